Context: an optimization exercise on an open-source flow, tuned for small area, a short achievable clock period and few clock cycles. The choices shown serve that exercise and are no tape-out recipe. Where RTL was checked, it was by simulation tests only, not by an equivalence proof against the original. The runs stand in the order in which they began. Some may have run side by side, so a run need not build on the results above it, and the first need not be the original design. The series may have gaps, and a smaller design here may also do less where the tests do not look. No functional check of the RTL was part of runs 3 to 5. Power is estimated from default activity; no workload was simulated.

[run.sh]
#!/bin/bash
# synth_recipe.tcl (not shown) runs the flow's synth.tcl, then flattens the netlist and writes it again
# the make line also repeats each setting of config.mk as NAME=value (left out here)
make -C /OpenROAD-flow-scripts/flow DESIGN_CONFIG=/design/flow/config.mk WORK_HOME=/design/flow/orfs CLKGATE_MAP_FILE= SYNTH_SCRIPT=/design/flow/synth_recipe.tcl finish
[config.mk]
export PLATFORM = sky130hd
export DESIGN_NAME = Pipelined_CPU
export DESIGN_NICKNAME = Pipelined_CPU
export VERILOG_FILES = /design/flow/design.v
export SDC_FILE = /design/flow/constraint.sdc
export NUM_CORES = 8
export LEC_CHECK = 0
export CAP_MARGIN = 20
export CORE_MARGIN = 2
export CORE_UTILIZATION = 40
export SETUP_SLACK_MARGIN = 1.0
export SLEW_MARGIN = 20
[constraint.sdc]
create_clock -name core_clock -period 22.0 [get_ports {clk}]
set_input_delay 4.4000 -clock core_clock [delete_from_list [all_inputs] [get_ports {clk}]]
set_output_delay 4.4000 -clock core_clock [all_outputs]
set_load 0.01 [all_outputs]
[design.v]
`timescale 1ns / 1ps
module PC_Reg(
   input clk,
	input rst_n,
	input [6:0]PCin,
	input StallF,
	output reg [6:0]PCF
    );
always@(posedge clk or negedge rst_n)
begin
  if(~rst_n)
    PCF <= 7'd0;
  else
  begin
    if(~StallF)  PCF <= PCin;
  end
end
endmodule
`timescale 1ns / 1ps
module PC_Plus_Module(
   input signed [6:0]PC_Plus1D,
	input signed [6:0]ins_extend,
	output [6:0]PCBranchD
    );
 assign PCBranchD = PC_Plus1D + ins_extend;
endmodule
`timescale 1ns / 1ps
module PCSrcD_Mulselect(
   input [1:0]PCSrcD,
   input [6:0]PC_plus1F,
	input [6:0]PC_BranchD,
	input [6:0]ins_extend,
	input [6:0]JR,
	output [6:0]PC
    );
assign PC = (PCSrcD==2'd0)?PC_plus1F:(PCSrcD==2'd1)?PC_BranchD:(PCSrcD==2'd2)?JR:ins_extend;
endmodule
`timescale 1ns / 1ps
module D_RegFile(
  input clk,
  input rst_n,
  input [31:0]ins,
  input StallD,
  input [6:0]PC_plus1F,
  input [1:0]PCSrcD,
  output reg [31:0]insD,
  output reg [6:0]PC_plus1D
    );
always@(posedge clk or negedge rst_n)
begin
  if(~rst_n)
     begin
     insD <= 32'd0;
     PC_plus1D <= 7'd0;
     end
  else if(~StallD)
     begin
	  if(PCSrcD!=2'd0)
		  begin
        insD <= 32'd0;
		  PC_plus1D <= 7'd0;
		  end
     else
        begin
	     insD <= ins;
	     PC_plus1D <= PC_plus1F;
		  end
	  end
end
endmodule
`timescale 1ns / 1ps
module CU(
   input [5:0]Op,
	input [5:0]Funct,
	input rst_n,
	output reg RegWriteD,
	output reg MemtoRegD,
	output reg MemWriteD,
	output reg [3:0]ALUControlD,
	output reg ALUSrcD,
	output reg RegDstD
    );
always@(*)
begin
   if(~rst_n)
	  begin
	    RegWriteD = 0;
	    MemtoRegD = 0;
	    MemWriteD = 0;
		 ALUControlD = 4'd0;
		 ALUSrcD = 0;
		 RegDstD = 0;
	  end
	else
	  begin
	    case(Op)
	    6'h00:   
		    begin
			   case(Funct)
				  6'h20:  
				    begin
					   RegWriteD = 1;
	               MemtoRegD = 0;
	               MemWriteD = 0;
		            ALUControlD = 4'd1;
		            ALUSrcD = 0;
		            RegDstD = 1;
		    		 end
				  6'h21:  
				    begin
					   RegWriteD = 1;
	               MemtoRegD = 0;
	               MemWriteD = 0;
		            ALUControlD = 4'h7;
		            ALUSrcD = 0;
		            RegDstD = 1;
					 end
				  6'h22: 
				    begin
					   RegWriteD = 1;
	               MemtoRegD = 0;
	               MemWriteD = 0;
		            ALUControlD = 4'h2;
		            ALUSrcD = 0;
		            RegDstD = 1;
					 end
				  6'h23:  
				    begin
					   RegWriteD = 1;
	               MemtoRegD = 0;
	               MemWriteD = 0;
		            ALUControlD = 4'h8;
		            ALUSrcD = 0;
		            RegDstD = 1;
					 end
				  6'h24:  
				    begin
					   RegWriteD = 1;
	               MemtoRegD = 0;
	               MemWriteD = 0;
		            ALUControlD = 4'h3;
		            ALUSrcD = 0;
		            RegDstD = 1;
					 end
				  6'h25:  
				    begin
					   RegWriteD = 1;
	               MemtoRegD = 0;
	               MemWriteD = 0;
		            ALUControlD = 4'h4;
		            ALUSrcD = 0;
		            RegDstD = 1;
					 end
				  6'h27:  
				    begin
					   RegWriteD = 1;
	               MemtoRegD = 0;
	               MemWriteD = 0;
		            ALUControlD = 4'h6;
		            ALUSrcD = 0;
		            RegDstD = 1;
					 end
				  6'h26:  
				    begin
					   RegWriteD = 1;
	               MemtoRegD = 0;
	               MemWriteD = 0;
		            ALUControlD = 4'h5;
		            ALUSrcD = 0;
		            RegDstD = 1;
					 end
				  6'h04:  
				    begin
					   RegWriteD = 1;
	               MemtoRegD = 0;
	               MemWriteD = 0;
		            ALUControlD = 4'h9;
		            ALUSrcD = 0;
		            RegDstD = 1;
					 end
				  6'h07:  
				    begin
					   RegWriteD = 1;
	               MemtoRegD = 0;
	               MemWriteD = 0;
		            ALUControlD = 4'hA;
		            ALUSrcD = 0;
		            RegDstD = 1;
					 end
				  6'h06:  
				    begin
					   RegWriteD = 1;
	               MemtoRegD = 0;
	               MemWriteD = 0;
		            ALUControlD = 4'hB;
		            ALUSrcD = 0;
		            RegDstD = 1;
					 end
				  6'h2A:   
				    begin
					   RegWriteD = 1;
	               MemtoRegD = 0;
	               MemWriteD = 0;
		            ALUControlD = 4'hC;
		            ALUSrcD = 0;
		            RegDstD = 1;
					 end
				  6'h2B:   
				    begin
					   RegWriteD = 1;
	               MemtoRegD = 0;
	               MemWriteD = 0;
		            ALUControlD = 4'hD;
		            ALUSrcD = 0;
		            RegDstD = 1;
					 end
				  6'h08:  
				    begin
					   RegWriteD = 0;
	               MemtoRegD = 0;
	               MemWriteD = 0;
		            ALUControlD = 4'h0;
		            ALUSrcD = 0;
		            RegDstD = 0;
					 end
				  default:
				    begin
					   RegWriteD = 0;
	               MemtoRegD = 0;
	               MemWriteD = 0;
		            ALUControlD = 4'h0;
		            ALUSrcD = 0;
		            RegDstD = 0;
					 end
			   endcase
			 end
	    6'h08:   
		    begin
			   RegWriteD = 1;
	         MemtoRegD = 0;
	         MemWriteD = 0;
		      ALUControlD = 4'd1;
		      ALUSrcD = 1;
		      RegDstD = 0;
			 end
		 6'h0D:   
		    begin
			   RegWriteD = 1;
	         MemtoRegD = 0;
	         MemWriteD = 0;
		      ALUControlD = 4'd4;
		      ALUSrcD = 1;
		      RegDstD = 0;
			 end
		 6'h0E:   
		     begin
			   RegWriteD = 1;
	         MemtoRegD = 0;
	         MemWriteD = 0;
		      ALUControlD = 4'd5;
		      ALUSrcD = 1;
		      RegDstD = 0;
			 end
		 6'h0F:   
		     begin
			   RegWriteD = 1;
	         MemtoRegD = 0;
	         MemWriteD = 0;
		      ALUControlD = 4'hE;
		      ALUSrcD = 1;
		      RegDstD = 0;
			 end
		 6'h09:   
		     begin
			   RegWriteD = 1;
	         MemtoRegD = 0;
	         MemWriteD = 0;
		      ALUControlD = 4'd7;
		      ALUSrcD = 1;
		      RegDstD = 0;
			  end
	    6'h0C:  
		    begin
			   RegWriteD = 1;
	         MemtoRegD = 0;
	         MemWriteD = 0;
		      ALUControlD = 4'd3;
		      ALUSrcD = 1;
		      RegDstD = 0;
			 end
		 6'h04:  
		    begin
			   RegWriteD = 0;
	         MemtoRegD = 0;
	         MemWriteD = 0;
		      ALUControlD = 4'd0;
		      ALUSrcD = 0;
		      RegDstD = 0;
			 end
		 6'h01:  
		    begin
			   RegWriteD = 0;
	         MemtoRegD = 0;
	         MemWriteD = 0;
		      ALUControlD = 4'd0;
		      ALUSrcD = 0;
		      RegDstD = 0;
			 end
		 6'h06:  
		    begin
			   RegWriteD = 0;
	         MemtoRegD = 0;
	         MemWriteD = 0;
		      ALUControlD = 4'd0;
		      ALUSrcD = 0;
		      RegDstD = 0;
			 end
		 6'h07:  
		    begin
			   RegWriteD = 0;
	         MemtoRegD = 0;
	         MemWriteD = 0;
		      ALUControlD = 4'd0;
		      ALUSrcD = 0;
		      RegDstD = 0;
			 end
		 6'h05:  
		    begin
			   RegWriteD = 0;
	         MemtoRegD = 0;
	         MemWriteD = 0;
		      ALUControlD = 4'd0;
		      ALUSrcD = 0;
		      RegDstD = 0;
			 end
		 6'h02:   
		    begin
			   RegWriteD = 0;
	         MemtoRegD = 0;
	         MemWriteD = 0;
		      ALUControlD = 4'd0;
		      ALUSrcD = 0;
		      RegDstD = 0;
			 end
		 6'h0A:  
		    begin
			   RegWriteD = 1;
	         MemtoRegD = 0;
	         MemWriteD = 0;
		      ALUControlD = 4'hC;
		      ALUSrcD = 1;
		      RegDstD = 0;
			 end
		 6'h0B:  
		    begin
			   RegWriteD = 1;
	         MemtoRegD = 0;
	         MemWriteD = 0;
		      ALUControlD = 4'hD;
		      ALUSrcD = 1;
		      RegDstD = 0;
			 end
		 6'h23:  
		    begin
			   RegWriteD = 1;
	         MemtoRegD = 1;
	         MemWriteD = 0;
		      ALUControlD = 4'd1;
		      ALUSrcD = 1;
		      RegDstD = 0;
			 end
		 6'h2B:  
		    begin
			   RegWriteD = 0;
	         MemtoRegD = 0;
	         MemWriteD = 1;
		      ALUControlD = 4'd1;
		      ALUSrcD = 1;
		      RegDstD = 0;
			 end
	    default:
		    begin
			   RegWriteD = 0;
	         MemtoRegD = 0;
	         MemWriteD = 0;
		      ALUControlD = 4'd0;
		      ALUSrcD = 0;
		      RegDstD = 0;
			 end
		endcase
	  end
end
endmodule
`timescale 1ns / 1ps
module REG(
    input clk,
    input rst_n,
    input [4:0]   r1_addr,
    input [4:0]	r2_addr,
    input [4:0]	r3_addr,
    input [31:0]  r3_din,
    input r3_wr,
    output  [31:0]	r1_dout,	
    output  [31:0]	r2_dout
    );
  reg [31:0] mem [31:0];
  integer i;
  always @(negedge clk or negedge rst_n)
  begin 
    if(~rst_n)
	 begin
		for(i=0; i<=31;i=i+1)
		  mem[i]<=0;
	 end
	else
	   begin
		if(r3_wr)
	    mem[r3_addr]<= r3_din;
	   else
	    mem[r3_addr]<= mem[r3_addr];
		end
  end
	assign r1_dout = mem[r1_addr];
	assign r2_dout = mem[r2_addr];
endmodule
`timescale 1ns / 1ps
module ForwardAD_Mulselect(
    input [1:0]ForwardAD,
	 input [31:0]ALUOutM,
	 input [31:0]RD1,
	 input [31:0]ResultW,
	 output [31:0]r1_out
    );
 assign r1_out = (ForwardAD==2'd0)?RD1:(ForwardAD==2'd1)?ALUOutM:ResultW;
endmodule
`timescale 1ns / 1ps
module ForwardBD_Mulselect(
    input [1:0]ForwardBD,
	 input [31:0]ALUOutM,
	 input [31:0]RD2,
	 input [31:0]ResultW,
	 output [31:0]r2_out
    );
 assign r2_out = (ForwardBD==2'd0)?RD2:(ForwardBD==2'd1)?ALUOutM:ResultW;
endmodule
`timescale 1ns / 1ps
module PCSrc_Branch(
   input rst_n,
   input signed [31:0]r1_dout,
	input signed [31:0]r2_dout,
	input [5:0]ins,
	input [5:0]Funct,
	input [4:0]bgez,
	input StallF,
	output reg [1:0]PCSrc,
	output reg [1:0]BranchD
    );
 wire EqualD;
 assign EqualD = (r1_dout==r2_dout)?1:0;
 always@(*)
 begin
    if(~rst_n)  PCSrc = 2'd0;
	 else
	   begin
	    case(ins)
		 6'h01: begin if(StallF) PCSrc = 2'd0; else if((bgez==5'd1&&r1_dout>=32'sd0)||(bgez==5'd0&&r1_dout<32'sd0)) PCSrc = 2'd1; else PCSrc = 2'd0; end
		 6'h00: begin if(StallF) PCSrc = 2'd0; else if(Funct==6'h08)  PCSrc = 2'd2; else PCSrc = 2'd0; end
		 6'h04: begin if(StallF) PCSrc = 2'd0; else if(EqualD) PCSrc = 2'd1; else PCSrc = 2'd0; end
		 6'h05: begin if(StallF) PCSrc = 2'd0; else if(EqualD) PCSrc = 2'd0; else PCSrc = 2'd1; end
		 6'h06: begin if(StallF) PCSrc = 2'd0; else if(r1_dout<=32'sd0) PCSrc = 2'd1; else PCSrc = 2'd0; end
	    6'h07: begin if(StallF) PCSrc = 2'd0; else if(r1_dout>32'sd0) PCSrc = 2'd1; else PCSrc = 2'd0; end
		 6'h02: PCSrc = 2'd3;
		 default: PCSrc = 2'd0;
		 endcase
		end
 end
 always@(*)
 begin
   if(~rst_n)  BranchD = 2'd0;
	else
	 begin
    case(ins)
	 6'h01:  BranchD = 2'd1;
	 6'h04:  BranchD = 2'd1;
	 6'h05:  BranchD = 2'd1;
	 6'h06:  BranchD = 2'd1;
    6'h07:  BranchD = 2'd1;
	 6'h00: begin if(Funct==6'h08) BranchD = 2'd2; else BranchD = 2'd0; end
	 6'h02: BranchD = 2'd3;
    default: BranchD = 2'd0;
	 endcase
	 end
 end
endmodule
`timescale 1ns / 1ps
module E_RegFile(
   input clk,
	input FlushE,
	input RegWriteD,
	input MemtoRegD,
	input MemWriteD,
	input [3:0]ALUControlD,
	input ALUSrcD,
	input RegDstD,
	input [31:0]RD1,
	input [31:0]RD2,
	input [4:0]RsD,
	input [4:0]RtD,
	input [4:0]RdD,
	input [15:0]extend,
	output reg RegWriteE,
	output reg MemtoRegE,
	output reg MemWriteE,
	output reg [3:0]ALUControlE,
	output reg ALUSrcE,
	output reg RegDstE,
	output reg [31:0]RD1_out,
	output reg [31:0]RD2_out,
	output reg [4:0]RsE,
	output reg [4:0]RtE,
	output reg [4:0]RdE,
	output reg [15:0]extend_out
    );
	always@(posedge clk)
	begin
	   if(FlushE)
		  begin 
		    RegWriteE <= 0;
			 MemtoRegE <= 0;
		    MemWriteE <= 0;
			 ALUControlE <= 4'd0;
			 ALUSrcE   <= 0;
			 RegDstE   <= 0;
			 RD1_out   <= 32'd0;
			 RD2_out   <= 32'd0;
			 RsE       <= 5'd0;
			 RtE       <= 5'd0;
			 RdE       <= 5'd0;
			 extend_out<= 16'h0;
		  end
	  else
	     begin
		    RegWriteE <= RegWriteD;
			 MemtoRegE <= MemtoRegD;
		    MemWriteE <= MemWriteD;
			 ALUControlE <= ALUControlD;
			 ALUSrcE   <= ALUSrcD;
			 RegDstE   <= RegDstD;
			 RD1_out   <= RD1;
			 RD2_out   <= RD2;
			 RsE       <= RsD;
			 RtE       <= RtD;
			 RdE       <= RdD;
			 extend_out<= extend;
		  end
	end
endmodule
`timescale 1ns / 1ps
module RegDstE_Mulselect(
    input [4:0]RtE,
	 input [4:0]RdE,
	 input RegDstE,
	 output [4:0]WriteRegE
    );
  assign WriteRegE = (~RegDstE)?RtE:RdE;
endmodule
`timescale 1ns / 1ps
module ForwardAE_Mulselect(
   input [31:0]RD1_out,
	input [31:0]ALUOutM,
	input [31:0]ResultW,
   input [1:0]ForwardAE,
	output [31:0]SrcAE
);
  assign SrcAE = (ForwardAE==2'd0)?RD1_out:(ForwardAE==2'd1)?ResultW:ALUOutM;
endmodule
`timescale 1ns / 1ps
module ForwardBE_Mulselect(
   input [31:0]RD2_out,
	input [31:0]ALUOutM,
	input [31:0]ResultW,
   input [1:0]ForwardBE,
	output [31:0]RD2_outE
);
  assign RD2_outE = (ForwardBE==2'd0)?RD2_out:(ForwardBE==2'd1)?ResultW:ALUOutM;
endmodule
module ALUSrcE_Mulselect(
   input [31:0]RD2_outE,
	input [15:0]extend_out,
	input ALUSrcE,
	output [31:0]SrcBE
    );
assign SrcBE[15:0] = (~ALUSrcE)?RD2_outE[15:0]:extend_out;
assign SrcBE[31:16]= (~ALUSrcE)?RD2_outE[31:16]:(extend_out[15:15]==0)?16'h0000:16'hFFFF;
endmodule
`timescale 1ns / 1ps
module ALU(
  input  [31:0]alu_a,
  input  [31:0]alu_b,
  input        [4:0]alu_op,
  output   reg [31:0]alu_out
    );
 parameter A_NOP=5'h00;
 parameter A_ADD=5'h01;
 parameter A_SUB=5'h02;
 parameter A_AND=5'h03;
 parameter A_OR =5'h04;
 parameter A_XOR=5'h05;
 parameter A_NOR=5'h06;
 parameter A_ADDU=5'h07;
 parameter A_SUBU=5'h08;
 parameter A_LL  =5'h09;
 parameter A_RR  =5'h0A;
 parameter A_RRU =5'h0B;
 parameter A_SMALL=5'h0C;
 parameter A_SMALLU=5'h0D;
 parameter A_LUI  =5'h0E;
 wire signed [31:0]alu_A_signed;
 wire signed [31:0]alu_B_signed;
 assign alu_A_signed = alu_a;
 assign alu_B_signed = alu_b;
 always @(*)
 begin
 case(alu_op)
	A_ADD:  alu_out=alu_A_signed+alu_B_signed;
	A_SUB:  alu_out=alu_A_signed-alu_B_signed;
	A_AND:  alu_out=alu_a&alu_b;
	A_OR:   alu_out=alu_a|alu_b;
	A_XOR:  alu_out=alu_a^alu_b;
	A_NOR:  alu_out=~(alu_a|alu_b);
	A_ADDU: alu_out=alu_a+alu_b;
	A_SUBU: alu_out=alu_a-alu_b;
	A_LL:   alu_out=alu_b<<alu_a;
	A_RR:   alu_out=alu_B_signed>>>alu_a;
	A_RRU:  alu_out=alu_b>>alu_a;
	A_SMALL:alu_out=(alu_A_signed<alu_B_signed)?32'd1:32'd0;
	A_SMALLU:  alu_out=(alu_a<alu_b)?32'd1:32'd0;
	A_LUI:  alu_out=alu_b<<16;
	default: alu_out=32'b0;
 endcase
 end
endmodule
`timescale 1ns / 1ps
module M_RegFile(
   input clk,
	input RegWriteE,
	input MemtoRegE,
   input MemWriteE,
   input [31:0]alu_out,
   input [31:0]WriteDataE,
   input [4:0]WriteRegE,
   output reg RegWriteM,
	output reg MemtoRegM,
   output reg MemWriteM,
   output reg [31:0]ALUOutM,
   output reg [31:0]WriteDataM,
   output reg [4:0]WriteRegM
    );
always@(posedge clk)
begin
          RegWriteM <= RegWriteE;
			 MemtoRegM <= MemtoRegE;
		    MemWriteM <= MemWriteE;
			 ALUOutM   <= alu_out;
			 WriteDataM<= WriteDataE;
			 WriteRegM <= WriteRegE;
end
endmodule
`timescale 1ns / 1ps
module W_RegFile(
   input clk,
	input RegWriteM,
	input MemtoRegM,
	input [31:0]ALUOutM,
	input [4:0]WriteRegM,
	output reg RegWriteW,
	output reg MemtoRegW,
	output reg [31:0]ALUOutW,
	output reg [4:0]WriteRegW
    );
always@(posedge clk)
begin
   RegWriteW <= RegWriteM;
	MemtoRegW <= MemtoRegM;
	ALUOutW   <= ALUOutM;
	WriteRegW <= WriteRegM;
end
endmodule
`timescale 1ns / 1ps
module MemtoRegW_Mulselect(
   input MemtoRegW,
	input [31:0]ReadDataW,
	input [31:0]ALUOutW,
	output [31:0]ResultW
    );
 assign ResultW = (~MemtoRegW)?ALUOutW:ReadDataW;
endmodule
module HU(
   input rst_n,
   input [1:0]BranchD,
	input [4:0]RsD,
	input [4:0]RtD,
	input [4:0]RtE,
	input [4:0]RsE,
	input [4:0]WriteRegE,
	input MemtoRegE,
	input RegWriteE,
	input MemtoRegM,
	input RegWriteM,
	input RegWriteW,
	input [4:0]WriteRegM,
	input [4:0]WriteRegW,
	input [1:0]PCSrcD,
	output StallF,
	output StallD,
	output [1:0]ForwardAD,
	output [1:0]ForwardBD,
	output FlushE,
	output [1:0]ForwardAE,
	output [1:0]ForwardBE
    );
 assign ForwardAE = (RegWriteM&&WriteRegM==RsE)?2'b10:(RegWriteW&&WriteRegW==RsE)?2'b01:2'b00;
 assign ForwardBE = (RegWriteM&&WriteRegM==RtE)?2'b10:(RegWriteW&&WriteRegW==RtE)?2'b01:2'b00;
 assign StallF    = ((MemtoRegE&&(RtE==RsD||RtE==RtD))||((BranchD==2'd1||BranchD==2'd2)&&((RegWriteE&&(WriteRegE==RsD||WriteRegE==RtD))||(MemtoRegM&&RegWriteM&&(WriteRegM==RsD||WriteRegM==RtD)))))?1:0;
 assign StallD    =  (~rst_n||StallF)?1:0;
 assign FlushE    =  (PCSrcD==2'd0&&~StallF)?0:1;
 assign ForwardAD = ((BranchD==2'd1||BranchD==2'd2)&&RegWriteM&&WriteRegM==RsD)?2'd1:((BranchD==2'd1||BranchD==2'd2)&&RegWriteW&&WriteRegW==RsD)?2'd2:2'd0;
 assign ForwardBD = ((BranchD==2'd1||BranchD==2'd2)&&RegWriteM&&WriteRegM==RtD)?2'd1:((BranchD==2'd1||BranchD==2'd2)&&RegWriteW&&WriteRegW==RtD)?2'd2:2'd0;
endmodule
`timescale 1ns / 1ps
module Pipelined_CPU(
   input clk,
	input rst_n,
	output [6:0]imem_addr,
	input [31:0]imem_data,
	output [6:0]dmem_addr,
	output [31:0]dmem_wdata,
	output dmem_we,
	input [31:0]dmem_rdata
    );
  wire [1:0]PCSrcD;
  wire [6:0]PCF;
  wire [1:0]BranchD;
  wire [6:0]PCBranchD;
  wire [6:0]PCin;
  wire StallF;
  wire StallD;
  wire [31:0]ins;
  wire [31:0]insD;
  wire  [6:0]PC_plus1D;
  wire RegWriteD;
  wire MemtoRegD;
  wire MemWriteD;
  wire [3:0]ALUControlD;
  wire ALUSrcD;
  wire RegDstD;
  wire [4:0]WriteRegW;
  wire [31:0]ResultW;
  wire [31:0]RD1;
  wire [31:0]RD2;
  wire [31:0]r1_out;
  wire [31:0]r2_out;
  wire [1:0]ForwardAD;
  wire [1:0]ForwardBD;
  wire [1:0]ForwardAE;
  wire [1:0]ForwardBE;
  wire [31:0]ALUOutM;
  wire FlushE;
  wire RegWriteE;
  wire MemtoRegE;
  wire MemWriteE;
  wire [3:0]ALUControlE;
  wire ALUSrcE;
  wire RegDstE;
  wire [31:0]RD1_out;
  wire [31:0]RD2_out;
  wire [4:0]RsE;
  wire [4:0]RtE;
  wire [4:0]RdE;
  wire [15:0]extend_out;
  wire [4:0]WriteRegE;
  wire [31:0]SrcAE;
  wire [31:0]SrcBE;
  wire [31:0]RD2_outE;
  wire [31:0]alu_out;
  wire RegWriteM;
  wire MemtoRegM;
  wire MemWriteM;
  wire [31:0]WriteDataM;
  wire [4:0]WriteRegM;
  wire RegWriteW;
  wire [31:0]ReadDataW;
  wire [31:0]ALUOutW;
  wire MemtoRegW;
  wire [4:0]ALUControlE_modify;
  assign ALUControlE_modify[4:4] = 0;
  assign ALUControlE_modify[3:0] = ALUControlE;
  PCSrcD_Mulselect PCSrcD_Mulselect(.PCSrcD(PCSrcD),.PC_plus1F(PCF+7'b0000001),.PC_BranchD(PCBranchD),.ins_extend(insD[6:0]),.JR(r1_out[6:0]),.PC(PCin));
  PC_Reg PC_Reg(.clk(clk),.rst_n(rst_n),.PCin(PCin),.StallF(StallF),.PCF(PCF));
  assign imem_addr = (~rst_n) ? 7'd0 : (StallF ? PCF : PCin);
  assign ins = imem_data;
  D_RegFile D_RegFile(.clk(clk),.rst_n(rst_n),.ins(ins),.StallD(StallD),.PC_plus1F(PCF+7'd1),.PCSrcD(PCSrcD),.insD(insD),.PC_plus1D(PC_plus1D));
  CU CU(.Op(insD[31:26]),.rst_n(rst_n),.Funct(insD[5:0]),.RegWriteD(RegWriteD),.MemtoRegD(MemtoRegD),.MemWriteD(MemWriteD),.ALUControlD(ALUControlD),.ALUSrcD(ALUSrcD),.RegDstD(RegDstD));
  REG Reg(.clk(clk),.rst_n(rst_n),.r1_addr(insD[25:21]),.r2_addr(insD[20:16]),.r3_addr(WriteRegW),.r3_din(ResultW),.r3_wr(RegWriteW),.r1_dout(RD1),.r2_dout(RD2));
  ForwardAD_Mulselect ForwardAD_Mulselect(.ForwardAD(ForwardAD),.ALUOutM(ALUOutM),.RD1(RD1),.ResultW(ResultW),.r1_out(r1_out));
  ForwardBD_Mulselect ForwardBD_Mulselect(.ForwardBD(ForwardBD),.ALUOutM(ALUOutM),.RD2(RD2),.ResultW(ResultW),.r2_out(r2_out));
  PCSrc_Branch PCSrc_Branch(.rst_n(rst_n),.r1_dout(r1_out),.r2_dout(r2_out),.Funct(insD[5:0]),.bgez(insD[20:16]),.StallF(StallF),.ins(insD[31:26]),.PCSrc(PCSrcD),.BranchD(BranchD));
  PC_Plus_Module PC_Plus_Module(.PC_Plus1D(PC_plus1D),.ins_extend(insD[6:0]),.PCBranchD(PCBranchD));
  E_RegFile E_RegFile(.clk(clk),.FlushE(FlushE),.RegWriteD(RegWriteD),.MemtoRegD(MemtoRegD),.MemWriteD(MemWriteD),.ALUControlD(ALUControlD),.ALUSrcD(ALUSrcD),.RegDstD(RegDstD),.RD1(RD1),.RD2(RD2),.RsD(insD[25:21]),.RtD(insD[20:16]),.RdD(insD[15:11]),.extend(insD[15:0]),.RegWriteE(RegWriteE),.MemtoRegE(MemtoRegE),.MemWriteE(MemWriteE),.ALUControlE(ALUControlE),.ALUSrcE(ALUSrcE),.RegDstE(RegDstE),.RD1_out(RD1_out),.RD2_out(RD2_out),.RsE(RsE),.RtE(RtE),.RdE(RdE),.extend_out(extend_out));
  RegDstE_Mulselect RegDstE_Mulselect(.RtE(RtE),.RdE(RdE),.RegDstE(RegDstE),.WriteRegE(WriteRegE));
  ForwardAE_Mulselect ForwardAE_Mulselect(.RD1_out(RD1_out),.ALUOutM(ALUOutM),.ResultW(ResultW),.ForwardAE(ForwardAE),.SrcAE(SrcAE));
  ForwardBE_Mulselect ForwardBE_Mulselect(.RD2_out(RD2_out),.ALUOutM(ALUOutM),.ResultW(ResultW),.ForwardBE(ForwardBE),.RD2_outE(RD2_outE));
  ALUSrcE_Mulselect ALUSrcE_Mulselect(.RD2_outE(RD2_outE),.extend_out(extend_out),.ALUSrcE(ALUSrcE),.SrcBE(SrcBE));
  ALU ALU(.alu_a(SrcAE),.alu_b(SrcBE),.alu_op(ALUControlE_modify),.alu_out(alu_out));
  M_RegFile M_RegFile(.clk(clk),.RegWriteE(RegWriteE),.MemtoRegE(MemtoRegE),.MemWriteE(MemWriteE),.alu_out(alu_out),.WriteDataE(RD2_outE),.WriteRegE(WriteRegE),.RegWriteM(RegWriteM),.MemtoRegM(MemtoRegM),.MemWriteM(MemWriteM),.ALUOutM(ALUOutM),.WriteDataM(WriteDataM),.WriteRegM(WriteRegM));
  assign dmem_addr = ALUOutM[8:2];
  assign dmem_wdata = WriteDataM;
  assign dmem_we = MemWriteM;
  assign ReadDataW = dmem_rdata;
  W_RegFile W_RegFile(.clk(clk),.RegWriteM(RegWriteM),.MemtoRegM(MemtoRegM),.ALUOutM(ALUOutM),.WriteRegM(WriteRegM),.RegWriteW(RegWriteW),.MemtoRegW(MemtoRegW),.ALUOutW(ALUOutW),.WriteRegW(WriteRegW));
  MemtoRegW_Mulselect MemtoRegW_Mulselect(.MemtoRegW(MemtoRegW),.ReadDataW(ReadDataW),.ALUOutW(ALUOutW),.ResultW(ResultW));
  HU HU(.rst_n(rst_n),.BranchD(BranchD),.RsD(insD[25:21]),.RtD(insD[20:16]),.RtE(RtE),.RsE(RsE),.PCSrcD(PCSrcD),.WriteRegE(WriteRegE),.MemtoRegE(MemtoRegE),.RegWriteE(RegWriteE),.MemtoRegM(MemtoRegM),.RegWriteM(RegWriteM),.RegWriteW(RegWriteW),.WriteRegM(WriteRegM),.WriteRegW(WriteRegW),.StallF(StallF),.StallD(StallD),.ForwardAD(ForwardAD),.ForwardBD(ForwardBD),.FlushE(FlushE),.ForwardAE(ForwardAE),.ForwardBE(ForwardBE));
endmodule
==> results of run 1 <==
worst max-delay path, delay by kind of cell (launching register included):
family,cells,cell delay [ns]
and+or+nand+nor,8,1.72
AOI/OAI and AO/OA,4,1.27
buffers and inverters,4,0.96
DFF,1,0.40
muxes,2,0.48
xor gates and xnor gates,1,0.16
cell type report:
cell class	count	share of cell area
Clock inverter	61	0.00887
Antenna cell	71	0.00194
Timing Repair Buffer	521	0.0498
Multi-Input combinational cell	7749	0.511
Tap cell	2672	0.0365
Sequential cell	1280	0.338
Clock buffer	213	0.0486
Inverter	135	0.00553
power groups by stage:
stage | Combinational, W | Clock (W) | Sequential [W]
2_1_floorplan | 0.00375 | 0 | 0.00416
3_3_place_gp | 0.00594 | 0 | 0.00465
3_5_place_dp | 0.00597 | 0 | 0.00467
4_1_cts | 0.00602 | 0.00273 | 0.00465
5_1_grt | 0.00665 | 0.00283 | 0.00481
6_report | 0.00633 | 0.00274 | 0.00474
per-stage QoR:
| step | util | hold WS, ns | worst slack, ns | power (W) |
|---|---|---|---|---|
| after CTS | 0.452 | 0.346 | 0.971 | 0.0134 |
| final | 0.454 | 0.343 | 0.812 | 0.0138 |
| after global routing | 0.453 | 0.352 | 0.810 | 0.0143 |
| after global placement | 0.425 | 0.319 | 0.560 | 0.0106 |
| after floorplan | - | 0.310 | 3.02 | 0.00791 |
| after detailed placement | 0.425 | 0.331 | 0.855 | 0.0106 |
registers in the layout (all words and copies together) (netlist names), 7 cells and up:
register	flops
D_RegFile.insD	32
E_RegFile.extend_out	15
D_RegFile.PC_plus1D	7
M_RegFile.ALUOutM	32
E_RegFile.RD1_out	32
E_RegFile.RD2_out	32
M_RegFile.WriteDataM	32
W_RegFile.ALUOutW	32
PC_Reg.PCF	7
Reg.mem	1024
metal layers:
layer / vias to the layer above / wire length (um)
li1: 37216 / -
met1: 45151 / 176000
met2: 9374 / 199000
met3: 3138 / 77500
met4: 32 / 54000
met5: - / 582
synthesized netlist by cell type, drive strengths merged (51+ instances only):
cell | number | area share
nor2 | 1263 | 0.059
a21oi | 1107 | 0.068
dfrtn | 1024 | 0.32
nand3 | 951 | 0.059
clkbuf | 832 | 0.038
nand2 | 625 | 0.029
o21ai | 567 | 0.035
a22oi | 483 | 0.045
and3 | 398 | 0.031
nand4 | 371 | 0.029
a221oi | 226 | 0.024
a22o | 215 | 0.023
dfxtp | 210 | 0.052
buf | 199 | 0.011
ha | 137 | 0.021
inv | 133 | 0.0062
mux2i | 121 | 0.015
xnor2 | 115 | 0.013
nor4 | 107 | 0.0086
nor3 | 98 | 0.0060
a2111oi | 88 | 0.0095
xor2 | 55 | 0.0059
mux2 | 51 | 0.0071
worst max-delay path by stage:
stage	from	to	slack (ns)	cells after the start
after global placement	Reg.mem[4][1]	imem_addr[6]	0.56	18
after CTS	Reg.mem[2][29]	imem_addr[2]	0.97	20
final	Reg.mem[8][19]	imem_addr[2]	0.81	19
after global routing	Reg.mem[7][10]	imem_addr[2]	0.81	18
after detailed placement	Reg.mem[14][25]	imem_addr[6]	0.85	17
after floorplan	Reg.mem[14][25]	imem_addr[5]	3.02	15
cells by family (layout without fill, tap and decap cells):
group	Yosys count	after routing	synth area share
muxes	173	173	0.0227
and+or+nand+nor	4088	4089	0.244
xor gates and xnor gates	170	170	0.0184
buffers and inverters	1166	930	0.0561
AOI/OAI and AO/OA	3176	3176	0.254
other	0	71	0
DFF	1280	1280	0.382
adders and majority gates	141	141	0.0221
timing repair:
| action | in CTS | in global routing |
|---|---|---|
| gates cloned | 1 | 0 |
| resized for setup | 47 | 36 |
| hold endpoints to repair | 0 | 0 |
| pin swaps | 8 | 6 |
| endpoints found under the setup margin | 7 | 7 |
| setup buffers | 8 | 2 |
==> impl_table.tex, run 1 <==
\begin{tabular}{lr}
\hline
Metric & Value \\
\hline
\multicolumn{2}{l}{\textbf{Outcome}} \\
\quad Status & timing/DRC/antenna clean \\
\multicolumn{2}{l}{\textbf{Route}} \\
\quad Wire length reported by the detailed router & 507,000 um \\
\quad Iteration-0 DRC count of the detailed router & 18,598 \\
\quad DR DRC count & 0 \\
\quad Post-route antenna net violation count & 0 \\
\quad Total via count in the routed design & 94,911 \\
\quad Vias/cell & 7.47 \\
\quad Wirelength per Cell & 39.9 um \\
\quad First-pass DRT Iterations & 12 \\
\multicolumn{2}{l}{\textbf{Global route}} \\
\quad Met2 global-route usage & 0.651 \\
\quad Number of antenna violations at the first check in global routing & 66 \\
\quad Global Route met1 Usage & 0.565 \\
\quad Met3 layer usage reported by global route & 0.207 \\
\quad First-pass GRT wire length & 695,000 um \\
\quad Global-route total usage across every layer & 0.474 \\
\quad GR Overflow Total & 0 \\
\quad Gr busiest metal & met2 \\
\quad Largest net degree at the start of global routing & 151 \\
\quad Via count of the first global-routing pass & 87,050 \\
\multicolumn{2}{l}{\textbf{Power}} \\
\quad Worst VDD drop & 0.0937 mV \\
\quad Comb pwr share & 0.458 \\
\quad PwrDens & 151 nW/um2 \\
\quad Switching part of the total & 0.492 \\
\quad Relative contribution of sequential cells to total power & 0.343 \\
\quad Switching power total & 0.00680 W \\
\quad Clock power frac & 0.198 \\
\quad Leakage & 36.3 nW \\
\quad Internal power consumption & 0.00702 W \\
\multicolumn{2}{l}{\textbf{Yosys}} \\
\quad Synth Flop Type & dfrtn\_1 \\
\quad Yosys warnings & 10 \\
\quad Gate count of the mapped netlist & 10,194 \\
\quad Synth async-reset ratio & 0.836 \\
\quad Yosys reg bits & 1,280 \\
\quad Number of enable-type register cells in the synthesized netlist & 0 \\
\quad Net Count, Synth & 10,401 \\
\quad Netlist area before placement & 81,100 um2 \\
\quad Share of the yosys chip area belonging to registers & 0.382 \\
\quad Yosys cell types & 98 \\
\quad Synthesized area divided by synthesized cell count & 7.96 um2 \\
\multicolumn{2}{l}{\textbf{Layout}} \\
\quad FF/Latch Area & 31,000 um2 \\
\quad Final instance count without filler cells & 12,702 \\
\quad Filler cell count & 19,990 \\
\quad Share of final-layout standard cells stronger than drive strength 1 & 0.101 \\
\quad Net total in the final layout & 10,047 \\
\quad Most common cell after layout, fill and taps aside & nor2\_1 \\
\quad Area Overhead vs Synth & 13.0\% \\
\quad Combined area of the multi-input logic cells & 46,800 um2 \\
\quad Most frequent cells in the layout & nor2\_1 (1,177), a21oi\_1 (1,067), dfrtn\_1 (1,024) \\
\quad Final Instance Area & 91,700 um2 \\
\multicolumn{2}{l}{\textbf{CTS}} \\
\quad Number of clock buffers inserted by TritonCTS & 153 \\
\quad TritonCTS clock tree & yes \\
\quad Clock input transition at the sequential cells of the worst setup and hold paths & 0.06 ns \\
\quad Largest buffer count on any clock path & 3 \\
\quad CTS H-tree lvls & 4 \\
\quad Insertion delay of the later-clocked pin in the worst-skew pair & 0.87 ns \\
\quad Root Driver & clkbuf\_16 \\
\quad Number of hold buffers added after CTS & 0 \\
\quad Clock sink count & 1,280 \\
\multicolumn{2}{l}{\textbf{Placed design}} \\
\quad Buffers on Ports & 112 \\
\quad Cell count after placement & 12,345 \\
\quad Global placement routability congestion & 1.08 \\
\quad Placed cell area & 85,800 um2 \\
\quad Hpwl dp & 330,000 um \\
\multicolumn{2}{l}{\textbf{Min path}} \\
\quad End point of the most critical hold path & M\_RegFile.MemWriteM \\
\quad Worst hold path startpoint & E\_RegFile.MemWriteE \\
\quad Hold path depth & 0 \\
\quad Type of the worst min-delay path & register to register \\
\multicolumn{2}{l}{\textbf{Die}} \\
\quad Floorplan die height & 454 um \\
\quad Overall die width & 454 um \\
\quad Core Box Area & 202,000 um2 \\
\quad Die Area & 206,000 um2 \\
\quad Number of standard-cell rows in the floorplan & 165 \\
\quad Effective utilization at floorplan & 0.402 \\
\quad I/O pin count & 113 \\
\multicolumn{2}{l}{\textbf{Worst setup path}} \\
\quad Standard cell with the maximum stage delay on the critical path & nor4\_1 \\
\quad R2R setup slack & 5.41 ns \\
\quad Reg-to-Reg End & E\_RegFile.RD2\_out[5] \\
\quad Worst-case reg-to-reg path depth & 19 \\
\quad Critical-path cell list & nand2b\_1 > nand3\_1 > nand4\_1 > nor4\_1 > a21oi\_1 > a22oi\_1 > xnor2\_1 > nand4\_1 > nor4\_4 > a31oi\_4 > buf\_4 > mux2i\_1 > buf\_6 > buf\_12 > nor2\_4 > mux2\_2 > a22oi\_1 > nor2\_1 > clkdlybuf4s50\_1 \\
\quad Arrival time of data at the critical path endpoint & 16.79 ns \\
\quad Crit end category & output pin \\
\quad CP max stage delay & 0.69 ns \\
\quad Kind of start point of the critical path & register \\
\quad Max Fanout on Critical Path & 8 \\
\quad Startpoint-to-endpoint class of the critical path & register to output pin \\
\quad Worst R2R Start & Reg.mem[8][19] \\
\quad CP required & 17.60 ns \\
\multicolumn{2}{l}{\textbf{Flow run}} \\
\quad Max Cap Viol & 0 \\
\multicolumn{2}{l}{\textbf{STA}} \\
\quad Number of hold violations in the final report & 0 \\
\quad Max\_slew headroom & 0.0795 \\
\quad Slew at the pin closest to its max-slew limit & 1.38 ns \\
\quad Setup repair after global routing missed its margin & true \\
\quad Count of pins over their slew limit & 0 \\
\quad Final setup violation count & 0 \\
\quad Setup tns final & 0 ns \\
\quad Worst setup skew after layout & 0.113 ns \\
\hline
\end{tabular}
Testbench counts, summed over its fixed seeds: cycles 49,596.
==> run 2, diff against run 1 <==
==> design.v (replaced) <==
`timescale 1ns / 1ps
module Pipelined_CPU(
  input         clk,
  input         rst_n,
  output [6:0]  imem_addr,
  input  [31:0] imem_data,
  output [6:0]  dmem_addr,
  output [31:0] dmem_wdata,
  output        dmem_we,
  input  [31:0] dmem_rdata
);
  reg  [6:0]  FA;           
  reg  [6:0]  IA;           
  reg         AV;           
  reg  [31:0] IR;           
  reg  [6:0]  XPC;          
  reg         XV;           
  reg  [6:0]  EPC;          
  reg  [31:0] M_res;        
  reg  [31:0] M_wd;         
  reg  [4:0]  M_dst;
  reg         M_wr, M_ld, M_st;
  reg  [31:0] W_res;
  reg  [4:0]  W_dst;
  reg         W_wr, W_ld;
  reg  [31:0] rf [0:31];
  reg  [31:0] rv;           
  assign imem_addr  = FA;
  assign dmem_addr  = M_res[8:2];
  assign dmem_wdata = M_wd;
  assign dmem_we    = M_st;
  wire [5:0] op = IR[31:26];
  wire [4:0] rs = IR[25:21];
  wire [4:0] rt = IR[20:16];
  wire [4:0] rd = IR[15:11];
  wire [5:0] fn = IR[5:0];
  wire [31:0] imm = {{16{IR[15]}}, IR[15:0]};
  wire rtype  = (op == 6'h00);
  wire f_add  = rtype & (fn[5:1] == 5'b10000);
  wire f_sub  = rtype & (fn[5:1] == 5'b10001);
  wire f_and  = rtype & (fn == 6'h24);
  wire f_or   = rtype & (fn == 6'h25);
  wire f_xor  = rtype & (fn == 6'h26);
  wire f_nor  = rtype & (fn == 6'h27);
  wire f_sll  = rtype & (fn == 6'h04);
  wire f_srl  = rtype & (fn == 6'h06);
  wire f_sra  = rtype & (fn == 6'h07);
  wire f_slt  = rtype & (fn == 6'h2A);
  wire f_sltu = rtype & (fn == 6'h2B);
  wire is_jr  = rtype & (fn == 6'h08);
  wire r_alu  = f_add | f_sub | f_and | f_or | f_xor | f_nor | f_sll | f_srl | f_sra | f_slt | f_sltu;
  wire i_add  = (op[5:1] == 5'b00100);
  wire i_slt  = (op == 6'h0A);
  wire i_sltu = (op == 6'h0B);
  wire i_and  = (op == 6'h0C);
  wire i_or   = (op == 6'h0D);
  wire i_xor  = (op == 6'h0E);
  wire i_lui  = (op == 6'h0F);
  wire is_lw  = (op == 6'h23);
  wire is_sw  = (op == 6'h2B);
  wire i_alu  = i_add | i_slt | i_sltu | i_and | i_or | i_xor;
  wire is_beq  = (op == 6'h04);
  wire is_bne  = (op == 6'h05);
  wire is_blez = (op == 6'h06);
  wire is_bgtz = (op == 6'h07);
  wire is_bltz = (op == 6'h01) & (rt == 5'd0);
  wire is_bgez = (op == 6'h01) & (rt == 5'd1);
  wire is_j    = (op == 6'h02);
  wire useA = r_alu | is_jr | i_alu | is_lw | is_sw | is_beq | is_bne | is_blez | is_bgtz | is_bltz | is_bgez;
  wire useB = r_alu | is_sw | is_beq | is_bne;
  wire wreg = r_alu | i_alu | i_lui | is_lw;
  wire [4:0] dst = rtype ? rd : rt;
  wire mA = M_wr & (M_dst == rs);
  wire mB = M_wr & (M_dst == rt);
  wire wA = W_wr & (W_dst == rs);
  wire wB = W_wr & (W_dst == rt);
  wire stall = XV & ((useA & (mA ? M_ld : (wA & W_ld))) |
                     (useB & (mB ? M_ld : (wB & W_ld))));
  wire xexec = XV & ~stall;
  wire [31:0] rfA = rv[rs] ? rf[rs] : 32'd0;
  wire [31:0] rfB = rv[rt] ? rf[rt] : 32'd0;
  wire [31:0] opA = mA ? M_res : (wA ? W_res : rfA);
  wire [31:0] opB = mB ? M_res : (wB ? W_res : rfB);
  wire        use_imm = ~rtype;
  wire [31:0] srcB = use_imm ? imm : opB;
  wire        sub  = f_sub | f_slt | f_sltu | i_slt | i_sltu;
  wire [32:0] sum  = {1'b0, opA} + {1'b0, srcB ^ {32{sub}}} + {32'd0, sub};
  wire        lt_s = (opA[31] ^ srcB[31]) ? opA[31] : sum[31];
  wire        lt_u = ~sum[32];
  function [31:0] rev32(input [31:0] x);
    integer k;
    begin
      for (k = 0; k < 32; k = k + 1) rev32[k] = x[31 - k];
    end
  endfunction
  wire [31:0] sh_in  = f_sll ? rev32(opB) : opB;
  wire        fill   = f_sra & opB[31];
  wire        sh_big = |opA[31:5];
  wire [63:0] sh_ext = {{32{fill}}, sh_in} >> opA[4:0];
  wire [31:0] sh_r   = sh_big ? {32{fill}} : sh_ext[31:0];
  wire [31:0] sh_out = f_sll ? rev32(sh_r) : sh_r;
  reg [31:0] alu;
  always @(*) begin
    if (f_and | i_and)        alu = opA & srcB;
    else if (f_or | i_or)     alu = opA | srcB;
    else if (f_xor | i_xor)   alu = opA ^ srcB;
    else if (f_nor)           alu = ~(opA | srcB);
    else if (f_slt | i_slt)   alu = {31'd0, lt_s};
    else if (f_sltu | i_sltu) alu = {31'd0, lt_u};
    else if (f_sll | f_srl | f_sra) alu = sh_out;
    else if (i_lui)           alu = {IR[15:0], 16'd0};
    else                      alu = sum[31:0];
  end
  wire eq   = (opA == opB);
  wire zer  = (opA == 32'd0);
  wire neg  = opA[31];
  wire taken = (is_beq & eq) | (is_bne & ~eq) | (is_blez & (neg | zer)) |
               (is_bgtz & ~(neg | zer)) | (is_bltz & neg) | (is_bgez & ~neg);
  wire [6:0] pc1  = XPC + 7'd1;
  wire [6:0] btgt = pc1 + IR[6:0];
  wire [6:0] xnext = is_jr ? opA[6:0] : is_j ? IR[6:0] : taken ? btgt : pc1;
  wire [6:0] expc   = XV ? (stall ? pc1 : xnext) : EPC;
  wire       accept = AV & ~stall & (IA == expc);
  wire [5:0] iop = imem_data[31:26];
  wire       ibr = (iop == 6'h04) | (iop == 6'h05) | (iop == 6'h06) | (iop == 6'h07) |
                   ((iop == 6'h01) & (imem_data[20:17] == 4'd0));
  wire       ij  = (iop == 6'h02);
  wire       ipt = ij | (ibr & imem_data[6]);
  wire [6:0] itgt = ij ? imem_data[6:0] : (IA + 7'd1 + imem_data[6:0]);
  wire [6:0] fa_next = accept ? (ipt ? itgt : FA + 7'd1)
                              : ((FA == expc) ? FA + 7'd1 : expc);
  always @(posedge clk or negedge rst_n) begin
    if (!rst_n) begin
      FA  <= 7'd0;
      AV  <= 1'b0;
      XV  <= 1'b0;
      EPC <= 7'd0;
      M_wr <= 1'b0;
      M_st <= 1'b0;
      W_wr <= 1'b0;
    end else begin
      FA  <= fa_next;
      AV  <= 1'b1;
      if (!stall) XV <= accept;
      if (xexec) EPC <= xnext;
      M_wr <= xexec & wreg;
      M_st <= xexec & is_sw;
      W_wr <= M_wr;
    end
  end
  always @(posedge clk) begin
    IA <= FA;
    if (!stall) begin
      IR  <= imem_data;
      XPC <= IA;
    end
    M_res <= alu;
    M_wd  <= opB;
    M_dst <= dst;
    M_ld  <= is_lw;
    W_res <= M_res;
    W_dst <= M_dst;
    W_ld  <= M_ld;
  end
  wire [31:0] wdata = W_ld ? dmem_rdata : W_res;
  always @(posedge clk) begin
    if (W_wr) rf[W_dst] <= wdata;
  end
  always @(posedge clk or negedge rst_n) begin
    if (!rst_n) rv <= 32'd0;
    else if (W_wr) rv[W_dst] <= 1'b1;
  end
endmodule
==> run 2 against run 1 <==
  * Still clean on timing, DRC and antenna
  * Sequential cell count fell by 41
  * Utilization barely moved
  * Critical path depth fell by 1
  * Die area fell by 19%
  * Non-clock buffer count decreased by 274
  * Critical endpoint is now FA[1]
  * Highest routed layer unchanged
==> impl_table.tex, run 2 <==
\begin{tabular}{lr}
\hline
Metric & Value \\
\hline
\multicolumn{2}{l}{\textbf{Flow run}} \\
\quad Max Cap Viol & 0 \\
\multicolumn{2}{l}{\textbf{Placed design}} \\
\quad Hpwl dp & 161,000 um \\
\quad Cell count after placement & 6,907 \\
\quad Global placement routability congestion & 1.03 \\
\quad Buffers on Ports & 112 \\
\quad Worst setup timing slack at the placement stage & 13.04 ns \\
\multicolumn{2}{l}{\textbf{Power}} \\
\quad Clock power frac & 0.380 \\
\quad Switching power total & 0.00175 W \\
\quad Relative contribution of sequential cells to total power & 0.459 \\
\quad Switching part of the total & 0.284 \\
\quad Internal power consumption & 0.00441 W \\
\quad PwrDens & 83.2 nW/um2 \\
\quad Worst VDD drop & 0.0732 mV \\
\quad Leakage & 26.2 nW \\
\quad Comb pwr share & 0.161 \\
\multicolumn{2}{l}{\textbf{CTS}} \\
\quad Clock input transition at the sequential cells of the worst setup and hold paths & 0.06 ns \\
\quad Number of buffers added for setup after CTS & 0 \\
\quad Number of clock buffers inserted by TritonCTS & 139 \\
\quad Largest buffer count on any clock path & 3 \\
\quad Root Driver & clkbuf\_16 \\
\quad Clock sink count & 1,239 \\
\quad Insertion delay of the later-clocked pin in the worst-skew pair & 0.80 ns \\
\quad Number of hold buffers added after CTS & 0 \\
\quad Resized Gates After CTS & 0 \\
\quad TritonCTS clock tree & yes \\
\quad CTS H-tree lvls & 4 \\
\multicolumn{2}{l}{\textbf{Worst setup path}} \\
\quad Kind of start point of the critical path & register \\
\quad Crit end category & register \\
\quad Arrival time of data at the critical path endpoint & 9.71 ns \\
\quad Startpoint-to-endpoint class of the critical path & register to register \\
\quad CP required & 22.65 ns \\
\quad Max Fanout on Critical Path & 116 \\
\multicolumn{2}{l}{\textbf{Die}} \\
\quad Floorplan die height & 409 um \\
\quad Number of standard-cell rows in the floorplan & 148 \\
\quad Core Box Area & 163,000 um2 \\
\quad I/O pin count & 113 \\
\quad Overall die width & 409 um \\
\quad Die Area & 167,000 um2 \\
\quad Effective utilization at floorplan & 0.403 \\
\multicolumn{2}{l}{\textbf{Global route}} \\
\quad Largest net degree at the start of global routing & 117 \\
\quad Number of antenna violations at the first check in global routing & 11 \\
\quad Global-route total usage across every layer & 0.299 \\
\quad Via count of the first global-routing pass & 46,890 \\
\quad First-pass GRT wire length & 357,000 um \\
\quad GR Overflow Total & 0 \\
\multicolumn{2}{l}{\textbf{STA}} \\
\quad Setup tns final & 0 ns \\
\quad Max\_slew headroom & 0.223 \\
\quad Period utilization & 0.412 \\
\quad Period minus WS final & 9.06 ns \\
\quad Count of pins over their slew limit & 0 \\
\quad Minimum setup slack in the final design & 12.94 ns \\
\quad Maximum achievable frequency & 0.110 GHz \\
\quad Final setup violation count & 0 \\
\quad Slew at the pin closest to its max-slew limit & 1.17 ns \\
\quad Setup repair after global routing missed its margin & false \\
\quad Worst setup skew after layout & 0.0530 ns \\
\quad Number of hold violations in the final report & 0 \\
\multicolumn{2}{l}{\textbf{Route}} \\
\quad Wirelength per Cell & 35.7 um \\
\quad Total via count in the routed design & 48,440 \\
\quad Vias/cell & 6.77 \\
\quad Post-route antenna net violation count & 0 \\
\quad DR DRC count & 0 \\
\quad Iteration-0 DRC count of the detailed router & 7,672 \\
\quad First-pass DRT Iterations & 8 \\
\quad Wire length reported by the detailed router & 256,000 um \\
\multicolumn{2}{l}{\textbf{Yosys}} \\
\quad Yosys top cell area share & 0.486 \\
\quad Number of enable-type register cells in the synthesized netlist & 1,063 \\
\quad Yosys warnings & 1 \\
\quad Post-synth top area cell & edfxtp\_1 \\
\quad Commonest cells in the synthesized netlist & edfxtp\_1 (1,063), mux2i\_1 (436), mux4\_2 (365) \\
\quad Synthesized area divided by synthesized cell count & 13.5 um2 \\
\quad Synth Flop Type & edfxtp\_1 \\
\quad Gate count of the mapped netlist & 4,848 \\
\quad Yosys reg bits & 1,239 \\
\quad Leading cell type by number of instances after synthesis & edfxtp\_1 \\
\quad Yosys cell types & 92 \\
\quad Synth async-reset ratio & 0.0412 \\
\quad Net Count, Synth & 5,030 \\
\quad Share of the yosys chip area belonging to registers & 0.544 \\
\quad Netlist area before placement & 65,600 um2 \\
\quad Cell types with the largest area share after synthesis & edfxtp\_1 (49\%), mux4\_2 (13\%), mux2i\_1 (6.6\%), dfxtp\_1 (3.8\%), a22oi\_1 (3.1\%) \\
\multicolumn{2}{l}{\textbf{Layout}} \\
\quad Share of final-layout standard cells stronger than drive strength 1 & 0.177 \\
\quad Filler cell count & 14,329 \\
\quad Combined area of the multi-input logic cells & 28,400 um2 \\
\quad Area Overhead vs Synth & 12.7\% \\
\quad Register bank with the most flops & rf \\
\quad Final instance count without filler cells & 7,160 \\
\quad Most frequent cells in the layout & edfxtp\_1 (1,063), mux2i\_1 (436), mux4\_2 (365) \\
\quad FF/Latch Area & 35,700 um2 \\
\quad Number of flip-flops under the largest register name & 1,024 \\
\quad Net total in the final layout & 5,055 \\
\quad Most common cell after layout, fill and taps aside & edfxtp\_1 \\
\multicolumn{2}{l}{\textbf{Outcome}} \\
\quad Status & timing/DRC/antenna clean \\
\multicolumn{2}{l}{\textbf{Min path}} \\
\quad Type of the worst min-delay path & register to register \\
\hline
\end{tabular}
run 2: changes by cell type after synthesis, moves of 209 or more:
cell | previous run | this run
a22oi_1 | 483 | 274
nand4_1 | 371 | 51
and3_1 | 398 | 49
mux2i_1 | 116 | 436
o21ai_0 | 549 | 173
nand3_1 | 951 | 210
edfxtp_1 | 0 | 1063
mux4_2 | 1 | 365
nand2_1 | 624 | 237
clkbuf_1 | 832 | 222
nor2_1 | 1260 | 209
a21oi_1 | 1107 | 150
dfrtn_1 | 1024 | 0
run 2: kinds of logic (layout without fill, tap and decap cells):
family | Yosys count | count (layout) | share of synthesized area
adder cells (fa/ha/maj) | 116 | 116 | 0.0225
multiplexers | 866 | 866 | 0.203
other | 1 | 2 | 0.0000571
XOR/XNOR | 112 | 112 | 0.0149
flip-flops | 1239 | 1239 | 0.544
AO/OA/AOI/OAI | 1086 | 1086 | 0.115
buffers and inverters | 474 | 610 | 0.0297
AND/OR/NAND/NOR | 954 | 954 | 0.0707
run 2: per-stage QoR:
step / power [W] / cell area [um2] / util / hold WS, ns
finish: 0.00616 / 74000 / 0.454 / 0.364
global route: 0.00633 / 74000 / 0.454 / 0.374
CTS: 0.00615 / 74000 / 0.454 / 0.359
detailed placement: 0.00384 / 69500 / 0.427 / 0.362
global placement: 0.00383 / 69400 / 0.427 / 0.359
floorplan: 0.00344 / 65600 / - / 0.344
run 2: final cells by class:
type,instances,share of cell area
Timing Repair Buffer,247,0.0293
Antenna cell,1,0.0000338
Clock inverter,76,0.00981
Multi-Input combinational cell,3135,0.384
Sequential cell,1239,0.483
Tap cell,2175,0.0368
Clock buffer,176,0.0510
Inverter,111,0.00563
run 2: power by group through the flow:
stage | Combinational (W) | Sequential, W | Clock, W
detailed placement | 0.000966 | 0.00287 | 0
global route | 0.00105 | 0.00283 | 0.00244
CTS | 0.000969 | 0.00282 | 0.00236
floorplan | 0.000649 | 0.00279 | 0
global placement | 0.000963 | 0.00287 | 0
finish | 0.000992 | 0.00283 | 0.00234
run 2: final timing paths:
check	from	to	slack, ns	depth (start not counted)
max in group asynchronous	rst_n	rv[26]	17.72	2
max reg2reg	register	FA[1]	12.94	18
min	M_res[31]	W_res[31]	0.36	0
min in group asynchronous	rst_n	EPC[2]	3.73	2
min reg2reg	M_res[31]	W_res[31]	0.36	0
max	register	FA[1]	12.94	18
run 2: per-layer routing:
layer / share of wire / global-route usage
met2: 0.44 / 0.449
met1: 0.37 / 0.390
met3: 0.13 / 0.0909
met5: 0.00028 / 0
met4: 0.060 / 0.153
run 2: worst max-delay path, cell delays in order (launching register included):
cell	delay, ns
dfxtp_4	0.80
buf_12	0.52
buf_4	0.93
mux4_2	0.43
a22oi_1	0.41
nand4_1	0.61
a222oi_1	0.81
nand3_1	0.15
a211oi_1	0.27
nand4_1	0.20
nor4_4	0.67
mux2i_1	0.66
o21ai_0	0.31
a2111oi_0	0.43
nand4bb_1	0.21
a41oi_1	0.11
a2111o_1	0.52
a2111oi_0	0.50
a211oi_2	0.09
Testbench counts for the RTL of run 2, summed over its fixed seeds: cycles 48,083.
==> run 3, diff against run 2 <==
--- a/design.v
+++ b/design.v
@@ -16,6 +16,8 @@
   reg  [6:0]  XPC;          
   reg         XV;           
   reg  [6:0]  EPC;          
+  reg  [31:0] SA, SB;       
+  reg  [6:0]  DA;           
   reg  [31:0] M_res;        
   reg  [31:0] M_wd;         
   reg  [4:0]  M_dst;
@@ -26,7 +28,7 @@
   reg  [31:0] rf [0:31];
   reg  [31:0] rv;           
   assign imem_addr  = FA;
-  assign dmem_addr  = M_res[8:2];
+  assign dmem_addr  = DA;
   assign dmem_wdata = M_wd;
   assign dmem_we    = M_st;
   wire [5:0] op = IR[31:26];
@@ -77,10 +79,26 @@
   wire stall = XV & ((useA & (mA ? M_ld : (wA & W_ld))) |
                      (useB & (mB ? M_ld : (wB & W_ld))));
   wire xexec = XV & ~stall;
-  wire [31:0] rfA = rv[rs] ? rf[rs] : 32'd0;
-  wire [31:0] rfB = rv[rt] ? rf[rt] : 32'd0;
-  wire [31:0] opA = mA ? M_res : (wA ? W_res : rfA);
-  wire [31:0] opB = mB ? M_res : (wB ? W_res : rfB);
+  reg  [31:0] rfA, rfB;
+  integer k;
+  always @(*) begin
+    rfA = 32'd0;
+    rfB = 32'd0;
+    for (k = 0; k < 32; k = k + 1) begin
+      rfA = rfA | ({32{SA[k]}} & rf[k]);
+      rfB = rfB | ({32{SB[k]}} & rf[k]);
+    end
+  end
+  wire rvA = |(SA & rv);
+  wire rvB = |(SB & rv);
+  wire sMA = mA;
+  wire sWA = ~mA & wA;
+  wire sRA = ~mA & ~wA & rvA;
+  wire sMB = mB;
+  wire sWB = ~mB & wB;
+  wire sRB = ~mB & ~wB & rvB;
+  wire [31:0] opA = ({32{sMA}} & M_res) | ({32{sWA}} & W_res) | ({32{sRA}} & rfA);
+  wire [31:0] opB = ({32{sMB}} & M_res) | ({32{sWB}} & W_res) | ({32{sRB}} & rfB);
   wire        use_imm = ~rtype;
   wire [31:0] srcB = use_imm ? imm : opB;
   wire        sub  = f_sub | f_slt | f_sltu | i_slt | i_sltu;
@@ -127,8 +145,28 @@
   wire       ij  = (iop == 6'h02);
   wire       ipt = ij | (ibr & imem_data[6]);
   wire [6:0] itgt = ij ? imem_data[6:0] : (IA + 7'd1 + imem_data[6:0]);
-  wire [6:0] fa_next = accept ? (ipt ? itgt : FA + 7'd1)
-                              : ((FA == expc) ? FA + 7'd1 : expc);
+  localparam NB = 2;
+  localparam NBB = (NB > 1) ? $clog2(NB) : 1;
+  reg  [6:0] bt_tag [0:NB-1];
+  reg  [6:0] bt_tgt [0:NB-1];
+  reg  [NB-1:0] bt_v;
+  wire [NBB-1:0] fidx = (NB > 1) ? FA[NBB-1:0] : 0;
+  wire [NBB-1:0] xidx = (NB > 1) ? XPC[NBB-1:0] : 0;
+  wire       bhit  = bt_v[fidx] & (bt_tag[fidx] == FA);
+  wire [6:0] bpred = bhit ? bt_tgt[fidx] : FA + 7'd1;
+  wire       xtk   = xexec & (is_jr | is_j | taken);
+  wire [6:0] fa_next = accept ? ((ipt & (FA != itgt)) ? itgt : bpred)
+                              : ((FA == expc) ? bpred : expc);
+  always @(posedge clk or negedge rst_n) begin
+    if (!rst_n) bt_v <= 0;
+    else if (xtk) bt_v[xidx] <= 1'b1;
+  end
+  always @(posedge clk) begin
+    if (xtk) begin
+      bt_tag[xidx] <= XPC;
+      bt_tgt[xidx] <= xnext;
+    end
+  end
   always @(posedge clk or negedge rst_n) begin
     if (!rst_n) begin
       FA  <= 7'd0;
@@ -153,7 +191,10 @@
     if (!stall) begin
       IR  <= imem_data;
       XPC <= IA;
-    end
+      SA  <= 32'd1 << imem_data[25:21];
+      SB  <= 32'd1 << imem_data[20:16];
+    end
+    if (xexec & (is_lw | is_sw)) DA <= sum[8:2];
     M_res <= alu;
     M_wd  <= opB;
     M_dst <= dst;
==> run 3 against run 2 <==
  * Final cell count up 3.3%
  * Maximum frequency up 4.1%
  * First-iteration DRC count up 76%
  * Combinational power down 24%
  * Synthesized cell count up 4.5%
  * Largest cell class unchanged
  * Largest power group unchanged
  * Highest routed layer unchanged
==> impl_table.tex, run 3 <==
\begin{tabular}{lr}
\hline
Metric & Value \\
\hline
\multicolumn{2}{l}{\textbf{Outcome}} \\
\quad Status & timing/DRC/antenna clean \\
\multicolumn{2}{l}{\textbf{Power}} \\
\quad Post-route total power & 0.00613 W \\
\quad Clock power frac & 0.400 \\
\quad Relative contribution of sequential cells to total power & 0.477 \\
\quad PwrDens & 85.0 nW/um2 \\
\quad Leakage & 24.3 nW \\
\quad Comb pwr share & 0.123 \\
\quad Worst VDD drop & 0.0751 mV \\
\quad Internal power consumption & 0.00445 W \\
\quad Switching power total & 0.00168 W \\
\quad Switching part of the total & 0.274 \\
\multicolumn{2}{l}{\textbf{Yosys}} \\
\quad Synthesized area divided by synthesized cell count & 12.4 um2 \\
\quad Commonest cells in the synthesized netlist & edfxtp\_1 (1,162), a22oi\_1 (1,073), clkbuf\_1 (296) \\
\quad Cell types with the largest area share after synthesis & edfxtp\_1 (56\%), a22oi\_1 (13\%), dfxtp\_1 (3.7\%), nand4\_1 (2.9\%), mux2i\_1 (2.2\%) \\
\quad Net Count, Synth & 5,207 \\
\quad Yosys warnings & 1 \\
\quad Area fraction in and, or, nand and nor cells after synthesis & 0.0967 \\
\quad Gate count of the mapped netlist & 5,065 \\
\quad Post-synth top area cell & edfxtp\_1 \\
\quad Yosys top cell area share & 0.556 \\
\quad Yosys reg bits & 1,330 \\
\quad Parity-gate share of the synthesized area counting xor and xnor cells & 0.0223 \\
\quad Area fraction in compound gates after synthesis & 0.193 \\
\quad Leading cell type by number of instances after synthesis & edfxtp\_1 \\
\quad Netlist area before placement & 62,800 um2 \\
\quad Share of the yosys chip area belonging to registers & 0.614 \\
\quad Yosys cell types & 90 \\
\quad Synth Flop Type & edfxtp\_1 \\
\quad Multiplexer fraction of the synthesized cell area & 0.0291 \\
\quad Post-Synth Adder-Cell Area & 0.0169 \\
\quad Number of enable-type register cells in the synthesized netlist & 1,162 \\
\quad Synth async-reset ratio & 0.0398 \\
\quad Largest family of logic cells by synthesized area & compound AO/OA/AOI/OAI gates \\
\multicolumn{2}{l}{\textbf{Die}} \\
\quad Number of standard-cell rows in the floorplan & 145 \\
\quad Core Box Area & 156,000 um2 \\
\quad Overall die width & 400 um \\
\quad Effective utilization at floorplan & 0.402 \\
\quad Die Area & 160,000 um2 \\
\quad Floorplan die height & 400 um \\
\quad I/O pin count & 113 \\
\multicolumn{2}{l}{\textbf{Worst setup path}} \\
\quad Crit end category & register \\
\quad CP required & 22.73 ns \\
\quad Max Fanout on Critical Path & 22 \\
\quad Largest delay contributor family on the critical path & compound AO/OA/AOI/OAI gates \\
\quad Kind of start point of the critical path & register \\
\quad Standard cell with the maximum stage delay on the critical path & nor4\_1 \\
\quad R2R setup slack & 13.30 ns \\
\quad CP max stage delay & 0.91 ns \\
\quad Arrival time of data at the critical path endpoint & 9.43 ns \\
\quad Critical Path Most Common Cell & o21ai\_0 \\
\quad Startpoint-to-endpoint class of the critical path & register to register \\
\quad Critical path buffer and inverter count & 2 \\
\multicolumn{2}{l}{\textbf{Layout}} \\
\quad Area Overhead vs Synth & 15.0\% \\
\quad Share of final-layout standard cells stronger than drive strength 1 & 0.113 \\
\quad Most frequent cells in the layout & edfxtp\_1 (1,162), a22oi\_1 (1,073), nand4\_1 (291) \\
\quad Number of flip-flops under the largest register name & 1,024 \\
\quad Register bank with the most flops & rf \\
\quad Net total in the final layout & 5,346 \\
\quad Most common cell after layout, fill and taps aside & edfxtp\_1 \\
\quad Final cell utilization of the core & 0.463 \\
\multicolumn{2}{l}{\textbf{CTS}} \\
\quad Clock input transition at the sequential cells of the worst setup and hold paths & 0.06 ns \\
\quad Largest buffer count on any clock path & 3 \\
\quad Resized Gates After CTS & 0 \\
\quad Root Driver & clkbuf\_16 \\
\quad TritonCTS clock tree & yes \\
\quad Number of buffers added for setup after CTS & 0 \\
\quad Number of hold buffers added after CTS & 0 \\
\quad Insertion delay of the later-clocked pin in the worst-skew pair & 0.84 ns \\
\quad CTS H-tree lvls & 4 \\
\quad Clock sink count & 1,330 \\
\quad Number of clock buffers inserted by TritonCTS & 143 \\
\multicolumn{2}{l}{\textbf{Route}} \\
\quad Iteration-0 DRC count of the detailed router & 13,520 \\
\quad Post-route antenna net violation count & 0 \\
\quad DR DRC count & 0 \\
\quad Total via count in the routed design & 55,366 \\
\quad First-pass DRT Iterations & 14 \\
\quad Wirelength per Cell & 41.6 um \\
\quad Vias/cell & 7.49 \\
\quad Wire length reported by the detailed router & 308,000 um \\
\multicolumn{2}{l}{\textbf{STA}} \\
\quad Number of hold violations in the final report & 0 \\
\quad Final hold slack & 0.376 ns \\
\quad Worst setup skew after layout & 0.0654 ns \\
\quad Minimum setup slack in the final design & 13.30 ns \\
\quad Count of pins over their slew limit & 0 \\
\quad Period utilization & 0.396 \\
\quad Maximum achievable frequency & 0.115 GHz \\
\quad Setup tns final & 0 ns \\
\quad Final setup violation count & 0 \\
\quad Setup repair after global routing missed its margin & false \\
\quad Slew at the pin closest to its max-slew limit & 1.38 ns \\
\quad Max\_slew headroom & 0.0757 \\
\quad Period minus WS final & 8.70 ns \\
\multicolumn{2}{l}{\textbf{Min path}} \\
\quad Type of the worst min-delay path & register to register \\
\multicolumn{2}{l}{\textbf{Global route}} \\
\quad Global-route total usage across every layer & 0.374 \\
\quad First-pass GRT wire length & 414,000 um \\
\quad GR Overflow Total & 0 \\
\quad Via count of the first global-routing pass & 51,311 \\
\quad Largest net degree at the start of global routing & 86 \\
\quad Number of antenna violations at the first check in global routing & 18 \\
\multicolumn{2}{l}{\textbf{Placed design}} \\
\quad Worst setup timing slack at the placement stage & 13.78 ns \\
\quad Global placement routability congestion & 1.03 \\
\quad Buffers on Ports & 112 \\
\quad Hpwl dp & 178,000 um \\
\multicolumn{2}{l}{\textbf{Flow run}} \\
\quad Max Cap Viol & 0 \\
\hline
\end{tabular}
run 3: layout make-up:
| class | instances | area, um2 |
|---|---|---|
| timing repair buffer | 340 | 2830 |
| inverter | 120 | 450 |
| multi-input combinational | 3269 | 23000 |
| antenna | 18 | 45.0 |
| clock buffer | 182 | 3810 |
| tap | 2058 | 2570 |
| clock inverter | 77 | 922 |
| sequential | 1330 | 38500 |
| fill | 13887 | 83800 |
run 3: stage by stage:
stage / instances / area, um2
after detailed placement: 7117 / 67400
after global routing: 7376 / 72200
after global placement: 7115 / 67300
after CTS: 7376 / 72100
after floorplan: 5065 / 62800
final: 7394 / 72200
run 3: path summary, 6_finish.rpt:
kind / startpoint / cells past startpoint / endpoint
worst max-delay path: SB[16] / 28 / M_res[22]
worst min-delay path: M_res[4] / 0 / W_res[4]
worst max register to register: SB[16] / 28 / M_res[22]
worst min register to register: M_res[4] / 0 / W_res[4]
max in group asynchronous: rst_n / 2 / rv[3]
min in group asynchronous: rst_n / 2 / FA[0]
run 3: cell families (layout without fill, tap and decap cells):
| family | after synthesis | in the layout |
|---|---|---|
| AOI/OAI and AO/OA | 1676 | 1676 |
| and+or+nand+nor | 1170 | 1170 |
| adders and majority gates | 85 | 85 |
| DFF | 1330 | 1330 |
| buffers and inverters | 466 | 719 |
| muxes | 177 | 177 |
| xor gates and xnor gates | 160 | 160 |
| other | 1 | 19 |
run 3: per-layer routing:
metal | vias up | part of all wire | wire (um) | track usage
li1 | 20812 | - | - | -
met2 | 6226 | 0.41 | 125000 | 0.534
met5 | - | 0.00088 | 270 | 0.0103
met4 | 18 | 0.093 | 28700 | 0.258
met3 | 1846 | 0.17 | 52500 | 0.176
met1 | 26464 | 0.33 | 101000 | 0.443
run 3: worst reg2reg max path: cells and delay by family, from the launching register on:
kind	cells	cell delay [ns]
compound gates	15	3.50
simple gates	7	1.86
flops	1	0.90
mux	2	0.81
buf+inv	2	0.81
xor+xnor	1	0.43
fa+ha+maj	1	0.33
run 3: power groups by stage:
stage          Clock [W]  Combinational [W]  Sequential (W)
2_1_floorplan          0           0.000439         0.00293
3_3_place_gp           0           0.000708         0.00297
3_5_place_dp           0           0.000711         0.00298
4_1_cts          0.00245           0.000714         0.00292
5_1_grt          0.00255           0.000788         0.00293
6_report         0.00245           0.000755         0.00293
==> run 4, diff against run 3 <==
==> design.v (replaced) <==
`timescale 1ns / 1ps
module Pipelined_CPU(
  input         clk,
  input         rst_n,
  output [6:0]  imem_addr,
  input  [31:0] imem_data,
  output [6:0]  dmem_addr,
  output [31:0] dmem_wdata,
  output        dmem_we,
  input  [31:0] dmem_rdata
);
  reg  [6:0]  FA;           
  reg  [6:0]  IA;           
  reg  [6:0]  IA1;          
  reg         AV;           
  reg  [31:0] IR;           
  reg  [6:0]  XPC;          
  reg         XV;           
  reg  [6:0]  EPC;          
  reg  [31:0] SA, SB;       
  reg  [6:0]  DA;           
  reg  [31:0] M_res;        
  reg  [31:0] M_wd;         
  reg  [4:0]  M_dst;
  reg         M_wr, M_ld, M_st;
  reg  [31:0] W_res;
  reg  [4:0]  W_dst;
  reg         W_wr, W_ld;
  reg  [31:0] rf [0:31];
  reg  [31:0] rv;           
  assign imem_addr  = FA;
  assign dmem_addr  = DA;
  assign dmem_wdata = M_wd;
  assign dmem_we    = M_st;
  localparam C_SUB = 0, C_RT = 1, C_AND = 2, C_OR = 3, C_XOR = 4, C_NOR = 5,
             C_SLT = 6, C_STU = 7, C_SH = 8, C_LUI = 9, C_SUM = 10, C_SLL = 11,
             C_SRA = 12, C_UA = 13, C_UB = 14, NCTL = 15;
  function [NCTL-1:0] decode(input [31:0] w);
    reg [5:0] o, f;
    reg rt0, fadd, fsub, fand, f_or, fxor, fnor, fsll, fsrl, fsra, fslt, fstu, fjr, ralu;
    reg iadd, islt, istu, iand, i_or, ixor, ilui, ilw, isw, ialu, ibr2, ibr1;
    begin
      o = w[31:26];
      f = w[5:0];
      rt0  = (o == 6'h00);
      fadd = rt0 & (f[5:1] == 5'b10000);
      fsub = rt0 & (f[5:1] == 5'b10001);
      fand = rt0 & (f == 6'h24);
      f_or = rt0 & (f == 6'h25);
      fxor = rt0 & (f == 6'h26);
      fnor = rt0 & (f == 6'h27);
      fsll = rt0 & (f == 6'h04);
      fsrl = rt0 & (f == 6'h06);
      fsra = rt0 & (f == 6'h07);
      fslt = rt0 & (f == 6'h2A);
      fstu = rt0 & (f == 6'h2B);
      fjr  = rt0 & (f == 6'h08);
      ralu = fadd | fsub | fand | f_or | fxor | fnor | fsll | fsrl | fsra | fslt | fstu;
      iadd = (o[5:1] == 5'b00100);
      islt = (o == 6'h0A);
      istu = (o == 6'h0B);
      iand = (o == 6'h0C);
      i_or = (o == 6'h0D);
      ixor = (o == 6'h0E);
      ilui = (o == 6'h0F);
      ilw  = (o == 6'h23);
      isw  = (o == 6'h2B);
      ialu = iadd | islt | istu | iand | i_or | ixor;
      ibr2 = (o == 6'h04) | (o == 6'h05);
      ibr1 = (o == 6'h06) | (o == 6'h07) | ((o == 6'h01) & (w[20:17] == 4'd0));
      decode[C_SUB] = fsub | fslt | fstu | islt | istu;
      decode[C_RT]  = rt0;
      decode[C_AND] = fand | iand;
      decode[C_OR]  = f_or | i_or;
      decode[C_XOR] = fxor | ixor;
      decode[C_NOR] = fnor;
      decode[C_SLT] = fslt | islt;
      decode[C_STU] = fstu | istu;
      decode[C_SH]  = fsll | fsrl | fsra;
      decode[C_LUI] = ilui;
      decode[C_SUM] = ~(fand | iand | f_or | i_or | fxor | ixor | fnor | fslt | islt |
                        fstu | istu | fsll | fsrl | fsra | ilui);
      decode[C_SLL] = fsll;
      decode[C_SRA] = fsra;
      decode[C_UA]  = ralu | fjr | ialu | ilw | isw | ibr2 | ibr1;
      decode[C_UB]  = ralu | isw | ibr2;
    end
  endfunction
  reg [NCTL-1:0] CTL;
  wire [5:0] op = IR[31:26];
  wire [4:0] rs = IR[25:21];
  wire [4:0] rt = IR[20:16];
  wire [4:0] rd = IR[15:11];
  wire [5:0] fn = IR[5:0];
  wire [31:0] imm = {{16{IR[15]}}, IR[15:0]};
  wire rtype   = CTL[C_RT];
  wire is_jr   = (op == 6'h00) & (fn == 6'h08);
  wire r_alu   = (op == 6'h00) & ((fn[5:3] == 3'b100) | (fn[5:1] == 5'b10101) |
                                  (fn == 6'h04) | (fn == 6'h06) | (fn == 6'h07));
  wire i_alu   = (op[5:3] == 3'b001) & (op != 6'h0F);
  wire i_lui   = CTL[C_LUI];
  wire is_lw   = (op == 6'h23);
  wire is_sw   = (op == 6'h2B);
  wire is_beq  = (op == 6'h04);
  wire is_bne  = (op == 6'h05);
  wire is_blez = (op == 6'h06);
  wire is_bgtz = (op == 6'h07);
  wire is_bltz = (op == 6'h01) & (rt == 5'd0);
  wire is_bgez = (op == 6'h01) & (rt == 5'd1);
  wire is_j    = (op == 6'h02);
  wire useA = CTL[C_UA];
  wire useB = CTL[C_UB];
  wire wreg = r_alu | i_alu | i_lui | is_lw;
  wire [4:0] dst = rtype ? rd : rt;
  wire mA = M_wr & (M_dst == rs);
  wire mB = M_wr & (M_dst == rt);
  wire wA = W_wr & (W_dst == rs);
  wire wB = W_wr & (W_dst == rt);
  wire stall = XV & ((useA & (mA ? M_ld : (wA & W_ld))) |
                     (useB & (mB ? M_ld : (wB & W_ld))));
  wire xexec = XV & ~stall;
  reg  [31:0] rfA, rfB;
  integer k;
  always @(*) begin
    rfA = 32'd0;
    rfB = 32'd0;
    for (k = 0; k < 32; k = k + 1) begin
      rfA = rfA | ({32{SA[k]}} & rf[k]);
      rfB = rfB | ({32{SB[k]}} & rf[k]);
    end
  end
  wire rvA = |(SA & rv);
  wire rvB = |(SB & rv);
  wire sMA = mA;
  wire sWA = ~mA & wA;
  wire sRA = ~mA & ~wA & rvA;
  wire sMB = mB;
  wire sWB = ~mB & wB;
  wire sRB = ~mB & ~wB & rvB;
  wire [31:0] opA = ({32{sMA}} & M_res) | ({32{sWA}} & W_res) | ({32{sRA}} & rfA);
  wire [31:0] opB = ({32{sMB}} & M_res) | ({32{sWB}} & W_res) | ({32{sRB}} & rfB);
  wire        use_imm = ~rtype;
  wire [31:0] srcB = ({32{sMB & rtype}} & M_res) | ({32{sWB & rtype}} & W_res) |
                     ({32{sRB & rtype}} & rfB) | ({32{use_imm}} & imm);
  wire        sub = CTL[C_SUB];
  wire [31:0] bx  = srcB ^ {32{sub}};
  function [31:0] carries(input [31:0] g, input [31:0] p, input cin);
    reg [31:0] G, P, Gn, Pn;
    integer l, i, j;
    begin
      G = g;
      P = p;
      G[0] = g[0] | (p[0] & cin);
      for (l = 0; l < 5; l = l + 1) begin
        Gn = G;
        Pn = P;
        for (i = 0; i < 32; i = i + 1) begin
          if ((i >> l) & 1) begin
            j = ((i >> (l + 1)) << (l + 1)) + (1 << l) - 1;
            Gn[i] = G[i] | (P[i] & G[j]);
            Pn[i] = P[i] & P[j];
          end
        end
        G = Gn;
        P = Pn;
      end
      carries = G;
    end
  endfunction
  wire [31:0] pg = opA & bx;
  wire [31:0] pp = opA ^ bx;
  wire [31:0] cy = carries(pg, pp, sub);
  wire [31:0] sum  = pp ^ {cy[30:0], sub};
  wire        lt_s = (opA[31] ^ srcB[31]) ? opA[31] : sum[31];
  wire        lt_u = ~cy[31];
  function [31:0] rev32(input [31:0] x);
    integer k;
    begin
      for (k = 0; k < 32; k = k + 1) rev32[k] = x[31 - k];
    end
  endfunction
  wire        f_sll  = CTL[C_SLL];
  wire [31:0] sh_in  = f_sll ? rev32(opB) : opB;
  wire        fill   = CTL[C_SRA] & opB[31];
  wire        sh_big = |opA[31:5];
  wire [63:0] sh_ext = {{32{fill}}, sh_in} >> opA[4:0];
  wire [31:0] sh_r   = sh_big ? {32{fill}} : sh_ext[31:0];
  wire [31:0] sh_out = f_sll ? rev32(sh_r) : sh_r;
  wire r_and = CTL[C_AND];
  wire r_or  = CTL[C_OR];
  wire r_xor = CTL[C_XOR];
  wire f_nor = CTL[C_NOR];
  wire r_slt = CTL[C_SLT];
  wire r_stu = CTL[C_STU];
  wire r_sh  = CTL[C_SH];
  wire r_sum = CTL[C_SUM];
  wire [31:0] alu = ({32{r_and}} & pg) | ({32{r_or}} & (pg | pp)) | ({32{r_xor}} & pp) |
                    ({32{f_nor}} & ~(pg | pp)) | ({32{r_sh}} & sh_out) |
                    ({32{i_lui}} & {IR[15:0], 16'd0}) | ({32{r_sum}} & sum) |
                    {31'd0, (r_slt & lt_s) | (r_stu & lt_u)};
  wire eq   = (opA == opB);
  wire zer  = (opA == 32'd0);
  wire neg  = opA[31];
  wire taken = (is_beq & eq) | (is_bne & ~eq) | (is_blez & (neg | zer)) |
               (is_bgtz & ~(neg | zer)) | (is_bltz & neg) | (is_bgez & ~neg);
  wire [6:0] pc1  = XPC + 7'd1;
  wire [6:0] btgt = pc1 + IR[6:0];
  wire [6:0] xnext = is_jr ? opA[6:0] : is_j ? IR[6:0] : taken ? btgt : pc1;
  wire s_epc = ~XV;
  wire s_jr  = XV & ~stall & is_jr;
  wire s_j   = XV & ~stall & is_j;
  wire s_bt  = XV & ~stall & ~is_jr & ~is_j & taken;
  wire s_pc1 = XV & ~(s_jr | s_j | s_bt);
  wire [6:0] expc = ({7{s_epc}} & EPC) | ({7{s_jr}} & opA[6:0]) | ({7{s_j}} & IR[6:0]) |
                    ({7{s_bt}} & btgt) | ({7{s_pc1}} & pc1);
  wire ia_hit = (s_epc & (IA == EPC)) | (s_jr & (IA == opA[6:0])) | (s_j & (IA == IR[6:0])) |
                (s_bt & (IA == btgt)) | (s_pc1 & (IA == pc1));
  wire fa_hit = (s_epc & (FA == EPC)) | (s_jr & (FA == opA[6:0])) | (s_j & (FA == IR[6:0])) |
                (s_bt & (FA == btgt)) | (s_pc1 & (FA == pc1));
  wire accept = AV & ~stall & ia_hit;
  wire [5:0] iop = imem_data[31:26];
  wire       ibr = (iop == 6'h04) | (iop == 6'h05) | (iop == 6'h06) | (iop == 6'h07) |
                   ((iop == 6'h01) & (imem_data[20:17] == 4'd0));
  wire       ij  = (iop == 6'h02);
  wire       ipt = ij | (ibr & imem_data[6]);
  wire [6:0] itgt = ij ? imem_data[6:0] : (IA1 + imem_data[6:0]);
  localparam NB = 2;
  localparam NBB = (NB > 1) ? $clog2(NB) : 1;
  reg  [6:0] bt_tag [0:NB-1];
  reg  [6:0] bt_tgt [0:NB-1];
  reg  [NB-1:0] bt_v;
  wire [NBB-1:0] fidx = (NB > 1) ? FA[NBB-1:0] : 0;
  wire [NBB-1:0] xidx = (NB > 1) ? XPC[NBB-1:0] : 0;
  wire       bhit  = bt_v[fidx] & (bt_tag[fidx] == FA);
  wire [6:0] bpred = bhit ? bt_tgt[fidx] : FA + 7'd1;
  wire       xtk   = xexec & (is_jr | is_j | taken);
  wire [6:0] fdist   = FA - IA1;
  wire       fa_same = ij ? (imem_data[6:0] == FA) : (imem_data[6:0] == fdist);
  wire       redir   = ipt & ~fa_same;
  wire [6:0] fa_next = accept ? (redir ? itgt : bpred) : (fa_hit ? bpred : expc);
  always @(posedge clk or negedge rst_n) begin
    if (!rst_n) bt_v <= 0;
    else if (xtk) bt_v[xidx] <= 1'b1;
  end
  always @(posedge clk) begin
    if (xtk) begin
      bt_tag[xidx] <= XPC;
      bt_tgt[xidx] <= xnext;
    end
  end
  always @(posedge clk or negedge rst_n) begin
    if (!rst_n) begin
      FA  <= 7'd0;
      AV  <= 1'b0;
      XV  <= 1'b0;
      EPC <= 7'd0;
      M_wr <= 1'b0;
      M_st <= 1'b0;
      W_wr <= 1'b0;
    end else begin
      FA  <= fa_next;
      AV  <= 1'b1;
      if (!stall) XV <= accept;
      if (xexec) EPC <= xnext;
      M_wr <= xexec & wreg;
      M_st <= xexec & is_sw;
      W_wr <= M_wr;
    end
  end
  always @(posedge clk) begin
    IA  <= FA;
    IA1 <= FA + 7'd1;
    IR  <= ir_n;
    CTL <= decode(ir_n);
    SA  <= 32'd1 << ir_n[25:21];
    SB  <= 32'd1 << ir_n[20:16];
    if (!stall) XPC <= IA;
    if (xexec & (is_lw | is_sw)) DA <= sum[8:2];
    M_res <= alu;
    M_wd  <= opB;
    M_dst <= dst;
    M_ld  <= is_lw;
    W_res <= M_res;
    W_dst <= M_dst;
    W_ld  <= M_ld;
  end
  wire [31:0] ir_n = stall ? IR : imem_data;
  wire [31:0] wdata = W_ld ? dmem_rdata : W_res;
  always @(posedge clk) begin
    if (W_wr) rf[W_dst] <= wdata;
  end
  always @(posedge clk or negedge rst_n) begin
    if (!rst_n) rv <= 32'd0;
    else if (W_wr) rv[W_dst] <= 1'b1;
  end
endmodule
==> run 4 against run 3 <==
  * Still clean
  * Critical path depth decreased by 2
  * Maximum frequency up 4.7%
  * Worst setup slack improved by 0.39 ns
  * Largest power group unchanged
  * First-iteration DRC count decreased by 2.2%
  * Clock power hardly changed
==> impl_table.tex, run 4 <==
\begin{tabular}{lr}
\hline
Metric & Value \\
\hline
\multicolumn{2}{l}{\textbf{Yosys}} \\
\quad Net Count, Synth & 5,060 \\
\quad Gate count of the mapped netlist & 4,914 \\
\quad Commonest cells in the synthesized netlist & edfxtp\_1 (1,076), a22oi\_1 (930), nor2\_1 (263) \\
\quad Synthesized area divided by synthesized cell count & 12.7 um2 \\
\quad Yosys top cell area share & 0.518 \\
\quad Synth async-reset ratio & 0.0392 \\
\quad Yosys cell types & 90 \\
\quad Number of enable-type register cells in the synthesized netlist & 1,076 \\
\quad Share of the yosys chip area belonging to registers & 0.610 \\
\quad Leading cell type by number of instances after synthesis & edfxtp\_1 \\
\quad Yosys reg bits & 1,352 \\
\quad Synth Flop Type & edfxtp\_1 \\
\quad Cell types with the largest area share after synthesis & edfxtp\_1 (52\%), a22oi\_1 (11\%), dfxtp\_1 (7.2\%), nand4\_1 (2.2\%), xnor2\_1 (2.2\%) \\
\quad Netlist area before placement & 62,400 um2 \\
\quad Yosys warnings & 1 \\
\quad Post-synth top area cell & edfxtp\_1 \\
\multicolumn{2}{l}{\textbf{STA}} \\
\quad Maximum achievable frequency & 0.120 GHz \\
\quad Setup tns final & 0 ns \\
\quad Setup repair after global routing missed its margin & false \\
\quad Max\_slew headroom & 0.105 \\
\quad Count of pins over their slew limit & 0 \\
\quad Final setup violation count & 0 \\
\quad Worst setup skew after layout & 0.0324 ns \\
\quad Period minus WS final & 8.31 ns \\
\quad Slew at the pin closest to its max-slew limit & 1.33 ns \\
\quad Number of hold violations in the final report & 0 \\
\quad Period utilization & 0.378 \\
\multicolumn{2}{l}{\textbf{Worst setup path}} \\
\quad Startpoint-to-endpoint class of the critical path & register to register \\
\quad Max Fanout on Critical Path & 28 \\
\quad Kind of start point of the critical path & register \\
\quad Crit end category & register \\
\quad Arrival time of data at the critical path endpoint & 9.01 ns \\
\quad R2R setup slack & 13.69 ns \\
\quad Worst R2R Start & SB[8] \\
\quad CP required & 22.70 ns \\
\quad Worst-case reg-to-reg path depth & 26 \\
\quad Reg-to-Reg End & M\_res[31] \\
\multicolumn{2}{l}{\textbf{CTS}} \\
\quad Resized Gates After CTS & 0 \\
\quad Number of buffers added for setup after CTS & 0 \\
\quad Largest buffer count on any clock path & 3 \\
\quad Number of clock buffers inserted by TritonCTS & 142 \\
\quad Clock input transition at the sequential cells of the worst setup and hold paths & 0.06 ns \\
\quad Clock sink count & 1,352 \\
\quad Root Driver & clkbuf\_16 \\
\quad Insertion delay of the later-clocked pin in the worst-skew pair & 0.81 ns \\
\quad CTS H-tree lvls & 4 \\
\quad Number of hold buffers added after CTS & 0 \\
\quad TritonCTS clock tree & yes \\
\multicolumn{2}{l}{\textbf{Global route}} \\
\quad Number of antenna violations at the first check in global routing & 20 \\
\quad First-pass GRT wire length & 413,000 um \\
\quad Global-route total usage across every layer & 0.376 \\
\quad Largest net degree at the start of global routing & 54 \\
\quad Via count of the first global-routing pass & 50,255 \\
\quad GR Overflow Total & 0 \\
\multicolumn{2}{l}{\textbf{Placed design}} \\
\quad Hpwl dp & 180,000 um \\
\quad Global placement routability congestion & 1.01 \\
\quad Placed cell area & 66,900 um2 \\
\quad Buffers on Ports & 112 \\
\multicolumn{2}{l}{\textbf{Flow run}} \\
\quad Max Cap Viol & 0 \\
\multicolumn{2}{l}{\textbf{Die}} \\
\quad Core Box Area & 155,000 um2 \\
\quad Effective utilization at floorplan & 0.404 \\
\quad Overall die width & 399 um \\
\quad I/O pin count & 113 \\
\quad Die Area & 159,000 um2 \\
\quad Number of standard-cell rows in the floorplan & 144 \\
\quad Floorplan die height & 399 um \\
\multicolumn{2}{l}{\textbf{Layout}} \\
\quad Final Instance Area & 71,600 um2 \\
\quad Number of flip-flops under the largest register name & 1,024 \\
\quad Share of final-layout standard cells stronger than drive strength 1 & 0.127 \\
\quad Area Overhead vs Synth & 14.8\% \\
\quad Register bank with the most flops & rf \\
\quad Most common cell after layout, fill and taps aside & edfxtp\_1 \\
\quad Net total in the final layout & 5,194 \\
\quad Filler cell count & 13,637 \\
\quad Most frequent cells in the layout & edfxtp\_1 (1,076), a22oi\_1 (930), nor2\_1 (231) \\
\multicolumn{2}{l}{\textbf{Power}} \\
\quad Internal power consumption & 0.00459 W \\
\quad Relative contribution of sequential cells to total power & 0.467 \\
\quad Comb pwr share & 0.152 \\
\quad Leakage & 24.4 nW \\
\quad Worst VDD drop & 0.0912 mV \\
\quad Switching part of the total & 0.284 \\
\quad Clock power frac & 0.382 \\
\quad PwrDens & 89.5 nW/um2 \\
\quad Switching power total & 0.00182 W \\
\multicolumn{2}{l}{\textbf{Route}} \\
\quad First-pass DRT Iterations & 12 \\
\quad Vias/cell & 7.52 \\
\quad Wirelength per Cell & 42.8 um \\
\quad Wire length reported by the detailed router & 309,000 um \\
\quad Iteration-0 DRC count of the detailed router & 13,217 \\
\quad Post-route antenna net violation count & 0 \\
\quad Total via count in the routed design & 54,200 \\
\quad DR DRC count & 0 \\
\multicolumn{2}{l}{\textbf{Min path}} \\
\quad Worst hold path startpoint & M\_res[1] \\
\quad End point of the most critical hold path & W\_res[1] \\
\quad Type of the worst min-delay path & register to register \\
\quad Hold path depth & 0 \\
\multicolumn{2}{l}{\textbf{Outcome}} \\
\quad Status & timing/DRC/antenna clean \\
\hline
\end{tabular}
-- run 4: changes by cell type after synthesis, sizes merged, moves of 36 or more --
cell	delta
buf	+44
a221oi	+71
o21ai	-64
a22o	+61
dfxtp	+108
edfxtp	-86
nand3	+52
clkbuf	-52
nand4	-75
a22oi	-143
a222oi	+39
nand2	-94
a21oi	-36
-- run 4: kinds of logic after synthesis --
family	synth area share
simple gates	0.0813
flops	0.610
other cells	0.0000601
buf+inv	0.0310
compound gates	0.189
fa+ha+maj	0.0169
mux	0.0404
xor+xnor	0.0309
-- run 4: final cells by class --
class / instances / area [um2] / area share
Tap cell: 2044 / 2560 / 0.0357
Sequential cell: 1352 / 38200 / 0.533
Timing Repair Buffer: 328 / 2830 / 0.0394
Inverter: 154 / 578 / 0.00807
Multi-Input combinational cell: 3070 / 22900 / 0.319
Antenna cell: 10 / 25.0 / 0.000349
Clock buffer: 174 / 3820 / 0.0533
Clock inverter: 78 / 790 / 0.0110
-- run 4: power by group through the flow --
stage | combinational [W] | sequential [W] | clock [W]
floorplan | 0.000637 | 0.00296 | 0
global placement | 0.000916 | 0.00304 | 0
detailed placement | 0.000920 | 0.00304 | 0
CTS | 0.000925 | 0.00299 | 0.00244
global route | 0.00102 | 0.00300 | 0.00253
finish | 0.000972 | 0.00299 | 0.00245
-- run 4: worst max-delay path by stage --
stage	from	to	slack (ns)
finish	SB[8]	M_res[31]	13.69
global route	SB[8]	M_res[31]	13.31
CTS	SB[8]	M_res[31]	14.05
detailed placement	imem_data[30]	FA[5]	13.78
global placement	imem_data[30]	FA[5]	13.69
floorplan	imem_data[30]	FA[0]	15.25
-- run 4: critical path, cell delays in order (launching register included) --
cell and delay (ns):
dfxtp_2 0.54, buf_4 0.44, a22oi_1 0.28, nand4_1 0.16
nor4_1 0.68, buf_4 0.28, nor3_2 0.04, buf_4 0.26
a222oi_1 0.99, nor2_1 0.07, a21oi_1 0.19, xnor2_1 0.11
ha_1 0.34, nor2b_1 0.13, o21ai_0 0.25, a21boi_0 0.26
o211a_1 0.29, o21ai_0 0.27, a21oi_1 0.14, o31ai_1 0.37
o2111ai_1 0.24, a31oi_1 0.49, o31a_1 0.25, o21ai_1 0.19
a211oi_1 0.40, mux2_2 0.38, o21ai_1 0.10
-- run 4: routing by layer --
| metal | vias up | global-route usage | wire length [um] |
|---|---|---|---|
| met5 | - | 0.00847 | 297 |
| met4 | 29 | 0.236 | 25800 |
| met3 | 1721 | 0.185 | 54800 |
| met2 | 5967 | 0.523 | 123000 |
| met1 | 26268 | 0.463 | 105000 |
| li1 | 20215 | - | - |
-- run 4: stage by stage --
stage          hold WS, ns  utilization  total power [W]  std cells  setup WS (ns)
2_1_floorplan        0.349            -          0.00359       4914          15.25
3_3_place_gp         0.358        0.432          0.00396       6942          13.69
3_5_place_dp         0.354        0.433          0.00396       6947          13.78
4_1_cts              0.376        0.463          0.00635       7199          14.05
5_1_grt              0.389        0.463          0.00655       7200          13.31
6_report             0.382        0.463          0.00641       7210          13.69
==> run 5, diff against run 4 <==
--- a/design.v
+++ b/design.v
@@ -19,6 +19,7 @@
   reg  [6:0]  EPC;          
   reg  [31:0] SA, SB;       
   reg  [6:0]  DA;           
+  reg  [6:0]  FAO;          
   reg  [31:0] M_res;        
   reg  [31:0] M_wd;         
   reg  [4:0]  M_dst;
@@ -28,7 +29,7 @@
   reg         W_wr, W_ld;
   reg  [31:0] rf [0:31];
   reg  [31:0] rv;           
-  assign imem_addr  = FA;
+  assign imem_addr  = FAO;
   assign dmem_addr  = DA;
   assign dmem_wdata = M_wd;
   assign dmem_we    = M_st;
@@ -255,7 +256,6 @@
       XV  <= 1'b0;
       EPC <= 7'd0;
       M_wr <= 1'b0;
-      M_st <= 1'b0;
       W_wr <= 1'b0;
     end else begin
       FA  <= fa_next;
@@ -263,7 +263,6 @@
       if (!stall) XV <= accept;
       if (xexec) EPC <= xnext;
       M_wr <= xexec & wreg;
-      M_st <= xexec & is_sw;
       W_wr <= M_wr;
     end
   end
@@ -275,7 +274,9 @@
     SA  <= 32'd1 << ir_n[25:21];
     SB  <= 32'd1 << ir_n[20:16];
     if (!stall) XPC <= IA;
-    if (xexec & (is_lw | is_sw)) DA <= sum[8:2];
+    DA  <= sum[8:2];
+    FAO  <= rst_n ? fa_next : 7'd0;
+    M_st <= rst_n & xexec & is_sw;
     M_res <= alu;
     M_wd  <= opB;
     M_dst <= dst;
==> flow/run.sh (new file) <==
#!/bin/bash
# Layout flow for this design: the standard ORFS flow (standard.sh, with
# the standard synthesis and the design's constraint.sdc unchanged), with
#  - the setup repair steps (floorplan, CTS, global route) asked for a larger
#    setup margin, so that they size and buffer the logic for speed instead of
#    stopping as soon as the 22 ns constraint is met;
#  - a plain buf_4 as the port buffer on every input and output;
#  - larger clock-tree sink clusters (fewer clock buffers).
# Each tool's full output is in orfs/logs/...; the make output is in flow.log.
set -euo pipefail
bash standard.sh \
  SETUP_SLACK_MARGIN=16.3 \
  "BUFFER_PORTS_ARGS=-buffer_cell sky130_fd_sc_hd__buf_4" \
  CTS_CLUSTER_SIZE=24 \
  CTS_CLUSTER_DIAMETER=150 \
  finish > flow.log 2>&1
==> standard.sh (new file) <==
#!/bin/bash
# synth_recipe.tcl (not shown) runs the flow's synth.tcl, then flattens the netlist and writes it again
# the make line also repeats each setting of config.mk as NAME=value (left out here)
make -C /OpenROAD-flow-scripts/flow DESIGN_CONFIG=/design/flow/config.mk WORK_HOME=/design/flow/orfs CLKGATE_MAP_FILE= SYNTH_SCRIPT=/design/flow/synth_recipe.tcl "${@:-finish}"
removed: run.sh
==> run 5 against run 4 <==
  * Still clean on timing, DRC and antenna
  * Final cell count grew 1.2%
  * Non-clock buffer count grew 246
  * Utilization grew 0.95 points
  * Power shrank 15%
  * Worst setup slack gained 2.4 ns
  * Global-route usage grew 1.2 points
  * Critical path depth shrank 4
==> impl_table.tex, run 5 <==
\begin{tabular}{lr}
\hline
Metric & Value \\
\hline
\multicolumn{2}{l}{\textbf{Worst setup path}} \\
\quad Reg-to-Reg End & M\_res[30] \\
\quad Crit end category & register \\
\quad Startpoint-to-endpoint class of the critical path & register to register \\
\quad R2R setup slack & 16.07 ns \\
\quad Max Fanout on Critical Path & 21 \\
\quad Largest delay contributor family on the critical path & compound AO/OA/AOI/OAI gates \\
\quad CP required & 22.65 ns \\
\quad Arrival time of data at the critical path endpoint & 6.58 ns \\
\quad Critical Path Most Common Cell & o21ai\_2 \\
\quad Standard cell with the maximum stage delay on the critical path & or4\_1 \\
\quad Critical-path cell list & buf\_6 > a22oi\_1 > nand4\_1 > or4\_1 > a222oi\_1 > bufbuf\_16 > fa\_2 > nor2b\_2 > o21ai\_2 > a21boi\_2 > o21ai\_2 > a211oi\_2 > o211ai\_1 > o311a\_1 > nand4b\_1 > a221o\_1 > a21o\_1 > a31oi\_4 > o31ai\_4 > a311oi\_2 > a21oi\_1 > a211o\_1 \\
\quad Worst R2R Start & SA[18] \\
\quad Kind of start point of the critical path & register \\
\quad CP max stage delay & 0.60 ns \\
\quad Critical path buffer and inverter count & 2 \\
\quad Worst-case reg-to-reg path depth & 22 \\
\multicolumn{2}{l}{\textbf{STA}} \\
\quad Worst setup skew after layout & 0.0498 ns \\
\quad Max\_slew headroom & 0.195 \\
\quad Minimum setup slack in the final design & 16.07 ns \\
\quad Period utilization & 0.270 \\
\quad Setup tns final & 0 ns \\
\quad Slew at the pin closest to its max-slew limit & 1.19 ns \\
\quad Final setup violation count & 0 \\
\quad Count of pins over their slew limit & 0 \\
\quad Number of hold violations in the final report & 0 \\
\quad Period minus WS final & 5.93 ns \\
\quad Maximum achievable frequency & 0.169 GHz \\
\quad Setup repair after global routing missed its margin & true \\
\multicolumn{2}{l}{\textbf{Layout}} \\
\quad Most frequent cells in the layout & edfxtp\_1 (1,069), a22oi\_1 (983), buf\_4 (430) \\
\quad Number of flip-flops under the largest register name & 1,024 \\
\quad Register bank with the most flops & rf \\
\quad Area Overhead vs Synth & 17.1\% \\
\quad Share of final-layout standard cells stronger than drive strength 1 & 0.200 \\
\quad Net total in the final layout & 5,356 \\
\quad Most common cell after layout, fill and taps aside & edfxtp\_1 \\
\multicolumn{2}{l}{\textbf{Placed design}} \\
\quad Worst setup timing slack at the placement stage & 14.03 ns \\
\quad Global placement routability congestion & 1.02 \\
\quad Hpwl dp & 189,000 um \\
\quad Buffers on Ports & 112 \\
\multicolumn{2}{l}{\textbf{Yosys}} \\
\quad Net Count, Synth & 5,050 \\
\quad Yosys reg bits & 1,359 \\
\quad Commonest cells in the synthesized netlist & edfxtp\_1 (1,069), a22oi\_1 (1,008), nand4\_1 (255) \\
\quad Synth Flop Type & edfxtp\_1 \\
\quad Netlist area before placement & 62,400 um2 \\
\quad Yosys cell types & 85 \\
\quad Synth async-reset ratio & 0.0383 \\
\quad Synthesized area divided by synthesized cell count & 12.7 um2 \\
\quad Post-synth top area cell & edfxtp\_1 \\
\quad Leading cell type by number of instances after synthesis & edfxtp\_1 \\
\quad Yosys top cell area share & 0.515 \\
\quad Cell types with the largest area share after synthesis & edfxtp\_1 (51\%), a22oi\_1 (12\%), dfxtp\_1 (7.6\%), mux2i\_1 (2.8\%), nand4\_1 (2.6\%) \\
\quad Share of the yosys chip area belonging to registers & 0.612 \\
\quad Gate count of the mapped netlist & 4,904 \\
\quad Yosys warnings & 1 \\
\quad Number of enable-type register cells in the synthesized netlist & 1,069 \\
\multicolumn{2}{l}{\textbf{CTS}} \\
\quad Number of clock buffers inserted by TritonCTS & 67 \\
\quad Root Driver & clkbuf\_16 \\
\quad TritonCTS clock tree & yes \\
\quad Largest buffer count on any clock path & 3 \\
\quad Number of hold buffers added after CTS & 0 \\
\quad Insertion delay of the later-clocked pin in the worst-skew pair & 0.77 ns \\
\quad CTS H-tree lvls & 3 \\
\quad Clock input transition at the sequential cells of the worst setup and hold paths & 0.11 ns \\
\quad Clock sink count & 1,359 \\
\multicolumn{2}{l}{\textbf{Route}} \\
\quad Post-route antenna net violation count & 0 \\
\quad DR DRC count & 0 \\
\quad Wire length reported by the detailed router & 322,000 um \\
\quad First-pass DRT Iterations & 15 \\
\quad Total via count in the routed design & 54,788 \\
\quad Vias/cell & 7.51 \\
\quad Wirelength per Cell & 44.2 um \\
\quad Iteration-0 DRC count of the detailed router & 12,992 \\
\multicolumn{2}{l}{\textbf{Power}} \\
\quad Worst VDD drop & 0.0615 mV \\
\quad Switching part of the total & 0.294 \\
\quad Leakage & 25.0 nW \\
\quad Relative contribution of sequential cells to total power & 0.547 \\
\quad Switching power total & 0.00160 W \\
\quad Internal power consumption & 0.00385 W \\
\quad PwrDens & 74.7 nW/um2 \\
\quad Clock power frac & 0.268 \\
\quad Comb pwr share & 0.186 \\
\multicolumn{2}{l}{\textbf{Global route}} \\
\quad Via count of the first global-routing pass & 50,428 \\
\quad Largest net degree at the start of global routing & 62 \\
\quad Global-route total usage across every layer & 0.388 \\
\quad Number of antenna violations at the first check in global routing & 18 \\
\quad First-pass GRT wire length & 424,000 um \\
\quad GR Overflow Total & 0 \\
\multicolumn{2}{l}{\textbf{Min path}} \\
\quad End point of the most critical hold path & W\_res[19] \\
\quad Worst hold path startpoint & M\_res[19] \\
\quad Hold path depth & 0 \\
\quad Type of the worst min-delay path & register to register \\
\multicolumn{2}{l}{\textbf{Die}} \\
\quad Overall die width & 399 um \\
\quad Number of standard-cell rows in the floorplan & 144 \\
\quad Floorplan die height & 399 um \\
\quad I/O pin count & 113 \\
\quad Core Box Area & 154,000 um2 \\
\quad Effective utilization at floorplan & 0.404 \\
\quad Die Area & 159,000 um2 \\
\multicolumn{2}{l}{\textbf{Outcome}} \\
\quad Status & timing/DRC/antenna clean \\
\multicolumn{2}{l}{\textbf{Flow run}} \\
\quad Max Cap Viol & 0 \\
\hline
\end{tabular}
## run 5: area by class of cell
type	instances	area [um2]
Inverter	147	564
Clock buffer	94	1820
Multi-Input combinational cell	3061	23700
Clock inverter	7	101
Fill cell	13537	81400
Sequential cell	1359	38300
Antenna cell	9	22.5
Timing Repair Buffer	574	5860
Tap cell	2044	2560
## run 5: stage by stage
stage               cells  total power (W)  utilization  hold WS [ns]  instance area [um2]
floorplan            4904          0.00357            -         0.345                62500
global placement     6931          0.00392        0.431         0.363                66600
detailed placement   6938          0.00393        0.432         0.366                66700
CTS                  7180          0.00536        0.460         0.385                71000
global route         7286          0.00558        0.473         0.405                73000
finish               7295          0.00546        0.473         0.391                73000
## run 5: kinds of logic (layout without fill, tap and decap cells)
logic type | count (synthesis) | after routing | synth area share
flip-flops | 1359 | 1359 | 0.612
multiplexers | 244 | 244 | 0.0427
other | 1 | 10 | 0.0000601
XOR/XNOR | 220 | 220 | 0.0309
AND/OR/NAND/NOR | 977 | 979 | 0.0834
AO/OA/AOI/OAI | 1537 | 1537 | 0.184
adder cells (fa/ha/maj) | 80 | 80 | 0.0168
buffers and inverters | 486 | 822 | 0.0302
## run 5: worst max path at each step
| stage | to | startpoint | cells past startpoint | slack [ns] |
|---|---|---|---|---|
| after floorplan | FAO[1] | imem_data[31] | 11 | 15.61 |
| after global placement | M_res[30] | SA[28] | 24 | 14.07 |
| after detailed placement | M_res[30] | SA[28] | 24 | 14.03 |
| after CTS | FAO[3] | imem_data[30] | 12 | 16.14 |
| after global routing | M_res[30] | SB[20] | 27 | 15.97 |
| final | M_res[30] | SA[18] | 22 | 16.07 |
## run 5: metal layers
metal / up-vias / GRT usage / part of all wire / wire length (um)
li1: 20406 / - / - / -
met1: 26417 / 0.463 / 0.33 / 108000
met2: 6007 / 0.544 / 0.40 / 128000
met3: 1940 / 0.190 / 0.17 / 55100
met4: 18 / 0.272 / 0.097 / 31400
met5: - / 0.00272 / 0.00048 / 156
## run 5: power groups by stage
| stage | registers [W] | logic (W) | clock network (W) |
|---|---|---|---|
| 2_1_floorplan | 0.00297 | 0.000600 | 0 |
| 3_3_place_gp | 0.00304 | 0.000878 | 0 |
| 3_5_place_dp | 0.00304 | 0.000886 | 0 |
| 4_1_cts | 0.00298 | 0.000930 | 0.00145 |
| 5_1_grt | 0.00299 | 0.00106 | 0.00153 |
| 6_report | 0.00298 | 0.00101 | 0.00146 |
## run 5: timing repair
item	4_1_cts	5_1_grt
setup buffers	134	95
pin swaps	52	88
resized for setup	258	212
gates cloned	7	11
setup endpoints to repair	101	73
==> run 6, diff against run 5 <==
--- a/design.v
+++ b/design.v
@@ -12,6 +12,7 @@
   reg  [6:0]  FA;           
   reg  [6:0]  IA;           
   reg  [6:0]  IA1;          
+  reg         BH;           
   reg         AV;           
   reg  [31:0] IR;           
   reg  [6:0]  XPC;          
@@ -145,32 +146,15 @@
                      ({32{sRB & rtype}} & rfB) | ({32{use_imm}} & imm);
   wire        sub = CTL[C_SUB];
   wire [31:0] bx  = srcB ^ {32{sub}};
-  function [31:0] carries(input [31:0] g, input [31:0] p, input cin);
-    reg [31:0] G, P, Gn, Pn;
-    integer l, i, j;
-    begin
-      G = g;
-      P = p;
-      G[0] = g[0] | (p[0] & cin);
-      for (l = 0; l < 5; l = l + 1) begin
-        Gn = G;
-        Pn = P;
-        for (i = 0; i < 32; i = i + 1) begin
-          if ((i >> l) & 1) begin
-            j = ((i >> (l + 1)) << (l + 1)) + (1 << l) - 1;
-            Gn[i] = G[i] | (P[i] & G[j]);
-            Pn[i] = P[i] & P[j];
-          end
-        end
-        G = Gn;
-        P = Pn;
-      end
-      carries = G;
-    end
-  endfunction
   wire [31:0] pg = opA & bx;
   wire [31:0] pp = opA ^ bx;
-  wire [31:0] cy = carries(pg, pp, sub);
+  wire [31:0] g0 = {pg[31:1], pg[0] | (pp[0] & sub)};
+  wire [31:0] g1, g2, g3, g4, cy, p1, p2, p3, p4, p5;
+  pfx_level #(0) pl0 (.g(g0), .p(pp), .go(g1), .po(p1));
+  pfx_level #(1) pl1 (.g(g1), .p(p1), .go(g2), .po(p2));
+  pfx_level #(2) pl2 (.g(g2), .p(p2), .go(g3), .po(p3));
+  pfx_level #(3) pl3 (.g(g3), .p(p3), .go(g4), .po(p4));
+  pfx_level #(4) pl4 (.g(g4), .p(p4), .go(cy), .po(p5));
   wire [31:0] sum  = pp ^ {cy[30:0], sub};
   wire        lt_s = (opA[31] ^ srcB[31]) ? opA[31] : sum[31];
   wire        lt_u = ~cy[31];
@@ -225,20 +209,17 @@
   wire       ij  = (iop == 6'h02);
   wire       ipt = ij | (ibr & imem_data[6]);
   wire [6:0] itgt = ij ? imem_data[6:0] : (IA1 + imem_data[6:0]);
-  localparam NB = 2;
-  localparam NBB = (NB > 1) ? $clog2(NB) : 1;
-  reg  [6:0] bt_tag [0:NB-1];
-  reg  [6:0] bt_tgt [0:NB-1];
-  reg  [NB-1:0] bt_v;
-  wire [NBB-1:0] fidx = (NB > 1) ? FA[NBB-1:0] : 0;
-  wire [NBB-1:0] xidx = (NB > 1) ? XPC[NBB-1:0] : 0;
+  reg  [6:0] bt_tag [0:1];
+  reg  [6:0] bt_tgt [0:1];
+  reg  [1:0] bt_v;
+  wire       fidx = FA[0];
+  wire       xidx = XPC[0];
   wire       bhit  = bt_v[fidx] & (bt_tag[fidx] == FA);
   wire [6:0] bpred = bhit ? bt_tgt[fidx] : FA + 7'd1;
   wire       xtk   = xexec & (is_jr | is_j | taken);
-  wire [6:0] fdist   = FA - IA1;
-  wire       fa_same = ij ? (imem_data[6:0] == FA) : (imem_data[6:0] == fdist);
-  wire       redir   = ipt & ~fa_same;
+  wire       redir   = ipt & ~BH;
   wire [6:0] fa_next = accept ? (redir ? itgt : bpred) : (fa_hit ? bpred : expc);
+  wire       bh_next = bhit & (accept ? ~redir : fa_hit);
   always @(posedge clk or negedge rst_n) begin
     if (!rst_n) bt_v <= 0;
     else if (xtk) bt_v[xidx] <= 1'b1;
@@ -252,6 +233,7 @@
   always @(posedge clk or negedge rst_n) begin
     if (!rst_n) begin
       FA  <= 7'd0;
+      BH  <= 1'b0;
       AV  <= 1'b0;
       XV  <= 1'b0;
       EPC <= 7'd0;
@@ -259,6 +241,7 @@
       W_wr <= 1'b0;
     end else begin
       FA  <= fa_next;
+      BH  <= bh_next;
       AV  <= 1'b1;
       if (!stall) XV <= accept;
       if (xexec) EPC <= xnext;
@@ -295,3 +278,23 @@
     else if (W_wr) rv[W_dst] <= 1'b1;
   end
 endmodule
+module pfx_level #(parameter L = 0) (
+  input  [31:0] g,
+  input  [31:0] p,
+  output [31:0] go,
+  output [31:0] po
+);
+  genvar i;
+  generate
+    for (i = 0; i < 32; i = i + 1) begin : b
+      if (((i >> L) & 1) == 1) begin : c
+        localparam integer J = ((i >> (L + 1)) << (L + 1)) + (1 << L) - 1;
+        assign go[i] = g[i] | (p[i] & g[J]);
+        assign po[i] = p[i] & p[J];
+      end else begin : n
+        assign go[i] = g[i];
+        assign po[i] = p[i];
+      end
+    end
+  endgenerate
+endmodule
==> flow/run.sh (replaced) <==
#!/bin/bash
# Layout flow for this design: the standard ORFS flow (standard.sh, with
# the standard synthesis and the design's constraint.sdc unchanged), with
#  - the setup repair steps (floorplan, CTS, global route) asked for a larger
#    setup margin, so that they size and buffer the logic for speed instead of
#    stopping as soon as the 22 ns constraint is met;
set -euo pipefail
bash standard.sh \
  SETUP_SLACK_MARGIN=16.8 \
  "BUFFER_PORTS_ARGS=-buffer_cell sky130_fd_sc_hd__buf_4" \
  finish > flow.log 2>&1
--- a/config.mk
+++ b/config.mk
@@ -8,5 +8,8 @@
 export CAP_MARGIN = 20
 export CORE_MARGIN = 2
 export CORE_UTILIZATION = 40
+export CTS_CLUSTER_DIAMETER = 120
+export CTS_CLUSTER_SIZE = 20
 export SETUP_SLACK_MARGIN = 1.0
 export SLEW_MARGIN = 20
+export SYNTH_HIERARCHICAL = 1
==> run 6 against run 5 <==
  * Register-to-register slack improved by 0.44 ns
  * Power increased by 1.6%
  * Clock skew increased by 0.015 ns
  * Count of clock-buffer cells in the layout increased by 26
  * Sequential power about the same
  * Combinational power decreased by 7%
  * Critical endpoint is now imem_addr[3]
  * Largest cell class unchanged
  * Highest routed layer unchanged
==> impl_table.tex, run 6 <==
\begin{tabular}{lr}
\hline
Metric & Value \\
\hline
\multicolumn{2}{l}{\textbf{Layout}} \\
\quad Filler cell count & 14,289 \\
\quad Register bank with the most flops & rf \\
\quad Final Instance Area & 74,300 um2 \\
\quad Number of flip-flops under the largest register name & 1,024 \\
\quad Most frequent cells in the layout & edfxtp\_1 (1,069), a22oi\_1 (905), buf\_4 (380) \\
\quad Net total in the final layout & 5,449 \\
\quad FF/Latch Area & 38,400 um2 \\
\quad Combined area of the multi-input logic cells & 24,800 um2 \\
\quad Area Overhead vs Synth & 15.1\% \\
\quad Most common cell after layout, fill and taps aside & edfxtp\_1 \\
\quad Share of final-layout standard cells stronger than drive strength 1 & 0.205 \\
\multicolumn{2}{l}{\textbf{CTS}} \\
\quad Clock input transition at the sequential cells of the worst setup and hold paths & 0.09 ns \\
\quad TritonCTS clock tree & yes \\
\quad Number of clock buffers inserted by TritonCTS & 79 \\
\quad Largest buffer count on any clock path & 3 \\
\quad Root Driver & clkbuf\_16 \\
\quad Number of hold buffers added after CTS & 0 \\
\quad Insertion delay of the later-clocked pin in the worst-skew pair & 0.77 ns \\
\quad Clock sink count & 1,360 \\
\quad CTS H-tree lvls & 3 \\
\multicolumn{2}{l}{\textbf{Global route}} \\
\quad Number of antenna violations at the first check in global routing & 8 \\
\quad First-pass GRT wire length & 431,000 um \\
\quad Via count of the first global-routing pass & 51,292 \\
\quad Largest net degree at the start of global routing & 63 \\
\quad GR Overflow Total & 0 \\
\quad Global-route total usage across every layer & 0.380 \\
\multicolumn{2}{l}{\textbf{Worst setup path}} \\
\quad Kind of start point of the critical path & register \\
\quad CP required & 17.60 ns \\
\quad Largest delay contributor family on the critical path & flip-flops \\
\quad Standard cell with the maximum stage delay on the critical path & dfxtp\_4 \\
\quad Startpoint-to-endpoint class of the critical path & register to output pin \\
\quad CP startpoint & FAO[3] \\
\quad Critical path buffer and inverter count & 1 \\
\quad Max Fanout on Critical Path & 1 \\
\quad Crit end category & output pin \\
\quad Worst-case reg-to-reg path depth & 14 \\
\quad Worst setup path endpoint & imem\_addr[3] \\
\quad Critical-path cell list & buf\_6 \\
\quad Worst R2R Start & SA[18] \\
\quad Critical path depth & 1 \\
\quad R2R setup slack & 16.51 ns \\
\quad CP max stage delay & 0.38 ns \\
\quad Arrival time of data at the critical path endpoint & 1.23 ns \\
\quad Reg-to-Reg End & FAO[2] \\
\multicolumn{2}{l}{\textbf{STA}} \\
\quad Setup repair after global routing missed its margin & true \\
\quad Max\_slew headroom & 0.178 \\
\quad Final setup violation count & 0 \\
\quad Setup tns final & 0 ns \\
\quad Period utilization & 0.256 \\
\quad Count of pins over their slew limit & 0 \\
\quad Maximum achievable frequency & 0.178 GHz \\
\quad Period minus WS final & 5.63 ns \\
\quad Worst setup skew after layout & 0.0644 ns \\
\quad Slew at the pin closest to its max-slew limit & 1.23 ns \\
\quad Number of hold violations in the final report & 0 \\
\multicolumn{2}{l}{\textbf{Placed design}} \\
\quad Global placement routability congestion & 1.04 \\
\quad Placed cell area & 67,400 um2 \\
\quad Hpwl dp & 188,000 um \\
\quad Buffers on Ports & 112 \\
\multicolumn{2}{l}{\textbf{Route}} \\
\quad Post-route antenna net violation count & 0 \\
\quad Iteration-0 DRC count of the detailed router & 13,613 \\
\quad DR DRC count & 0 \\
\quad Wire length reported by the detailed router & 328,000 um \\
\quad Total via count in the routed design & 56,281 \\
\quad Wirelength per Cell & 43.7 um \\
\quad Vias/cell & 7.49 \\
\quad First-pass DRT Iterations & 16 \\
\multicolumn{2}{l}{\textbf{Yosys}} \\
\quad Yosys warnings & 7 \\
\quad Synthesized area divided by synthesized cell count & 12.5 um2 \\
\quad Netlist area before placement & 64,600 um2 \\
\quad Gate count of the mapped netlist & 5,160 \\
\quad Net Count, Synth & 5,310 \\
\multicolumn{2}{l}{\textbf{Die}} \\
\quad Die Area & 165,000 um2 \\
\quad Overall die width & 406 um \\
\quad Effective utilization at floorplan & 0.403 \\
\quad Number of standard-cell rows in the floorplan & 147 \\
\quad Core Box Area & 160,000 um2 \\
\quad I/O pin count & 113 \\
\quad Floorplan die height & 406 um \\
\multicolumn{2}{l}{\textbf{Min path}} \\
\quad Type of the worst min-delay path & register to register \\
\multicolumn{2}{l}{\textbf{Power}} \\
\quad Worst VDD drop & 0.0626 mV \\
\quad Leakage & 26.8 nW \\
\quad PwrDens & 74.6 nW/um2 \\
\multicolumn{2}{l}{\textbf{Flow run}} \\
\quad Max Cap Viol & 0 \\
\multicolumn{2}{l}{\textbf{Outcome}} \\
\quad Status & timing/DRC/antenna clean \\
\hline
\end{tabular}
run 6: worst min path at each step:
stage	from	to	slack, ns	cells past startpoint
finish	M_res[3]	W_res[3]	0.37	0
global route	M_res[3]	W_res[3]	0.39	0
CTS	M_res[3]	W_res[3]	0.37	0
detailed placement	M_res[3]	W_res[3]	0.36	0
global placement	M_res[3]	W_res[3]	0.35	0
floorplan	M_res[11]	W_res[11]	0.34	0
run 6: cell type report:
cell class,instances,share of cell area
Sequential cell,1360,0.517
Multi-Input combinational cell,3161,0.333
Timing Repair Buffer,544,0.0738
Tap cell,2160,0.0364
Clock buffer,120,0.0292
Inverter,152,0.00791
Clock inverter,9,0.00229
Antenna cell,7,0.000236
Timing Repair inverter,1,0.0000673
run 6: per-stage QoR:
stage	hold WS [ns]	utilization	power [W]	worst slack, ns	instances
final	0.372	0.464	0.00554	16.37	7514
after global routing	0.386	0.463	0.00566	16.31	7509
after CTS	0.373	0.450	0.00544	16.31	7374
after detailed placement	0.362	0.421	0.00384	15.32	7120
after global placement	0.352	0.420	0.00384	14.31	7117
after floorplan	0.336	-	0.00351	15.92	5160
run 6: report_power, final:
part / switching, W / internal, W
clock: 0.000905 / 0.000706
sequential: 0.000124 / 0.00287
combinational: 0.000590 / 0.000347
total: 0.00162 / 0.00392
run 6: repair_timing:
action                                  in CTS  in global routing
gates cloned                                10                 11
resized for setup                          354                170
pin swaps                                   59                105
endpoints found under the setup margin     152                150
buffers inserted                           115                121
run 6: layer usage:
metal | GRT usage | routed length, um | vias up
li1 | - | - | 20751
met1 | 0.450 | 106000 | 27218
met2 | 0.548 | 132000 | 6330
met3 | 0.180 | 56900 | 1962
met4 | 0.250 | 32300 | 20
met5 | 0.00565 | 407 | -
Testbench counts for the RTL of run 6, summed over its fixed seeds: cycles 45,979.
==> run 7, diff against run 6 <==
==> run.sh (new file) <==
#!/bin/bash
# synth_recipe.tcl (not shown) runs the flow's synth.tcl, then flattens the netlist and writes it again
# the make line also repeats each setting of config.mk as NAME=value (left out here)
make -C /OpenROAD-flow-scripts/flow DESIGN_CONFIG=/design/flow/config.mk WORK_HOME=/design/flow/orfs CLKGATE_MAP_FILE= SYNTH_SCRIPT=/design/flow/synth_recipe.tcl finish
--- a/config.mk
+++ b/config.mk
@@ -12,4 +12,3 @@
 export CTS_CLUSTER_SIZE = 20
 export SETUP_SLACK_MARGIN = 1.0
 export SLEW_MARGIN = 20
-export SYNTH_HIERARCHICAL = 1
removed: flow/run.sh
removed: standard.sh
==> run 7 against run 6 <==
  * Die area fell by 3.6%
  * Worst setup slack lost 2.0 ns
  * Final cell count is 6.9% lower
  * Routed wire length is 7.8% lower
  * Non-clock buffer count down 252
  * Global-route usage shrank 1.0 points
  * Utilization decreased by 1.8 points
  * Largest cell class unchanged
==> impl_table.tex, run 7 <==
\begin{tabular}{lr}
\hline
Metric & Value \\
\hline
\multicolumn{2}{l}{\textbf{Placed design}} \\
\quad Cell count after placement & 6,866 \\
\quad Global placement routability congestion & 1.04 \\
\quad Placed cell area & 66,400 um2 \\
\quad Hpwl dp & 177,000 um \\
\quad Buffers on Ports & 112 \\
\multicolumn{2}{l}{\textbf{Layout}} \\
\quad Most frequent cells in the layout & edfxtp\_1 (1,069), a22oi\_1 (978), nand4\_1 (246) \\
\quad Filler cell count & 14,018 \\
\quad Most common cell after layout, fill and taps aside & edfxtp\_1 \\
\quad Number of flip-flops under the largest register name & 1,024 \\
\quad Share of final-layout standard cells stronger than drive strength 1 & 0.108 \\
\quad Net total in the final layout & 5,042 \\
\quad Final instance count without filler cells & 6,997 \\
\quad Area Overhead vs Synth & 10.4\% \\
\quad Final Instance Area & 68,700 um2 \\
\quad Register bank with the most flops & rf \\
\multicolumn{2}{l}{\textbf{CTS}} \\
\quad TritonCTS clock tree & yes \\
\quad Root Driver & clkbuf\_16 \\
\quad Insertion delay of the later-clocked pin in the worst-skew pair & 0.76 ns \\
\quad Clock input transition at the sequential cells of the worst setup and hold paths & 0.10 ns \\
\quad Resized Gates After CTS & 0 \\
\quad Number of hold buffers added after CTS & 0 \\
\quad Number of clock buffers inserted by TritonCTS & 78 \\
\quad Largest buffer count on any clock path & 3 \\
\quad Clock sink count & 1,360 \\
\quad Number of buffers added for setup after CTS & 0 \\
\quad CTS H-tree lvls & 3 \\
\multicolumn{2}{l}{\textbf{Die}} \\
\quad Core Box Area & 154,000 um2 \\
\quad Die Area & 159,000 um2 \\
\quad I/O pin count & 113 \\
\quad Effective utilization at floorplan & 0.403 \\
\quad Number of standard-cell rows in the floorplan & 144 \\
\quad Overall die width & 398 um \\
\quad Floorplan die height & 398 um \\
\multicolumn{2}{l}{\textbf{STA}} \\
\quad Worst setup skew after layout & 0.0603 ns \\
\quad Count of pins over their slew limit & 0 \\
\quad Maximum achievable frequency & 0.132 GHz \\
\quad Period utilization & 0.346 \\
\quad Slew at the pin closest to its max-slew limit & 1.31 ns \\
\quad Period minus WS final & 7.60 ns \\
\quad Final setup violation count & 0 \\
\quad Setup tns final & 0 ns \\
\quad Max\_slew headroom & 0.122 \\
\quad Number of hold violations in the final report & 0 \\
\quad Setup repair after global routing missed its margin & false \\
\multicolumn{2}{l}{\textbf{Power}} \\
\quad Leakage & 22.7 nW \\
\quad Worst VDD drop & 0.0736 mV \\
\quad PwrDens & 79.9 nW/um2 \\
\multicolumn{2}{l}{\textbf{Outcome}} \\
\quad Status & timing/DRC/antenna clean \\
\multicolumn{2}{l}{\textbf{Global route}} \\
\quad Global-route total usage across every layer & 0.370 \\
\quad First-pass GRT wire length & 406,000 um \\
\quad Via count of the first global-routing pass & 49,073 \\
\quad GR Overflow Total & 0 \\
\quad Largest net degree at the start of global routing & 82 \\
\quad Number of antenna violations at the first check in global routing & 18 \\
\multicolumn{2}{l}{\textbf{Worst setup path}} \\
\quad Standard cell with the maximum stage delay on the critical path & a222oi\_1 \\
\quad Arrival time of data at the critical path endpoint & 8.22 ns \\
\quad Crit end category & register \\
\quad Critical Path Most Common Cell & a21oi\_1 \\
\quad CP required & 22.62 ns \\
\quad CP max stage delay & 0.96 ns \\
\quad Kind of start point of the critical path & register \\
\quad Max Fanout on Critical Path & 26 \\
\quad Startpoint-to-endpoint class of the critical path & register to register \\
\multicolumn{2}{l}{\textbf{Yosys}} \\
\quad Yosys top cell area share & 0.516 \\
\quad Parity-gate share of the synthesized area counting xor and xnor cells & 0.0284 \\
\quad Post-synth top area cell & edfxtp\_1 \\
\quad Gate count of the mapped netlist & 4,873 \\
\quad Area fraction in and, or, nand and nor cells after synthesis & 0.0844 \\
\quad Yosys reg bits & 1,360 \\
\quad Synth async-reset ratio & 0.0390 \\
\quad Yosys cell types & 97 \\
\quad Largest family of logic cells by synthesized area & compound AO/OA/AOI/OAI gates \\
\quad Number of enable-type register cells in the synthesized netlist & 1,069 \\
\quad Synth Flop Type & edfxtp\_1 \\
\quad Netlist area before placement & 62,200 um2 \\
\quad Commonest cells in the synthesized netlist & edfxtp\_1 (1,069), a22oi\_1 (978), clkbuf\_1 (263) \\
\quad Net Count, Synth & 5,012 \\
\quad Multiplexer fraction of the synthesized cell area & 0.0407 \\
\quad Area fraction in compound gates after synthesis & 0.187 \\
\quad Post-Synth Adder-Cell Area & 0.0153 \\
\quad Cell types with the largest area share after synthesis & edfxtp\_1 (52\%), a22oi\_1 (12\%), dfxtp\_1 (7.7\%), nand4\_1 (2.5\%), mux2i\_1 (2.3\%) \\
\quad Synthesized area divided by synthesized cell count & 12.8 um2 \\
\quad Leading cell type by number of instances after synthesis & edfxtp\_1 \\
\quad Yosys warnings & 1 \\
\quad Share of the yosys chip area belonging to registers & 0.614 \\
\multicolumn{2}{l}{\textbf{Min path}} \\
\quad Type of the worst min-delay path & register to register \\
\multicolumn{2}{l}{\textbf{Route}} \\
\quad Wire length reported by the detailed router & 303,000 um \\
\quad DR DRC count & 0 \\
\quad Wire length on met3 & 53,700 um \\
\quad Vias/cell & 7.56 \\
\quad Post-route antenna net violation count & 0 \\
\quad Met1 routed wirelength after detailed routing & 103,000 um \\
\quad First-pass DRT Iterations & 13 \\
\quad Total via count in the routed design & 52,929 \\
\quad Wirelength per Cell & 43.2 um \\
\quad Iteration-0 DRC count of the detailed router & 13,635 \\
\quad Top metal layer carrying routed signals & met5 \\
\quad WL met2 & 120,000 um \\
\multicolumn{2}{l}{\textbf{Flow run}} \\
\quad Max Cap Viol & 0 \\
\hline
\end{tabular}
-- run 7: through the flow --
stage	util	hold slack, ns	total power, W	setup slack [ns]
global route	0.445	0.382	0.00562	13.87
floorplan	-	0.342	0.00356	15.72
global placement	0.430	0.366	0.00392	14.88
finish	0.446	0.383	0.00549	14.40
CTS	0.445	0.378	0.00544	14.64
detailed placement	0.430	0.363	0.00393	14.68
-- run 7: layout make-up --
cell class	instances	area, um2	area share
clock inverters	10	164	0.00239
flip-flops and latches	1360	38300	0.557
well taps	2044	2560	0.0372
diodes	11	27.5	0.000401
multi-input cells	3023	22600	0.329
repair buffers	292	2460	0.0359
clock buffers	109	2090	0.0304
inverters	148	556	0.00808
-- run 7: critical path: cells and delay by family, from the launching register on --
kind / cells / cell delay, ns
DFF: 1 / 0.61
buffers and inverters: 1 / 0.26
adders and majority gates: 1 / 0.27
AOI/OAI and AO/OA: 14 / 4.20
and+or+nand+nor: 7 / 1.77
xor gates and xnor gates: 2 / 0.35
-- run 7: routing by layer --
layer  global-route usage  up-vias
li1                     -    19744
met1                0.454    25484
met2                0.517     5901
met3                0.186     1784
met4                0.222       16
met5                    0        -
-- run 7: cell families after synthesis --
family,count (synthesis)
other,1
DFF,1360
adders and majority gates,73
and+or+nand+nor,979
AOI/OAI and AO/OA,1546
muxes,222
buffers and inverters,490
xor gates and xnor gates,202
-- run 7: path summary, 6_finish.rpt --
path	startpoint	endpoint	slack, ns	cells past startpoint
hold / removal	M_res[1]	W_res[1]	0.38	0
min in group asynchronous	rst_n	FA[4]	3.85	2
setup / recovery	W_dst[2]	M_res[0]	14.40	25
hold reg to reg	M_res[1]	W_res[1]	0.38	0
max in group asynchronous	rst_n	rv[3]	17.59	2
setup reg to reg	W_dst[2]	M_res[0]	14.40	25
-- run 7: report_power, final --
part | internal, W | total (W) | switching, W
sequential | 0.00289 | 0.00304 | 0.000142
combinational | 0.000314 | 0.000885 | 0.000571
clock | 0.000675 | 0.00157 | 0.000894
==> run 8, diff against run 7 <==
--- a/design.v
+++ b/design.v
@@ -15,7 +15,7 @@
   reg         BH;           
   reg         AV;           
   reg  [31:0] IR;           
-  reg  [6:0]  XPC;          
+  reg  [6:0]  XP1;          
   reg         XV;           
   reg  [6:0]  EPC;          
   reg  [31:0] SA, SB;       
@@ -188,7 +188,7 @@
   wire neg  = opA[31];
   wire taken = (is_beq & eq) | (is_bne & ~eq) | (is_blez & (neg | zer)) |
                (is_bgtz & ~(neg | zer)) | (is_bltz & neg) | (is_bgez & ~neg);
-  wire [6:0] pc1  = XPC + 7'd1;
+  wire [6:0] pc1  = XP1;
   wire [6:0] btgt = pc1 + IR[6:0];
   wire [6:0] xnext = is_jr ? opA[6:0] : is_j ? IR[6:0] : taken ? btgt : pc1;
   wire s_epc = ~XV;
@@ -212,10 +212,11 @@
   reg  [6:0] bt_tag [0:1];
   reg  [6:0] bt_tgt [0:1];
   reg  [1:0] bt_v;
-  wire       fidx = FA[0];
-  wire       xidx = XPC[0];
-  wire       bhit  = bt_v[fidx] & (bt_tag[fidx] == FA);
-  wire [6:0] bpred = bhit ? bt_tgt[fidx] : FA + 7'd1;
+  wire [6:0] FA1  = FA + 7'd1;
+  wire       fidx = FA1[0];
+  wire       xidx = XP1[0];
+  wire       bhit  = bt_v[fidx] & (bt_tag[fidx] == FA1);
+  wire [6:0] bpred = bhit ? bt_tgt[fidx] : FA1;
   wire       xtk   = xexec & (is_jr | is_j | taken);
   wire       redir   = ipt & ~BH;
   wire [6:0] fa_next = accept ? (redir ? itgt : bpred) : (fa_hit ? bpred : expc);
@@ -226,7 +227,7 @@
   end
   always @(posedge clk) begin
     if (xtk) begin
-      bt_tag[xidx] <= XPC;
+      bt_tag[xidx] <= XP1;
       bt_tgt[xidx] <= xnext;
     end
   end
@@ -256,7 +257,7 @@
     CTL <= decode(ir_n);
     SA  <= 32'd1 << ir_n[25:21];
     SB  <= 32'd1 << ir_n[20:16];
-    if (!stall) XPC <= IA;
+    if (!stall) XP1 <= IA1;
     DA  <= sum[8:2];
     FAO  <= rst_n ? fa_next : 7'd0;
     M_st <= rst_n & xexec & is_sw;
==> flow/run.sh (new file) <==
#!/bin/bash
# Layout flow for this design: the standard ORFS flow (standard.sh, with
# the standard synthesis and the design's constraint.sdc unchanged), with
#  - the setup repair steps (floorplan, CTS, global route) asked for a larger
#    setup margin, so that they size and buffer the logic for speed instead of
#    stopping as soon as the 22 ns constraint is met;
set -euo pipefail
bash standard.sh \
  SETUP_SLACK_MARGIN=16.4 \
  "BUFFER_PORTS_ARGS=-buffer_cell sky130_fd_sc_hd__buf_4" \
  finish > flow.log 2>&1
==> standard.sh (new file) <==
#!/bin/bash
# synth_recipe.tcl (not shown) runs the flow's synth.tcl, then flattens the netlist and writes it again
# the make line also repeats each setting of config.mk as NAME=value (left out here)
make -C /OpenROAD-flow-scripts/flow DESIGN_CONFIG=/design/flow/config.mk WORK_HOME=/design/flow/orfs CLKGATE_MAP_FILE= SYNTH_SCRIPT=/design/flow/synth_recipe.tcl "${@:-finish}"
--- a/config.mk
+++ b/config.mk
@@ -7,8 +7,9 @@
 export LEC_CHECK = 0
 export CAP_MARGIN = 20
 export CORE_MARGIN = 2
-export CORE_UTILIZATION = 40
+export CORE_UTILIZATION = 55
 export CTS_CLUSTER_DIAMETER = 120
 export CTS_CLUSTER_SIZE = 20
 export SETUP_SLACK_MARGIN = 1.0
 export SLEW_MARGIN = 20
+export SYNTH_HIERARCHICAL = 1
removed: run.sh
==> run 8 against run 7 <==
  * Global-route usage up 12 points
  * Hold slack worse by 0.0029 ns
  * Combinational power down 12%
  * Sequential share of layout area down 1.1 points
  * Power down 2.9%
  * Synthesized cell count up 4.5%
  * Routed wire length up 0.54%
  * Critical path type unchanged
  * Largest cell class unchanged
  * Largest power group unchanged
==> impl_table.tex, run 8 <==
\begin{tabular}{lr}
\hline
Metric & Value \\
\hline
\multicolumn{2}{l}{\textbf{CTS}} \\
\quad Insertion delay of the later-clocked pin in the worst-skew pair & 0.75 ns \\
\quad Number of hold buffers added after CTS & 0 \\
\quad Root Driver & clkbuf\_16 \\
\quad Number of clock buffers inserted by TritonCTS & 78 \\
\quad Clock input transition at the sequential cells of the worst setup and hold paths & 0.10 ns \\
\quad CTS H-tree lvls & 3 \\
\quad Clock sink count & 1,360 \\
\quad Largest buffer count on any clock path & 3 \\
\quad TritonCTS clock tree & yes \\
\multicolumn{2}{l}{\textbf{STA}} \\
\quad Final hold slack & 0.380 ns \\
\quad Setup repair after global routing missed its margin & true \\
\quad Max\_slew headroom & 0.216 \\
\quad Slew at the pin closest to its max-slew limit & 1.17 ns \\
\quad Final setup violation count & 0 \\
\quad Period minus WS final & 5.76 ns \\
\quad Setup tns final & 0 ns \\
\quad Maximum achievable frequency & 0.174 GHz \\
\quad Worst setup skew after layout & 0.0467 ns \\
\quad Period utilization & 0.262 \\
\quad Number of hold violations in the final report & 0 \\
\quad Minimum setup slack in the final design & 16.24 ns \\
\quad Count of pins over their slew limit & 0 \\
\multicolumn{2}{l}{\textbf{Die}} \\
\quad Floorplan die height & 347 um \\
\quad I/O pin count & 113 \\
\quad Effective utilization at floorplan & 0.555 \\
\quad Overall die width & 347 um \\
\quad Core Box Area & 116,000 um2 \\
\quad Die Area & 120,000 um2 \\
\quad Number of standard-cell rows in the floorplan & 125 \\
\multicolumn{2}{l}{\textbf{Power}} \\
\quad Worst VDD drop & 0.0759 mV \\
\quad Clock power frac & 0.293 \\
\quad Comb pwr share & 0.145 \\
\quad Leakage & 24.5 nW \\
\quad Relative contribution of sequential cells to total power & 0.561 \\
\quad Internal power consumption & 0.00382 W \\
\quad PwrDens & 75.9 nW/um2 \\
\quad Switching part of the total & 0.283 \\
\quad Switching power total & 0.00151 W \\
\multicolumn{2}{l}{\textbf{Route}} \\
\quad Iteration-0 DRC count of the detailed router & 13,429 \\
\quad Post-route antenna net violation count & 0 \\
\quad Wirelength per Cell & 46.0 um \\
\quad Total via count in the routed design & 54,014 \\
\quad First-pass DRT Iterations & 11 \\
\quad Wire length reported by the detailed router & 304,000 um \\
\quad DR DRC count & 0 \\
\quad Vias/cell & 8.16 \\
\multicolumn{2}{l}{\textbf{Global route}} \\
\quad Largest net degree at the start of global routing & 53 \\
\quad Via count of the first global-routing pass & 50,360 \\
\quad Number of antenna violations at the first check in global routing & 14 \\
\quad GR Overflow Total & 0 \\
\quad First-pass GRT wire length & 410,000 um \\
\quad Global-route total usage across every layer & 0.494 \\
\multicolumn{2}{l}{\textbf{Layout}} \\
\quad Most common cell after layout, fill and taps aside & edfxtp\_1 \\
\quad Final cell utilization of the core & 0.604 \\
\quad Share of final-layout standard cells stronger than drive strength 1 & 0.153 \\
\quad Register bank with the most flops & rf \\
\quad Most frequent cells in the layout & edfxtp\_1 (1,069), a22oi\_1 (1,036), nand4\_1 (289) \\
\quad Number of flip-flops under the largest register name & 1,024 \\
\quad Net total in the final layout & 5,194 \\
\quad Area Overhead vs Synth & 8.85\% \\
\quad Final instance count without filler cells & 6,619 \\
\multicolumn{2}{l}{\textbf{Placed design}} \\
\quad Hpwl dp & 177,000 um \\
\quad Buffers on Ports & 112 \\
\quad Global placement routability congestion & 1.00 \\
\quad Worst setup timing slack at the placement stage & 14.82 ns \\
\quad Cell count after placement & 6,452 \\
\multicolumn{2}{l}{\textbf{Worst setup path}} \\
\quad Arrival time of data at the critical path endpoint & 6.34 ns \\
\quad CP required & 22.58 ns \\
\quad Kind of start point of the critical path & register \\
\quad Startpoint-to-endpoint class of the critical path & register to register \\
\quad Max Fanout on Critical Path & 19 \\
\quad Crit end category & register \\
\multicolumn{2}{l}{\textbf{Yosys}} \\
\quad Netlist area before placement & 64,500 um2 \\
\quad Net Count, Synth & 5,242 \\
\quad Synthesized area divided by synthesized cell count & 12.7 um2 \\
\quad Gate count of the mapped netlist & 5,092 \\
\quad Yosys warnings & 7 \\
\multicolumn{2}{l}{\textbf{Outcome}} \\
\quad Status & timing/DRC/antenna clean \\
\multicolumn{2}{l}{\textbf{Min path}} \\
\quad Type of the worst min-delay path & register to register \\
\multicolumn{2}{l}{\textbf{Flow run}} \\
\quad Max Cap Viol & 0 \\
\hline
\end{tabular}
==> run 8: power groups by stage <==
stage	Combinational (W)	Clock, W	Sequential (W)
2_1_floorplan	0.000484	0	0.00297
3_3_place_gp	0.000704	0	0.00305
3_5_place_dp	0.000706	0	0.00305
4_1_cts	0.000721	0.00156	0.00299
5_1_grt	0.000803	0.00165	0.00300
6_report	0.000775	0.00156	0.00299
==> run 8: routing by layer <==
metal / vias up / GRT usage / wire, um
met1: 26061 / 0.612 / 100000
met4: 16 / 0.332 / 28600
met2: 5921 / 0.698 / 123000
met5: - / 0 / 122
met3: 1820 / 0.214 / 52500
li1: 20196 / - / -
==> run 8: critical path: stages, from the launching register on <==
cell and delay, ns:
dfxtp_2 0.57, buf_4 0.44, a22oi_1 0.27, nand4_1 0.16
or4_1 0.63, a222oi_1 0.35, buf_4 0.30, nand2_1 0.08
o21ai_0 0.12, xnor2_1 0.15, ha_1 0.39, and2_1 0.18
and2_1 0.15, a21o_4 0.25, a21o_4 0.31, a21o_2 0.27
xor2_1 0.14, maj3_1 0.36, a221oi_1 0.30, o21ai_0 0.14
==> run 8: final timing paths <==
kind / cells after the start / endpoint / slack, ns / start
max: 19 / M_res[0] / 16.24 / SB[12]
min reg2reg: 0 / W_res[25] / 0.38 / M_res[25]
min in group asynchronous: 1 / AV / 3.56 / rst_n
max reg2reg: 19 / M_res[0] / 16.24 / SB[12]
min: 0 / W_res[25] / 0.38 / M_res[25]
max in group asynchronous: 2 / rv[27] / 17.56 / rst_n
==> run 8: what timing repair did <==
action / CTS / global route
pin swaps: 12 / 26
gates cloned: 1 / 0
setup buffers: 11 / 24
endpoints found under the setup margin: 107 / 96
resized for setup: 116 / 106
endpoints found under the hold margin: 0 / 0
==> run 8: layout make-up <==
class	instances	area, um2
Antenna cell	4	10.0
Clock buffer	118	2100
Clock inverter	9	171
Fill cell	9259	46100
Inverter	155	593
Multi-Input combinational cell	3094	24000
Sequential cell	1360	38300
Tap cell	1524	1910
Timing Repair Buffer	355	3100
==> run 8: metrics by stage <==
step,area [um2],power (W)
floorplan,64600,0.00345
global route,70200,0.00545
detailed placement,66800,0.00375
global placement,66800,0.00375
CTS,69600,0.00527
finish,70300,0.00533
Testbench counts for the RTL of run 8, summed over its fixed seeds: cycles 45,979.
==> run 9, diff against run 8 <==
--- a/design.v
+++ b/design.v
@@ -19,6 +19,7 @@
   reg         XV;           
   reg  [6:0]  EPC;          
   reg  [31:0] SA, SB;       
+  reg         BMA, BWA, LDA, BMB, BWB, LDB;
   reg  [6:0]  DA;           
   reg  [6:0]  FAO;          
   reg  [31:0] M_res;        
@@ -114,12 +115,7 @@
   wire useB = CTL[C_UB];
   wire wreg = r_alu | i_alu | i_lui | is_lw;
   wire [4:0] dst = rtype ? rd : rt;
-  wire mA = M_wr & (M_dst == rs);
-  wire mB = M_wr & (M_dst == rt);
-  wire wA = W_wr & (W_dst == rs);
-  wire wB = W_wr & (W_dst == rt);
-  wire stall = XV & ((useA & (mA ? M_ld : (wA & W_ld))) |
-                     (useB & (mB ? M_ld : (wB & W_ld))));
+  wire stall = XV & ((useA & LDA) | (useB & LDB));
   wire xexec = XV & ~stall;
   reg  [31:0] rfA, rfB;
   integer k;
@@ -131,19 +127,11 @@
       rfB = rfB | ({32{SB[k]}} & rf[k]);
     end
   end
-  wire rvA = |(SA & rv);
-  wire rvB = |(SB & rv);
-  wire sMA = mA;
-  wire sWA = ~mA & wA;
-  wire sRA = ~mA & ~wA & rvA;
-  wire sMB = mB;
-  wire sWB = ~mB & wB;
-  wire sRB = ~mB & ~wB & rvB;
-  wire [31:0] opA = ({32{sMA}} & M_res) | ({32{sWA}} & W_res) | ({32{sRA}} & rfA);
-  wire [31:0] opB = ({32{sMB}} & M_res) | ({32{sWB}} & W_res) | ({32{sRB}} & rfB);
+  wire [31:0] opA = ({32{BMA}} & M_res) | ({32{BWA}} & W_res) | rfA;
+  wire [31:0] opB = ({32{BMB}} & M_res) | ({32{BWB}} & W_res) | rfB;
   wire        use_imm = ~rtype;
-  wire [31:0] srcB = ({32{sMB & rtype}} & M_res) | ({32{sWB & rtype}} & W_res) |
-                     ({32{sRB & rtype}} & rfB) | ({32{use_imm}} & imm);
+  wire [31:0] srcB = ({32{BMB & rtype}} & M_res) | ({32{BWB & rtype}} & W_res) |
+                     ({32{rtype}} & rfB) | ({32{use_imm}} & imm);
   wire        sub = CTL[C_SUB];
   wire [31:0] bx  = srcB ^ {32{sub}};
   wire [31:0] pg = opA & bx;
@@ -208,14 +196,16 @@
                    ((iop == 6'h01) & (imem_data[20:17] == 4'd0));
   wire       ij  = (iop == 6'h02);
   wire       ipt = ij | (ibr & imem_data[6]);
-  wire [6:0] itgt = ij ? imem_data[6:0] : (IA1 + imem_data[6:0]);
-  reg  [6:0] bt_tag [0:1];
+  wire [6:0] isum;
+  add7 tadd (.a(IA1), .b(imem_data[6:0]), .s(isum));
+  wire [6:0] itgt = ij ? imem_data[6:0] : isum;
+  reg  [6:1] bt_tag [0:1];
   reg  [6:0] bt_tgt [0:1];
   reg  [1:0] bt_v;
   wire [6:0] FA1  = FA + 7'd1;
   wire       fidx = FA1[0];
   wire       xidx = XP1[0];
-  wire       bhit  = bt_v[fidx] & (bt_tag[fidx] == FA1);
+  wire       bhit  = bt_v[fidx] & (bt_tag[fidx] == FA1[6:1]);
   wire [6:0] bpred = bhit ? bt_tgt[fidx] : FA1;
   wire       xtk   = xexec & (is_jr | is_j | taken);
   wire       redir   = ipt & ~BH;
@@ -227,7 +217,7 @@
   end
   always @(posedge clk) begin
     if (xtk) begin
-      bt_tag[xidx] <= XP1;
+      bt_tag[xidx] <= XP1[6:1];
       bt_tgt[xidx] <= xnext;
     end
   end
@@ -252,11 +242,17 @@
   end
   always @(posedge clk) begin
     IA  <= FA;
-    IA1 <= FA + 7'd1;
+    IA1 <= FA1;
     IR  <= ir_n;
     CTL <= decode(ir_n);
-    SA  <= 32'd1 << ir_n[25:21];
-    SB  <= 32'd1 << ir_n[20:16];
+    SA  <= (32'd1 << nrs) & rv_n & {32{~(n_ma | n_wa)}};
+    SB  <= (32'd1 << nrt) & rv_n & {32{~(n_mb | n_wb)}};
+    BMA <= n_ma & ~is_lw;
+    BWA <= ~n_ma & n_wa & ~M_ld;
+    LDA <= n_ma ? is_lw : (n_wa & M_ld);
+    BMB <= n_mb & ~is_lw;
+    BWB <= ~n_mb & n_wb & ~M_ld;
+    LDB <= n_mb ? is_lw : (n_wb & M_ld);
     if (!stall) XP1 <= IA1;
     DA  <= sum[8:2];
     FAO  <= rst_n ? fa_next : 7'd0;
@@ -270,13 +266,21 @@
     W_ld  <= M_ld;
   end
   wire [31:0] ir_n = stall ? IR : imem_data;
+  wire [31:0] rv_n = rv | ({32{W_wr}} & (32'd1 << W_dst));
+  wire [4:0] nrs  = ir_n[25:21];
+  wire [4:0] nrt  = ir_n[20:16];
+  wire       n_wx = xexec & wreg;
+  wire       n_ma = n_wx & (dst == nrs);
+  wire       n_mb = n_wx & (dst == nrt);
+  wire       n_wa = M_wr & (M_dst == nrs);
+  wire       n_wb = M_wr & (M_dst == nrt);
   wire [31:0] wdata = W_ld ? dmem_rdata : W_res;
   always @(posedge clk) begin
     if (W_wr) rf[W_dst] <= wdata;
   end
   always @(posedge clk or negedge rst_n) begin
     if (!rst_n) rv <= 32'd0;
-    else if (W_wr) rv[W_dst] <= 1'b1;
+    else rv <= rv_n;
   end
 endmodule
 module pfx_level #(parameter L = 0) (
@@ -291,6 +295,39 @@
       if (((i >> L) & 1) == 1) begin : c
         localparam integer J = ((i >> (L + 1)) << (L + 1)) + (1 << L) - 1;
         assign go[i] = g[i] | (p[i] & g[J]);
+        assign po[i] = p[i] & p[J];
+      end else begin : n
+        assign go[i] = g[i];
+        assign po[i] = p[i];
+      end
+    end
+  endgenerate
+endmodule
+module add7 (
+  input  [6:0] a,
+  input  [6:0] b,
+  output [6:0] s
+);
+  wire [6:0] g0 = a & b;
+  wire [6:0] p0 = a ^ b;
+  wire [6:0] g1, p1, g2, p2, g3;
+  pfx_level7 #(0) l0 (.g(g0), .p(p0), .go(g1), .po(p1));
+  pfx_level7 #(1) l1 (.g(g1), .p(p1), .go(g2), .po(p2));
+  pfx_level7 #(2) l2 (.g(g2), .p(p2), .go(g3), .po());
+  assign s = p0 ^ {g3[5:0], 1'b0};
+endmodule
+module pfx_level7 #(parameter L = 0) (
+  input  [6:0] g,
+  input  [6:0] p,
+  output [6:0] go,
+  output [6:0] po
+);
+  genvar i;
+  generate
+    for (i = 0; i < 7; i = i + 1) begin : b
+      if (((i >> L) & 1) == 1) begin : c
+        localparam integer J = ((i >> (L + 1)) << (L + 1)) + (1 << L) - 1;
+        assign go[i] = g[i] | (p[i] & g[J]);
         assign po[i] = p[i] & p[J];
       end else begin : n
         assign go[i] = g[i];
--- a/flow/run.sh
+++ b/flow/run.sh
@@ -6,6 +6,6 @@
 #    stopping as soon as the 22 ns constraint is met;
 set -euo pipefail
 bash standard.sh \
-  SETUP_SLACK_MARGIN=16.4 \
+  SETUP_SLACK_MARGIN=16.6 \
   "BUFFER_PORTS_ARGS=-buffer_cell sky130_fd_sc_hd__buf_4" \
   finish > flow.log 2>&1
==> run 9 against run 8 <==
  * Still clean
  * Routed wire length grew 0.22%
  * Die area shrank 1.3%
  * Via count is 1.4% lower
  * Hold slack better by 0.050 ns
  * Final cell count decreased by 1.7%
  * Critical path type unchanged
==> impl_table.tex, run 9 <==
\begin{tabular}{lr}
\hline
Metric & Value \\
\hline
\multicolumn{2}{l}{\textbf{STA}} \\
\quad Period minus WS final & 5.74 ns \\
\quad Period utilization & 0.261 \\
\quad Slew at the pin closest to its max-slew limit & 1.27 ns \\
\quad Maximum achievable frequency & 0.174 GHz \\
\quad Setup repair after global routing missed its margin & true \\
\quad Final setup violation count & 0 \\
\quad Minimum setup slack in the final design & 16.26 ns \\
\quad Count of pins over their slew limit & 0 \\
\quad Setup tns final & 0 ns \\
\quad Worst setup skew after layout & 0.0516 ns \\
\quad Max\_slew headroom & 0.154 \\
\quad Number of hold violations in the final report & 0 \\
\multicolumn{2}{l}{\textbf{Global route}} \\
\quad First-pass GRT wire length & 405,000 um \\
\quad Number of antenna violations at the first check in global routing & 21 \\
\quad GR Overflow Total & 0 \\
\quad Largest net degree at the start of global routing & 60 \\
\quad Global-route total usage across every layer & 0.504 \\
\quad Via count of the first global-routing pass & 48,666 \\
\multicolumn{2}{l}{\textbf{Min path}} \\
\quad Worst hold path startpoint & M\_dst[1] \\
\quad Type of the worst min-delay path & register to register \\
\multicolumn{2}{l}{\textbf{Route}} \\
\quad Total via count in the routed design & 53,254 \\
\quad First-pass DRT Iterations & 11 \\
\quad Wire length reported by the detailed router & 305,000 um \\
\quad Post-route antenna net violation count & 0 \\
\quad Wirelength per Cell & 46.9 um \\
\quad DR DRC count & 0 \\
\quad Iteration-0 DRC count of the detailed router & 12,974 \\
\quad Vias/cell & 8.19 \\
\multicolumn{2}{l}{\textbf{Yosys}} \\
\quad Gate count of the mapped netlist & 4,986 \\
\quad Net Count, Synth & 5,131 \\
\quad Netlist area before placement & 63,700 um2 \\
\quad Synthesized area divided by synthesized cell count & 12.8 um2 \\
\quad Yosys warnings & 7 \\
\multicolumn{2}{l}{\textbf{CTS}} \\
\quad Number of hold buffers added after CTS & 0 \\
\quad TritonCTS clock tree & yes \\
\quad Root Driver & clkbuf\_16 \\
\quad CTS H-tree lvls & 3 \\
\quad Clock input transition at the sequential cells of the worst setup and hold paths & 0.10 ns \\
\quad Insertion delay of the later-clocked pin in the worst-skew pair & 0.73 ns \\
\quad Clock sink count & 1,364 \\
\quad Number of clock buffers inserted by TritonCTS & 79 \\
\quad Largest buffer count on any clock path & 3 \\
\multicolumn{2}{l}{\textbf{Placed design}} \\
\quad Worst setup timing slack at the placement stage & 15.68 ns \\
\quad Buffers on Ports & 112 \\
\quad Global placement routability congestion & 0.996 \\
\quad Hpwl dp & 176,000 um \\
\multicolumn{2}{l}{\textbf{Layout}} \\
\quad Number of flip-flops under the largest register name & 1,024 \\
\quad Area Overhead vs Synth & 8.02\% \\
\quad Most frequent cells in the layout & edfxtp\_1 (1,067), a22oi\_1 (1,045), buf\_4 (249) \\
\quad Share of final-layout standard cells stronger than drive strength 1 & 0.160 \\
\quad Filler cell count & 9,039 \\
\quad Final cell utilization of the core & 0.600 \\
\quad Most common cell after layout, fill and taps aside & edfxtp\_1 \\
\quad Register bank with the most flops & rf \\
\quad Net total in the final layout & 5,060 \\
\multicolumn{2}{l}{\textbf{Worst setup path}} \\
\quad CP startpoint & SB[24] \\
\quad CP required & 22.60 ns \\
\quad Arrival time of data at the critical path endpoint & 6.34 ns \\
\quad Kind of start point of the critical path & register \\
\quad Worst R2R Start & SB[24] \\
\quad Max Fanout on Critical Path & 23 \\
\quad Crit end category & register \\
\quad Startpoint-to-endpoint class of the critical path & register to register \\
\multicolumn{2}{l}{\textbf{Die}} \\
\quad Overall die width & 344 um \\
\quad Effective utilization at floorplan & 0.556 \\
\quad I/O pin count & 113 \\
\quad Die Area & 119,000 um2 \\
\quad Core Box Area & 115,000 um2 \\
\quad Number of standard-cell rows in the floorplan & 124 \\
\quad Floorplan die height & 344 um \\
\multicolumn{2}{l}{\textbf{Power}} \\
\quad Leakage & 24.6 nW \\
\quad Worst VDD drop & 0.0727 mV \\
\quad PwrDens & 77.6 nW/um2 \\
\multicolumn{2}{l}{\textbf{Flow run}} \\
\quad Max Cap Viol & 0 \\
\multicolumn{2}{l}{\textbf{Outcome}} \\
\quad Status & timing/DRC/antenna clean \\
\hline
\end{tabular}
run 9: area by class of cell:
type                    instances  area (um2)  share of cell area
diodes                         22        55.1            0.000800
multi-input cells            2995       23000               0.334
clock inverters                 9         135             0.00196
flip-flops and latches       1364       38400               0.558
clock buffers                 128        2180              0.0317
repair buffers                308        2550              0.0370
inverters                     167         629             0.00914
well taps                    1512        1890              0.0275
run 9: path summary, 6_finish.rpt:
kind	slack (ns)	to	cells after the start
max	16.26	M_res[0]	18
min	0.43	W_dst[1]	0
max reg2reg	16.26	M_res[0]	18
min reg2reg	0.43	W_dst[1]	0
max in group asynchronous	17.42	bt_v[1]	2
min in group asynchronous	3.97	rv[7]	2
run 9: through the flow:
step	power [W]	cell area, um2	cells	hold slack [ns]
6_report	0.00534	68800	6505	0.430
5_1_grt	0.00546	68800	6484	0.433
4_1_cts	0.00528	68400	6463	0.422
3_5_place_dp	0.00374	65500	6303	0.405
3_3_place_gp	0.00373	65500	6303	0.392
2_1_floorplan	0.00350	64100	4986	0.345
run 9: worst max-delay path, stage by stage, from the launching register on:
cell      delay (ns)
dfxtp_2         0.53
buf_4           0.44
a22oi_1         0.37
nand4_1         0.15
nor4_1          0.24
nand4_1         0.72
mux2_2          0.58
xor2_1          0.16
ha_1            0.41
and2_1          0.18
a21o_1          0.22
a21o_1          0.21
a21o_4          0.29
a21o_2          0.27
xnor2_1         0.14
a21oi_1         0.05
o21bai_1        0.16
a221oi_1        0.28
o21ai_0         0.14
run 9: what timing repair did:
action / in CTS / in global routing
cloned: 1 / 0
hold endpoints to repair: 0 / 0
pin swaps: 26 / 21
gates resized for setup: 123 / 53
setup buffers: 22 / 20
setup endpoints to repair: 113 / 147
run 9: metal layers:
layer	share of wire	vias to the layer above	GRT usage
li1	-	19540	-
met5	0.00091	-	0.00681
met2	0.40	6122	0.705
met4	0.094	23	0.334
met1	0.32	25637	0.607
met3	0.18	1932	0.257
run 9: power by group:
group	internal, W	total, W	switching (W)
registers	0.00288	0.00300	0.000117
clock network	0.000694	0.00159	0.000899
logic	0.000283	0.000749	0.000466
total	0.00386	0.00534	0.00148
Testbench counts for the RTL of run 9, summed over its fixed seeds: cycles 45,979.
==> run 10, diff against run 9 <==
--- a/flow/run.sh
+++ b/flow/run.sh
@@ -6,6 +6,6 @@
 #    stopping as soon as the 22 ns constraint is met;
 set -euo pipefail
 bash standard.sh \
-  SETUP_SLACK_MARGIN=16.6 \
+  SETUP_SLACK_MARGIN=16.9 \
   "BUFFER_PORTS_ARGS=-buffer_cell sky130_fd_sc_hd__buf_4" \
   finish > flow.log 2>&1
==> run 10 against run 9 <==
  * Utilization is 1.2 points higher
  * Combinational power is 4.3% higher
  * Final area is 1.9% higher
  * Worst setup slack better by 0.14 ns
  * Critical endpoint is now dmem_wdata[14]
  * Final cell count is 1.0% higher
  * Routed wire length is 0.66% higher
  * Area after synthesis stayed put
  * First-iteration DRC count is 2.3% lower
  * Synthesized cell count stayed put
  * Sequential share of layout area is 1.0 points lower
  * Critical path depth is 17 lower
==> impl_table.tex, run 10 <==
\begin{tabular}{lr}
\hline
Metric & Value \\
\hline
\multicolumn{2}{l}{\textbf{Power}} \\
\quad PwrDens & 76.6 nW/um2 \\
\quad Comb pwr share & 0.145 \\
\quad Internal power consumption & 0.00388 W \\
\quad Clock power frac & 0.297 \\
\quad Switching part of the total & 0.279 \\
\quad Relative contribution of sequential cells to total power & 0.558 \\
\quad Switching power total & 0.00150 W \\
\quad Worst VDD drop & 0.0727 mV \\
\quad Leakage & 25.2 nW \\
\multicolumn{2}{l}{\textbf{Global route}} \\
\quad First-pass GRT wire length & 408,000 um \\
\quad GR Overflow Total & 0 \\
\quad Via count of the first global-routing pass & 49,209 \\
\quad Number of antenna violations at the first check in global routing & 15 \\
\quad Global-route total usage across every layer & 0.507 \\
\quad Largest net degree at the start of global routing & 60 \\
\multicolumn{2}{l}{\textbf{CTS}} \\
\quad Largest buffer count on any clock path & 3 \\
\quad Root Driver & clkbuf\_16 \\
\quad Clock sink count & 1,364 \\
\quad CTS H-tree lvls & 3 \\
\quad Clock input transition at the sequential cells of the worst setup and hold paths & 0.10 ns \\
\quad Insertion delay of the later-clocked pin in the worst-skew pair & 0.74 ns \\
\quad Number of clock buffers inserted by TritonCTS & 79 \\
\quad TritonCTS clock tree & yes \\
\multicolumn{2}{l}{\textbf{STA}} \\
\quad Count of pins over their slew limit & 0 \\
\quad Period minus WS final & 5.60 ns \\
\quad Period utilization & 0.254 \\
\quad Final hold slack & 0.432 ns \\
\quad Setup repair after global routing missed its margin & true \\
\quad Number of hold violations in the final report & 0 \\
\quad Maximum achievable frequency & 0.179 GHz \\
\quad Max\_slew headroom & 0.195 \\
\quad Slew at the pin closest to its max-slew limit & 1.20 ns \\
\quad Setup tns final & 0 ns \\
\quad Worst setup skew after layout & 0.0507 ns \\
\quad Final setup violation count & 0 \\
\quad Minimum setup slack in the final design & 16.40 ns \\
\multicolumn{2}{l}{\textbf{Route}} \\
\quad Wire length reported by the detailed router & 307,000 um \\
\quad First-pass DRT Iterations & 11 \\
\quad Wirelength per Cell & 46.7 um \\
\quad WL met2 & 124,000 um \\
\quad Total via count in the routed design & 53,505 \\
\quad Post-route antenna net violation count & 0 \\
\quad Top metal layer carrying routed signals & met5 \\
\quad Met1 routed wirelength after detailed routing & 99,100 um \\
\quad Wire length on met3 & 54,900 um \\
\quad DR DRC count & 0 \\
\quad Vias/cell & 8.14 \\
\quad Iteration-0 DRC count of the detailed router & 12,673 \\
\multicolumn{2}{l}{\textbf{Min path}} \\
\quad Type of the worst min-delay path & register to register \\
\multicolumn{2}{l}{\textbf{Placed design}} \\
\quad Worst setup timing slack at the placement stage & 15.68 ns \\
\quad Cell count after placement & 6,303 \\
\quad Hpwl dp & 176,000 um \\
\quad Global placement routability congestion & 0.996 \\
\quad Buffers on Ports & 112 \\
\multicolumn{2}{l}{\textbf{Layout}} \\
\quad Most common cell after layout, fill and taps aside & edfxtp\_1 \\
\quad Register bank with the most flops & rf \\
\quad Final instance count without filler cells & 6,572 \\
\quad Share of final-layout standard cells stronger than drive strength 1 & 0.190 \\
\quad Number of flip-flops under the largest register name & 1,024 \\
\quad Filler cell count & 8,917 \\
\quad Net total in the final layout & 5,130 \\
\quad Area Overhead vs Synth & 10.1\% \\
\quad Most frequent cells in the layout & edfxtp\_1 (1,067), a22oi\_1 (1,045), buf\_4 (275) \\
\multicolumn{2}{l}{\textbf{Worst setup path}} \\
\quad Standard cell with the maximum stage delay on the critical path & dfxtp\_2 \\
\quad Max Fanout on Critical Path & 1 \\
\quad Arrival time of data at the critical path endpoint & 1.20 ns \\
\quad CP required & 17.60 ns \\
\quad Crit end category & output pin \\
\quad Critical path buffer and inverter count & 1 \\
\quad Startpoint-to-endpoint class of the critical path & register to output pin \\
\quad Critical-path cell list & buf\_6 \\
\quad Largest delay contributor family on the critical path & flip-flops \\
\quad CP max stage delay & 0.36 ns \\
\quad Kind of start point of the critical path & register \\
\multicolumn{2}{l}{\textbf{Yosys}} \\
\quad Netlist area before placement & 63,700 um2 \\
\quad Yosys warnings & 7 \\
\quad Net Count, Synth & 5,131 \\
\quad Synthesized area divided by synthesized cell count & 12.8 um2 \\
\quad Gate count of the mapped netlist & 4,986 \\
\multicolumn{2}{l}{\textbf{Die}} \\
\quad Number of standard-cell rows in the floorplan & 124 \\
\quad Overall die width & 344 um \\
\quad Floorplan die height & 344 um \\
\quad I/O pin count & 113 \\
\quad Die Area & 119,000 um2 \\
\quad Effective utilization at floorplan & 0.556 \\
\quad Core Box Area & 115,000 um2 \\
\multicolumn{2}{l}{\textbf{Flow run}} \\
\quad Max Cap Viol & 0 \\
\multicolumn{2}{l}{\textbf{Outcome}} \\
\quad Status & timing/DRC/antenna clean \\
\hline
\end{tabular}
## run 10: metrics by stage
step / util / power [W] / cell area (um2)
CTS: 0.606 / 0.00531 / 69400
global route: 0.612 / 0.00549 / 70100
finish: 0.612 / 0.00538 / 70200
detailed placement: 0.571 / 0.00374 / 65500
floorplan: - / 0.00350 / 64100
global placement: 0.571 / 0.00373 / 65500
## run 10: final cells by class
class | instances | area (um2) | share of cell area
inverter | 167 | 632 | 0.00900
multi-input combinational | 2995 | 23600 | 0.336
tap | 1512 | 1890 | 0.0270
sequential | 1364 | 38400 | 0.547
antenna | 19 | 47.5 | 0.000677
clock inverter | 9 | 135 | 0.00193
clock buffer | 128 | 2180 | 0.0311
timing repair buffer | 378 | 3280 | 0.0467
## run 10: power groups by stage
stage          clock (W)  sequential (W)  combinational, W
2_1_floorplan          0         0.00298          0.000522
3_3_place_gp           0         0.00305          0.000684
3_5_place_dp           0         0.00305          0.000691
4_1_cts          0.00158         0.00299          0.000736
5_1_grt          0.00167         0.00300          0.000825
6_report         0.00160         0.00300          0.000781
## run 10: worst register-to-register path: cells and delay by family (launching register included)
family                     cells  cell delay [ns]
xor gates and xnor gates       2             0.31
and+or+nand+nor                7             2.30
DFF                            1             0.49
AOI/OAI and AO/OA              7             1.23
adders and majority gates      1             0.40
buffers and inverters          2             0.55
## run 10: worst paths after layout
path                            slack, ns  cells past startpoint     start        endpoint
max in group asynchronous           17.70                      2     rst_n         bt_v[1]
min in group asynchronous            3.85                      2     rst_n           rv[3]
worst min-delay path                 0.43                      0  M_dst[1]        W_dst[1]
worst min register to register       0.43                      0  M_dst[1]        W_dst[1]
worst max register to register      16.61                     19     SB[7]        M_res[0]
worst max-delay path                16.40                      1  M_wd[14]  dmem_wdata[14]
## run 10: metal layers
layer / track usage / vias up
li1: - / 19682
met1: 0.613 / 25798
met2: 0.708 / 6070
met3: 0.257 / 1931
met4: 0.337 / 24
met5: 0.00441 / -
## run 10: timing repair
item                       CTS  global route
setup buffers               77            35
cloned                       1             0
pin swaps                   63            46
setup endpoints to repair  210           206
resized for setup          247            94
hold buffers                 0             0
==> run 11, diff against run 10 <==
--- a/design.v
+++ b/design.v
@@ -38,57 +38,6 @@
   localparam C_SUB = 0, C_RT = 1, C_AND = 2, C_OR = 3, C_XOR = 4, C_NOR = 5,
              C_SLT = 6, C_STU = 7, C_SH = 8, C_LUI = 9, C_SUM = 10, C_SLL = 11,
              C_SRA = 12, C_UA = 13, C_UB = 14, NCTL = 15;
-  function [NCTL-1:0] decode(input [31:0] w);
-    reg [5:0] o, f;
-    reg rt0, fadd, fsub, fand, f_or, fxor, fnor, fsll, fsrl, fsra, fslt, fstu, fjr, ralu;
-    reg iadd, islt, istu, iand, i_or, ixor, ilui, ilw, isw, ialu, ibr2, ibr1;
-    begin
-      o = w[31:26];
-      f = w[5:0];
-      rt0  = (o == 6'h00);
-      fadd = rt0 & (f[5:1] == 5'b10000);
-      fsub = rt0 & (f[5:1] == 5'b10001);
-      fand = rt0 & (f == 6'h24);
-      f_or = rt0 & (f == 6'h25);
-      fxor = rt0 & (f == 6'h26);
-      fnor = rt0 & (f == 6'h27);
-      fsll = rt0 & (f == 6'h04);
-      fsrl = rt0 & (f == 6'h06);
-      fsra = rt0 & (f == 6'h07);
-      fslt = rt0 & (f == 6'h2A);
-      fstu = rt0 & (f == 6'h2B);
-      fjr  = rt0 & (f == 6'h08);
-      ralu = fadd | fsub | fand | f_or | fxor | fnor | fsll | fsrl | fsra | fslt | fstu;
-      iadd = (o[5:1] == 5'b00100);
-      islt = (o == 6'h0A);
-      istu = (o == 6'h0B);
-      iand = (o == 6'h0C);
-      i_or = (o == 6'h0D);
-      ixor = (o == 6'h0E);
-      ilui = (o == 6'h0F);
-      ilw  = (o == 6'h23);
-      isw  = (o == 6'h2B);
-      ialu = iadd | islt | istu | iand | i_or | ixor;
-      ibr2 = (o == 6'h04) | (o == 6'h05);
-      ibr1 = (o == 6'h06) | (o == 6'h07) | ((o == 6'h01) & (w[20:17] == 4'd0));
-      decode[C_SUB] = fsub | fslt | fstu | islt | istu;
-      decode[C_RT]  = rt0;
-      decode[C_AND] = fand | iand;
-      decode[C_OR]  = f_or | i_or;
-      decode[C_XOR] = fxor | ixor;
-      decode[C_NOR] = fnor;
-      decode[C_SLT] = fslt | islt;
-      decode[C_STU] = fstu | istu;
-      decode[C_SH]  = fsll | fsrl | fsra;
-      decode[C_LUI] = ilui;
-      decode[C_SUM] = ~(fand | iand | f_or | i_or | fxor | ixor | fnor | fslt | islt |
-                        fstu | istu | fsll | fsrl | fsra | ilui);
-      decode[C_SLL] = fsll;
-      decode[C_SRA] = fsra;
-      decode[C_UA]  = ralu | fjr | ialu | ilw | isw | ibr2 | ibr1;
-      decode[C_UB]  = ralu | isw | ibr2;
-    end
-  endfunction
   reg [NCTL-1:0] CTL;
   wire [5:0] op = IR[31:26];
   wire [4:0] rs = IR[25:21];
@@ -191,11 +140,8 @@
   wire fa_hit = (s_epc & (FA == EPC)) | (s_jr & (FA == opA[6:0])) | (s_j & (FA == IR[6:0])) |
                 (s_bt & (FA == btgt)) | (s_pc1 & (FA == pc1));
   wire accept = AV & ~stall & ia_hit;
-  wire [5:0] iop = imem_data[31:26];
-  wire       ibr = (iop == 6'h04) | (iop == 6'h05) | (iop == 6'h06) | (iop == 6'h07) |
-                   ((iop == 6'h01) & (imem_data[20:17] == 4'd0));
-  wire       ij  = (iop == 6'h02);
-  wire       ipt = ij | (ibr & imem_data[6]);
+  wire       ij, ipt;
+  ipredict ipd (.w(imem_data), .j(ij), .pt(ipt));
   wire [6:0] isum;
   add7 tadd (.a(IA1), .b(imem_data[6:0]), .s(isum));
   wire [6:0] itgt = ij ? imem_data[6:0] : isum;
@@ -244,9 +190,9 @@
     IA  <= FA;
     IA1 <= FA1;
     IR  <= ir_n;
-    CTL <= decode(ir_n);
-    SA  <= (32'd1 << nrs) & rv_n & {32{~(n_ma | n_wa)}};
-    SB  <= (32'd1 << nrt) & rv_n & {32{~(n_mb | n_wb)}};
+    CTL <= ctl_n[NCTL-1:0];
+    SA  <= oh_a & rv_n & {32{~(n_ma | n_wa)}};
+    SB  <= oh_b & rv_n & {32{~(n_mb | n_wb)}};
     BMA <= n_ma & ~is_lw;
     BWA <= ~n_ma & n_wa & ~M_ld;
     LDA <= n_ma ? is_lw : (n_wa & M_ld);
@@ -274,6 +220,11 @@
   wire       n_mb = n_wx & (dst == nrt);
   wire       n_wa = M_wr & (M_dst == nrs);
   wire       n_wb = M_wr & (M_dst == nrt);
+  wire [31:0] oh_a, oh_b;
+  wire [15:0] ctl_n;
+  onehot5 oha (.a(nrs), .y(oh_a));
+  onehot5 ohb (.a(nrt), .y(oh_b));
+  idecode idc (.w(ir_n), .c(ctl_n));
   wire [31:0] wdata = W_ld ? dmem_rdata : W_res;
   always @(posedge clk) begin
     if (W_wr) rf[W_dst] <= wdata;
@@ -336,3 +287,80 @@
     end
   endgenerate
 endmodule
+module ipredict (
+  input  [31:0] w,
+  output        j,
+  output        pt
+);
+  wire [5:0] op = w[31:26];
+  wire       z3 = ~(op[5] | op[4] | op[3]);
+  wire       br = op[2] | (~op[1] & op[0] & ~(w[20] | w[19] | w[18] | w[17]));
+  assign j  = z3 & ~op[2] & op[1] & ~op[0];
+  assign pt = j | (z3 & br & w[6]);
+endmodule
+module idecode (
+  input  [31:0] w,
+  output [15:0] c
+);
+  localparam C_SUB = 0, C_RT = 1, C_AND = 2, C_OR = 3, C_XOR = 4, C_NOR = 5,
+             C_SLT = 6, C_STU = 7, C_SH = 8, C_LUI = 9, C_SUM = 10, C_SLL = 11,
+             C_SRA = 12, C_UA = 13, C_UB = 14, NCTL = 15;
+  function [NCTL-1:0] decode(input [31:0] w);
+    reg [5:0] o, f;
+    reg rt0, fadd, fsub, fand, f_or, fxor, fnor, fsll, fsrl, fsra, fslt, fstu, fjr, ralu;
+    reg iadd, islt, istu, iand, i_or, ixor, ilui, ilw, isw, ialu, ibr2, ibr1;
+    begin
+      o = w[31:26];
+      f = w[5:0];
+      rt0  = (o == 6'h00);
+      fadd = rt0 & (f[5:1] == 5'b10000);
+      fsub = rt0 & (f[5:1] == 5'b10001);
+      fand = rt0 & (f == 6'h24);
+      f_or = rt0 & (f == 6'h25);
+      fxor = rt0 & (f == 6'h26);
+      fnor = rt0 & (f == 6'h27);
+      fsll = rt0 & (f == 6'h04);
+      fsrl = rt0 & (f == 6'h06);
+      fsra = rt0 & (f == 6'h07);
+      fslt = rt0 & (f == 6'h2A);
+      fstu = rt0 & (f == 6'h2B);
+      fjr  = rt0 & (f == 6'h08);
+      ralu = fadd | fsub | fand | f_or | fxor | fnor | fsll | fsrl | fsra | fslt | fstu;
+      iadd = (o[5:1] == 5'b00100);
+      islt = (o == 6'h0A);
+      istu = (o == 6'h0B);
+      iand = (o == 6'h0C);
+      i_or = (o == 6'h0D);
+      ixor = (o == 6'h0E);
+      ilui = (o == 6'h0F);
+      ilw  = (o == 6'h23);
+      isw  = (o == 6'h2B);
+      ialu = iadd | islt | istu | iand | i_or | ixor;
+      ibr2 = (o == 6'h04) | (o == 6'h05);
+      ibr1 = (o == 6'h06) | (o == 6'h07) | ((o == 6'h01) & (w[20:17] == 4'd0));
+      decode[C_SUB] = fsub | fslt | fstu | islt | istu;
+      decode[C_RT]  = rt0;
+      decode[C_AND] = fand | iand;
+      decode[C_OR]  = f_or | i_or;
+      decode[C_XOR] = fxor | ixor;
+      decode[C_NOR] = fnor;
+      decode[C_SLT] = fslt | islt;
+      decode[C_STU] = fstu | istu;
+      decode[C_SH]  = fsll | fsrl | fsra;
+      decode[C_LUI] = ilui;
+      decode[C_SUM] = ~(fand | iand | f_or | i_or | fxor | ixor | fnor | fslt | islt |
+                        fstu | istu | fsll | fsrl | fsra | ilui);
+      decode[C_SLL] = fsll;
+      decode[C_SRA] = fsra;
+      decode[C_UA]  = ralu | fjr | ialu | ilw | isw | ibr2 | ibr1;
+      decode[C_UB]  = ralu | isw | ibr2;
+    end
+  endfunction
+  assign c = {1'b0, decode(w)};
+endmodule
+module onehot5 (
+  input  [4:0]  a,
+  output [31:0] y
+);
+  assign y = 32'd1 << a;
+endmodule
==> run 11 against run 10 <==
  * Critical path depth did not move
  * Sequential power barely moved
  * Combinational power fell by 5.0%
  * Via count rose by 1.5%
  * Final cell count rose by 1.6%
  * Non-clock buffer count rose by 5
  * Hold slack got worse by 0.048 ns
  * Final area rose by 1.2%
  * Count of clock-buffer cells in the layout rose by 8
  * Register-to-register slack improved by 0.15 ns
  * Sequential share of layout area fell by 0.75 points
==> impl_table.tex, run 11 <==
\begin{tabular}{lr}
\hline
Metric & Value \\
\hline
\multicolumn{2}{l}{\textbf{Outcome}} \\
\quad Status & timing/DRC/antenna clean \\
\multicolumn{2}{l}{\textbf{CTS}} \\
\quad TritonCTS clock tree & yes \\
\quad Root Driver & clkbuf\_16 \\
\quad Number of hold buffers added after CTS & 0 \\
\quad Insertion delay of the later-clocked pin in the worst-skew pair & 0.77 ns \\
\quad Largest buffer count on any clock path & 3 \\
\quad Clock sink count & 1,364 \\
\quad Number of clock buffers inserted by TritonCTS & 80 \\
\quad Clock input transition at the sequential cells of the worst setup and hold paths & 0.10 ns \\
\quad CTS H-tree lvls & 3 \\
\multicolumn{2}{l}{\textbf{Route}} \\
\quad DR DRC count & 0 \\
\quad Wirelength per Cell & 46.2 um \\
\quad Total via count in the routed design & 54,287 \\
\quad First-pass DRT Iterations & 10 \\
\quad Post-route antenna net violation count & 0 \\
\quad Iteration-0 DRC count of the detailed router & 12,335 \\
\quad Wire length reported by the detailed router & 308,000 um \\
\quad Vias/cell & 8.13 \\
\multicolumn{2}{l}{\textbf{Power}} \\
\quad Comb pwr share & 0.138 \\
\quad Switching power total & 0.00148 W \\
\quad Leakage & 25.3 nW \\
\quad Worst VDD drop & 0.0983 mV \\
\quad Switching part of the total & 0.276 \\
\quad Relative contribution of sequential cells to total power & 0.558 \\
\quad PwrDens & 75.6 nW/um2 \\
\quad Internal power consumption & 0.00389 W \\
\quad Clock power frac & 0.304 \\
\multicolumn{2}{l}{\textbf{Layout}} \\
\quad Share of final-layout standard cells stronger than drive strength 1 & 0.192 \\
\quad Final Instance Area & 71,000 um2 \\
\quad Filler cell count & 9,208 \\
\quad Most common cell after layout, fill and taps aside & edfxtp\_1 \\
\quad Combined area of the multi-input logic cells & 24,200 um2 \\
\quad Register bank with the most flops & rf \\
\quad Net total in the final layout & 5,222 \\
\quad Area Overhead vs Synth & 10.5\% \\
\quad Most frequent cells in the layout & edfxtp\_1 (1,057), a22oi\_1 (1,020), nand4\_1 (251) \\
\quad Final cell utilization of the core & 0.612 \\
\quad FF/Latch Area & 38,300 um2 \\
\quad Number of flip-flops under the largest register name & 1,024 \\
\multicolumn{2}{l}{\textbf{Placed design}} \\
\quad Worst setup timing slack at the placement stage & 15.56 ns \\
\quad Placed cell area & 66,000 um2 \\
\quad Buffers on Ports & 112 \\
\quad Hpwl dp & 171,000 um \\
\quad Global placement routability congestion & 0.982 \\
\multicolumn{2}{l}{\textbf{Flow run}} \\
\quad Max Cap Viol & 0 \\
\multicolumn{2}{l}{\textbf{Global route}} \\
\quad GR Overflow Total & 0 \\
\quad Via count of the first global-routing pass & 49,808 \\
\quad Largest net degree at the start of global routing & 56 \\
\quad Number of antenna violations at the first check in global routing & 17 \\
\quad First-pass GRT wire length & 411,000 um \\
\quad Global-route total usage across every layer & 0.499 \\
\multicolumn{2}{l}{\textbf{STA}} \\
\quad Number of hold violations in the final report & 0 \\
\quad Setup tns final & 0 ns \\
\quad Period utilization & 0.256 \\
\quad Period minus WS final & 5.63 ns \\
\quad Count of pins over their slew limit & 0 \\
\quad Final setup violation count & 0 \\
\quad Slew at the pin closest to its max-slew limit & 1.24 ns \\
\quad Worst setup skew after layout & 0.0551 ns \\
\quad Max\_slew headroom & 0.171 \\
\quad Setup repair after global routing missed its margin & true \\
\quad Minimum setup slack in the final design & 16.37 ns \\
\quad Maximum achievable frequency & 0.178 GHz \\
\multicolumn{2}{l}{\textbf{Worst setup path}} \\
\quad Crit end category & output pin \\
\quad Largest delay contributor family on the critical path & flip-flops \\
\quad Critical path buffer and inverter count & 1 \\
\quad CP required & 17.60 ns \\
\quad Arrival time of data at the critical path endpoint & 1.23 ns \\
\quad Critical-path cell list & buf\_6 \\
\quad R2R setup slack & 16.76 ns \\
\quad Kind of start point of the critical path & register \\
\quad CP max stage delay & 0.37 ns \\
\quad Standard cell with the maximum stage delay on the critical path & dfxtp\_2 \\
\quad Max Fanout on Critical Path & 1 \\
\quad Startpoint-to-endpoint class of the critical path & register to output pin \\
\multicolumn{2}{l}{\textbf{Yosys}} \\
\quad Net Count, Synth & 5,231 \\
\quad Netlist area before placement & 64,200 um2 \\
\quad Gate count of the mapped netlist & 5,086 \\
\quad Synthesized area divided by synthesized cell count & 12.6 um2 \\
\quad Yosys warnings & 8 \\
\multicolumn{2}{l}{\textbf{Die}} \\
\quad Number of standard-cell rows in the floorplan & 125 \\
\quad Effective utilization at floorplan & 0.554 \\
\quad Core Box Area & 116,000 um2 \\
\quad Die Area & 120,000 um2 \\
\quad Overall die width & 346 um \\
\quad Floorplan die height & 346 um \\
\quad I/O pin count & 113 \\
\multicolumn{2}{l}{\textbf{Min path}} \\
\quad Type of the worst min-delay path & register to register \\
\hline
\end{tabular}
-- run 11: final cells by class --
cell class / instances / area share
diodes: 12 / 0.000423
clock buffers: 136 / 0.0318
clock inverters: 8 / 0.00211
inverters: 136 / 0.00724
multi-input cells: 3111 / 0.341
flip-flops and latches: 1364 / 0.540
well taps: 1524 / 0.0269
repair buffers: 383 / 0.0504
repair inverters: 1 / 0.000106
-- run 11: worst paths after layout --
| check | from | end | cells past startpoint |
|---|---|---|---|
| hold / removal | M_res[1] | W_res[1] | 0 |
| hold reg to reg | M_res[1] | W_res[1] | 0 |
| setup / recovery | M_wd[17] | dmem_wdata[17] | 1 |
| min in group asynchronous | rst_n | rv[1] | 2 |
| setup reg to reg | SA[28] | FA[1] | 15 |
| max in group asynchronous | rst_n | bt_v[0] | 2 |
-- run 11: metrics by stage --
step                hold slack, ns  power (W)  instances
floorplan                    0.345    0.00349       5086
global placement             0.363    0.00371       6393
detailed placement           0.364    0.00371       6395
CTS                          0.384    0.00529       6611
global route                 0.387    0.00549       6663
finish                       0.384    0.00536       6675
-- run 11: what timing repair did --
| action | 4_1_cts | 5_1_grt |
|---|---|---|
| cloned | 6 | 2 |
| setup endpoints to repair | 210 | 178 |
| buffers inserted | 66 | 50 |
| pin swaps | 38 | 55 |
| gates resized for setup | 189 | 186 |
-- run 11: power groups by stage --
stage / Clock, W / Sequential [W] / Combinational [W]
final: 0.00163 / 0.00299 / 0.000742
after global routing: 0.00170 / 0.00300 / 0.000790
after CTS: 0.00161 / 0.00299 / 0.000694
after detailed placement: 0 / 0.00305 / 0.000668
after global placement: 0 / 0.00305 / 0.000661
after floorplan: 0 / 0.00297 / 0.000520
-- run 11: metal layers --
| metal | up-vias | global-route usage | part of all wire |
|---|---|---|---|
| met5 | - | 0.00880 | 0.0010 |
| met4 | 22 | 0.351 | 0.097 |
| met3 | 1921 | 0.241 | 0.18 |
| met2 | 6060 | 0.703 | 0.40 |
| met1 | 26256 | 0.598 | 0.32 |
| li1 | 20028 | - | - |
Testbench counts for the RTL of run 11, summed over its fixed seeds: cycles 45,979.
==> run 12, diff against run 11 <==
==> design.v: back to that of run 9 <==
==> run.sh (new file) <==
#!/bin/bash
# synth_recipe.tcl (not shown) runs the flow's synth.tcl, then flattens the netlist and writes it again
# the make line also repeats each setting of config.mk as NAME=value (left out here)
make -C /OpenROAD-flow-scripts/flow DESIGN_CONFIG=/design/flow/config.mk WORK_HOME=/design/flow/orfs CLKGATE_MAP_FILE= SYNTH_SCRIPT=/design/flow/synth_recipe.tcl finish
--- a/config.mk
+++ b/config.mk
@@ -12,4 +12,3 @@
 export CTS_CLUSTER_SIZE = 20
 export SETUP_SLACK_MARGIN = 1.0
 export SLEW_MARGIN = 20
-export SYNTH_HIERARCHICAL = 1
removed: flow/run.sh
removed: standard.sh
==> run 12 against run 11 <==
  * Routed wire length is 0.85% lower
  * Count of clock-buffer cells in the layout is 2 higher
  * Via count is 0.45% lower
  * Final cell count is 3.1% lower
  * Sequential power hardly changed
  * Sequential share of layout area is 2.8 points higher
  * Global-route usage is 1.8 points higher
  * Highest routed layer unchanged
  * Die area is 3.5% lower
  * Clock skew is 0.0047 ns higher
  * Critical path type is now register to register
==> impl_table.tex, run 12 <==
\begin{tabular}{lr}
\hline
Metric & Value \\
\hline
\multicolumn{2}{l}{\textbf{Outcome}} \\
\quad Status & timing/DRC/antenna clean \\
\multicolumn{2}{l}{\textbf{Route}} \\
\quad Vias/cell & 8.36 \\
\quad Total via count in the routed design & 54,044 \\
\quad Wire length reported by the detailed router & 306,000 um \\
\quad Iteration-0 DRC count of the detailed router & 14,158 \\
\quad Wirelength per Cell & 47.2 um \\
\quad First-pass DRT Iterations & 11 \\
\quad Post-route antenna net violation count & 0 \\
\quad DR DRC count & 0 \\
\multicolumn{2}{l}{\textbf{Worst setup path}} \\
\quad Reg-to-Reg End & M\_res[15] \\
\quad Arrival time of data at the critical path endpoint & 7.53 ns \\
\quad Kind of start point of the critical path & register \\
\quad Crit end category & register \\
\quad R2R setup slack & 15.03 ns \\
\quad Worst-case reg-to-reg path depth & 19 \\
\quad Largest delay contributor family on the critical path & compound AO/OA/AOI/OAI gates \\
\quad Critical-path cell list & buf\_4 > a22oi\_1 > nand4\_1 > nor4\_1 > nand4\_1 > mux2\_2 > xnor2\_1 > ha\_1 > o21a\_1 > o21ai\_0 > a21oi\_1 > o211ai\_1 > a21boi\_0 > nor3\_1 > o21bai\_1 > a21oi\_1 > o21ai\_0 > a21o\_1 > o211ai\_1 \\
\quad Worst R2R Start & SB[5] \\
\quad CP required & 22.56 ns \\
\quad Critical path buffer and inverter count & 1 \\
\quad Max Fanout on Critical Path & 20 \\
\quad Startpoint-to-endpoint class of the critical path & register to register \\
\quad CP max stage delay & 0.81 ns \\
\quad Standard cell with the maximum stage delay on the critical path & nand4\_1 \\
\multicolumn{2}{l}{\textbf{CTS}} \\
\quad Clock input transition at the sequential cells of the worst setup and hold paths & 0.10 ns \\
\quad Number of clock buffers inserted by TritonCTS & 78 \\
\quad Largest buffer count on any clock path & 3 \\
\quad Insertion delay of the later-clocked pin in the worst-skew pair & 0.75 ns \\
\quad Resized Gates After CTS & 0 \\
\quad Root Driver & clkbuf\_16 \\
\quad Clock sink count & 1,364 \\
\quad CTS H-tree lvls & 3 \\
\quad Number of hold buffers added after CTS & 0 \\
\quad TritonCTS clock tree & yes \\
\quad Number of buffers added for setup after CTS & 0 \\
\multicolumn{2}{l}{\textbf{STA}} \\
\quad Period utilization & 0.317 \\
\quad Max\_slew headroom & 0.195 \\
\quad Setup repair after global routing missed its margin & false \\
\quad Maximum achievable frequency & 0.143 GHz \\
\quad Final setup violation count & 0 \\
\quad Setup tns final & 0 ns \\
\quad Final hold slack & 0.376 ns \\
\quad Period minus WS final & 6.97 ns \\
\quad Count of pins over their slew limit & 0 \\
\quad Number of hold violations in the final report & 0 \\
\quad Slew at the pin closest to its max-slew limit & 1.21 ns \\
\quad Worst setup skew after layout & 0.0598 ns \\
\multicolumn{2}{l}{\textbf{Layout}} \\
\quad Register bank with the most flops & rf \\
\quad Area Overhead vs Synth & 9.00\% \\
\quad Most common cell after layout, fill and taps aside & edfxtp\_1 \\
\quad Final cell utilization of the core & 0.602 \\
\quad Net total in the final layout & 5,013 \\
\quad Share of final-layout standard cells stronger than drive strength 1 & 0.108 \\
\quad Most frequent cells in the layout & edfxtp\_1 (1,067), a22oi\_1 (1,037), nand2\_1 (251) \\
\quad Final instance count without filler cells & 6,467 \\
\quad Filler cell count & 8,836 \\
\quad Number of flip-flops under the largest register name & 1,024 \\
\multicolumn{2}{l}{\textbf{Min path}} \\
\quad Type of the worst min-delay path & register to register \\
\quad Hold path depth & 0 \\
\quad End point of the most critical hold path & W\_res[21] \\
\quad Worst hold path startpoint & M\_res[21] \\
\multicolumn{2}{l}{\textbf{Global route}} \\
\quad Gr busiest metal & met2 \\
\quad Met3 layer usage reported by global route & 0.258 \\
\quad Largest net degree at the start of global routing & 53 \\
\quad First-pass GRT wire length & 409,000 um \\
\quad Global Route met1 Usage & 0.654 \\
\quad Met2 global-route usage & 0.691 \\
\quad Via count of the first global-routing pass & 49,394 \\
\quad Number of antenna violations at the first check in global routing & 20 \\
\quad Global-route total usage across every layer & 0.517 \\
\quad GR Overflow Total & 0 \\
\multicolumn{2}{l}{\textbf{Yosys}} \\
\quad Net Count, Synth & 4,954 \\
\quad Leading cell type by number of instances after synthesis & edfxtp\_1 \\
\quad Gate count of the mapped netlist & 4,819 \\
\quad Synthesized area divided by synthesized cell count & 12.9 um2 \\
\quad Synth async-reset ratio & 0.0389 \\
\quad Yosys reg bits & 1,364 \\
\quad Post-synth top area cell & edfxtp\_1 \\
\quad Yosys cell types & 92 \\
\quad Share of the yosys chip area belonging to registers & 0.617 \\
\quad Yosys top cell area share & 0.517 \\
\quad Yosys warnings & 1 \\
\quad Cell types with the largest area share after synthesis & edfxtp\_1 (52\%), a22oi\_1 (13\%), dfxtp\_1 (7.9\%), nand4\_1 (2.5\%), mux2i\_1 (2.2\%) \\
\quad Netlist area before placement & 62,000 um2 \\
\quad Commonest cells in the synthesized netlist & edfxtp\_1 (1,067), a22oi\_1 (1,037), nand2\_1 (252) \\
\quad Synth Flop Type & edfxtp\_1 \\
\quad Number of enable-type register cells in the synthesized netlist & 1,067 \\
\multicolumn{2}{l}{\textbf{Die}} \\
\quad Number of standard-cell rows in the floorplan & 123 \\
\quad Effective utilization at floorplan & 0.553 \\
\quad Core Box Area & 112,000 um2 \\
\quad Floorplan die height & 340 um \\
\quad I/O pin count & 113 \\
\quad Die Area & 115,000 um2 \\
\quad Overall die width & 340 um \\
\multicolumn{2}{l}{\textbf{Power}} \\
\quad Worst VDD drop & 0.0787 mV \\
\quad Relative contribution of sequential cells to total power & 0.559 \\
\quad Clock power frac & 0.297 \\
\quad PwrDens & 79.4 nW/um2 \\
\quad Internal power consumption & 0.00387 W \\
\quad Leakage & 22.8 nW \\
\quad Switching part of the total & 0.279 \\
\quad Comb pwr share & 0.144 \\
\quad Switching power total & 0.00150 W \\
\multicolumn{2}{l}{\textbf{Placed design}} \\
\quad Buffers on Ports & 112 \\
\quad Hpwl dp & 179,000 um \\
\quad Cell count after placement & 6,296 \\
\quad Global placement routability congestion & 1.03 \\
\multicolumn{2}{l}{\textbf{Flow run}} \\
\quad Max Cap Viol & 0 \\
\hline
\end{tabular}
-- run 12: area by class of cell --
type,instances,area (um2),share of cell area
flip-flops and latches,1364,38300,0.567
multi-input cells,2996,21900,0.324
repair buffers,294,2540,0.0375
clock buffers,138,2200,0.0325
well taps,1500,1880,0.0278
inverters,144,542,0.00802
clock inverters,7,145,0.00215
diodes,24,60.1,0.000889
-- run 12: worst max-delay path by stage --
stage / start / depth (start not counted) / to
floorplan: imem_data[0] / 10 / FA[5]
global placement: imem_data[0] / 14 / FAO[4]
detailed placement: imem_data[27] / 9 / FAO[1]
CTS: SB[5] / 20 / M_res[29]
global route: SB[5] / 20 / M_res[29]
finish: SB[5] / 19 / M_res[15]
-- run 12: through the flow --
stage | power (W) | cell area [um2] | setup slack, ns
final | 0.00536 | 67600 | 15.03
after CTS | 0.00531 | 67500 | 15.49
after global placement | 0.00379 | 65100 | 14.81
after detailed placement | 0.00379 | 65100 | 14.76
after global routing | 0.00548 | 67500 | 15.12
after floorplan | 0.00349 | 62000 | 15.55
-- run 12: cells by family (layout without fill, tap and decap cells) --
family / after synthesis / in the layout / share of synthesized area
compound gates: 1472 / 1472 / 0.177
flops: 1364 / 1364 / 0.617
simple gates: 1029 / 1029 / 0.0860
buf+inv: 459 / 583 / 0.0345
mux: 232 / 232 / 0.0435
xor+xnor: 193 / 193 / 0.0273
fa+ha+maj: 69 / 69 / 0.0148
other cells: 1 / 25 / 0.0000605
-- run 12: power by group through the flow --
stage / Sequential [W] / Combinational (W) / Clock (W)
detailed placement: 0.00305 / 0.000744 / 0
global route: 0.00300 / 0.000819 / 0.00166
finish: 0.00300 / 0.000773 / 0.00159
global placement: 0.00305 / 0.000743 / 0
CTS: 0.00299 / 0.000748 / 0.00157
floorplan: 0.00299 / 0.000502 / 0
-- run 12: per-layer routing --
metal | share of wire | vias to the layer above
met1 | 0.33 | 25729
met4 | 0.094 | 18
met3 | 0.19 | 2065
li1 | - | 19484
met2 | 0.39 | 6748
met5 | 0.00073 | -
Testbench counts for the RTL of run 12, summed over its fixed seeds: cycles 45,979.
==> run 13, diff against run 12 <==
--- a/design.v
+++ b/design.v
@@ -38,57 +38,6 @@
   localparam C_SUB = 0, C_RT = 1, C_AND = 2, C_OR = 3, C_XOR = 4, C_NOR = 5,
              C_SLT = 6, C_STU = 7, C_SH = 8, C_LUI = 9, C_SUM = 10, C_SLL = 11,
              C_SRA = 12, C_UA = 13, C_UB = 14, NCTL = 15;
-  function [NCTL-1:0] decode(input [31:0] w);
-    reg [5:0] o, f;
-    reg rt0, fadd, fsub, fand, f_or, fxor, fnor, fsll, fsrl, fsra, fslt, fstu, fjr, ralu;
-    reg iadd, islt, istu, iand, i_or, ixor, ilui, ilw, isw, ialu, ibr2, ibr1;
-    begin
-      o = w[31:26];
-      f = w[5:0];
-      rt0  = (o == 6'h00);
-      fadd = rt0 & (f[5:1] == 5'b10000);
-      fsub = rt0 & (f[5:1] == 5'b10001);
-      fand = rt0 & (f == 6'h24);
-      f_or = rt0 & (f == 6'h25);
-      fxor = rt0 & (f == 6'h26);
-      fnor = rt0 & (f == 6'h27);
-      fsll = rt0 & (f == 6'h04);
-      fsrl = rt0 & (f == 6'h06);
-      fsra = rt0 & (f == 6'h07);
-      fslt = rt0 & (f == 6'h2A);
-      fstu = rt0 & (f == 6'h2B);
-      fjr  = rt0 & (f == 6'h08);
-      ralu = fadd | fsub | fand | f_or | fxor | fnor | fsll | fsrl | fsra | fslt | fstu;
-      iadd = (o[5:1] == 5'b00100);
-      islt = (o == 6'h0A);
-      istu = (o == 6'h0B);
-      iand = (o == 6'h0C);
-      i_or = (o == 6'h0D);
-      ixor = (o == 6'h0E);
-      ilui = (o == 6'h0F);
-      ilw  = (o == 6'h23);
-      isw  = (o == 6'h2B);
-      ialu = iadd | islt | istu | iand | i_or | ixor;
-      ibr2 = (o == 6'h04) | (o == 6'h05);
-      ibr1 = (o == 6'h06) | (o == 6'h07) | ((o == 6'h01) & (w[20:17] == 4'd0));
-      decode[C_SUB] = fsub | fslt | fstu | islt | istu;
-      decode[C_RT]  = rt0;
-      decode[C_AND] = fand | iand;
-      decode[C_OR]  = f_or | i_or;
-      decode[C_XOR] = fxor | ixor;
-      decode[C_NOR] = fnor;
-      decode[C_SLT] = fslt | islt;
-      decode[C_STU] = fstu | istu;
-      decode[C_SH]  = fsll | fsrl | fsra;
-      decode[C_LUI] = ilui;
-      decode[C_SUM] = ~(fand | iand | f_or | i_or | fxor | ixor | fnor | fslt | islt |
-                        fstu | istu | fsll | fsrl | fsra | ilui);
-      decode[C_SLL] = fsll;
-      decode[C_SRA] = fsra;
-      decode[C_UA]  = ralu | fjr | ialu | ilw | isw | ibr2 | ibr1;
-      decode[C_UB]  = ralu | isw | ibr2;
-    end
-  endfunction
   reg [NCTL-1:0] CTL;
   wire [5:0] op = IR[31:26];
   wire [4:0] rs = IR[25:21];
@@ -191,11 +140,8 @@
   wire fa_hit = (s_epc & (FA == EPC)) | (s_jr & (FA == opA[6:0])) | (s_j & (FA == IR[6:0])) |
                 (s_bt & (FA == btgt)) | (s_pc1 & (FA == pc1));
   wire accept = AV & ~stall & ia_hit;
-  wire [5:0] iop = imem_data[31:26];
-  wire       ibr = (iop == 6'h04) | (iop == 6'h05) | (iop == 6'h06) | (iop == 6'h07) |
-                   ((iop == 6'h01) & (imem_data[20:17] == 4'd0));
-  wire       ij  = (iop == 6'h02);
-  wire       ipt = ij | (ibr & imem_data[6]);
+  wire       ij, ipt;
+  ipredict ipd (.w(imem_data), .j(ij), .pt(ipt));
   wire [6:0] isum;
   add7 tadd (.a(IA1), .b(imem_data[6:0]), .s(isum));
   wire [6:0] itgt = ij ? imem_data[6:0] : isum;
@@ -209,8 +155,14 @@
   wire [6:0] bpred = bhit ? bt_tgt[fidx] : FA1;
   wire       xtk   = xexec & (is_jr | is_j | taken);
   wire       redir   = ipt & ~BH;
-  wire [6:0] fa_next = accept ? (redir ? itgt : bpred) : (fa_hit ? bpred : expc);
-  wire       bh_next = bhit & (accept ? ~redir : fa_hit);
+  wire       hz;
+  ihazard ihz (.w(imem_data), .mdst(M_dst), .mld(M_wr & M_ld), .xdst(dst), .xwr(xexec & wreg),
+               .hz(hz));
+  wire       hold    = accept & hz;
+  wire [6:0] fa_next = (accept & redir) ? itgt :
+                       hold ? FA :
+                       (accept | fa_hit) ? bpred : expc;
+  wire       bh_next = bhit & ~hold & (accept ? ~redir : fa_hit);
   always @(posedge clk or negedge rst_n) begin
     if (!rst_n) bt_v <= 0;
     else if (xtk) bt_v[xidx] <= 1'b1;
@@ -244,9 +196,9 @@
     IA  <= FA;
     IA1 <= FA1;
     IR  <= ir_n;
-    CTL <= decode(ir_n);
-    SA  <= (32'd1 << nrs) & rv_n & {32{~(n_ma | n_wa)}};
-    SB  <= (32'd1 << nrt) & rv_n & {32{~(n_mb | n_wb)}};
+    CTL <= ctl_n[NCTL-1:0];
+    SA  <= oh_a & rv_n & {32{~(n_ma | n_wa)}};
+    SB  <= oh_b & rv_n & {32{~(n_mb | n_wb)}};
     BMA <= n_ma & ~is_lw;
     BWA <= ~n_ma & n_wa & ~M_ld;
     LDA <= n_ma ? is_lw : (n_wa & M_ld);
@@ -274,6 +226,11 @@
   wire       n_mb = n_wx & (dst == nrt);
   wire       n_wa = M_wr & (M_dst == nrs);
   wire       n_wb = M_wr & (M_dst == nrt);
+  wire [31:0] oh_a, oh_b;
+  wire [15:0] ctl_n;
+  onehot5 oha (.a(nrs), .y(oh_a));
+  onehot5 ohb (.a(nrt), .y(oh_b));
+  idecode idc (.w(ir_n), .c(ctl_n));
   wire [31:0] wdata = W_ld ? dmem_rdata : W_res;
   always @(posedge clk) begin
     if (W_wr) rf[W_dst] <= wdata;
@@ -336,3 +293,95 @@
     end
   endgenerate
 endmodule
+module ipredict (
+  input  [31:0] w,
+  output        j,
+  output        pt
+);
+  wire [5:0] op = w[31:26];
+  wire       z3 = ~(op[5] | op[4] | op[3]);
+  wire       br = op[2] | (~op[1] & op[0] & ~(w[20] | w[19] | w[18] | w[17]));
+  assign j  = z3 & ~op[2] & op[1] & ~op[0];
+  assign pt = j | (z3 & br & w[6]);
+endmodule
+module idecode (
+  input  [31:0] w,
+  output [15:0] c
+);
+  localparam C_SUB = 0, C_RT = 1, C_AND = 2, C_OR = 3, C_XOR = 4, C_NOR = 5,
+             C_SLT = 6, C_STU = 7, C_SH = 8, C_LUI = 9, C_SUM = 10, C_SLL = 11,
+             C_SRA = 12, C_UA = 13, C_UB = 14, NCTL = 15;
+  function [NCTL-1:0] decode(input [31:0] w);
+    reg [5:0] o, f;
+    reg rt0, fadd, fsub, fand, f_or, fxor, fnor, fsll, fsrl, fsra, fslt, fstu, fjr, ralu;
+    reg iadd, islt, istu, iand, i_or, ixor, ilui, ilw, isw, ialu, ibr2, ibr1;
+    begin
+      o = w[31:26];
+      f = w[5:0];
+      rt0  = (o == 6'h00);
+      fadd = rt0 & (f[5:1] == 5'b10000);
+      fsub = rt0 & (f[5:1] == 5'b10001);
+      fand = rt0 & (f == 6'h24);
+      f_or = rt0 & (f == 6'h25);
+      fxor = rt0 & (f == 6'h26);
+      fnor = rt0 & (f == 6'h27);
+      fsll = rt0 & (f == 6'h04);
+      fsrl = rt0 & (f == 6'h06);
+      fsra = rt0 & (f == 6'h07);
+      fslt = rt0 & (f == 6'h2A);
+      fstu = rt0 & (f == 6'h2B);
+      fjr  = rt0 & (f == 6'h08);
+      ralu = fadd | fsub | fand | f_or | fxor | fnor | fsll | fsrl | fsra | fslt | fstu;
+      iadd = (o[5:1] == 5'b00100);
+      islt = (o == 6'h0A);
+      istu = (o == 6'h0B);
+      iand = (o == 6'h0C);
+      i_or = (o == 6'h0D);
+      ixor = (o == 6'h0E);
+      ilui = (o == 6'h0F);
+      ilw  = (o == 6'h23);
+      isw  = (o == 6'h2B);
+      ialu = iadd | islt | istu | iand | i_or | ixor;
+      ibr2 = (o == 6'h04) | (o == 6'h05);
+      ibr1 = (o == 6'h06) | (o == 6'h07) | ((o == 6'h01) & (w[20:17] == 4'd0));
+      decode[C_SUB] = fsub | fslt | fstu | islt | istu;
+      decode[C_RT]  = rt0;
+      decode[C_AND] = fand | iand;
+      decode[C_OR]  = f_or | i_or;
+      decode[C_XOR] = fxor | ixor;
+      decode[C_NOR] = fnor;
+      decode[C_SLT] = fslt | islt;
+      decode[C_STU] = fstu | istu;
+      decode[C_SH]  = fsll | fsrl | fsra;
+      decode[C_LUI] = ilui;
+      decode[C_SUM] = ~(fand | iand | f_or | i_or | fxor | ixor | fnor | fslt | islt |
+                        fstu | istu | fsll | fsrl | fsra | ilui);
+      decode[C_SLL] = fsll;
+      decode[C_SRA] = fsra;
+      decode[C_UA]  = ralu | fjr | ialu | ilw | isw | ibr2 | ibr1;
+      decode[C_UB]  = ralu | isw | ibr2;
+    end
+  endfunction
+  assign c = {1'b0, decode(w)};
+endmodule
+module onehot5 (
+  input  [4:0]  a,
+  output [31:0] y
+);
+  assign y = 32'd1 << a;
+endmodule
+module ihazard (
+  input  [31:0] w,
+  input  [4:0]  mdst,
+  input         mld,
+  input  [4:0]  xdst,
+  input         xwr,
+  output        hz
+);
+  wire [5:0] op = w[31:26];
+  wire       ua = (op != 6'h02) & (op != 6'h0F);
+  wire       ub = (op == 6'h00) | (op == 6'h2B) | (op == 6'h04) | (op == 6'h05);
+  wire       ha = (mdst == w[25:21]) & ~(xwr & (xdst == w[25:21]));
+  wire       hb = (mdst == w[20:16]) & ~(xwr & (xdst == w[20:16]));
+  assign hz = mld & ((ua & ha) | (ub & hb));
+endmodule
==> flow/run.sh (new file) <==
#!/bin/bash
# Layout flow for this design: the standard ORFS flow (standard.sh, with
# the standard synthesis and the design's constraint.sdc unchanged), with
#  - the setup repair steps (floorplan, CTS, global route) asked for a larger
#    setup margin, so that they size and buffer the logic for speed instead of
#    stopping as soon as the 22 ns constraint is met;
set -euo pipefail
bash standard.sh \
  SETUP_SLACK_MARGIN=16.9 \
  "BUFFER_PORTS_ARGS=-buffer_cell sky130_fd_sc_hd__buf_4" \
  finish > flow.log 2>&1
==> standard.sh (new file) <==
#!/bin/bash
# synth_recipe.tcl (not shown) runs the flow's synth.tcl, then flattens the netlist and writes it again
# the make line also repeats each setting of config.mk as NAME=value (left out here)
make -C /OpenROAD-flow-scripts/flow DESIGN_CONFIG=/design/flow/config.mk WORK_HOME=/design/flow/orfs CLKGATE_MAP_FILE= SYNTH_SCRIPT=/design/flow/synth_recipe.tcl "${@:-finish}"
--- a/config.mk
+++ b/config.mk
@@ -12,3 +12,4 @@
 export CTS_CLUSTER_SIZE = 20
 export SETUP_SLACK_MARGIN = 1.0
 export SLEW_MARGIN = 20
+export SYNTH_HIERARCHICAL = 1
removed: run.sh
==> run 13 against run 12 <==
  * Largest power group unchanged
  * Clock skew fell by 0.020 ns
  * Sequential power is essentially flat
  * Sequential share of layout area fell by 2.7 points
==> impl_table.tex, run 13 <==
\begin{tabular}{lr}
\hline
Metric & Value \\
\hline
\multicolumn{2}{l}{\textbf{Route}} \\
\quad Wirelength per Cell & 46.6 um \\
\quad First-pass DRT Iterations & 13 \\
\quad Post-route antenna net violation count & 0 \\
\quad Vias/cell & 8.15 \\
\quad Iteration-0 DRC count of the detailed router & 13,802 \\
\quad DR DRC count & 0 \\
\quad Wire length reported by the detailed router & 312,000 um \\
\quad Total via count in the routed design & 54,459 \\
\multicolumn{2}{l}{\textbf{Global route}} \\
\quad First-pass GRT wire length & 414,000 um \\
\quad GR Overflow Total & 0 \\
\quad Largest net degree at the start of global routing & 56 \\
\quad Global-route total usage across every layer & 0.513 \\
\quad Number of antenna violations at the first check in global routing & 19 \\
\quad Via count of the first global-routing pass & 50,130 \\
\multicolumn{2}{l}{\textbf{STA}} \\
\quad Worst setup skew after layout & 0.0394 ns \\
\quad Maximum achievable frequency & 0.180 GHz \\
\quad Number of hold violations in the final report & 0 \\
\quad Minimum setup slack in the final design & 16.43 ns \\
\quad Max\_slew headroom & 0.156 \\
\quad Setup repair after global routing missed its margin & true \\
\quad Period minus WS final & 5.57 ns \\
\quad Period utilization & 0.253 \\
\quad Slew at the pin closest to its max-slew limit & 1.27 ns \\
\quad Count of pins over their slew limit & 0 \\
\quad Final setup violation count & 0 \\
\quad Setup tns final & 0 ns \\
\multicolumn{2}{l}{\textbf{Min path}} \\
\quad Type of the worst min-delay path & register to register \\
\quad Worst hold path startpoint & M\_res[21] \\
\multicolumn{2}{l}{\textbf{CTS}} \\
\quad Insertion delay of the later-clocked pin in the worst-skew pair & 0.73 ns \\
\quad TritonCTS clock tree & yes \\
\quad Largest buffer count on any clock path & 3 \\
\quad Number of clock buffers inserted by TritonCTS & 79 \\
\quad Clock input transition at the sequential cells of the worst setup and hold paths & 0.09 ns \\
\quad CTS H-tree lvls & 3 \\
\quad Root Driver & clkbuf\_16 \\
\quad Number of hold buffers added after CTS & 0 \\
\quad Clock sink count & 1,364 \\
\multicolumn{2}{l}{\textbf{Placed design}} \\
\quad Buffers on Ports & 112 \\
\quad Worst setup timing slack at the placement stage & 15.15 ns \\
\quad Global placement routability congestion & 1.00 \\
\quad Hpwl dp & 179,000 um \\
\multicolumn{2}{l}{\textbf{Die}} \\
\quad Number of standard-cell rows in the floorplan & 124 \\
\quad Floorplan die height & 344 um \\
\quad I/O pin count & 113 \\
\quad Effective utilization at floorplan & 0.556 \\
\quad Overall die width & 344 um \\
\quad Die Area & 119,000 um2 \\
\quad Core Box Area & 115,000 um2 \\
\multicolumn{2}{l}{\textbf{Worst setup path}} \\
\quad CP required & 17.60 ns \\
\quad Max Fanout on Critical Path & 1 \\
\quad Reg-to-Reg End & M\_res[22] \\
\quad CP startpoint & M\_st \\
\quad Critical-path cell list & buf\_6 \\
\quad Arrival time of data at the critical path endpoint & 1.17 ns \\
\quad Critical path depth & 1 \\
\quad Crit end category & output pin \\
\quad Worst setup path endpoint & dmem\_we \\
\quad Largest delay contributor family on the critical path & flip-flops \\
\quad Startpoint-to-endpoint class of the critical path & register to output pin \\
\quad Worst R2R Start & SB[15] \\
\quad Critical path buffer and inverter count & 1 \\
\quad CP max stage delay & 0.37 ns \\
\quad R2R setup slack & 16.74 ns \\
\quad Worst-case reg-to-reg path depth & 13 \\
\quad Kind of start point of the critical path & register \\
\quad Standard cell with the maximum stage delay on the critical path & dfxtp\_2 \\
\multicolumn{2}{l}{\textbf{Layout}} \\
\quad Most frequent cells in the layout & a22oi\_1 (1,078), edfxtp\_1 (1,057), nand4\_1 (261) \\
\quad Net total in the final layout & 5,235 \\
\quad Filler cell count & 8,950 \\
\quad Most common cell after layout, fill and taps aside & a22oi\_1 \\
\quad Register bank with the most flops & rf \\
\quad Area Overhead vs Synth & 11.4\% \\
\quad Share of final-layout standard cells stronger than drive strength 1 & 0.184 \\
\quad Number of flip-flops under the largest register name & 1,024 \\
\multicolumn{2}{l}{\textbf{Power}} \\
\quad PwrDens & 77.2 nW/um2 \\
\quad Leakage & 25.3 nW \\
\quad Worst VDD drop & 0.107 mV \\
\multicolumn{2}{l}{\textbf{Outcome}} \\
\quad Status & timing/DRC/antenna clean \\
\multicolumn{2}{l}{\textbf{Yosys}} \\
\quad Yosys warnings & 8 \\
\quad Synthesized area divided by synthesized cell count & 12.5 um2 \\
\quad Net Count, Synth & 5,251 \\
\quad Gate count of the mapped netlist & 5,106 \\
\quad Netlist area before placement & 63,700 um2 \\
\multicolumn{2}{l}{\textbf{Flow run}} \\
\quad Max Cap Viol & 0 \\
\hline
\end{tabular}
[run 13: how the worst min path moves through the flow]
stage                      endpoint  slack, ns  cells past startpoint
after floorplan               IA[2]       0.35                      0
after global placement    W_res[21]       0.37                      0
after detailed placement  W_res[21]       0.36                      0
after CTS                 W_res[21]       0.38                      0
after global routing      W_res[21]       0.39                      0
final                     W_res[21]       0.38                      0
[run 13: metal layers]
layer,vias up,track usage,share of wire
met4,22,0.358,0.10
met3,2098,0.261,0.18
met2,6339,0.717,0.39
li1,20027,-,-
met1,25973,0.613,0.32
met5,-,0.0136,0.0013
[run 13: layout make-up]
class,count,area [um2],area share
well taps,1512,1890,0.0267
clock buffers,134,2180,0.0308
flip-flops and latches,1364,38300,0.540
repair inverters,1,7.51,0.000106
multi-input cells,3125,24000,0.338
diodes,17,42.5,0.000600
inverters,137,524,0.00739
repair buffers,382,3830,0.0539
clock inverters,11,133,0.00187
[run 13: what timing repair did]
item	CTS	global route
pin swaps	39	40
buffers inserted	53	27
gates resized for setup	249	200
setup endpoints to repair	213	192
cloned	8	4
[run 13: power by group]
group / leakage (nW) / total, W / internal, W / switching [W]
sequential: 12.4 / 0.00303 / 0.00290 / 0.000129
clock: 1.10 / 0.00159 / 0.000692 / 0.000897
combinational: 11.8 / 0.000859 / 0.000322 / 0.000537
[run 13: stage by stage]
stage | std cells | utilization | instance area, um2 | hold slack (ns) | power (W)
6_report | 6683 | 0.619 | 70900 | 0.384 | 0.00548
3_3_place_gp | 6427 | 0.575 | 65900 | 0.371 | 0.00386
4_1_cts | 6635 | 0.608 | 69800 | 0.377 | 0.00541
3_5_place_dp | 6429 | 0.575 | 65900 | 0.362 | 0.00386
2_1_floorplan | 5106 | - | 63900 | 0.345 | 0.00359
5_1_grt | 6666 | 0.618 | 70900 | 0.389 | 0.00560
Testbench counts for the RTL of run 13, summed over its fixed seeds: cycles 45,743.
==> run 14, diff against run 13 <==
==> design.v: back to that of run 9 <==
--- a/config.mk
+++ b/config.mk
@@ -7,7 +7,7 @@
 export LEC_CHECK = 0
 export CAP_MARGIN = 20
 export CORE_MARGIN = 2
-export CORE_UTILIZATION = 55
+export CORE_UTILIZATION = 65
 export CTS_CLUSTER_DIAMETER = 120
 export CTS_CLUSTER_SIZE = 20
 export SETUP_SLACK_MARGIN = 1.0
==> run 14 against run 13 <==
  * Still clean
  * Register-to-register slack got worse by 0.30 ns
  * Final cell count fell by 5.2%
  * Routed wire length fell by 6.6%
  * Sequential power barely moved
  * Power fell by 2.1%
  * Area after synthesis barely moved
  * Worst setup slack got worse by 0.0079 ns
  * Critical path depth did not move
  * Combinational power fell by 9.8%
  * Critical path type unchanged
==> impl_table.tex, run 14 <==
\begin{tabular}{lr}
\hline
Metric & Value \\
\hline
\multicolumn{2}{l}{\textbf{Yosys}} \\
\quad Yosys warnings & 7 \\
\quad Gate count of the mapped netlist & 4,986 \\
\quad Netlist area before placement & 63,700 um2 \\
\quad Synthesized area divided by synthesized cell count & 12.8 um2 \\
\quad Net Count, Synth & 5,131 \\
\multicolumn{2}{l}{\textbf{Layout}} \\
\quad Area Overhead vs Synth & 10.5\% \\
\quad Register bank with the most flops & rf \\
\quad Share of final-layout standard cells stronger than drive strength 1 & 0.194 \\
\quad Final Instance Area & 70,400 um2 \\
\quad Number of flip-flops under the largest register name & 1,024 \\
\quad Final instance count without filler cells & 6,338 \\
\quad Most frequent cells in the layout & edfxtp\_1 (1,067), a22oi\_1 (1,044), buf\_4 (250) \\
\quad Net total in the final layout & 5,130 \\
\quad Most common cell after layout, fill and taps aside & edfxtp\_1 \\
\multicolumn{2}{l}{\textbf{CTS}} \\
\quad Number of hold buffers added after CTS & 0 \\
\quad Largest buffer count on any clock path & 3 \\
\quad CTS H-tree lvls & 3 \\
\quad TritonCTS clock tree & yes \\
\quad Clock input transition at the sequential cells of the worst setup and hold paths & 0.09 ns \\
\quad Root Driver & clkbuf\_16 \\
\quad Clock sink count & 1,364 \\
\quad Number of clock buffers inserted by TritonCTS & 79 \\
\quad Insertion delay of the later-clocked pin in the worst-skew pair & 0.75 ns \\
\multicolumn{2}{l}{\textbf{Die}} \\
\quad I/O pin count & 113 \\
\quad Die Area & 101,000 um2 \\
\quad Overall die width & 317 um \\
\quad Effective utilization at floorplan & 0.657 \\
\quad Floorplan die height & 317 um \\
\quad Core Box Area & 97,000 um2 \\
\quad Number of standard-cell rows in the floorplan & 114 \\
\multicolumn{2}{l}{\textbf{Route}} \\
\quad WL met2 & 111,000 um \\
\quad Iteration-0 DRC count of the detailed router & 14,296 \\
\quad Vias/cell & 8.62 \\
\quad Met1 routed wirelength after detailed routing & 85,700 um \\
\quad Wirelength per Cell & 45.9 um \\
\quad Wire length on met3 & 59,800 um \\
\quad Post-route antenna net violation count & 0 \\
\quad First-pass DRT Iterations & 22 \\
\quad DR DRC count & 0 \\
\quad Top metal layer carrying routed signals & met5 \\
\quad Wire length reported by the detailed router & 291,000 um \\
\quad Total via count in the routed design & 54,624 \\
\multicolumn{2}{l}{\textbf{Worst setup path}} \\
\quad Crit end category & output pin \\
\quad R2R setup slack & 16.44 ns \\
\quad Critical-path cell list & buf\_6 \\
\quad CP required & 17.60 ns \\
\quad Startpoint-to-endpoint class of the critical path & register to output pin \\
\quad Worst R2R Start & SA[23] \\
\quad Critical path buffer and inverter count & 1 \\
\quad Critical path depth & 1 \\
\quad CP startpoint & M\_wd[4] \\
\quad Worst setup path endpoint & dmem\_wdata[4] \\
\quad Max Fanout on Critical Path & 1 \\
\quad CP max stage delay & 0.34 ns \\
\quad Kind of start point of the critical path & register \\
\quad Standard cell with the maximum stage delay on the critical path & dfxtp\_2 \\
\quad Reg-to-Reg End & FAO[5] \\
\quad Worst-case reg-to-reg path depth & 13 \\
\quad Largest delay contributor family on the critical path & flip-flops \\
\quad Arrival time of data at the critical path endpoint & 1.17 ns \\
\multicolumn{2}{l}{\textbf{Placed design}} \\
\quad Global placement routability congestion & 1.02 \\
\quad Cell count after placement & 6,063 \\
\quad Buffers on Ports & 112 \\
\quad Placed cell area & 65,200 um2 \\
\quad Hpwl dp & 166,000 um \\
\multicolumn{2}{l}{\textbf{STA}} \\
\quad Period utilization & 0.253 \\
\quad Final setup violation count & 0 \\
\quad Max\_slew headroom & 0.208 \\
\quad Count of pins over their slew limit & 0 \\
\quad Setup tns final & 0 ns \\
\quad Maximum achievable frequency & 0.179 GHz \\
\quad Worst setup skew after layout & 0.0629 ns \\
\quad Slew at the pin closest to its max-slew limit & 1.19 ns \\
\quad Setup repair after global routing missed its margin & true \\
\quad Period minus WS final & 5.57 ns \\
\quad Final hold slack & 0.385 ns \\
\quad Number of hold violations in the final report & 0 \\
\multicolumn{2}{l}{\textbf{Min path}} \\
\quad Type of the worst min-delay path & register to register \\
\multicolumn{2}{l}{\textbf{Power}} \\
\quad Leakage & 25.4 nW \\
\quad Worst VDD drop & 0.0804 mV \\
\quad PwrDens & 76.2 nW/um2 \\
\multicolumn{2}{l}{\textbf{Outcome}} \\
\quad Status & timing/DRC/antenna clean \\
\multicolumn{2}{l}{\textbf{Global route}} \\
\quad Number of antenna violations at the first check in global routing & 12 \\
\quad GR Overflow Total & 0 \\
\quad First-pass GRT wire length & 389,000 um \\
\quad Via count of the first global-routing pass & 49,724 \\
\quad Global-route total usage across every layer & 0.566 \\
\quad Largest net degree at the start of global routing & 61 \\
\multicolumn{2}{l}{\textbf{Flow run}} \\
\quad Max Cap Viol & 0 \\
\hline
\end{tabular}
==> run 14: area by class of cell <==
class                      count  area [um2]
antenna                       14        35.0
clock buffer                 137        2240
clock inverter                 7         134
fill                        6399       26600
inverter                     167         634
multi-input combinational   2995       23900
sequential                  1364       38400
tap                         1276        1600
timing repair buffer         378        3430
==> run 14: stage by stage <==
step	util	total power (W)	setup WS [ns]
floorplan	-	0.00350	16.03
global placement	0.672	0.00371	15.69
detailed placement	0.672	0.00372	15.71
CTS	0.714	0.00526	16.43
global route	0.725	0.00546	16.41
finish	0.726	0.00536	16.43
==> run 14: worst min path at each step <==
stage | start | to | slack [ns] | cells past startpoint
after global routing | M_res[15] | W_res[15] | 0.40 | 0
final | M_res[31] | W_res[31] | 0.39 | 0
after CTS | M_res[14] | W_res[14] | 0.39 | 0
after floorplan | FA[2] | IA[2] | 0.35 | 0
after detailed placement | M_res[14] | W_res[14] | 0.37 | 0
after global placement | M_res[19] | W_res[19] | 0.38 | 0
==> run 14: timing repair <==
item / 4_1_cts / 5_1_grt
cloned: 1 / 0
buffers inserted: 74 / 42
pin swaps: 65 / 43
endpoints found under the setup margin: 227 / 206
gates resized for setup: 256 / 178
==> run 14: report_power, final <==
part / switching [W] / internal [W] / total (W)
clock network: 0.000884 / 0.000706 / 0.00159
registers: 0.000115 / 0.00288 / 0.00300
logic: 0.000478 / 0.000298 / 0.000775
total: 0.00148 / 0.00389 / 0.00536
==> run 14: layer usage <==
metal  track usage  vias up
met4         0.413       33
li1              -    19670
met5        0.0805        -
met3         0.349     2525
met1         0.652    25389
met2         0.759     7007
Testbench counts for the RTL of run 14, summed over its fixed seeds: cycles 45,979.
==> run 15, diff against run 14 <==
--- a/flow/run.sh
+++ b/flow/run.sh
@@ -6,6 +6,6 @@
 #    stopping as soon as the 22 ns constraint is met;
 set -euo pipefail
 bash standard.sh \
-  SETUP_SLACK_MARGIN=16.9 \
+  SETUP_SLACK_MARGIN=17.2 \
   "BUFFER_PORTS_ARGS=-buffer_cell sky130_fd_sc_hd__buf_4" \
   finish > flow.log 2>&1
--- a/config.mk
+++ b/config.mk
@@ -7,9 +7,10 @@
 export LEC_CHECK = 0
 export CAP_MARGIN = 20
 export CORE_MARGIN = 2
-export CORE_UTILIZATION = 65
+export CORE_UTILIZATION = 55
 export CTS_CLUSTER_DIAMETER = 120
 export CTS_CLUSTER_SIZE = 20
 export SETUP_SLACK_MARGIN = 1.0
 export SLEW_MARGIN = 20
 export SYNTH_HIERARCHICAL = 1
+export TNS_END_PERCENT = 10
==> run 15 against run 14 <==
  * Non-clock buffer count is 36 lower
  * Combinational power is 4.0% lower
  * Via count is 3.4% lower
  * Final cell count is 3.0% higher
  * Routed wire length is 3.6% higher
  * Hold slack worse by 0.0031 ns
  * Count of clock-buffer cells in the layout is 7 lower
  * Critical endpoint is now dmem_wdata[1]
==> impl_table.tex, run 15 <==
\begin{tabular}{lr}
\hline
Metric & Value \\
\hline
\multicolumn{2}{l}{\textbf{Outcome}} \\
\quad Status & timing/DRC/antenna clean \\
\multicolumn{2}{l}{\textbf{Route}} \\
\quad DR DRC count & 0 \\
\quad Wirelength per Cell & 46.2 um \\
\quad Post-route antenna net violation count & 0 \\
\quad First-pass DRT Iterations & 12 \\
\quad Wire length reported by the detailed router & 302,000 um \\
\quad Total via count in the routed design & 52,768 \\
\quad Vias/cell & 8.08 \\
\quad Iteration-0 DRC count of the detailed router & 12,584 \\
\multicolumn{2}{l}{\textbf{Die}} \\
\quad Die Area & 119,000 um2 \\
\quad I/O pin count & 113 \\
\quad Effective utilization at floorplan & 0.556 \\
\quad Number of standard-cell rows in the floorplan & 124 \\
\quad Floorplan die height & 344 um \\
\quad Core Box Area & 115,000 um2 \\
\quad Overall die width & 344 um \\
\multicolumn{2}{l}{\textbf{CTS}} \\
\quad CTS H-tree lvls & 3 \\
\quad Insertion delay of the later-clocked pin in the worst-skew pair & 0.75 ns \\
\quad Number of clock buffers inserted by TritonCTS & 79 \\
\quad TritonCTS clock tree & yes \\
\quad Clock input transition at the sequential cells of the worst setup and hold paths & 0.09 ns \\
\quad Number of hold buffers added after CTS & 0 \\
\quad Clock sink count & 1,364 \\
\quad Root Driver & clkbuf\_16 \\
\quad Largest buffer count on any clock path & 3 \\
\multicolumn{2}{l}{\textbf{Worst setup path}} \\
\quad Critical-path cell list & buf\_6 \\
\quad Standard cell with the maximum stage delay on the critical path & dfxtp\_2 \\
\quad Kind of start point of the critical path & register \\
\quad CP required & 17.60 ns \\
\quad Crit end category & output pin \\
\quad Largest delay contributor family on the critical path & flip-flops \\
\quad Critical path buffer and inverter count & 1 \\
\quad Arrival time of data at the critical path endpoint & 1.18 ns \\
\quad Max Fanout on Critical Path & 1 \\
\quad CP max stage delay & 0.34 ns \\
\quad Startpoint-to-endpoint class of the critical path & register to output pin \\
\multicolumn{2}{l}{\textbf{Layout}} \\
\quad Filler cell count & 9,133 \\
\quad Register bank with the most flops & rf \\
\quad Share of final-layout standard cells stronger than drive strength 1 & 0.166 \\
\quad Most frequent cells in the layout & edfxtp\_1 (1,067), a22oi\_1 (1,045), buf\_4 (284) \\
\quad Net total in the final layout & 5,094 \\
\quad Most common cell after layout, fill and taps aside & edfxtp\_1 \\
\quad Area Overhead vs Synth & 8.70\% \\
\quad Number of flip-flops under the largest register name & 1,024 \\
\multicolumn{2}{l}{\textbf{STA}} \\
\quad Count of pins over their slew limit & 0 \\
\quad Setup tns final & 0 ns \\
\quad Period minus WS final & 5.58 ns \\
\quad Number of hold violations in the final report & 0 \\
\quad Final setup violation count & 0 \\
\quad Maximum achievable frequency & 0.179 GHz \\
\quad Worst setup skew after layout & 0.0756 ns \\
\quad Slew at the pin closest to its max-slew limit & 1.24 ns \\
\quad Period utilization & 0.254 \\
\quad Setup repair after global routing missed its margin & true \\
\quad Max\_slew headroom & 0.174 \\
\multicolumn{2}{l}{\textbf{Power}} \\
\quad Post-route total power & 0.00535 W \\
\quad Worst VDD drop & 0.0813 mV \\
\quad Leakage & 24.9 nW \\
\quad PwrDens & 77.3 nW/um2 \\
\multicolumn{2}{l}{\textbf{Global route}} \\
\quad First-pass GRT wire length & 400,000 um \\
\quad Global-route total usage across every layer & 0.496 \\
\quad Number of antenna violations at the first check in global routing & 9 \\
\quad Largest net degree at the start of global routing & 61 \\
\quad GR Overflow Total & 0 \\
\quad Via count of the first global-routing pass & 48,595 \\
\multicolumn{2}{l}{\textbf{Flow run}} \\
\quad Max Cap Viol & 0 \\
\multicolumn{2}{l}{\textbf{Placed design}} \\
\quad Buffers on Ports & 112 \\
\quad Global placement routability congestion & 0.990 \\
\quad Hpwl dp & 175,000 um \\
\multicolumn{2}{l}{\textbf{Yosys}} \\
\quad Net Count, Synth & 5,131 \\
\quad Gate count of the mapped netlist & 4,986 \\
\quad Yosys warnings & 7 \\
\quad Netlist area before placement & 63,700 um2 \\
\quad Synthesized area divided by synthesized cell count & 12.8 um2 \\
\multicolumn{2}{l}{\textbf{Min path}} \\
\quad Type of the worst min-delay path & register to register \\
\hline
\end{tabular}
==> run 15: routing by layer <==
layer / track usage / part of all wire
met5: 0.0216 / 0.0020
met4: 0.346 / 0.094
met3: 0.241 / 0.17
met2: 0.697 / 0.41
met1: 0.595 / 0.32
==> run 15: power breakdown <==
part / leakage, nW / switching [W] / internal [W]
sequential: 12.4 / 0.000117 / 0.00288
combinational: 11.3 / 0.000457 / 0.000287
clock: 1.13 / 0.000907 / 0.000704
==> run 15: layout make-up <==
| type | instances | area (um2) | share of cell area |
|---|---|---|---|
| repair buffers | 342 | 2820 | 0.0407 |
| diodes | 11 | 27.5 | 0.000397 |
| well taps | 1512 | 1890 | 0.0273 |
| flip-flops and latches | 1364 | 38400 | 0.554 |
| inverters | 167 | 631 | 0.00910 |
| clock inverters | 9 | 168 | 0.00242 |
| multi-input cells | 2995 | 23100 | 0.334 |
| clock buffers | 130 | 2210 | 0.0319 |
==> run 15: per-stage QoR <==
step	hold WS [ns]	utilization	std cells	setup WS, ns	cell area, um2
after floorplan	0.345	-	4986	16.03	64100
after global placement	0.373	0.572	6305	15.68	65600
after detailed placement	0.370	0.572	6305	15.68	65600
after CTS	0.380	0.601	6497	16.40	68900
after global routing	0.384	0.604	6519	16.39	69200
final	0.382	0.604	6530	16.42	69300
==> run 15: timing repair <==
| item | 4_1_cts | 5_1_grt |
|---|---|---|
| pin swaps | 40 | 11 |
| gates cloned | 1 | 0 |
| setup buffers | 52 | 22 |
| endpoints found under the setup margin | 228 | 223 |
| resized for setup | 136 | 48 |
==> run 15: worst paths after layout <==
check	start	endpoint	slack, ns	cells after the start
worst max-delay path	M_wd[1]	dmem_wdata[1]	16.42	1
worst min-delay path	M_res[25]	W_res[25]	0.38	0
worst max register to register	SB[2]	M_res[0]	16.68	20
worst min register to register	M_res[25]	W_res[25]	0.38	0
max in group asynchronous	rst_n	FA[0]	17.56	1
min in group asynchronous	rst_n	rv[16]	3.79	1
==> run 16, diff against run 15 <==
--- a/design.v
+++ b/design.v
@@ -209,8 +209,10 @@
   wire [6:0] bpred = bhit ? bt_tgt[fidx] : FA1;
   wire       xtk   = xexec & (is_jr | is_j | taken);
   wire       redir   = ipt & ~BH;
-  wire [6:0] fa_next = accept ? (redir ? itgt : bpred) : (fa_hit ? bpred : expc);
-  wire       bh_next = bhit & (accept ? ~redir : fa_hit);
+  wire       seq     = (FA == IA1) | BH;
+  wire [6:0] fa_int  = accept ? (seq ? bpred : IA1) : (fa_hit ? bpred : expc);
+  wire [6:0] fa_next = (accept & redir) ? itgt : fa_int;
+  wire       bh_next = bhit & (accept ? (~redir & seq) : fa_hit);
   always @(posedge clk or negedge rst_n) begin
     if (!rst_n) bt_v <= 0;
     else if (xtk) bt_v[xidx] <= 1'b1;
==> run 16 against run 15 <==
  * Still clean on timing, DRC and antenna
  * Combinational power grew 4.6%
  * Utilization grew 1.3 points
  * Routed wire length increased by 2.1%
  * Final area is 1.7% higher
  * Count of clock-buffer cells in the layout up 5
  * Area after synthesis fell by 1.1%
  * Non-clock buffer count up 81
  * Critical path depth did not move
  * Power grew 0.70%
  * Synthesized cell count is 0.88% higher
  * Hold slack improved by 0.017 ns
  * Maximum frequency is 0.32% lower
  * Largest power group unchanged
==> impl_table.tex, run 16 <==
\begin{tabular}{lr}
\hline
Metric & Value \\
\hline
\multicolumn{2}{l}{\textbf{Outcome}} \\
\quad Status & timing/DRC/antenna clean \\
\multicolumn{2}{l}{\textbf{STA}} \\
\quad Final setup violation count & 0 \\
\quad Maximum achievable frequency & 0.179 GHz \\
\quad Setup tns final & 0 ns \\
\quad Slew at the pin closest to its max-slew limit & 1.22 ns \\
\quad Final hold slack & 0.399 ns \\
\quad Max\_slew headroom & 0.184 \\
\quad Period minus WS final & 5.60 ns \\
\quad Number of hold violations in the final report & 0 \\
\quad Worst setup skew after layout & 0.0719 ns \\
\quad Count of pins over their slew limit & 0 \\
\quad Setup repair after global routing missed its margin & true \\
\quad Period utilization & 0.254 \\
\multicolumn{2}{l}{\textbf{Die}} \\
\quad Overall die width & 343 um \\
\quad Effective utilization at floorplan & 0.553 \\
\quad Number of standard-cell rows in the floorplan & 124 \\
\quad Floorplan die height & 343 um \\
\quad Die Area & 117,000 um2 \\
\quad I/O pin count & 113 \\
\quad Core Box Area & 114,000 um2 \\
\multicolumn{2}{l}{\textbf{Yosys}} \\
\quad Netlist area before placement & 63,000 um2 \\
\quad Gate count of the mapped netlist & 5,030 \\
\quad Net Count, Synth & 5,175 \\
\quad Yosys warnings & 7 \\
\quad Synthesized area divided by synthesized cell count & 12.5 um2 \\
\multicolumn{2}{l}{\textbf{CTS}} \\
\quad Number of hold buffers added after CTS & 0 \\
\quad TritonCTS clock tree & yes \\
\quad Largest buffer count on any clock path & 3 \\
\quad CTS H-tree lvls & 3 \\
\quad Root Driver & clkbuf\_16 \\
\quad Clock sink count & 1,364 \\
\quad Insertion delay of the later-clocked pin in the worst-skew pair & 0.74 ns \\
\quad Number of clock buffers inserted by TritonCTS & 79 \\
\quad Clock input transition at the sequential cells of the worst setup and hold paths & 0.09 ns \\
\multicolumn{2}{l}{\textbf{Layout}} \\
\quad Number of flip-flops under the largest register name & 1,024 \\
\quad Share of final-layout standard cells stronger than drive strength 1 & 0.174 \\
\quad Net total in the final layout & 5,218 \\
\quad Register bank with the most flops & rf \\
\quad Area Overhead vs Synth & 11.7\% \\
\quad Final cell utilization of the core & 0.618 \\
\quad Most frequent cells in the layout & a22oi\_1 (1,073), edfxtp\_1 (1,067), buf\_4 (331) \\
\quad Most common cell after layout, fill and taps aside & a22oi\_1 \\
\quad Final Instance Area & 70,400 um2 \\
\multicolumn{2}{l}{\textbf{Global route}} \\
\quad Largest net degree at the start of global routing & 57 \\
\quad Via count of the first global-routing pass & 49,289 \\
\quad Number of antenna violations at the first check in global routing & 16 \\
\quad GR Overflow Total & 0 \\
\quad First-pass GRT wire length & 405,000 um \\
\quad Global-route total usage across every layer & 0.505 \\
\multicolumn{2}{l}{\textbf{Worst setup path}} \\
\quad Startpoint-to-endpoint class of the critical path & register to output pin \\
\quad CP required & 17.60 ns \\
\quad Largest delay contributor family on the critical path & flip-flops \\
\quad Critical path buffer and inverter count & 1 \\
\quad Standard cell with the maximum stage delay on the critical path & dfxtp\_4 \\
\quad Critical-path cell list & buf\_6 \\
\quad CP startpoint & M\_wd[5] \\
\quad R2R setup slack & 16.69 ns \\
\quad Worst R2R Start & SA[20] \\
\quad Reg-to-Reg End & M\_res[17] \\
\quad Critical path depth & 1 \\
\quad CP max stage delay & 0.37 ns \\
\quad Arrival time of data at the critical path endpoint & 1.20 ns \\
\quad Kind of start point of the critical path & register \\
\quad Crit end category & output pin \\
\quad Worst-case reg-to-reg path depth & 17 \\
\quad Max Fanout on Critical Path & 1 \\
\multicolumn{2}{l}{\textbf{Route}} \\
\quad First-pass DRT Iterations & 14 \\
\quad Vias/cell & 8.12 \\
\quad Wirelength per Cell & 46.2 um \\
\quad DR DRC count & 0 \\
\quad Wire length reported by the detailed router & 308,000 um \\
\quad Iteration-0 DRC count of the detailed router & 13,484 \\
\quad Total via count in the routed design & 54,158 \\
\quad Post-route antenna net violation count & 0 \\
\multicolumn{2}{l}{\textbf{Placed design}} \\
\quad Buffers on Ports & 112 \\
\quad Global placement routability congestion & 1.01 \\
\quad Hpwl dp & 176,000 um \\
\quad Placed cell area & 65,300 um2 \\
\multicolumn{2}{l}{\textbf{Min path}} \\
\quad End point of the most critical hold path & W\_res[14] \\
\quad Worst hold path startpoint & M\_res[14] \\
\quad Type of the worst min-delay path & register to register \\
\quad Hold path depth & 0 \\
\multicolumn{2}{l}{\textbf{Power}} \\
\quad Worst VDD drop & 0.0780 mV \\
\quad Leakage & 25.4 nW \\
\quad PwrDens & 76.6 nW/um2 \\
\multicolumn{2}{l}{\textbf{Flow run}} \\
\quad Max Cap Viol & 0 \\
\hline
\end{tabular}
[run 16: changes by cell type in the layout (fill, tap and decap cells not counted), sizes merged, moves of 17 or more]
cell    change
a221oi     -24
a22o       -21
a22oi      +32
buf        +74
nand2      +24
xnor2      +28
xor2       -17
[run 16: worst max-delay path by stage]
stage and endpoint:
4_1_cts dmem_wdata[5], 2_1_floorplan FAO[1], 5_1_grt FAO[3], 6_report dmem_wdata[5]
3_3_place_gp FAO[0], 3_5_place_dp FAO[0]
[run 16: per-layer routing]
| metal | vias up | GRT usage | wire [um] |
|---|---|---|---|
| met4 | 18 | 0.345 | 31200 |
| met3 | 2101 | 0.277 | 56900 |
| met5 | - | 0.00641 | 308 |
| li1 | 19856 | - | - |
| met2 | 6345 | 0.698 | 121000 |
| met1 | 25838 | 0.599 | 98200 |
[run 16: timing repair]
| item | CTS | global route |
|---|---|---|
| setup endpoints to repair | 229 | 229 |
| setup buffers | 49 | 96 |
| gates resized for setup | 84 | 259 |
| pin swaps | 33 | 45 |
| cloned | 0 | 5 |
[run 16: worst reg2reg max path, delay by kind of cell (launching register included)]
kind            cells  cell delay, ns
compound gates      4            0.76
buf+inv             5            1.21
flops               1            0.43
simple gates        8            2.57
[run 16: through the flow]
step                setup slack, ns  std cells  power (W)
finish                        16.40       6666    0.00539
global route                  16.37       6649    0.00551
CTS                           16.39       6546    0.00532
detailed placement            15.41       6354    0.00376
global placement              15.39       6354    0.00376
floorplan                     15.95       5030    0.00352
[run 16: power breakdown]
group	internal (W)	leakage [nW]	switching (W)
Clock	0.000705	1.12	0.000898
Combinational	0.000293	11.9	0.000485
Sequential	0.00289	12.4	0.000123
[run 16: layout make-up]
class | instances | area (um2)
inverter | 162 | 624
fill | 8867 | 43600
clock inverter | 8 | 124
multi-input combinational | 3043 | 23200
timing repair buffer | 423 | 3910
antenna | 19 | 47.5
tap | 1512 | 1890
sequential | 1364 | 38400
clock buffer | 135 | 2230
Testbench counts for the RTL of run 16, summed over its fixed seeds: cycles 45,822.

==> port drivers added, routing unchanged <==
No port has a modelled driver above. Below, the same layouts with a new extraction and two added sets of constraints. Step 1, drivers: a clkbuf_16 drives clk and a buf_2 each remaining input, both assumed. Step 2 moves the port delays by t, midway between the first and last clock arrival at a register: inputs arrive t later, outputs are due t later. That takes back most of the time a late clock gives input paths. Three values: ideal, step 1, step 2; two values: the first two.
| run | shift t [ns] | setup slack, ns | hold slack, ns | worst setup path after step 2 |
|---|---|---|---|---|
| run 2 | 0.849 | 12.940 / 12.940 / 12.940 | 0.364 / 0.364 / 0.364 | register to register |
| run 3 | 0.893 | 13.296 / 13.296 / 13.296 | 0.376 / 0.376 / 0.376 | register to register |
| run 4 | 0.873 | 13.690 / 13.690 / 13.690 | 0.382 / 0.382 / 0.382 | register to register |
| run 5 | 0.826 | 16.070 / 16.070 / 15.323 | 0.391 / 0.391 / 0.391 | input to register |
| run 6 | 0.819 | 16.366 / 16.283 / 15.632 | 0.372 / 0.372 / 0.372 | input to register |
| run 7 | 0.805 | 14.399 / 14.399 / 14.399 | 0.383 / 0.383 / 0.383 | register to register |
| run 8 | 0.797 | 16.238 / 16.238 / 15.521 | 0.380 / 0.380 / 0.380 | input to register |
| run 9 | 0.785 | 16.260 / 16.260 / 15.779 | 0.430 / 0.430 / 0.430 | input to register |
| run 10 | 0.790 | 16.402 / 16.326 / 15.784 | 0.432 / 0.432 / 0.432 | input to register |
| run 11 | 0.815 | 16.373 / 16.299 / 15.762 | 0.384 / 0.384 / 0.384 | input to register |
| run 12 | 0.806 | 15.028 / 15.028 / 14.698 | 0.376 / 0.376 / 0.376 | input to register |
| run 13 | 0.782 | 16.433 / 16.358 / 15.778 | 0.384 / 0.384 / 0.384 | input to register |
| run 14 | 0.791 | 16.425 / 16.352 / 15.719 | 0.385 / 0.385 / 0.385 | input to register |
| run 15 | 0.786 | 16.420 / 16.348 / 15.789 | 0.382 / 0.382 / 0.382 | input to register |
| run 16 | 0.779 | 16.402 / 16.327 / 15.692 | 0.399 / 0.399 / 0.399 | input to register |
After both steps setup and hold are still met in every run listed. For run 5, which loses most, drivers alone change the setup slack by 0.000 ns; drivers and shift together by -0.747 ns.
